This is an optimization exercise on Yosys and OpenROAD, whose aim is a short achievable clock period and few clock cycles, not a production implementation. The RTL was checked by simulation tests, not by an equivalence proof against the original design. Order is by start time. A run may have started before the one above it ended, and the first run may already hold edits. Not every run is shown, and edits may drop behaviour that the tests do not exercise. Power is estimated from default activity; no workload was simulated.

==> design/flow/design.v <==
module ALU (
    input   logic   [ 3:0]  alu_ctrl,
    input   logic   [31:0]  src1,
    input   logic   [31:0]  src2,
    output  logic   [31:0]  out
);
    always_comb begin
        case(alu_ctrl)
            4'b0000: out = src1 + src2;
            4'b0001: out = src1 - src2;
            4'b0010: out = src1 & src2;
            4'b0011: out = src1 | src2;
            4'b0100: out = ~ (src1 | src2);
            4'b0101: out = src1 ^ src2;        
            4'b0110: out = src2 << src1;
            4'b0111: out = $signed(src2) >>> src1;
            4'b1000: out = src2 >> src1;
            4'b1001: out = {31'b0, $signed(src1) < $signed(src2)};
            4'b1010: out = {31'b0, src1 < src2};
            4'b1011: out = {src2[15:0], 16'b0};
            4'b1110: out = src1;
            4'b1111: out = src2;
            default: out = 32'b0;
        endcase
    end
endmodule
module SignExtend (
    input   logic   [15:0] in,
    output  logic   [31:0] out
);
    assign out = {{16{in[15]}}, in};
endmodule
/*verilator lint_off WIDTHTRUNC*/
module RegFile(
    input   logic   rst,
    input   logic   clk,
    input   logic   [4:0]read_addr_1,
    input   logic   [4:0]read_addr_2,
    input   logic   [4:0]write_addr,
    input   logic   [31:0]write_data,
    input   logic   write_enabled,
    output  logic   [31:0]data_1,
    output  logic   [31:0]data_2,
    output  logic   magic
);
    assign magic = (regs[2] == 32'h12345);
    logic [31:0] regs[31:0];
    integer i;
    always_ff @(posedge clk) begin
        if (rst) begin
            for (i = 0; i <= 31; i = i + 1) begin
                if (i == 32'd29) begin
                    regs[i] <= 32'h8000;
                end else if (i == 32'd31) begin
                    regs[i] <= 32'h1000 + 32'h8080;
                end else begin
                    regs[i] <= 32'b0;
                end
            end
        end
    end
    always_ff @(posedge clk) begin
        if (write_enabled && write_addr == read_addr_1) begin
            data_1 <= write_data;
        end else begin
            data_1 <= regs[read_addr_1];
        end
        if (write_enabled && write_addr == read_addr_2) begin
            data_2 <= write_data;
        end else begin
            data_2 <= regs[read_addr_2];
        end
    end
    always_ff @(posedge clk) begin
        if (write_enabled) begin
            regs[write_addr] <= write_data;
        end
    end
endmodule
/*verilator lint_off UNUSEDSIGNAL*/
module Hazard(
    input   logic   rst,
    input   logic   clk,
    input   logic   reg_write_e,
    input   logic   reg_write_m,
    input   logic   reg_write_w,
    input   logic   [4:0] rs_d,
    input   logic   [4:0] rt_d,
    input   logic   [4:0] write_reg_e,
    input   logic   [4:0] write_reg_m,
    input   logic   [4:0] write_reg_w,
    input   logic   [31:0] alu_out_e,
    input   logic   [31:0] alu_out_m,
    input   logic   [31:0] result_w,
    output  logic   forward_src_a_enabled,
    output  logic   [31:0] forward_src_a,
    output  logic   forward_src_b_enabled,
    output  logic   [31:0] forward_src_b
);
    always_comb begin
        if (reg_write_e && write_reg_e == rs_d) begin
            forward_src_a_enabled = 1'b1;
            forward_src_a = alu_out_e;
        end else if (reg_write_m && write_reg_m == rs_d) begin
            forward_src_a_enabled = 1'b1;
            forward_src_a = alu_out_m;
        end else if (reg_write_w && write_reg_w == rs_d) begin
            forward_src_a_enabled = 1'b1;
            forward_src_a = result_w;
        end else begin
            forward_src_a_enabled = 1'b0;
            forward_src_a = 32'b0;
        end
        if (reg_write_e && write_reg_e == rt_d) begin
            forward_src_b_enabled = 1'b1;
            forward_src_b = alu_out_e;
        end else if (reg_write_m && write_reg_m == rt_d) begin
            forward_src_b_enabled = 1'b1;
            forward_src_b = alu_out_m;
        end else if (reg_write_w && write_reg_w == rt_d) begin
            forward_src_b_enabled = 1'b1;
            forward_src_b = result_w;
        end else begin
            forward_src_b_enabled = 1'b0;
            forward_src_b = 32'b0;
        end
    end
endmodule
/*verilator lint_off UNUSEDSIGNAL*/
module InstMemory(
    input   logic   clk,
    input   logic   rst,
    input   logic   stall,
    input   logic   [31:0] addr,
    input   logic   [31:0] mem_rdata,
    output  logic   [31:0] r_data,
    output  logic   [1:0] r_data_status
);
    parameter latency_cycles = 1;
    logic [7:0] cycle_counter;
    always_ff @(posedge clk) begin
        if (rst || stall) begin
            r_data_status <= 2'b0;
            cycle_counter <= 8'b0;
            r_data <= 32'b0;
        end else begin
            if (r_data_status == 2'b0) begin
                r_data_status <= 2'b1;
                cycle_counter <= 8'b0;
                r_data <= 32'b0;
            end else if (r_data_status == 2'b1) begin
                if (cycle_counter == latency_cycles) begin
                    r_data <= mem_rdata;
                    r_data_status <= 2'b10;
                    cycle_counter <= 8'b0;
                end else begin
                    cycle_counter <= cycle_counter + 1;
                end
            end else begin
                r_data_status <= 2'b0;
                cycle_counter <= 8'b0;
                r_data <= 32'b0;
            end
        end
    end
endmodule
/*verilator lint_off UNUSEDSIGNAL*/
module DataMemory(
    input   logic   reset,
    input   logic   clk,
    input   logic   valid,
    input   logic   [31:0] addr,
    input   logic   write_enabled,
    input   logic   [31:0] w_data,
    input   logic   [31:0] mem_rdata,
    output  logic   mem_we,
    output  logic   [31:0] r_data,
    output  logic   [1:0] status
);
    parameter latency_cycles = 10;
    logic [7:0] cycle_counter;
    assign mem_we = ~reset && status == 2'b1 && cycle_counter == latency_cycles && write_enabled;
    always_ff @(posedge clk) begin
        if (reset) begin
            status <= 2'b0;
            cycle_counter <= 8'b0;
        end else begin
            if (status == 2'b0 && valid) begin
                status <= 2'b1;
                cycle_counter <= 8'b1;
            end else if (status == 2'b1) begin
                if (cycle_counter == latency_cycles) begin
                    if (!write_enabled) begin
                        r_data <= mem_rdata;
                    end
                    status <= 2'b10;
                    cycle_counter <= 8'b0;
                end else begin
                    cycle_counter <= cycle_counter + 1;
                end
            end else begin
                status <= 2'b0;
                cycle_counter <= 8'b0;
            end
        end
    end
endmodule
/*verilator lint_off UNUSEDSIGNAL*/
/*verilator lint_off UNDRIVEN*/
module Decode(
    input   logic   rst,
    input   logic   clk,
    input   logic   [31:0]inst,
    input   logic   [31:0]pc,
    input   logic   [4:0]write_reg,
    input   logic   [31:0]write_data,
    input   logic   write_enabled,
    input   logic   branch_continue,
    input   logic   dmem_continue,
    output  logic   branch_stall,
    output  logic   dmem_stall,
    output  logic   reg_write_d,
    output  logic   mem_to_reg_d,
    output  logic   mem_write_d,
    output  logic   branch_d,
    output  logic   [3:0]alu_control_d,
    output  logic   [1:0]alu_src_d,
    output  logic   reg_dst_d,
    output  logic   [31:0]rd1_d,
    output  logic   [31:0]rd2_d,
    output  logic   [4:0]rs_d,
    output  logic   [4:0]rt_d,
    output  logic   [4:0]rd_d,
    output  logic   [31:0]imm_d,
    output  logic   [4:0]shamt_d,
    output  logic   [31:0]pc_plus_4d,
    output  logic   [31:0]jump_addr_d,
    output  logic   [3:0]branch_type_d,
    output  logic   mem_access_d,
    output  logic   magic
);
    logic [5:0] op, funct;
    logic [4:0] rs, rt, rd;
    logic [15:0] imm;
    assign op = inst[31:26];
    assign funct = inst[5:0];
    assign rs = inst[25:21];
    assign rt = inst[20:16];
    assign rd = inst[15:11];
    always_ff @(posedge clk) begin
        shamt_d <= inst[10:6];
        rs_d <= inst[25:21];
        rt_d <= inst[20:16];
        rd_d <= inst[15:11];
        imm <= inst[15:0];
        pc_plus_4d <= pc + 4;
        jump_addr_d <= {pc[31:28], inst[25:0], 2'b0};
        if (branch_stall && branch_continue) begin
            branch_stall <= 1'b0;
        end else if (op == 6'b000100 || op == 6'b000101 || op == 6'b000001 || op == 6'b000010 || op == 6'b000011 || (op == 6'b000000 && funct == 6'b001000)) begin
            if (op == 6'b000010) begin
                branch_type_d <= 4'b0001;
            end else if (op == 6'b000011) begin
                branch_type_d <= 4'b0010;
            end else if (op == 6'b000000 && funct == 6'b001000) begin
                branch_type_d <= 4'b0011;
            end else if (op == 6'b000100) begin
                branch_type_d <= 4'b0100;
            end else if (op == 6'b000101) begin
                branch_type_d <= 4'b0101;
            end else if (op == 6'b000001 && inst[20:16] == 5'b1) begin
                branch_type_d <= 4'b0110;
            end else if (op == 6'b000001 && inst[20:16] != 5'b1) begin
                branch_type_d <= 4'b0111;
            end
            branch_stall <= 1'b1;
        end else begin
            branch_type_d <= 4'b0000;
        end
        if (dmem_stall && dmem_continue) begin
            dmem_stall <= 1'b0;
        end else if (op == 6'b101011  || op == 6'b100011) begin
            dmem_stall <= 1'b1;
        end
        if (rst) begin
            reg_write_d <= 1'b0;
            mem_to_reg_d <= 1'b0;
            mem_write_d <= 1'b0;
            branch_d <= 1'b0;
            alu_control_d <= 4'b0000;
            alu_src_d <= 2'b00;
            reg_dst_d <= 1'b1;
            mem_access_d <= 1'b0;
            branch_stall <= 1'b0;
            dmem_stall <= 1'b0;
        end 
        else if (op == 6'b000000) begin
            case(funct)
                6'b100000: begin
                    reg_write_d <= 1'b1;
                    mem_to_reg_d <= 1'b0;
                    mem_write_d <= 1'b0;
                    branch_d <= 1'b0;
                    alu_control_d <= 4'b0000;
                    alu_src_d <= 2'b00;
                    reg_dst_d <= 1'b1;
                    mem_access_d <= 1'b0;
                end
                6'b100001: begin
                    reg_write_d <= 1'b1;
                    mem_to_reg_d <= 1'b0;
                    mem_write_d <= 1'b0;
                    branch_d <= 1'b0;
                    alu_control_d <= 4'b0000;
                    alu_src_d <= 2'b00;
                    reg_dst_d <= 1'b1;
                    mem_access_d <= 1'b0;
                end
                6'b100011: begin
                    reg_write_d <= 1'b1;
                    mem_to_reg_d <= 1'b0;
                    mem_write_d <= 1'b0;
                    branch_d <= 1'b0;
                    alu_control_d <= 4'b0001;
                    alu_src_d <= 2'b00;
                    reg_dst_d <= 1'b1;
                    mem_access_d <= 1'b0;
                end
                6'b100100: begin
                    reg_write_d <= 1'b1;
                    mem_to_reg_d <= 1'b0;
                    mem_write_d <= 1'b0;
                    branch_d <= 1'b0;
                    alu_control_d <= 4'b0010;
                    alu_src_d <= 2'b00;
                    reg_dst_d <= 1'b1;
                    mem_access_d <= 1'b0;
                end
                6'b100101: begin
                    reg_write_d <= 1'b1;
                    mem_to_reg_d <= 1'b0;
                    mem_write_d <= 1'b0;
                    branch_d <= 1'b0;
                    alu_control_d <= 4'b0011;
                    alu_src_d <= 2'b00;
                    reg_dst_d <= 1'b1;
                    mem_access_d <= 1'b0;
                end
                6'b100111: begin
                    reg_write_d <= 1'b1;
                    mem_to_reg_d <= 1'b0;
                    mem_write_d <= 1'b0;
                    branch_d <= 1'b0;
                    alu_control_d <= 4'b0100;
                    alu_src_d <= 2'b00;
                    reg_dst_d <= 1'b1;
                    mem_access_d <= 1'b0;
                end
                6'b100110: begin
                    reg_write_d <= 1'b1;
                    mem_to_reg_d <= 1'b0;
                    mem_write_d <= 1'b0;
                    branch_d <= 1'b0;
                    alu_control_d <= 4'b0101;
                    alu_src_d <= 2'b00;
                    reg_dst_d <= 1'b1;
                    mem_access_d <= 1'b0;
                end     
                6'b000000: begin
                    if (inst[15:11] == 5'b0) begin
                        reg_write_d <= 1'b0;
                        mem_to_reg_d <= 1'b0;
                        mem_write_d <= 1'b0;
                        branch_d <= 1'b0;
                        alu_control_d <= 4'b0000;
                        alu_src_d <= 2'b00;
                        reg_dst_d <= 1'b0;
                        mem_access_d <= 1'b0;
                    end else begin
                        reg_write_d <= 1'b1;
                        mem_to_reg_d <= 1'b0;
                        mem_write_d <= 1'b0;
                        branch_d <= 1'b0;
                        alu_control_d <= 4'b0110;
                        alu_src_d <= 2'b01;
                        reg_dst_d <= 1'b1;
                        mem_access_d <= 1'b0;
                    end
                end
                6'b000011: begin
                    reg_write_d <= 1'b1;
                    mem_to_reg_d <= 1'b0;
                    mem_write_d <= 1'b0;
                    branch_d <= 1'b0;
                    alu_control_d <= 4'b0111;
                    alu_src_d <= 2'b01;
                    reg_dst_d <= 1'b1;
                    mem_access_d <= 1'b0;
                end
                6'b000010: begin
                    reg_write_d <= 1'b1;
                    mem_to_reg_d <= 1'b0;
                    mem_write_d <= 1'b0;
                    branch_d <= 1'b0;
                    alu_control_d <= 4'b1000;
                    alu_src_d <= 2'b01;
                    reg_dst_d <= 1'b1;
                    mem_access_d <= 1'b0;
                end
                6'b101010: begin
                    reg_write_d <= 1'b1;
                    mem_to_reg_d <= 1'b0;
                    mem_write_d <= 1'b0;
                    branch_d <= 1'b0;
                    alu_control_d <= 4'b1001;
                    alu_src_d <= 2'b00;
                    reg_dst_d <= 1'b1;
                    mem_access_d <= 1'b0;
                end
                6'b101011: begin
                    reg_write_d <= 1'b1;
                    mem_to_reg_d <= 1'b0;
                    mem_write_d <= 1'b0;
                    branch_d <= 1'b0;
                    alu_control_d <= 4'b1010;
                    alu_src_d <= 2'b00;
                    reg_dst_d <= 1'b1;
                    mem_access_d <= 1'b0;
                end
                6'b001000: begin
                    reg_write_d <= 1'b0;
                    mem_to_reg_d <= 1'b0;
                    mem_write_d <= 1'b0;
                    branch_d <= 1'b1;
                    alu_control_d <= 4'b1110;
                    alu_src_d <= 2'b00;
                    reg_dst_d <= 1'b1;
                    mem_access_d <= 1'b0;
                end
                default: begin
                end
            endcase
        end else begin
            case(op)
                6'b001001: begin
                    reg_write_d <= 1'b1;
                    mem_to_reg_d <= 1'b0;
                    mem_write_d <= 1'b0;
                    branch_d <= 1'b0;
                    alu_control_d <= 4'b0000;
                    alu_src_d <= 2'b10;
                    reg_dst_d <= 1'b0;
                    mem_access_d <= 1'b0;
                end
                6'b001100: begin
                    reg_write_d <= 1'b1;
                    mem_to_reg_d <= 1'b0;
                    mem_write_d <= 1'b0;
                    branch_d <= 1'b0;
                    alu_control_d <= 4'b0010;
                    alu_src_d <= 2'b10;
                    reg_dst_d <= 1'b0;
                    mem_access_d <= 1'b0;
                end
                6'b001101: begin
                    reg_write_d <= 1'b1;
                    mem_to_reg_d <= 1'b0;
                    mem_write_d <= 1'b0;
                    branch_d <= 1'b0;
                    alu_control_d <= 4'b0011;
                    alu_src_d <= 2'b10;
                    reg_dst_d <= 1'b0;
                    mem_access_d <= 1'b0;
                end
                6'b001110: begin
                    reg_write_d <= 1'b1;
                    mem_to_reg_d <= 1'b0;
                    mem_write_d <= 1'b0;
                    branch_d <= 1'b0;
                    alu_control_d <= 4'b0101;
                    alu_src_d <= 2'b10;
                    reg_dst_d <= 1'b0;
                    mem_access_d <= 1'b0;
                end
                6'b001010: begin
                    reg_write_d <= 1'b1;
                    mem_to_reg_d <= 1'b0;
                    mem_write_d <= 1'b0;
                    branch_d <= 1'b0;
                    alu_control_d <= 4'b1001;
                    alu_src_d <= 2'b10;
                    reg_dst_d <= 1'b0;
                    mem_access_d <= 1'b0;
                end
                6'b001011: begin
                    reg_write_d <= 1'b1;
                    mem_to_reg_d <= 1'b0;
                    mem_write_d <= 1'b0;
                    branch_d <= 1'b0;
                    alu_control_d <= 4'b1010;
                    alu_src_d <= 2'b10;
                    reg_dst_d <= 1'b0;
                    mem_access_d <= 1'b0;
                end
                6'b001111: begin
                    reg_write_d <= 1'b1;
                    mem_to_reg_d <= 1'b0;
                    mem_write_d <= 1'b0;
                    branch_d <= 1'b0;
                    alu_control_d <= 4'b1011;
                    alu_src_d <= 2'b10;
                    reg_dst_d <= 1'b0;
                    mem_access_d <= 1'b0;
                end
                6'b000100: begin
                    reg_write_d <= 1'b0;
                    mem_to_reg_d <= 1'b0;
                    mem_write_d <= 1'b0;
                    branch_d <= 1'b1;
                    alu_control_d <= 4'b0001;
                    alu_src_d <= 2'b00;
                    reg_dst_d <= 1'b0;
                    mem_access_d <= 1'b0;
                end
                6'b000101: begin
                    reg_write_d <= 1'b0;
                    mem_to_reg_d <= 1'b0;
                    mem_write_d <= 1'b0;
                    branch_d <= 1'b1;
                    alu_control_d <= 4'b0001;
                    alu_src_d <= 2'b00;
                    reg_dst_d <= 1'b0;
                    mem_access_d <= 1'b0;
                end
                6'b000001: begin
                    reg_write_d <= 1'b0;
                    mem_to_reg_d <= 1'b0;
                    mem_write_d <= 1'b0;
                    branch_d <= 1'b1;
                    alu_control_d <= 4'b1110;
                    alu_src_d <= 2'b00;
                    reg_dst_d <= 1'b0;
                    mem_access_d <= 1'b0;
                end
                6'b101011: begin
                    reg_write_d <= 1'b0;
                    mem_to_reg_d <= 1'b0;
                    mem_write_d <= 1'b1;
                    branch_d <= 1'b0;
                    alu_control_d <= 4'b0000;
                    alu_src_d <= 2'b10;
                    reg_dst_d <= 1'b0;
                    mem_access_d <= 1'b1;
                end
                6'b100011: begin
                    reg_write_d <= 1'b1;
                    mem_to_reg_d <= 1'b1;
                    mem_write_d <= 1'b0;
                    branch_d <= 1'b0;
                    alu_control_d <= 4'b0000;
                    alu_src_d <= 2'b10;
                    reg_dst_d <= 1'b0;
                    mem_access_d <= 1'b1;
                end
                6'b000010: begin
                    reg_write_d <= 1'b0;
                    mem_to_reg_d <= 1'b0;
                    mem_write_d <= 1'b0;
                    branch_d <= 1'b1;
                    alu_control_d <= 4'b0000;
                    alu_src_d <= 2'b00;
                    reg_dst_d <= 1'b0;
                    mem_access_d <= 1'b0;
                end
                default: begin
                    $display("[PC: %0x] instruction %0x not implemented. ", pc, inst);
                end
            endcase
        end
    end
    RegFile reg_file(
        .rst(rst),
        .clk(clk),
        .read_addr_1(rs),
        .read_addr_2(rt),
        .write_addr(write_reg),
        .write_data(write_data),
        .write_enabled(write_enabled),
        .data_1(rd1_d),
        .data_2(rd2_d),
        .magic(magic)
    );
    SignExtend extend(
        .in(imm),
        .out(imm_d)
    );
endmodule
module Execute(
    input   logic   clk,
    input   logic   rst,
    input   logic   [4:0] shamt_d,
    input   logic   [31:0] rd1_d,
    input   logic   [31:0] rd2_d,
    input   logic   [4:0] rt_d,
    input   logic   [4:0] rd_d,
    input   logic   [31:0] imm_d,
    input   logic   reg_write_d,
    input   logic   mem_to_reg_d,
    input   logic   mem_write_d,
    input   logic   branch_d,
    input   logic   [3:0] alu_control_d,
    input   logic   [1:0] alu_src_d,
    input   logic   reg_dst_d,
    input   logic   [31:0] pc_plus_4d,
    input   logic   mem_access_d,
    input   logic   forward_src_a_enabled,
    input   logic   [31:0] forward_src_a,
    input   logic   forward_src_b_enabled,
    input   logic   [31:0] forward_src_b,
    input   logic   [31:0] jump_addr_d,
    input   logic   [3:0] branch_type_d,
    output  logic   [31:0] alu_out_e,
    output  logic   [31:0] write_data_e,
    output  logic   [4:0] write_reg_e,
    output  logic   reg_write_e,
    output  logic   mem_to_reg_e,
    output  logic   mem_write_e,
    output  logic   branch_e,
    output  logic   zero_e,
    output  logic   [31:0] pc_branch_e,
    output  logic   [31:0] jump_addr_e,
    output  logic   [3:0] branch_type_e,
    output  logic   mem_access_e
);
    logic [3:0]alu_control_e;
    logic [1:0]alu_src_e;
    logic reg_dst_e;
    logic [31:0]rd1_e;
    logic [31:0]rd2_e;
    logic [4:0]rt_e;
    logic [4:0]rd_e;
    logic [31:0]imm_e;
    logic [31:0]src1_e;
    logic [31:0]src2_e;
    logic [4:0]shamt_e;
    assign src1_e = alu_src_e[0] ? {27'b0, shamt_e} : rd1_e;
    assign src2_e = alu_src_e[1] ? imm_e : rd2_e;
    assign write_data_e = rd2_e;
    assign write_reg_e = reg_dst_e ? rd_e : rt_e;
    always_ff @(posedge clk) begin
        if (rst) begin
            reg_write_e <= 1'b0;
            mem_to_reg_e <= 1'b0;
            mem_write_e <= 1'b0;
            branch_e <= 1'b0;
            alu_control_e <= 4'b0;
            alu_src_e <= 2'b0;
            reg_dst_e <= 1'b0;
            rd1_e <= 32'b0;
            rd2_e <= 32'b0;
            rt_e <= 5'b0;
            rd_e <= 5'b0;
            imm_e <= 32'b0;
            shamt_e <= 5'b0;
            pc_branch_e <= 32'b0;
            jump_addr_e <= 32'b0;
            branch_type_e <= 4'b0;
            mem_access_e <= 1'b0;
        end else begin
            reg_write_e <= reg_write_d;
            mem_to_reg_e <= mem_to_reg_d;
            mem_write_e <= mem_write_d;
            branch_e <= branch_d;
            alu_control_e <= alu_control_d;
            alu_src_e <= alu_src_d;
            reg_dst_e <= reg_dst_d;
            pc_branch_e <= pc_plus_4d + (imm_d << 2);
            jump_addr_e <= jump_addr_d;
            branch_type_e <= branch_type_d;
            mem_access_e <= mem_access_d;
            if (forward_src_a_enabled) begin
                rd1_e <= forward_src_a;
            end else begin
                rd1_e <= rd1_d;
            end
            if (forward_src_b_enabled) begin
                rd2_e <= forward_src_b;
            end else begin
                rd2_e <= rd2_d;
            end
            rt_e <= rt_d;
            rd_e <= rd_d;
            imm_e <= imm_d;
            shamt_e <= shamt_d;
        end
    end
    ALU alu(
        .alu_ctrl(alu_control_e),
        .src1(src1_e),
        .src2(src2_e),
        .out(alu_out_e)
    );
    assign zero_e = (alu_out_e == 32'b0) ? 1 : 0;
endmodule
/*verilator lint_off UNUSEDSIGNAL*/
/*verilator lint_off UNDRIVEN*/
module Memory(
    input   logic   clk,
    input   logic   rst,
    input   logic   mem_access_e,
    input   logic   reg_write_e,
    input   logic   mem_to_reg_e,
    input   logic   mem_write_e,
    input   logic   branch_e,
    input   logic   [31:0] alu_out_e,
    input   logic   [31:0] write_data_e,
    input   logic   [4:0] write_reg_e,
    input   logic   zero_e,
    input   logic   [31:0] pc_branch_e,
    input   logic   [31:0] jump_addr_e,
    input   logic   [3:0] branch_type_e,
    output  logic   [31:0] read_data_m,
    output  logic   [31:0] alu_out_m,
    output  logic   [4:0] write_reg_m,
    output  logic   reg_write_m,
    output  logic   mem_to_reg_m,
    output  logic   [1:0] if_pc_src,
    output  logic   [31:0] if_pc_branch_in,
    output  logic   [1:0] dmem_status,
    input   logic   [31:0] dmem_rdata,
    output  logic   dmem_we,
    output  logic   [31:0] dmem_wdata
);
    logic zero_m;
    logic [31:0] write_data_m;
    logic mem_write_m;
    logic branch_m;
    logic is_jump;
    logic branch_take;
    logic mem_access_m;
    always_comb begin
        is_jump = (branch_type_e == 4'b0001) || (branch_type_e == 4'b0010) || (branch_type_e == 4'b0011);
        branch_take = (branch_e) && ((zero_e && branch_type_e == 4'b0100) ||(!zero_e && branch_type_e == 4'b0101) || (($signed(alu_out_e) >= 0) && branch_type_e == 4'b0110) || (($signed(alu_out_e) < 0) && branch_type_e == 4'b0111));
        if_pc_src = (is_jump || branch_take) ? 2'b1 : 2'b0;
        if (branch_e) begin
            if (branch_take) begin
                if_pc_branch_in = pc_branch_e;
            end else if (branch_type_e == 4'b0011) begin
                if_pc_branch_in = alu_out_e;
            end else if (branch_type_e == 4'b0010 || branch_type_e == 4'b0001) begin
                if_pc_branch_in = jump_addr_e;
            end else begin
                if_pc_branch_in = 32'b0;
            end
        end else begin
            if_pc_branch_in = 32'b0;
        end
    end
    always_ff @(posedge clk) begin
        if (rst) begin
            reg_write_m <= 1'b0;
            mem_to_reg_m <= 1'b0;
            mem_write_m <= 1'b0;
            branch_m <= 1'b0;
            alu_out_m <= 32'b0;
            write_data_m <= 32'b0;
            write_reg_m <= 5'b0;
            zero_m <= 1'b0;
            mem_access_m <= 1'b0;
        end else if ((~mem_access_m) || (mem_access_m && dmem_status == 2'b10)) begin
            reg_write_m <= reg_write_e;
            mem_to_reg_m <= mem_to_reg_e;
            mem_write_m <= mem_write_e;
            branch_m <= branch_e;
            alu_out_m <= alu_out_e;
            write_data_m <= write_data_e;
            write_reg_m <= write_reg_e;
            zero_m <= zero_e;
            mem_access_m <= mem_access_e;
        end
    end
    DataMemory data_memory(
        .reset(rst),
        .clk(clk),
        .write_enabled(mem_write_m),
        .valid(mem_access_m),
        .addr(alu_out_m),
        .w_data(write_data_m),
        .mem_rdata(dmem_rdata),
        .mem_we(dmem_we),
        .r_data(read_data_m),
        .status(dmem_status)
    );
    assign dmem_wdata = write_data_m;
endmodule
/*verilator lint_off UNUSEDSIGNAL*/
module WriteBack(
    input   logic   rst,
    input   logic   clk,
    input   logic   reg_write_m,
    input   logic   mem_to_reg_m,
    input   logic   [31:0] alu_out_m,
    input   logic   [31:0] read_data_m,
    input   logic   [4:0] write_reg_m,
    output  logic   [31:0] result_w,
    output  logic   [4:0] write_reg_w,
    output  logic   reg_write_w
);
    logic   mem_to_reg_w;
    logic   [31:0] read_data_w;
    always_ff @(posedge clk) begin
        if (rst) begin
            reg_write_w <= 1'b0;
            mem_to_reg_w <= 1'b0;
            read_data_w <= 32'b0;
            write_reg_w <= 5'b0;
            result_w <= 32'b0;
        end else begin
            reg_write_w <= reg_write_m;
            mem_to_reg_w <= mem_to_reg_m;
            read_data_w <= read_data_m;
            write_reg_w <= write_reg_m;
            result_w <= mem_to_reg_m ? read_data_m : alu_out_m;
        end
    end
endmodule
module Top (
    input	logic	rst,
    input	logic	clk,
    output	logic	halt,
    output	logic	err,
    output	logic	[31:0] imem_addr,
    input	logic	[31:0] imem_rdata,
    output	logic	[31:0] dmem_addr,
    output	logic	[31:0] dmem_wdata,
    output	logic	dmem_we,
    input	logic	[31:0] dmem_rdata
);
    logic [31:0] pc;
    logic magic;
    always_comb begin
        if (pc == 32'h1000 + 32'h8080) begin
            halt = 1'b1;
            err = ~magic;
        end else begin
            halt = 1'b0;
            err = 1'b0;
        end
    end
    logic branch_stall;
    logic imem_stall;
    logic dmem_stall;
    logic branch_continue;
    logic dmem_continue;
    logic stall;
    assign imem_stall = ~(imem_status == 2'b10);
    assign branch_continue = branch_e;
    assign dmem_continue = dmem_status == 2'b10;
    assign stall = branch_stall || imem_stall || dmem_stall;
    logic forward_src_a_enabled;
    logic [31:0] forward_src_a;
    logic forward_src_b_enabled;
    logic [31:0] forward_src_b;
    Hazard hazard(
        .clk(clk),
        .rst(rst),
        .reg_write_e(reg_write_e),
        .reg_write_m(reg_write_m),
        .reg_write_w(reg_write_w),
        .rs_d(rs_d),
        .rt_d(rt_d),
        .write_reg_e(write_reg_e),
        .write_reg_m(write_reg_m),
        .write_reg_w(write_reg_w),
        .alu_out_e(alu_out_e),
        .alu_out_m(alu_out_m),
        .result_w(result_w),
        .forward_src_a_enabled(forward_src_a_enabled),
        .forward_src_a(forward_src_a),
        .forward_src_b_enabled(forward_src_b_enabled),
        .forward_src_b(forward_src_b)
    );
    logic [31:0] inst;
    logic [1:0] if_pc_src;
    logic [31:0] if_pc_branch_in;
    logic [1:0] imem_status;
    always_ff @(posedge clk) begin
        if (rst) begin
            pc <= 32'h1000;
        end else begin
            case (if_pc_src)
                2'h0: begin
                    pc <= stall ? pc : pc + 32'd4;
                end
                2'h1: begin
                    pc <= if_pc_branch_in;
                end
                default: begin
                    pc <= 32'h1000;
                end
            endcase  
        end
    end
    InstMemory inst_mem (
        .rst(rst),
        .clk(clk),
        .stall(dmem_stall || branch_stall),
        .addr(pc),
        .mem_rdata(imem_rdata),
        .r_data(inst),
        .r_data_status(imem_status)
    );
    logic reg_write_d;
    logic mem_to_reg_d;
    logic mem_write_d;
    logic branch_d;
    logic [3:0]alu_control_d;
    logic [1:0]alu_src_d;
    logic reg_dst_d;
    logic [31:0]rd1_d;
    logic [31:0]rd2_d;
    logic [4:0]rs_d;
    logic [4:0]rt_d;
    logic [4:0]rd_d;
    logic [31:0]imm_d;
    logic [4:0]shamt_d;
    logic [31:0]pc_plus_4d;
    logic [31:0]jump_addr_d;
    logic [3:0] branch_type_d;
    logic mem_access_d;
    Decode decode(
        .inst(inst),
        .rst(rst),
        .clk(clk),
        .pc(pc),
        .reg_write_d(reg_write_d),
        .mem_to_reg_d(mem_to_reg_d),
        .mem_write_d(mem_write_d),
        .branch_d(branch_d),
        .alu_control_d(alu_control_d),
        .alu_src_d(alu_src_d),
        .reg_dst_d(reg_dst_d),
        .rd1_d(rd1_d),
        .rd2_d(rd2_d),
        .rs_d(rs_d),
        .rt_d(rt_d),
        .rd_d(rd_d),
        .imm_d(imm_d),
        .shamt_d(shamt_d),
        .write_reg(write_reg_w),
        .write_data(result_w),
        .write_enabled(reg_write_w),
        .branch_stall(branch_stall),
        .dmem_stall(dmem_stall),
        .pc_plus_4d(pc_plus_4d),
        .branch_continue(branch_continue),
        .dmem_continue(dmem_continue),
        .jump_addr_d(jump_addr_d),
        .branch_type_d(branch_type_d),
        .magic(magic),
        .mem_access_d(mem_access_d)
    );
    logic [31:0] alu_out_e;
    logic [31:0] write_data_e;
    logic [4:0] write_reg_e;
    logic reg_write_e;
    logic mem_to_reg_e;
    logic mem_write_e;
    logic branch_e;
    logic zero_e;
    logic [31:0] pc_branch_e;
    logic [31:0]jump_addr_e;
    logic [3:0] branch_type_e;
    logic mem_access_e;
    Execute execute (
        .clk(clk),
        .rst(rst),
        .shamt_d(shamt_d),
        .rd1_d(rd1_d),
        .rd2_d(rd2_d),
        .rt_d(rt_d),
        .rd_d(rd_d),
        .imm_d(imm_d),
        .reg_write_d(reg_write_d),
        .mem_to_reg_d(mem_to_reg_d),
        .mem_write_d(mem_write_d),
        .branch_d(branch_d),
        .alu_control_d(alu_control_d),
        .alu_src_d(alu_src_d),
        .reg_dst_d(reg_dst_d),
        .jump_addr_d(jump_addr_d),
        .branch_type_d(branch_type_d),
        .mem_access_d(mem_access_d),
        .forward_src_a_enabled(forward_src_a_enabled),
        .forward_src_a(forward_src_a),
        .forward_src_b_enabled(forward_src_b_enabled),
        .forward_src_b(forward_src_b),
        .alu_out_e(alu_out_e),
        .write_data_e(write_data_e),
        .write_reg_e(write_reg_e),
        .reg_write_e(reg_write_e),
        .mem_to_reg_e(mem_to_reg_e),
        .mem_write_e(mem_write_e),
        .branch_e(branch_e),
        .zero_e(zero_e),
        .pc_plus_4d(pc_plus_4d),
        .pc_branch_e(pc_branch_e),
        .jump_addr_e(jump_addr_e),
        .branch_type_e(branch_type_e),
        .mem_access_e(mem_access_e)
    );
    logic [31:0] read_data_m;
    logic [31:0] alu_out_m;
    logic reg_write_m;
    logic mem_to_reg_m;
    logic [4:0] write_reg_m;
    logic [1:0] dmem_status;
    Memory memory(
        .clk(clk),
        .rst(rst),
        .mem_access_e(mem_access_e),
        .reg_write_e(reg_write_e),
        .mem_to_reg_e(mem_to_reg_e),
        .mem_write_e(mem_write_e),
        .branch_e(branch_e),
        .alu_out_e(alu_out_e),
        .write_data_e(write_data_e),
        .write_reg_e(write_reg_e),
        .zero_e(zero_e),
        .read_data_m(read_data_m),
        .alu_out_m(alu_out_m),
        .reg_write_m(reg_write_m),
        .mem_to_reg_m(mem_to_reg_m),
        .write_reg_m(write_reg_m),
        .if_pc_branch_in(if_pc_branch_in),
        .if_pc_src(if_pc_src),
        .pc_branch_e(pc_branch_e),
        .jump_addr_e(jump_addr_e),
        .branch_type_e(branch_type_e),
        .dmem_status(dmem_status),
        .dmem_rdata(dmem_rdata),
        .dmem_we(dmem_we),
        .dmem_wdata(dmem_wdata)
    );
    assign imem_addr = pc;
    assign dmem_addr = alu_out_m;
    logic [31:0] result_w;
    logic [4:0] write_reg_w;
    logic reg_write_w;
    WriteBack write_back(
        .rst(rst),
        .clk(clk),
        .reg_write_m(reg_write_m),
        .mem_to_reg_m(mem_to_reg_m),
        .alu_out_m(alu_out_m),
        .read_data_m(read_data_m),
        .write_reg_m(write_reg_m),
        .write_reg_w(write_reg_w),
        .result_w(result_w),
        .reg_write_w(reg_write_w)
    );
endmodule
==> design/flow/run.sh <==
#!/bin/bash
# synth_recipe.tcl (not shown) runs the flow's synth.tcl, then flattens the netlist and writes it again
# the make line also repeats each setting of config.mk as NAME=value (left out here)
make -C /OpenROAD-flow-scripts/flow DESIGN_CONFIG=/design/flow/config.mk WORK_HOME=/design/flow/orfs CLKGATE_MAP_FILE= SYNTH_SCRIPT=/design/flow/synth_recipe.tcl finish
==> design/flow/config.mk <==
export PLATFORM = sky130hd
export DESIGN_NAME = Top
export DESIGN_NICKNAME = Top
export VERILOG_FILES = /design/flow/design.v
export SDC_FILE = /design/flow/constraint.sdc
export NUM_CORES = 4
export LEC_CHECK = 0
export CAP_MARGIN = 20
export CORE_MARGIN = 2
export CORE_UTILIZATION = 40
export SLEW_MARGIN = 20
==> design/flow/constraint.sdc <==
create_clock -name core_clock -period 8.5 [get_ports {clk}]
set_input_delay 1.7000 -clock core_clock [delete_from_list [all_inputs] [get_ports {clk}]]
set_output_delay 1.7000 -clock core_clock [all_outputs]
set_load 0.01 [all_outputs]
==> results.txt, run 1 <==
* Final nets at 9,573
* Finish-stage setup viols at 0
* Register area share after synthesis at 0.371
* Vias in the first global route at 74,004
* CP arrival at 8350 ps
* Reg2Reg Setup Slack at 880 ps
* Post-DRT Antenna Nets at 0
* Worst hold margin at 358 ps
* Hold WC Path Type: reg -> reg
* Initial antenna violation count at 17
* Simple-gate area share of the yosys netlist at 0.182
* CTS Buf Count at 172
* Routability cong. at 1.09
* XOR/XNOR share of the synthesized area at 0.0135
* Ys async rst share at 0
* Gr ovfl total at 0
* First-pass GRT wire length at 568 mm
* Sw power at 4.72 mW
* Final hold violations at 0
* Setup Buffers After CTS at 0
* Area delta synth->final at 12.8%
* Pint at 12.5 mW
* Max cap viols at 0
* Clk buf depth at 3
* Die W at 462 µm
* Synth Warn # at 10
* Hold_sp: inst_mem.r_data[9]
* Gate power share at 0.103
* Req. time, crit path at 9230 ps
* Hold Crit Endpoint: decode.shamt_d[3]
* Synth cell types at 98
* Largest net degree at the start of global routing at 225
* PortBufs at 164
* Total Routing Usage GR at 0.373
* Starting Density at 0.403
* Crit Path Max Fanout at 21
* Critical path class: reg -> reg
* Top Ports at 165
* Commonest cells post-synth: 2,535 x nand2_1, 1,500 x dfxtp_1, 1,338 x a21oi_1, 746 x clkbuf_1, 644 x mux4_2
* Insertion delay to the later sink of the worst-skew pair at 870 ps
* Root Driver: clkbuf_16
* Mapped Cells at 9,631
* Sw Share at 0.275
* First drt pass iteration count at 6
* Period utilization at 0.896
* Routed vias/inst at 6.35
* Top cells by area, synth: dfxtp_1 36%, mux4_2 17%, nand2_1 11%
* Slew Limit Headroom at 0.104
* Post-synthesis compound-gate area fraction at 0.152
* Status: timing/DRC/antenna clean
* Final min period at 7620 ps
* Clock power frac at 0.464
* Cell area power density at 182 nW/µm²
* Die area at 213,000 µm²
* Max VDD drop at 0.000234 V
* Sequential share of power at 0.432
* Final wirelength at 408 mm
* Syn_area_per_cell at 8.70 µm²
* Post-synth top flop: dfxtp_1
* R2R depth at 22
* Maximum clock frequency at 131 MHz
* Residual DRC count at 0
* Synth top area share at 0.359
* CTS clk-pin slew, worst paths at 60 ps
* Mean routed wirelength per cell at 33.1 µm
* Layout cell share with drive strength beyond 1 at 0.152
* RSZ-0062 raised after global routing: false
* Main combinational cell family by area after synthesis: multiplexers
* Worst Tran Pin Value at 1330 ps
* Post-synth top area cell: dfxtp_1
* Most numerous cell in the Yosys netlist: nand2_1
* CTS tree: done
* Mux contribution to synthesized area at 0.215
* Netlist Area Pre-Place at 83,800 µm²
* CP Capture Type: register
* Setup TNS at 0 ps
* H-tree levels at 4
* Sink Count at 1,535
* Post-Synth Adder-Cell Area at 0.0203
* CP startpoint kind: register
* Critical R2R Launch: execute.alu_src_e[1]
* Cell Rows at 167
* Hold depth at 0
* Leakage at 31.2 nW
* Terminus of the critical flop-to-flop path: pc[0]
* Die H at 462 µm
* Skew final at 58.1 ps
* Vias at 78,166
* Post-CTS resize count at 0
* Yosys reg bits at 1,535
* Post-DP HPWL at 272 mm
* Core area at 208,000 µm²
* Number of DRC violations after detailed-routing iteration 0 at 10,657
* Post-CTS Hold Buffers at 0
* Fin. max-slew vios at 0
* Post-synth EDFFs at 35
-- per-stage QoR --
stage	setup slack (ps)	util	cell area [µm²]	std cells	total power, mW
floorplan	2510	-	83800	9631	8.51
global placement	944	0.426	88400	11987	9.32
detailed placement	1080	0.426	88400	11987	9.30
CTS	1070	0.455	94500	12310	17.2
global route	686	0.455	94500	12311	17.6
finish	881	0.455	94500	12317	17.2
-- worst max path at each step --
stage,to,slack (ps),cells past startpoint,startpoint
4_1_cts,pc[0],1070,21,execute.alu_src_e[1]
5_1_grt,pc[3],690,20,execute.alu_src_e[1]
3_3_place_gp,pc[0],940,21,execute.alu_src_e[1]
3_5_place_dp,pc[0],1080,21,execute.alu_src_e[1]
6_report,pc[0],880,22,execute.alu_src_e[1]
2_1_floorplan,pc[11],2510,25,execute.alu_src_e[0]
-- cell usage in the layout (no fill, tap or decap), types with 40 or more instances in the layout --
cell type / Yosys / layout
o211ai_1: 49 / 49
dfxtp_1: 1500 / 1484
inv_1: 98 / 97
clkbuf_16: 0 / 174
ha_1: 131 / 131
and3_1: 58 / 52
buf_4: 3 / 286
xor2_1: 64 / 64
nand2_1: 2535 / 2504
o21ai_0: 200 / 200
mux2i_1: 293 / 288
mux4_2: 644 / 644
xnor2_1: 65 / 65
clkdlybuf4s50_1: 0 / 163
nand3_1: 78 / 75
a22oi_1: 64 / 64
a21oi_1: 1338 / 1336
a211oi_1: 126 / 126
nor3_1: 110 / 107
o22ai_1: 53 / 53
nor2_1: 540 / 507
nor2b_1: 104 / 102
nor4_1: 41 / 40
-- power groups by stage --
stage               Combinational [mW]  Clock (mW)  Sequential (mW)
finish                            1.78        7.97             7.43
global route                      1.84        8.32             7.43
CTS                               1.72        8.03             7.43
detailed placement                1.72           0             7.58
global placement                  1.73           0             7.58
floorplan                         1.02           0             7.49
-- routing by layer --
metal  vias up  global-route usage  share of wire
met3      1202              0.0842           0.10
met4        12               0.270          0.085
met1     38559               0.471           0.38
li1      33668                   -              -
met2      4725               0.563           0.44
met5         -                   0        0.00021
-- area by class of cell --
cell class,count,area [µm²]
Antenna cell,7,17.5
Clock buffer,246,5000
Clock inverter,77,1050
Fill cell,19943,113000
Inverter,113,427
Multi-Input combinational cell,7085,49300
Sequential cell,1535,31100
Tap cell,2788,3490
Timing Repair Buffer,466,4110
-- sequential cells by signal, summed over array words and instances, names as in the netlist, 7 cells and up --
name	flops
memory.data_memory.cycle_counter	8
pc	32
memory.write_data_m	32
write_back.result_w	32
decode.reg_file.regs	1024
decode.jump_addr_d	7
decode.reg_file.data_1	32
decode.imm	7
memory.data_memory.r_data	32
execute.pc_branch_e	32
inst_mem.r_data	32
inst_mem.cycle_counter	8
execute.rd1_e	32
decode.reg_file.data_2	32
memory.alu_out_m	32
execute.rd2_e	32
decode.pc_plus_4d	32
execute.jump_addr_e	22
-- critical path: stages (launching register included) --
cell and delay (ps):
dfxtp_2 840, buf_4 450, mux2i_1 640, ha_1 450
nand2b_1 110, o211ai_1 170, a31oi_1 370, nor4b_1 700
o22ai_1 220, and2_1 210, o22ai_1 490, o2111a_1 400
nand4_1 230, nor4_2 540, buf_4 200, nand4_1 140
nor3_1 280, buf_4 160, o21a_1 120, nand3_1 70
buf_4 190, a221o_1 350, nor2b_1 120
-- kinds of logic after synthesis --
family / after synthesis
flip-flops: 1535
adder cells (fa/ha/maj): 134
buffers and inverters: 1011
AO/OA/AOI/OAI: 2172
AND/OR/NAND/NOR: 3670
multiplexers: 980
XOR/XNOR: 129
Testbench counts, summed over its fixed seeds: cycles 178,236.
==> run 2, diff against run 1 <==
==> design/flow/design.v (replaced) <==
module Top (
    input	logic	rst,
    input	logic	clk,
    output	logic	halt,
    output	logic	err,
    output	logic	[31:0] imem_addr,
    input	logic	[31:0] imem_rdata,
    output	logic	[31:0] dmem_addr,
    output	logic	[31:0] dmem_wdata,
    output	logic	dmem_we,
    input	logic	[31:0] dmem_rdata
);
    localparam logic [31:0] EXIT = 32'h1000 + 32'h8080;
    logic [31:0] pc_f;
    logic        valid_e;
    logic [31:0] a_e, b_e, sd_e;
    logic        fwd_a_e, fwd_b_e, fwd_sd_e;
    logic [4:0]  sh_e;
    logic        s_add_e, s_sub_e, s_and_e, s_or_e, s_xor_e, s_nor_e;
    logic        s_slt_e, s_sltu_e, s_sll_e, s_srl_e, s_sra_e, s_lui_e;
    logic        wr_e, ld_e, st_e;
    logic [4:0]  wreg_e;
    logic        beq_e, bne_e, bgez_e, bltz_e, br_e, j_e, jr_e, pred_e;
    logic [31:0] tgt_e, pc4_e;
    logic        wr_m, ld_m, st_m;
    logic [4:0]  wreg_m;
    logic [31:0] alu_m, sd_m;
    logic        halt_r, err_r, magic_r;
    logic [31:0] rf [1:31];
    logic [31:0] res_m;
    assign res_m = ld_m ? dmem_rdata : alu_m;
    genvar gi;
    generate
        for (gi = 1; gi < 32; gi = gi + 1) begin : g_rf
            always_ff @(posedge clk) begin
                if (rst) begin
                    if (gi == 29)      rf[gi] <= 32'h8000;
                    else if (gi == 31) rf[gi] <= EXIT;
                    else               rf[gi] <= 32'h0;
                end else if (wr_m && wreg_m == gi) begin
                    rf[gi] <= res_m;
                end
            end
        end
    endgenerate
    logic [31:0] ins;
    logic [5:0]  op, fn;
    logic [4:0]  rs, rt, rd;
    logic [15:0] imm;
    logic [31:0] se;
    assign ins = imem_rdata;
    assign op  = ins[31:26];
    assign fn  = ins[5:0];
    assign rs  = ins[25:21];
    assign rt  = ins[20:16];
    assign rd  = ins[15:11];
    assign imm = ins[15:0];
    assign se  = {{16{imm[15]}}, imm};
    logic is_r, is_jr, is_addiu, is_andi, is_ori, is_xori, is_slti, is_sltiu, is_lui;
    logic is_lw, is_sw, is_beq, is_bne, is_regimm, is_j, is_br, is_ialu;
    logic is_shift;
    assign is_r      = op == 6'b000000;
    assign is_jr     = is_r && fn == 6'b001000;
    assign is_addiu  = op == 6'b001001;
    assign is_andi   = op == 6'b001100;
    assign is_ori    = op == 6'b001101;
    assign is_xori   = op == 6'b001110;
    assign is_slti   = op == 6'b001010;
    assign is_sltiu  = op == 6'b001011;
    assign is_lui    = op == 6'b001111;
    assign is_lw     = op == 6'b100011;
    assign is_sw     = op == 6'b101011;
    assign is_beq    = op == 6'b000100;
    assign is_bne    = op == 6'b000101;
    assign is_regimm = op == 6'b000001;
    assign is_j      = op == 6'b000010;
    assign is_br     = is_beq || is_bne || is_regimm;
    assign is_ialu   = is_addiu || is_andi || is_ori || is_xori || is_slti || is_sltiu || is_lui;
    assign is_shift  = is_r && (fn == 6'b000000 || fn == 6'b000010 || fn == 6'b000011);
    logic       wr_d, use_rs, use_rt, b_imm;
    logic [4:0] wreg_d;
    assign wreg_d = is_r ? rd : rt;
    assign wr_d   = ((is_r && !is_jr) || is_ialu || is_lw) && wreg_d != 5'd0;
    assign use_rs = !is_j && !is_shift && !is_lui;
    assign use_rt = is_r || is_beq || is_bne || is_sw;
    assign b_imm  = is_ialu || is_lw || is_sw;
    logic [31:0] ra, rb;
    logic        byp_a, byp_b;
    assign byp_a = wr_m && wreg_m == rs;
    assign byp_b = wr_m && wreg_m == rt;
    assign ra = byp_a ? res_m : (rs == 5'd0 ? 32'h0 : rf[rs]);
    assign rb = byp_b ? res_m : (rt == 5'd0 ? 32'h0 : rf[rt]);
    logic m_rs_e, m_rt_e, stall;
    assign m_rs_e = valid_e && wr_e && wreg_e == rs;
    assign m_rt_e = valid_e && wr_e && wreg_e == rt;
    assign stall  = ld_e && ((use_rs && m_rs_e) || (use_rt && m_rt_e));
    logic [31:0] pc4_f, btgt_f, jtgt_f, ptgt_f;
    logic        pred_f;
    logic [16:0] lo_sum;
    logic [13:0] hi_inc, hi_dec, hi_sel;
    assign pc4_f  = pc_f + 32'd4;
    assign lo_sum = {1'b0, pc4_f[17:2]} + {1'b0, imm};
    assign hi_inc = pc4_f[31:18] + 14'd1;
    assign hi_dec = pc4_f[31:18] - 14'd1;
    always_comb begin
        case ({lo_sum[16], imm[15]})
            2'b10:   hi_sel = hi_inc;
            2'b01:   hi_sel = hi_dec;
            default: hi_sel = pc4_f[31:18];
        endcase
    end
    assign btgt_f = {hi_sel, lo_sum[15:0], 2'b00};
    assign jtgt_f = {pc_f[31:28], ins[25:0], 2'b00};
    assign pred_f = is_j || (is_br && imm[15]);
    assign ptgt_f = is_j ? jtgt_f : btgt_f;
    logic [31:0] a, b, sdv, alu_e;
    assign a   = fwd_a_e ? alu_m : a_e;
    assign b   = fwd_b_e ? alu_m : b_e;
    assign sdv = fwd_sd_e ? alu_m : sd_e;
    logic [31:0] sum, dif, sra_v;
    assign sra_v = $signed(b) >>> sh_e;
    logic        lt_s, lt_u;
    assign sum  = a + b;
    assign dif  = a - b;
    assign lt_u = a < b;
    assign lt_s = $signed(a) < $signed(b);
    always_comb begin
        alu_e = ({32{s_add_e}}  & sum)
              | ({32{s_sub_e}}  & dif)
              | ({32{s_and_e}}  & (a & b))
              | ({32{s_or_e}}   & (a | b))
              | ({32{s_xor_e}}  & (a ^ b))
              | ({32{s_nor_e}}  & ~(a | b))
              | ({32{s_slt_e}}  & {31'b0, lt_s})
              | ({32{s_sltu_e}} & {31'b0, lt_u})
              | ({32{s_sll_e}}  & (b << sh_e))
              | ({32{s_srl_e}}  & (b >> sh_e))
              | ({32{s_sra_e}}  & sra_v)
              | ({32{s_lui_e}}  & b);
    end
    logic eq, taken, mispred, redirect;
    logic [31:0] rtgt;
    assign eq       = a == b;
    assign taken    = (beq_e && eq) || (bne_e && !eq) || (bgez_e && !a[31]) || (bltz_e && a[31]);
    assign mispred  = valid_e && br_e && (taken != pred_e);
    assign redirect = mispred || (valid_e && jr_e);
    assign rtgt     = jr_e ? a : (pred_e ? pc4_e : tgt_e);
    logic halt_c;
    always_comb begin
        if (jr_e)
            halt_c = a == EXIT;
        else if (j_e || (br_e && taken))
            halt_c = tgt_e == EXIT;
        else
            halt_c = pc4_e == EXIT;
        halt_c = halt_c && valid_e;
    end
    always_ff @(posedge clk) begin
        if (rst)           pc_f <= 32'h1000;
        else if (redirect) pc_f <= rtgt;
        else if (stall)    pc_f <= pc_f;
        else if (pred_f)   pc_f <= ptgt_f;
        else               pc_f <= pc4_f;
    end
    always_ff @(posedge clk) begin
        valid_e <= !(rst || redirect || stall);
        a_e     <= ra;
        b_e     <= b_imm ? (is_lui ? {imm, 16'h0} : se) : rb;
        sd_e    <= rb;
        fwd_a_e <= m_rs_e;
        fwd_b_e <= m_rt_e && !b_imm;
        fwd_sd_e <= m_rt_e;
        sh_e    <= ins[10:6];
        s_add_e  <= (is_r && (fn == 6'b100000 || fn == 6'b100001)) || is_addiu || is_lw || is_sw;
        s_sub_e  <= is_r && fn == 6'b100011;
        s_and_e  <= (is_r && fn == 6'b100100) || is_andi;
        s_or_e   <= (is_r && fn == 6'b100101) || is_ori;
        s_xor_e  <= (is_r && fn == 6'b100110) || is_xori;
        s_nor_e  <= is_r && fn == 6'b100111;
        s_slt_e  <= (is_r && fn == 6'b101010) || is_slti;
        s_sltu_e <= (is_r && fn == 6'b101011) || is_sltiu;
        s_sll_e  <= is_r && fn == 6'b000000;
        s_srl_e  <= is_r && fn == 6'b000010;
        s_sra_e  <= is_r && fn == 6'b000011;
        s_lui_e  <= is_lui;
        wr_e    <= wr_d;
        ld_e    <= is_lw && !(rst || redirect || stall);
        st_e    <= is_sw;
        wreg_e  <= wreg_d;
        beq_e   <= is_beq;
        bne_e   <= is_bne;
        bgez_e  <= is_regimm && rt == 5'd1;
        bltz_e  <= is_regimm && rt != 5'd1;
        br_e    <= is_br;
        j_e     <= is_j;
        jr_e    <= is_jr;
        pred_e  <= pred_f;
        tgt_e   <= ptgt_f;
        pc4_e   <= pc4_f;
    end
    always_ff @(posedge clk) begin
        wr_m   <= !rst && valid_e && wr_e;
        ld_m   <= ld_e;
        st_m   <= !rst && valid_e && st_e;
        wreg_m <= wreg_e;
        alu_m  <= alu_e;
        sd_m   <= sdv;
    end
    logic magic_n;
    assign magic_n = (wr_m && wreg_m == 5'd2) ? (res_m == 32'h12345) : magic_r;
    always_ff @(posedge clk) begin
        if (rst) begin
            halt_r  <= 1'b0;
            err_r   <= 1'b0;
            magic_r <= 1'b0;
        end else begin
            magic_r <= magic_n;
            if (!halt_r) begin
                halt_r <= halt_c;
                err_r  <= halt_c && !magic_n;
            end
        end
    end
    assign halt       = halt_r;
    assign err        = err_r;
    assign imem_addr  = pc_f;
    assign dmem_addr  = alu_m;
    assign dmem_wdata = sd_m;
    assign dmem_we    = st_m;
endmodule
==> results.txt, run 2 <==
* Pint at 10.6 mW (-15%)
* Slew Limit Headroom at 0.0975 (-0.00683)
* Yosys reg bits at 1,294 (-16%)
* Area delta synth->final at 14.6%
* Crit Path Max Fanout at 7 (-67%)
* Commonest cells post-synth: 1,337 x nor2_1, 1,294 x dfxtp_1, 1,038 x a211oi_1, 740 x clkbuf_1, 681 x a22oi_1
* Post-DP HPWL at 230 mm (-15%)
* Final wirelength at 370 mm (-9.4%)
* Sink Count at 1,294 (-16%)
* Skew final at 52.5 ps (-5.61 ps)
* H-tree levels at 4 (unchanged)
* First-pass GRT wire length at 511 mm (-10%)
* CTS clk-pin slew, worst paths at 60 ps (about the same)
* Routed vias/inst at 7.16 (+13%)
* Status: timing/DRC/antenna clean
* Setup TNS at 0 ps (unchanged)
* Critical R2R Launch: pc_f[2]
* Die area at 171,000 µm² (-20%)
* Mean routed wirelength per cell at 36.5 µm (+10%)
* Most common cell after layout, fill and taps aside: dfxtp_1
* Post-CTS Hold Buffers at 0 (unchanged)
* Final std cells w/o fill at 10,117 (-18%)
* CP startpoint kind: input port
* Synth top area share at 0.386 (+0.0279)
* Core area at 167,000 µm² (-20%)
* CP arrival at 7980 ps (-370 ps)
* Initial antenna violation count at 20 (+3)
* Worst Tran Pin Value at 1350 ps (+24.3 ps)
* Max VDD drop at 0.000190 V (-19%)
* Vias at 72,471 (-7.3%)
* Top cells by area, synth: dfxtp_1 39%, a211oi_1 12%, a22oi_1 7.6%
* Synth Warn # at 34 (+24)
* Top Ports at 165 (unchanged)
* Hold WC Path Type: reg -> reg
* Clock power frac at 0.464 (about the same)
* Cell Rows at 150 (-10%)
* Area of the multi-input gates at 38,600 µm² (-22%)
* Residual DRC count at 0 (unchanged)
* Gate power share at 0.112 (+0.009)
* Syn_area_per_cell at 8.33 µm² (-4.2%)
* Register area share after synthesis at 0.386 (+0.0153)
* Most frequent cells in the layout: 1,283 x dfxtp_1, 1,245 x nor2_1, 1,038 x a211oi_1
* CTS tree: done
* Total Routing Usage GR at 0.415 (+0.0415)
* Cell area power density at 192 nW/µm² (+5.6%)
* Placed Instances at 9,829 (-18%)
* Synth cell types at 100 (+2.0%)
* Mapped Cells at 8,043 (-16%)
* Period utilization at 0.856 (-0.0399)
* Post-CTS resize count at 0 (unchanged)
* Hold_sp: wreg_e[1]
* Final nets at 7,976 (-17%)
* Post-synth top flop: dfxtp_1
* Final hold violations at 0 (unchanged)
* Routability cong. at 1.03 (-4.8%)
* CTS Buf Count at 147 (-15%)
* Biggest register: rf
* Sw power at 4.11 mW (-13%)
* RSZ-0062 raised after global routing: false
* Setup Buffers After CTS at 0 (unchanged)
* Netlist Area Pre-Place at 67,000 µm² (-20%)
* Gr ovfl total at 0 (unchanged)
* Fill count at 16,101 (-19%)
* Number of DRC violations after detailed-routing iteration 0 at 14,553 (+37%)
* Post-DRT Antenna Nets at 0 (unchanged)
* Starting Density at 0.402 (-0.00146)
* Largest net degree at the start of global routing at 238 (+5.8%)
* Root Driver: clkbuf_16
* Die W at 413 µm (-10%)
* Register area at 25,900 µm² (-17%)
* Most numerous cell in the Yosys netlist: nor2_1
* Req. time, crit path at 9210 ps (-20 ps)
* Largest register FFs at 992 (-3.1%)
* Final min period at 7280 ps (-339 ps)
* Layout cell share with drive strength beyond 1 at 0.104 (-0.0483)
* Clk buf depth at 3 (unchanged)
* Sw Share at 0.279 (+0.00373)
* PortBufs at 164 (unchanged)
* Fin. max-slew vios at 0 (unchanged)
* Post-synth EDFFs at 0 (-100%)
* Finish-stage setup viols at 0 (unchanged)
* Insertion delay to the later sink of the worst-skew pair at 820 ps (-50 ps)
* Die H at 413 µm (-10%)
* Critical Path Source: imem_rdata[0]
* Ys async rst share at 0 (unchanged)
* Sequential share of power at 0.424 (-0.008)
* Max cap viols at 0 (unchanged)
* Critical path class: in -> reg
* First drt pass iteration count at 12 (+6)
* Vias in the first global route at 66,436 (-10%)
* CP Capture Type: register
* Maximum clock frequency at 137 MHz (+4.7%)
* Post-synth top area cell: dfxtp_1
* Leakage at 25.4 nW (-18%)
==> run 2: changes by cell type in the layout (fill, tap and decap cells not counted), moves of 58 or more <==
cell,change
mux4_2,-609
a21oi_1,-1020
nand4_1,+159
a221oi_1,+92
a211oi_1,+912
nor2_4,+58
a22oi_1,+617
nand2_1,-2142
mux2i_1,-124
nor2b_1,-72
a22o_1,+77
dfxtp_1,-201
nor2_1,+738
==> run 2: per-stage QoR <==
stage | setup WS (ps) | hold WS [ps] | power (mW) | util | instance area (µm²)
after floorplan | 1770 | 346 | 7.23 | - | 67000
after global placement | 564 | 387 | 7.92 | 0.428 | 71300
after detailed placement | 569 | 381 | 7.93 | 0.428 | 71400
after CTS | 1360 | 389 | 14.6 | 0.459 | 76500
after global routing | 744 | 399 | 15.0 | 0.460 | 76800
final | 1220 | 399 | 14.8 | 0.461 | 76800
==> run 2: layout make-up <==
cell class	count	share of cell area
clock buffer	197	0.0544
clock inverter	71	0.0129
sequential	1294	0.337
antenna	8	0.000261
tap	2204	0.0359
multi-input combinational	5785	0.502
timing repair buffer	416	0.0501
inverter	142	0.00694
==> run 2: logic make-up after synthesis <==
family          after synthesis  synth area share
flops                      1294             0.386
compound gates             2871             0.312
fa+ha+maj                   124            0.0236
xor+xnor                     70           0.00915
mux                         311            0.0548
buf+inv                     964            0.0547
simple gates               2409             0.160
==> run 2: worst max-delay path, cell delays in order <==
cell and delay, ps:
clkdlybuf4s50_1 530, ha_1 260, inv_1 80, fa_1 210, nor2b_1 50, o21ai_0 220, a21oi_1 130, o21ai_0 350
a211oi_1 200, o21ai_0 420, a21oi_1 190, a21o_1 220, a21o_1 170, a21oi_1 280, ha_1 400, ha_1 340
and3_1 190, o41ai_1 60, o211ai_1 260, o221ai_1 320, a221oi_1 190, a221oi_2 480, o21ai_2 120, a211oi_2 260
xnor2_1 100, o32ai_1 240
==> run 2: final timing paths <==
path	to	slack (ps)	cells after the start
hold / removal	wreg_m[1]	400	0
hold reg to reg	wreg_m[1]	400	0
setup / recovery	pc_f[29]	1220	26
setup reg to reg	pc_f[29]	1630	25
==> run 2: power groups by stage <==
stage | Clock (mW) | Combinational, mW | Sequential (mW)
2_1_floorplan | 0 | 0.892 | 6.34
3_3_place_gp | 0 | 1.53 | 6.39
3_5_place_dp | 0 | 1.54 | 6.39
4_1_cts | 6.84 | 1.54 | 6.26
5_1_grt | 7.09 | 1.68 | 6.26
6_report | 6.85 | 1.65 | 6.26
==> run 2: metal layers <==
| metal | GRT usage | part of all wire |
|---|---|---|
| met3 | 0.160 | 0.15 |
| met4 | 0.280 | 0.086 |
| met2 | 0.589 | 0.40 |
| met5 | 0.0107 | 0.0010 |
| met1 | 0.515 | 0.36 |
Testbench counts for the RTL of run 2, summed over its fixed seeds: cycles 24,664.
==> run 3, diff against run 2 <==
==> design/flow/design.v (replaced) <==
module bit_and #(parameter int W = 32) (
    input  logic [W-1:0] a,
    input  logic [W-1:0] b,
    output logic [W-1:0] y
);
    assign y = a & b;
endmodule
module bit_xor #(parameter int W = 32) (
    input  logic [W-1:0] a,
    input  logic [W-1:0] b,
    output logic [W-1:0] y
);
    assign y = a ^ b;
endmodule
module ks_tree #(parameter int W = 32) (
    input  logic [W-1:0] g_in,
    input  logic [W-1:0] p_in,
    input  logic         cin,
    output logic [W-1:0] s,
    output logic         cout
);
    localparam int L = (W >= 32) ? 6 : (W >= 16) ? 5 : (W >= 8) ? 4 : 3;   
    logic [W:0] g [0:L];
    logic [W:0] p [0:L];
    assign g[0] = {g_in, cin};
    assign p[0] = {p_in, 1'b0};
    genvar lv, i;
    generate
        for (lv = 0; lv < L; lv = lv + 1) begin : g_lv
            for (i = 0; i <= W; i = i + 1) begin : g_bit
                if (i >= (1 << lv)) begin : g_op
                    assign g[lv+1][i] = g[lv][i] | (p[lv][i] & g[lv][i - (1 << lv)]);
                    assign p[lv+1][i] = p[lv][i] & p[lv][i - (1 << lv)];
                end else begin : g_pass
                    assign g[lv+1][i] = g[lv][i];
                    assign p[lv+1][i] = p[lv][i];
                end
            end
        end
    endgenerate
    assign s    = p_in ^ g[L][W-1:0];
    assign cout = g[L][W];
endmodule
module ks_add #(parameter int W = 32) (
    input  logic [W-1:0] a,
    input  logic [W-1:0] b,
    input  logic         cin,
    output logic [W-1:0] s,
    output logic         cout
);
    logic [W-1:0] g, p;
    bit_and #(.W(W)) u_g (.a(a), .b(b), .y(g));
    bit_xor #(.W(W)) u_p (.a(a), .b(b), .y(p));
    ks_tree #(.W(W)) u_t (.g_in(g), .p_in(p), .cin(cin), .s(s), .cout(cout));
endmodule
module ks_inc #(parameter int W = 14) (
    input  logic [W-1:0] x,
    output logic [W-1:0] inc,
    output logic [W-1:0] dec
);
    genvar i;
    generate
        for (i = 0; i < W; i = i + 1) begin : g_bit
            if (i == 0) begin : g_lsb
                assign inc[i] = ~x[i];
                assign dec[i] = ~x[i];
            end else begin : g_up
                assign inc[i] = x[i] ^ (&x[i-1:0]);
                assign dec[i] = x[i] ^ ~(|x[i-1:0]);
            end
        end
    endgenerate
endmodule
module eq32 (
    input  logic [31:0] a,
    input  logic [31:0] b,
    output logic        eq
);
    assign eq = a == b;
endmodule
module rf_read (
    input  logic [1023:0] regs,
    input  logic [4:0]    idx,
    output logic [31:0]   q
);
    assign q = regs[idx*32 +: 32];
endmodule
module br_target (
    input  logic [15:0] lo,        
    input  logic [13:0] hi,        
    input  logic [13:0] hi_inc,
    input  logic [13:0] hi_dec,
    input  logic [15:0] imm,
    input  logic        cin,       
    output logic [31:0] tgt
);
    logic [15:0] s;
    logic        c;
    logic [13:0] h;
    ks_add #(.W(16)) u_lo (.a(lo), .b(imm), .cin(cin), .s(s), .cout(c));
    always_comb begin
        case ({c, imm[15]})
            2'b10:   h = hi_inc;
            2'b01:   h = hi_dec;
            default: h = hi;
        endcase
    end
    assign tgt = {h, s, 2'b00};
endmodule
module pc_parts (
    input  logic [29:0] w,
    output logic [13:0] hi_inc,
    output logic [13:0] hi_dec
);
    ks_inc #(.W(14)) u_hi (.x(w[29:16]), .inc(hi_inc), .dec(hi_dec));
endmodule
module idec (
    input  logic [31:0] ins,
    output logic        wr,           
    output logic [4:0]  wreg,
    output logic        use_rs,
    output logic        use_rt,
    output logic        b_imm,        
    output logic [31:0] bimm,
    output logic        is_lw,
    output logic        is_sw,
    output logic        is_mem,
    output logic        is_ctl,       
    output logic        is_j,
    output logic        is_jr,
    output logic        is_br,
    output logic        pred,         
    output logic        rd_eq,        
    output logic        rd_ne,        
    output logic        rd_neg,       
    output logic        rd_pos,       
    output logic        s_add, s_sub, s_log, s_sll, s_srl, s_sra, s_lui, s_slt, s_sltu,
    output logic [1:0]  lop
);
    logic [5:0]  op, fn;
    logic [4:0]  rs, rt, rd;
    logic [15:0] imm;
    logic is_r, is_addiu, is_andi, is_ori, is_xori, is_slti, is_sltiu, is_lui;
    logic is_beq, is_bne, is_regimm, is_ialu, is_shift;
    assign op  = ins[31:26];
    assign fn  = ins[5:0];
    assign rs  = ins[25:21];
    assign rt  = ins[20:16];
    assign rd  = ins[15:11];
    assign imm = ins[15:0];
    assign is_r      = op == 6'b000000;
    assign is_jr     = is_r && fn == 6'b001000;
    assign is_addiu  = op == 6'b001001;
    assign is_andi   = op == 6'b001100;
    assign is_ori    = op == 6'b001101;
    assign is_xori   = op == 6'b001110;
    assign is_slti   = op == 6'b001010;
    assign is_sltiu  = op == 6'b001011;
    assign is_lui    = op == 6'b001111;
    assign is_lw     = op == 6'b100011;
    assign is_sw     = op == 6'b101011;
    assign is_beq    = op == 6'b000100;
    assign is_bne    = op == 6'b000101;
    assign is_regimm = op == 6'b000001;
    assign is_j      = op == 6'b000010;
    assign is_br     = is_beq || is_bne || is_regimm;
    assign is_ialu   = is_addiu || is_andi || is_ori || is_xori || is_slti || is_sltiu || is_lui;
    assign is_shift  = is_r && (fn == 6'b000000 || fn == 6'b000010 || fn == 6'b000011);
    assign is_mem    = is_lw || is_sw;
    assign is_ctl    = is_j || is_jr || is_br;
    assign wreg   = is_r ? rd : rt;
    assign wr     = ((is_r && !is_jr) || is_ialu || is_lw) && wreg != 5'd0;
    assign use_rs = !is_j && !is_shift && !is_lui;
    assign use_rt = is_r || is_beq || is_bne || is_sw;
    assign b_imm  = is_ialu || is_lw || is_sw;
    assign bimm   = is_lui ? {imm, 16'h0} : {{16{imm[15]}}, imm};
    logic pbr;
    assign pbr  = imm[15] || (is_beq && rs == rt) || (is_bne && rs != rt)
               || (is_regimm && rt == 5'd1 && rs == 5'd0);
    assign pred = is_j || (is_br && pbr);
    assign rd_eq  = (is_beq && !pbr) || (is_bne && pbr);
    assign rd_ne  = (is_beq && pbr) || (is_bne && !pbr);
    assign rd_neg = is_regimm && (rt == 5'd1 ? pbr : !pbr);
    assign rd_pos = is_regimm && (rt == 5'd1 ? !pbr : pbr);
    assign s_add  = (is_r && (fn == 6'b100000 || fn == 6'b100001)) || is_addiu || is_lw || is_sw;
    assign s_sub  = is_r && fn == 6'b100011;
    assign s_log  = (is_r && (fn == 6'b100100 || fn == 6'b100101 || fn == 6'b100110 || fn == 6'b100111))
                 || is_andi || is_ori || is_xori;
    assign lop    = is_r ? fn[1:0] : op[1:0];
    assign s_slt  = (is_r && fn == 6'b101010) || is_slti;
    assign s_sltu = (is_r && fn == 6'b101011) || is_sltiu;
    assign s_sll  = is_r && fn == 6'b000000;
    assign s_srl  = is_r && fn == 6'b000010;
    assign s_sra  = is_r && fn == 6'b000011;
    assign s_lui  = is_lui;
endmodule
module fwd_sel (
    input  logic [4:0] r,
    input  logic       use_r,
    input  logic       we0, we1,      
    input  logic [4:0] de0, de1,
    input  logic       le0, le1,      
    input  logic       wm0, wm1,      
    input  logic [4:0] dm0, dm1,
    output logic [6:0] sel
);
    logic e0, e1, m0, m1;
    assign e1 = we1 && de1 == r;
    assign e0 = we0 && de0 == r;
    assign m1 = wm1 && dm1 == r;
    assign m0 = wm0 && dm0 == r;
    always_comb begin
        sel = 7'b0;
        if (e1)      sel = le1 ? (use_r ? 7'b1000000 : 7'b0000001) : 7'b0000100;
        else if (e0) sel = le0 ? (use_r ? 7'b0100000 : 7'b0000001) : 7'b0000010;
        else if (m1) sel = 7'b0010000;
        else if (m0) sel = 7'b0001000;
        else         sel = 7'b0000001;
    end
endmodule
module alu (
    input  logic [31:0] a,
    input  logic [31:0] b,
    input  logic [4:0]  sh,
    input  logic        s_add, s_sub,
    input  logic        s_log,           
    input  logic [1:0]  lop,
    input  logic        s_sll, s_srl, s_sra, s_lui,
    input  logic        s_slt, s_sltu,
    output logic [31:0] y,
    output logic [31:0] sum
);
    logic [31:0] dif, sra_v, logv, other;
    logic        c_add, c_sub, lt_s, lt_u;
    ks_add #(.W(32)) u_add (.a(a), .b(b),  .cin(1'b0), .s(sum), .cout(c_add));
    ks_add #(.W(32)) u_sub (.a(a), .b(~b), .cin(1'b1), .s(dif), .cout(c_sub));
    assign lt_u  = !c_sub;
    assign lt_s  = (a[31] != b[31]) ? a[31] : lt_u;
    assign sra_v = $signed(b) >>> sh;
    always_comb begin
        case (lop)
            2'd0:    logv = a & b;
            2'd1:    logv = a | b;
            2'd2:    logv = a ^ b;
            default: logv = ~(a | b);
        endcase
    end
    assign other = ({32{s_log}} & logv)
                 | ({32{s_sll}} & (b << sh))
                 | ({32{s_srl}} & (b >> sh))
                 | ({32{s_sra}} & sra_v)
                 | ({32{s_lui}} & b);
    alu_out u_out (.sum(sum), .dif(dif),
                   .other({other[31:1], other[0] | (s_slt & lt_s) | (s_sltu & lt_u)}),
                   .s_add(s_add), .s_sub(s_sub), .y(y));
endmodule
module alu_out (
    input  logic [31:0] sum,
    input  logic [31:0] dif,
    input  logic [31:0] other,
    input  logic        s_add,
    input  logic        s_sub,
    output logic [31:0] y
);
    assign y = ({32{s_add}} & sum) | ({32{s_sub}} & dif) | other;
endmodule
module pc_sel (
    input  logic        rst,
    input  logic        redirect,
    input  logic [31:0] rtgt,
    input  logic [31:0] fd_next,
    output logic [31:0] pc_next
);
    assign pc_next = rst ? 32'h1000 : redirect ? rtgt : fd_next;
endmodule
module pc_sel4 (
    input  logic        rst,
    input  logic        redirect,
    input  logic [31:0] rtgt,
    input  logic [31:0] fd_next,
    output logic [31:0] pc_next
);
    assign pc_next = rst ? 32'h1000 + 32'd4 : redirect ? rtgt : fd_next;
endmodule
module Top (
    input	logic	rst,
    input	logic	clk,
    output	logic	halt,
    output	logic	err,
    output	logic	[31:0] imem_addr,
    input	logic	[31:0] imem_rdata,
    output	logic	[31:0] dmem_addr,
    output	logic	[31:0] dmem_wdata,
    output	logic	dmem_we,
    input	logic	[31:0] dmem_rdata
);
    localparam logic [31:0] EXIT = 32'h1000 + 32'h8080;
    logic [31:0] pc_f;           
    logic [31:0] pc4_r;          
    logic [31:0] da_r;           
    logic        f1_r;           
    logic [1:0]        v_e;
    logic [1:0][31:0]  a_e, b_e;
    logic [1:0][6:0]   as_e, bs_e;        
    logic [1:0][4:0]   sh_e;
    logic [1:0]        s_add_e, s_sub_e, s_log_e, s_sll_e, s_srl_e, s_sra_e, s_lui_e;
    logic [1:0]        s_slt_e, s_sltu_e;
    logic [1:0][1:0]   lop_e;
    logic [1:0]        wr_e, ld_e;
    logic [1:0][4:0]   wreg_e;
    logic [1:0]        rd_eq_e, rd_ne_e, rd_neg_e, rd_pos_e;
    logic              memop_e, mslot_e, st_e;
    logic [31:0]       sd_e;
    logic [6:0]        ss_e;
    logic              jr_e, jrs_e, j_e, cb_e, cbs_e, pred_e;
    logic [31:0]       tgt_e, tgt4_e, pcn_e, pcn4_e;
    logic              tx_e, px_e;   
    assign tx_e = tgt_e == EXIT;
    assign px_e = pcn_e == EXIT;
    logic [1:0]        wr_m, ld_m;
    logic [1:0][4:0]   wreg_m;
    logic [1:0][31:0]  alu_m;
    logic              st_m;
    logic [31:0]       sd_m;
    logic [1:0][31:0]  w_val;
    logic        halt_r, halt_p, err_r, magic_r;
    logic [31:0] rf [1:31];
    logic [1:0][31:0] res_m;
    assign res_m[0] = ld_m[0] ? dmem_rdata : alu_m[0];
    assign res_m[1] = ld_m[1] ? dmem_rdata : alu_m[1];
    genvar gi;
    generate
        for (gi = 1; gi < 32; gi = gi + 1) begin : g_rf
            always_ff @(posedge clk) begin
                if (rst) begin
                    if (gi == 29)      rf[gi] <= 32'h8000;
                    else if (gi == 31) rf[gi] <= EXIT;
                    else               rf[gi] <= 32'h0;
                end else if (wr_m[1] && wreg_m[1] == gi) begin
                    rf[gi] <= res_m[1];
                end else if (wr_m[0] && wreg_m[0] == gi) begin
                    rf[gi] <= res_m[0];
                end
            end
        end
    endgenerate
    logic [1023:0] rf_flat;
    always_comb begin
        rf_flat[31:0] = 32'h0;
        for (int k = 1; k < 32; k++) rf_flat[k*32 +: 32] = rf[k];
    end
    logic [1:0][31:0] ins;
    assign ins[0] = imem_rdata;
    assign ins[1] = dmem_rdata;
    logic [1:0]       d_wr, d_use_rs, d_use_rt, d_b_imm, d_lw, d_sw, d_mem, d_ctl;
    logic [1:0]       d_j, d_jr, d_br, d_pred, d_rd_eq, d_rd_ne, d_rd_neg, d_rd_pos;
    logic [1:0]       d_add, d_sub, d_log, d_sll, d_srl, d_sra, d_lui, d_slt, d_sltu;
    logic [1:0][1:0]  d_lop;
    logic [1:0][4:0]  d_wreg;
    logic [1:0][31:0] d_bimm, ra, rb;
    logic [1:0][6:0]  asel, bsel;
    genvar gs;
    generate
        for (gs = 0; gs < 2; gs = gs + 1) begin : g_dec
            idec u_dec (
                .ins(ins[gs]), .wr(d_wr[gs]), .wreg(d_wreg[gs]),
                .use_rs(d_use_rs[gs]), .use_rt(d_use_rt[gs]),
                .b_imm(d_b_imm[gs]), .bimm(d_bimm[gs]),
                .is_lw(d_lw[gs]), .is_sw(d_sw[gs]), .is_mem(d_mem[gs]), .is_ctl(d_ctl[gs]),
                .is_j(d_j[gs]), .is_jr(d_jr[gs]), .is_br(d_br[gs]), .pred(d_pred[gs]),
                .rd_eq(d_rd_eq[gs]), .rd_ne(d_rd_ne[gs]), .rd_neg(d_rd_neg[gs]), .rd_pos(d_rd_pos[gs]),
                .s_add(d_add[gs]), .s_sub(d_sub[gs]), .s_log(d_log[gs]), .s_sll(d_sll[gs]),
                .s_srl(d_srl[gs]), .s_sra(d_sra[gs]), .s_lui(d_lui[gs]), .s_slt(d_slt[gs]),
                .s_sltu(d_sltu[gs]), .lop(d_lop[gs]));
            rf_read u_ra (.regs(rf_flat), .idx(ins[gs][25:21]), .q(ra[gs]));
            rf_read u_rb (.regs(rf_flat), .idx(ins[gs][20:16]), .q(rb[gs]));
            fwd_sel u_fa (.r(ins[gs][25:21]), .use_r(d_use_rs[gs]),
                          .we0(v_e[0] && wr_e[0]), .we1(v_e[1] && wr_e[1]),
                          .de0(wreg_e[0]), .de1(wreg_e[1]), .le0(ld_e[0]), .le1(ld_e[1]),
                          .wm0(wr_m[0]), .wm1(wr_m[1]), .dm0(wreg_m[0]), .dm1(wreg_m[1]),
                          .sel(asel[gs]));
            fwd_sel u_fb (.r(ins[gs][20:16]), .use_r(d_use_rt[gs]),
                          .we0(v_e[0] && wr_e[0]), .we1(v_e[1] && wr_e[1]),
                          .de0(wreg_e[0]), .de1(wreg_e[1]), .le0(ld_e[0]), .le1(ld_e[1]),
                          .wm0(wr_m[0]), .wm1(wr_m[1]), .dm0(wreg_m[0]), .dm1(wreg_m[1]),
                          .sel(bsel[gs]));
        end
    endgenerate
    logic [29:0] pc4w, pc8w, pc12w, unused_w0, unused_w1;
    assign pc4w = pc4_r[31:2];
    ks_inc #(.W(30)) u_i8  (.x(pc4w), .inc(pc8w),  .dec(unused_w0));
    ks_inc #(.W(30)) u_i12 (.x(pc8w), .inc(pc12w), .dec(unused_w1));
    logic [31:0] pc4_f, pc8_f, pc12_f;
    assign pc4_f  = pc4_r;
    assign pc8_f  = {pc8w, 2'b00};
    assign pc12_f = {pc12w, 2'b00};
    logic [13:0] h4i, h4d, h8i, h8d;
    pc_parts u_p4  (.w(pc4w),  .hi_inc(h4i),  .hi_dec(h4d));
    pc_parts u_p8  (.w(pc8w),  .hi_inc(h8i),  .hi_dec(h8d));
    logic [31:0] bt0, bt0p4, bt1, bt1p4, jt0, jt0p4, jt1, jt1p4;
    logic [31:0] t0, t0p4, t1, t1p4;
    br_target u_bt0   (.lo(pc4w[15:0]), .hi(pc4w[29:16]), .hi_inc(h4i), .hi_dec(h4d),
                       .imm(ins[0][15:0]), .cin(1'b0), .tgt(bt0));
    br_target u_bt0p4 (.lo(pc4w[15:0]), .hi(pc4w[29:16]), .hi_inc(h4i), .hi_dec(h4d),
                       .imm(ins[0][15:0]), .cin(1'b1), .tgt(bt0p4));
    br_target u_bt1   (.lo(pc4w[15:0]), .hi(pc4w[29:16]), .hi_inc(h4i), .hi_dec(h4d),
                       .imm(ins[1][15:0]), .cin(1'b1), .tgt(bt1));
    br_target u_bt1p4 (.lo(pc8w[15:0]), .hi(pc8w[29:16]), .hi_inc(h8i), .hi_dec(h8d),
                       .imm(ins[1][15:0]), .cin(1'b1), .tgt(bt1p4));
    logic [29:0] jw0p4, jw1p4;
    logic [29:0] unused_w5, unused_w6;
    assign jt0 = {pc_f[31:28], ins[0][25:0], 2'b00};
    assign jt1 = {pc4_f[31:28], ins[1][25:0], 2'b00};
    ks_inc #(.W(30)) u_j0 (.x(jt0[31:2]), .inc(jw0p4), .dec(unused_w5));
    ks_inc #(.W(30)) u_j1 (.x(jt1[31:2]), .inc(jw1p4), .dec(unused_w6));
    assign jt0p4 = {jw0p4, 2'b00};
    assign jt1p4 = {jw1p4, 2'b00};
    assign t0    = d_j[0] ? jt0 : bt0;
    assign t0p4  = d_j[0] ? jt0p4 : bt0p4;
    assign t1    = d_j[1] ? jt1 : bt1;
    assign t1p4  = d_j[1] ? jt1p4 : bt1p4;
    logic dual, dep;
    assign dep  = d_wr[0] && ((d_use_rs[1] && d_wreg[0] == ins[1][25:21])
                           || (d_use_rt[1] && d_wreg[0] == ins[1][20:16])
                           || (d_wr[1] && d_wreg[0] == d_wreg[1]));
    assign dual = f1_r && !d_ctl[0] && !dep && !(d_mem[0] && d_mem[1]) && pc4_f != EXIT;
    logic take0, take1;
    assign take0 = d_ctl[0] && d_pred[0];
    assign take1 = dual && d_ctl[1] && d_pred[1];
    logic [1:0][31:0] a, b, alu_e, sum_e;
    logic [1:0]       eq;
    logic [31:0]      sdv;
    generate
        for (gs = 0; gs < 2; gs = gs + 1) begin : g_ex
            assign a[gs] = ({32{as_e[gs][0]}} & a_e[gs])
                         | ({32{as_e[gs][1]}} & alu_m[0]) | ({32{as_e[gs][2]}} & alu_m[1])
                         | ({32{as_e[gs][3]}} & w_val[0]) | ({32{as_e[gs][4]}} & w_val[1]);
            assign b[gs] = ({32{bs_e[gs][0]}} & b_e[gs])
                         | ({32{bs_e[gs][1]}} & alu_m[0]) | ({32{bs_e[gs][2]}} & alu_m[1])
                         | ({32{bs_e[gs][3]}} & w_val[0]) | ({32{bs_e[gs][4]}} & w_val[1]);
            alu u_alu (.a(a[gs]), .b(b[gs]), .sh(sh_e[gs]),
                       .s_add(s_add_e[gs]), .s_sub(s_sub_e[gs]), .s_log(s_log_e[gs]),
                       .lop(lop_e[gs]), .s_sll(s_sll_e[gs]), .s_srl(s_srl_e[gs]),
                       .s_sra(s_sra_e[gs]), .s_lui(s_lui_e[gs]),
                       .s_slt(s_slt_e[gs]), .s_sltu(s_sltu_e[gs]),
                       .y(alu_e[gs]), .sum(sum_e[gs]));
            eq32 u_eq (.a(a[gs]), .b(b[gs]), .eq(eq[gs]));
        end
    endgenerate
    assign sdv = ({32{ss_e[0]}} & sd_e)
               | ({32{ss_e[1]}} & alu_m[0]) | ({32{ss_e[2]}} & alu_m[1])
               | ({32{ss_e[3]}} & w_val[0]) | ({32{ss_e[4]}} & w_val[1])
               | ({32{ss_e[5] || ss_e[6]}} & dmem_rdata);
    logic stall_e, go_e;
    assign stall_e = (v_e[0] && (as_e[0][5] || as_e[0][6] || bs_e[0][5] || bs_e[0][6]))
                  || (v_e[1] && (as_e[1][5] || as_e[1][6] || bs_e[1][5] || bs_e[1][6]));
    assign go_e    = v_e[0] && !stall_e;
    logic redirect, taken;
    logic [31:0] a_j, rtgt, rtgt4, a_j4;
    logic [29:0] a_j4w, unused_w7;
    assign redirect = go_e && (jr_e
        || (eq[0] && rd_eq_e[0]) || (!eq[0] && rd_ne_e[0])
        || (a[0][31] && rd_neg_e[0]) || (!a[0][31] && rd_pos_e[0])
        || (eq[1] && rd_eq_e[1]) || (!eq[1] && rd_ne_e[1])
        || (a[1][31] && rd_neg_e[1]) || (!a[1][31] && rd_pos_e[1]));
    assign taken = j_e || (cb_e && (pred_e != (cbs_e
        ? ((eq[1] && rd_eq_e[1]) || (!eq[1] && rd_ne_e[1]) || (a[1][31] && rd_neg_e[1]) || (!a[1][31] && rd_pos_e[1]))
        : ((eq[0] && rd_eq_e[0]) || (!eq[0] && rd_ne_e[0]) || (a[0][31] && rd_neg_e[0]) || (!a[0][31] && rd_pos_e[0])))));
    assign a_j = jrs_e ? a[1] : a[0];
    ks_inc #(.W(30)) u_aj4 (.x(a_j[31:2]), .inc(a_j4w), .dec(unused_w7));
    assign a_j4  = {a_j4w, a_j[1:0]};
    assign rtgt  = jr_e ? a_j  : (pred_e ? pcn_e  : tgt_e);
    assign rtgt4 = jr_e ? a_j4 : (pred_e ? pcn4_e : tgt4_e);
    logic halt_c, nx_exit;
    always_comb begin
        if (jr_e)       nx_exit = a_j == EXIT;
        else if (taken) nx_exit = tx_e;
        else            nx_exit = px_e;
    end
    assign halt_c = go_e && nx_exit;
    logic [31:0] fd_next, fd_next4, pc_next, dnext;
    always_comb begin
        if (stall_e)    begin fd_next = pc_f;  fd_next4 = pc4_f;  end
        else if (take0) begin fd_next = t0;    fd_next4 = t0p4;   end
        else if (take1) begin fd_next = t1;    fd_next4 = t1p4;   end
        else if (dual)  begin fd_next = pc8_f; fd_next4 = pc12_f; end
        else            begin fd_next = pc4_f; fd_next4 = pc8_f;  end
    end
    pc_sel u_pcsel (.rst(rst), .redirect(redirect), .rtgt(rtgt), .fd_next(fd_next),
                    .pc_next(pc_next));
    pc_sel4 u_dsel (.rst(rst), .redirect(redirect), .rtgt(rtgt4), .fd_next(fd_next4),
                    .pc_next(dnext));
    logic mem_go;
    assign mem_go = go_e && memop_e;
    always_ff @(posedge clk) begin
        pc_f <= pc_next;
        pc4_r <= dnext;
        da_r <= mem_go ? (mslot_e ? sum_e[1] : sum_e[0]) : dnext;
        f1_r <= !mem_go;
    end
    logic [1:0] v_in;
    assign v_in[0] = 1'b1;
    assign v_in[1] = dual;
    always_ff @(posedge clk) begin
        if (rst || redirect)
            v_e <= 2'b00;
        else if (!stall_e)
            v_e <= v_in;
    end
    generate
        for (gs = 0; gs < 2; gs = gs + 1) begin : g_fde
            always_ff @(posedge clk) begin
                if (stall_e) begin
                    a_e[gs]  <= a[gs];
                    as_e[gs] <= {2'b00, as_e[gs][6], as_e[gs][5], 2'b00, !(as_e[gs][5] || as_e[gs][6])};
                    b_e[gs]  <= b[gs];
                    bs_e[gs] <= {2'b00, bs_e[gs][6], bs_e[gs][5], 2'b00, !(bs_e[gs][5] || bs_e[gs][6])};
                end else begin
                    a_e[gs]  <= ra[gs];
                    as_e[gs] <= asel[gs];
                    b_e[gs]  <= d_b_imm[gs] ? d_bimm[gs] : rb[gs];
                    bs_e[gs] <= d_b_imm[gs] ? 7'b0000001 : bsel[gs];
                    sh_e[gs]     <= ins[gs][10:6];
                    s_add_e[gs]  <= d_add[gs];
                    s_sub_e[gs]  <= d_sub[gs];
                    s_log_e[gs]  <= d_log[gs];
                    lop_e[gs]    <= d_lop[gs];
                    s_sll_e[gs]  <= d_sll[gs];
                    s_srl_e[gs]  <= d_srl[gs];
                    s_sra_e[gs]  <= d_sra[gs];
                    s_lui_e[gs]  <= d_lui[gs];
                    s_slt_e[gs]  <= d_slt[gs];
                    s_sltu_e[gs] <= d_sltu[gs];
                    wr_e[gs]     <= d_wr[gs];
                    ld_e[gs]     <= d_lw[gs];
                    wreg_e[gs]   <= d_wreg[gs];
                    rd_eq_e[gs]  <= v_in[gs] && d_rd_eq[gs];
                    rd_ne_e[gs]  <= v_in[gs] && d_rd_ne[gs];
                    rd_neg_e[gs] <= v_in[gs] && d_rd_neg[gs];
                    rd_pos_e[gs] <= v_in[gs] && d_rd_pos[gs];
                end
            end
        end
    endgenerate
    logic [31:0] g_pcn, g_pcn4, g_tgt, g_tgt4;
    logic        g_c1;
    assign g_c1   = !d_ctl[0];                  
    assign g_pcn  = d_ctl[0] ? pc4_f : dual ? pc8_f : pc4_f;
    assign g_pcn4 = d_ctl[0] ? pc8_f : dual ? pc12_f : pc8_f;
    assign g_tgt  = g_c1 ? t1 : t0;
    assign g_tgt4 = g_c1 ? t1p4 : t0p4;
    always_ff @(posedge clk) begin
        if (stall_e) begin
            sd_e <= sdv;
            ss_e <= 7'b0000001;
        end else begin
            memop_e <= d_mem[0] || (dual && d_mem[1]);
            mslot_e <= !d_mem[0];
            st_e    <= d_sw[0] || (dual && d_sw[1]);
            sd_e    <= d_sw[0] ? rb[0] : rb[1];
            ss_e    <= d_sw[0] ? bsel[0] : bsel[1];
            jr_e    <= d_jr[0] || (dual && d_jr[1]);
            jrs_e   <= !d_jr[0];
            j_e     <= d_j[0] || (dual && d_j[1]);
            cb_e    <= d_br[0] || (dual && d_br[1]);
            cbs_e   <= !d_br[0];
            pred_e  <= d_ctl[0] ? d_pred[0] : d_pred[1];
            tgt_e   <= g_tgt;
            tgt4_e  <= g_tgt4;
            pcn_e   <= g_pcn;
            pcn4_e  <= g_pcn4;
        end
    end
    always_ff @(posedge clk) begin
        wr_m[0] <= !rst && go_e && wr_e[0];
        wr_m[1] <= !rst && go_e && v_e[1] && wr_e[1];
        ld_m[0] <= go_e && ld_e[0];
        ld_m[1] <= go_e && v_e[1] && ld_e[1];
        st_m    <= !rst && go_e && st_e;
        wreg_m  <= wreg_e;
        alu_m   <= alu_e;
        sd_m    <= sdv;
        w_val   <= res_m;
    end
    logic magic_n, halt_n;
    always_comb begin
        if (wr_m[1] && wreg_m[1] == 5'd2)      magic_n = res_m[1] == 32'h12345;
        else if (wr_m[0] && wreg_m[0] == 5'd2) magic_n = res_m[0] == 32'h12345;
        else                                   magic_n = magic_r;
    end
    assign halt_n = (halt_c && !v_e[1]) || halt_p;
    always_ff @(posedge clk) begin
        if (rst) begin
            halt_r  <= 1'b0;
            halt_p  <= 1'b0;
            err_r   <= 1'b0;
            magic_r <= 1'b0;
        end else begin
            magic_r <= magic_n;
            if (!halt_r) begin
                halt_p <= halt_c && v_e[1];
                halt_r <= halt_n;
                err_r  <= halt_n && !magic_n;
            end
        end
    end
    assign halt       = halt_r;
    assign err        = err_r;
    assign imem_addr  = pc_f;
    assign dmem_addr  = da_r;
    assign dmem_wdata = sd_m;
    assign dmem_we    = st_m;
endmodule
--- a/design/flow/config.mk
+++ b/design/flow/config.mk
@@ -9,3 +9,7 @@
 export CORE_MARGIN = 2
-export CORE_UTILIZATION = 40
+export CORE_UTILIZATION = 65
+export SETUP_SLACK_MARGIN = 5
 export SLEW_MARGIN = 20
+export SYNTH_HIERARCHICAL = 1
+export SYNTH_MINIMUM_KEEP_SIZE = 0
+export TNS_END_PERCENT = 100
==> results.txt, run 3 <==
* Status: did not finish
* Last stage: 5_1_grt
* First error: [ERROR GRT-0232] Routing congestion too high. Check the congestion heatmap in the GUI.
* Worst setup endpoint GRT: halt_p$_SDFFE_PP0N_/D
* Routability cong. at 1.14 (+10%)
* CTS Buf Count at 189 (+29%)
* Clk buf depth at 3 (unchanged)
* Synth Warn # at 17 (-50%)
* Post-CTS Hold Buffers at 0 (unchanged)
* H-tree levels at 4 (unchanged)
* Netlist Area Pre-Place at 146,000 µm² (+120%)
* PortBufs at 164 (unchanged)
* Cell Rows at 174 (+16%)
* Worst endpoint type: sequential cell input
* Root Driver: clkbuf_16
* Mapped Cells at 18,617 (+130%)
* Largest net degree at the start of global routing at 179
* Total Routing Usage GR at 0.813
* Syn_area_per_cell at 7.85 µm² (-5.9%)
* Die H at 478 µm (+16%)
* Post-DP HPWL at 498 mm (+120%)
* Top Ports at 165 (unchanged)
* Die W at 478 µm (+16%)
* Gr ovfl total at 526
* Starting Density at 0.652 (+0.250)
* Placed Instance Area at 149,000 µm² (+110%)
## run 3: per-layer routing
metal / GRT overflow / global-route usage
met2: 206 / 0.925
met5: 10 / 0.466
met4: 203 / 0.761
met1: 51 / 0.843
met3: 56 / 0.697
## run 3: worst max-delay path by stage
stage / start / end / slack (ps) / cells after the start
after floorplan: imem_rdata[29] / da_r[12] / 3200 / 18
after global placement: dmem_rdata[30] / pc_f[31] / 1540 / 16
after detailed placement: dmem_rdata[30] / pc_f[30] / 1480 / 16
after CTS: as_e[3] / halt_p / 3840 / 15
## run 3: stage by stage
stage               cells  utilization  hold WS (ps)  worst slack [ps]
floorplan           18763            -           434              3200
global placement    20642        0.666           463              1540
detailed placement  20643        0.666           472              1480
CTS                 21639        0.758           459              3840
## run 3: timing repair
action	CTS
gates cloned	73
setup buffers	577
gates resized for setup	1895
setup endpoints to repair	617
pin swaps	437
## run 3: power groups by stage
stage | Combinational, mW | Sequential [mW] | Clock [mW]
global placement | 7.78 | 8.62 | 0
CTS | 9.12 | 8.45 | 8.79
detailed placement | 7.81 | 8.62 | 0
floorplan | 4.83 | 8.52 | 0
Testbench counts for the RTL of run 3, summed over its fixed seeds: cycles 18,472.
==> run 4, diff against run 3 <==
--- a/design/flow/design.v
+++ b/design/flow/design.v
@@ -223,2 +223,4 @@
     input  logic [31:0] b,
+    input  logic [31:0] aa,              
+    input  logic [31:0] ba,
     input  logic [4:0]  sh,
@@ -233,7 +235,6 @@
     logic [31:0] dif, sra_v, logv, other;
-    logic        c_add, c_sub, lt_s, lt_u;
-    ks_add #(.W(32)) u_add (.a(a), .b(b),  .cin(1'b0), .s(sum), .cout(c_add));
-    ks_add #(.W(32)) u_sub (.a(a), .b(~b), .cin(1'b1), .s(dif), .cout(c_sub));
+    logic        c_add, c_sub, lt_u;
+    ks_add #(.W(32)) u_add (.a(aa), .b(ba),  .cin(1'b0), .s(sum), .cout(c_add));
+    ks_add #(.W(32)) u_sub (.a(aa), .b(~ba), .cin(1'b1), .s(dif), .cout(c_sub));
     assign lt_u  = !c_sub;
-    assign lt_s  = (a[31] != b[31]) ? a[31] : lt_u;
     assign sra_v = $signed(b) >>> sh;
@@ -252,5 +253,8 @@
                  | ({32{s_lui}} & b);
-    alu_out u_out (.sum(sum), .dif(dif),
-                   .other({other[31:1], other[0] | (s_slt & lt_s) | (s_sltu & lt_u)}),
-                   .s_add(s_add), .s_sub(s_sub), .y(y));
+    logic sdiff, lt_sel, neg_sel;
+    assign sdiff   = aa[31] != ba[31];
+    assign lt_sel  = (s_slt && !sdiff) || s_sltu;
+    assign neg_sel = s_slt && sdiff && aa[31];
+    alu_out u_out (.sum(sum), .dif(dif), .other({other[31:1], other[0] || neg_sel}),
+                   .s_add(s_add), .s_sub(s_sub), .lt_sel(lt_sel), .lt_u(lt_u), .y(y));
 endmodule
@@ -262,23 +266,37 @@
     input  logic        s_sub,
+    input  logic        lt_sel,
+    input  logic        lt_u,
     output logic [31:0] y
 );
-    assign y = ({32{s_add}} & sum) | ({32{s_sub}} & dif) | other;
+    assign y = ({32{s_add}} & sum) | ({32{s_sub}} & dif) | other | {31'b0, lt_sel && lt_u};
 endmodule
-module pc_sel (
-    input  logic        rst,
-    input  logic        redirect,
-    input  logic [31:0] rtgt,
-    input  logic [31:0] fd_next,
-    output logic [31:0] pc_next
+module opnd_nx (
+    input  logic        stall,
+    input  logic [6:0]  sel,
+    input  logic [1:0]  lq,
+    input  logic [31:0] rv,
+    input  logic [31:0] cur,
+    input  logic [31:0] m0,
+    input  logic [31:0] m1,
+    input  logic [31:0] x0,
+    input  logic [31:0] x1,
+    output logic [31:0] y
 );
-    assign pc_next = rst ? 32'h1000 : redirect ? rtgt : fd_next;
+    logic s_r, s_m0, s_m1, s_cur, s_x0, s_x1;
+    assign s_r   = !stall && !(sel[1] || sel[2] || sel[3] || sel[4]);
+    assign s_m0  = stall ? lq[0] : sel[3];
+    assign s_m1  = stall ? lq[1] : sel[4];
+    assign s_cur = stall && lq == 2'b00;
+    assign s_x0  = !stall && sel[1];
+    assign s_x1  = !stall && sel[2];
+    assign y = ({32{s_r}} & rv) | ({32{s_m0}} & m0) | ({32{s_m1}} & m1) | ({32{s_cur}} & cur)
+             | ({32{s_x0}} & x0) | ({32{s_x1}} & x1);
 endmodule
-module pc_sel4 (
-    input  logic        rst,
-    input  logic        redirect,
-    input  logic [31:0] rtgt,
-    input  logic [31:0] fd_next,
-    output logic [31:0] pc_next
+module nxt_sel (
+    input  logic [7:0]  s,
+    input  logic [31:0] v0, v1, v2, v3, v4, v5, v6, v7,
+    output logic [31:0] y
 );
-    assign pc_next = rst ? 32'h1000 + 32'd4 : redirect ? rtgt : fd_next;
+    assign y = ({32{s[0]}} & v0) | ({32{s[1]}} & v1) | ({32{s[2]}} & v2) | ({32{s[3]}} & v3)
+             | ({32{s[4]}} & v4) | ({32{s[5]}} & v5) | ({32{s[6]}} & v6) | ({32{s[7]}} & v7);
 endmodule
@@ -303,3 +321,3 @@
     logic [1:0][31:0]  a_e, b_e;
-    logic [1:0][6:0]   as_e, bs_e;        
+    logic [1:0][1:0]   al_e, bl_e;        
     logic [1:0][4:0]   sh_e;
@@ -313,5 +331,9 @@
     logic [31:0]       sd_e;
-    logic [6:0]        ss_e;
+    logic              sl_e;              
     logic              jr_e, jrs_e, j_e, cb_e, cbs_e, pred_e;
-    logic [31:0]       tgt_e, tgt4_e, pcn_e, pcn4_e;
+    logic [31:0]       tgt_e, pcn_e, pcn4_e;
+    logic [31:0]       p4_e, p8_e, p12_e;     
+    logic              two_e;                 
+    assign pcn_e  = two_e ? p8_e : p4_e;
+    assign pcn4_e = two_e ? p12_e : p8_e;
     logic              tx_e, px_e;   
@@ -324,3 +346,2 @@
     logic [31:0]       sd_m;
-    logic [1:0][31:0]  w_val;
     logic        halt_r, halt_p, err_r, magic_r;
@@ -388,6 +409,8 @@
     endgenerate
-    logic [29:0] pc4w, pc8w, pc12w, unused_w0, unused_w1;
+    logic [29:0] pc4w, pc8w, pc12w, unused_w0;
+    logic [28:0] unused_w1;
     assign pc4w = pc4_r[31:2];
     ks_inc #(.W(30)) u_i8  (.x(pc4w), .inc(pc8w),  .dec(unused_w0));
-    ks_inc #(.W(30)) u_i12 (.x(pc8w), .inc(pc12w), .dec(unused_w1));
+    ks_inc #(.W(29)) u_i12 (.x(pc4w[29:1]), .inc(pc12w[29:1]), .dec(unused_w1));
+    assign pc12w[0] = pc4w[0];
     logic [31:0] pc4_f, pc8_f, pc12_f;
@@ -396,6 +419,5 @@
     assign pc12_f = {pc12w, 2'b00};
-    logic [13:0] h4i, h4d, h8i, h8d;
+    logic [13:0] h4i, h4d;
     pc_parts u_p4  (.w(pc4w),  .hi_inc(h4i),  .hi_dec(h4d));
-    pc_parts u_p8  (.w(pc8w),  .hi_inc(h8i),  .hi_dec(h8d));
-    logic [31:0] bt0, bt0p4, bt1, bt1p4, jt0, jt0p4, jt1, jt1p4;
+    logic [31:0] bt0, bt0p4, bt1, jt0, jt0p4, jt1, jt1p4;
     logic [31:0] t0, t0p4, t1, t1p4;
@@ -407,4 +429,2 @@
                        .imm(ins[1][15:0]), .cin(1'b1), .tgt(bt1));
-    br_target u_bt1p4 (.lo(pc8w[15:0]), .hi(pc8w[29:16]), .hi_inc(h8i), .hi_dec(h8d),
-                       .imm(ins[1][15:0]), .cin(1'b1), .tgt(bt1p4));
     logic [29:0] jw0p4, jw1p4;
@@ -420,12 +440,17 @@
     assign t1    = d_j[1] ? jt1 : bt1;
-    assign t1p4  = d_j[1] ? jt1p4 : bt1p4;
+    assign t1p4  = jt1p4;         
     logic dual, dep;
-    assign dep  = d_wr[0] && ((d_use_rs[1] && d_wreg[0] == ins[1][25:21])
-                           || (d_use_rt[1] && d_wreg[0] == ins[1][20:16])
-                           || (d_wr[1] && d_wreg[0] == d_wreg[1]));
-    assign dual = f1_r && !d_ctl[0] && !dep && !(d_mem[0] && d_mem[1]) && pc4_f != EXIT;
-    logic take0, take1;
+    logic rd_rs, rd_rt, rt_rs, rt_rt, is_r0;
+    assign rd_rs = ins[0][15:11] == ins[1][25:21];
+    assign rd_rt = ins[0][15:11] == ins[1][20:16];
+    assign rt_rs = ins[0][20:16] == ins[1][25:21];
+    assign rt_rt = ins[0][20:16] == ins[1][20:16];
+    assign is_r0 = ins[0][31:26] == 6'b000000;
+    assign dep  = d_wr[0] && (is_r0 ? ((d_use_rs[1] && rd_rs) || (d_use_rt[1] && rd_rt))
+                                    : ((d_use_rs[1] && rt_rs) || (d_use_rt[1] && rt_rt)));
+    assign dual = f1_r && !d_ctl[0] && !dep && !(d_mem[0] && d_mem[1])
+               && !(d_br[1] && d_pred[1]) && pc4_f != EXIT;
+    logic take0;
     assign take0 = d_ctl[0] && d_pred[0];
-    assign take1 = dual && d_ctl[1] && d_pred[1];
-    logic [1:0][31:0] a, b, alu_e, sum_e;
+    logic [1:0][31:0] a, b, aa, ba, alu_e, sum_e;
     logic [1:0]       eq;
@@ -434,9 +459,7 @@
         for (gs = 0; gs < 2; gs = gs + 1) begin : g_ex
-            assign a[gs] = ({32{as_e[gs][0]}} & a_e[gs])
-                         | ({32{as_e[gs][1]}} & alu_m[0]) | ({32{as_e[gs][2]}} & alu_m[1])
-                         | ({32{as_e[gs][3]}} & w_val[0]) | ({32{as_e[gs][4]}} & w_val[1]);
-            assign b[gs] = ({32{bs_e[gs][0]}} & b_e[gs])
-                         | ({32{bs_e[gs][1]}} & alu_m[0]) | ({32{bs_e[gs][2]}} & alu_m[1])
-                         | ({32{bs_e[gs][3]}} & w_val[0]) | ({32{bs_e[gs][4]}} & w_val[1]);
-            alu u_alu (.a(a[gs]), .b(b[gs]), .sh(sh_e[gs]),
+            assign a[gs]  = a_e[gs];
+            assign b[gs]  = b_e[gs];
+            assign aa[gs] = a_e[gs];
+            assign ba[gs] = b_e[gs];
+            alu u_alu (.a(a[gs]), .b(b[gs]), .aa(aa[gs]), .ba(ba[gs]), .sh(sh_e[gs]),
                        .s_add(s_add_e[gs]), .s_sub(s_sub_e[gs]), .s_log(s_log_e[gs]),
@@ -449,9 +472,6 @@
     endgenerate
-    assign sdv = ({32{ss_e[0]}} & sd_e)
-               | ({32{ss_e[1]}} & alu_m[0]) | ({32{ss_e[2]}} & alu_m[1])
-               | ({32{ss_e[3]}} & w_val[0]) | ({32{ss_e[4]}} & w_val[1])
-               | ({32{ss_e[5] || ss_e[6]}} & dmem_rdata);
+    assign sdv = sl_e ? dmem_rdata : sd_e;
     logic stall_e, go_e;
-    assign stall_e = (v_e[0] && (as_e[0][5] || as_e[0][6] || bs_e[0][5] || bs_e[0][6]))
-                  || (v_e[1] && (as_e[1][5] || as_e[1][6] || bs_e[1][5] || bs_e[1][6]));
+    assign stall_e = (v_e[0] && (al_e[0] != 2'b00 || bl_e[0] != 2'b00))
+                  || (v_e[1] && (al_e[1] != 2'b00 || bl_e[1] != 2'b00));
     assign go_e    = v_e[0] && !stall_e;
@@ -472,3 +492,5 @@
     assign rtgt  = jr_e ? a_j  : (pred_e ? pcn_e  : tgt_e);
-    assign rtgt4 = jr_e ? a_j4 : (pred_e ? pcn4_e : tgt4_e);
+    logic [29:0] tgt4w, unused_w8;
+    ks_inc #(.W(30)) u_t4 (.x(tgt_e[31:2]), .inc(tgt4w), .dec(unused_w8));
+    assign rtgt4 = jr_e ? a_j4 : (pred_e ? pcn4_e : {tgt4w, 2'b00});
     logic halt_c, nx_exit;
@@ -480,14 +502,18 @@
     assign halt_c = go_e && nx_exit;
-    logic [31:0] fd_next, fd_next4, pc_next, dnext;
-    always_comb begin
-        if (stall_e)    begin fd_next = pc_f;  fd_next4 = pc4_f;  end
-        else if (take0) begin fd_next = t0;    fd_next4 = t0p4;   end
-        else if (take1) begin fd_next = t1;    fd_next4 = t1p4;   end
-        else if (dual)  begin fd_next = pc8_f; fd_next4 = pc12_f; end
-        else            begin fd_next = pc4_f; fd_next4 = pc8_f;  end
-    end
-    pc_sel u_pcsel (.rst(rst), .redirect(redirect), .rtgt(rtgt), .fd_next(fd_next),
-                    .pc_next(pc_next));
-    pc_sel4 u_dsel (.rst(rst), .redirect(redirect), .rtgt(rtgt4), .fd_next(fd_next4),
-                    .pc_next(dnext));
+    logic [31:0] pc_next, pc4_next, dnext;
+    logic [7:0] nsel;
+    assign nsel[0] = !rst && redirect;                                    
+    assign nsel[1] = !rst && !redirect && !stall_e && take0 && d_br[0];    
+    assign nsel[2] = !rst && !redirect && !stall_e && take0 && d_j[0];     
+    assign nsel[3] = !rst && !redirect && stall_e;                         
+    assign nsel[4] = !rst && !redirect && !stall_e && dual && d_j[1];      
+    assign nsel[5] = !rst && !redirect && !stall_e && dual && !d_j[1];     
+    assign nsel[6] = !rst && !redirect && !stall_e && !take0 && !dual;     
+    assign nsel[7] = rst;
+    nxt_sel u_npc  (.s(nsel), .v0(rtgt), .v1(bt0), .v2(jt0), .v3(pc_f), .v4(jt1),
+                    .v5(pc8_f), .v6(pc4_f), .v7(32'h1000), .y(pc_next));
+    nxt_sel u_npc4 (.s(nsel), .v0(rtgt4), .v1(bt0p4), .v2(jt0p4), .v3(pc4_f), .v4(jt1p4),
+                    .v5(pc12_f), .v6(pc8_f), .v7(32'h1000 + 32'd4), .y(pc4_next));
+    nxt_sel u_nda  (.s(nsel), .v0(rtgt4), .v1(bt0p4), .v2(jt0p4), .v3(pc4_f), .v4(jt1p4),
+                    .v5(pc12_f), .v6(pc8_f), .v7(32'h1000 + 32'd4), .y(dnext));
     logic mem_go;
@@ -496,3 +522,3 @@
         pc_f <= pc_next;
-        pc4_r <= dnext;
+        pc4_r <= pc4_next;
         da_r <= mem_go ? (mslot_e ? sum_e[1] : sum_e[0]) : dnext;
@@ -500,2 +526,26 @@
     end
+    logic [1:0][31:0] a_nx, b_nx;
+    logic [31:0]      sd_nx;
+    logic [31:0]      sd_rb;
+    logic [6:0]       sd_sel;
+    assign sd_rb  = d_sw[0] ? rb[0] : rb[1];
+    assign sd_sel = d_sw[0] ? bsel[0] : bsel[1];
+    generate
+        for (gs = 0; gs < 2; gs = gs + 1) begin : g_opnx
+            logic [31:0] ra_v, rb_v;
+            logic [6:0]  bs_v;
+            assign ra_v = ra[gs];
+            assign rb_v = d_b_imm[gs] ? d_bimm[gs] : rb[gs];
+            assign bs_v = d_b_imm[gs] ? 7'b0000001 : bsel[gs];
+            opnd_nx u_an (.stall(stall_e), .sel(asel[gs]), .lq(al_e[gs]), .rv(ra_v),
+                          .cur(a_e[gs]), .m0(res_m[0]), .m1(res_m[1]),
+                          .x0(alu_e[0]), .x1(alu_e[1]), .y(a_nx[gs]));
+            opnd_nx u_bn (.stall(stall_e), .sel(bs_v), .lq(bl_e[gs]), .rv(rb_v),
+                          .cur(b_e[gs]), .m0(res_m[0]), .m1(res_m[1]),
+                          .x0(alu_e[0]), .x1(alu_e[1]), .y(b_nx[gs]));
+        end
+    endgenerate
+    opnd_nx u_sn (.stall(stall_e), .sel(sd_sel), .lq(2'b00), .rv(sd_rb),
+                  .cur(sdv), .m0(res_m[0]), .m1(res_m[1]),
+                  .x0(alu_e[0]), .x1(alu_e[1]), .y(sd_nx));
     logic [1:0] v_in;
@@ -512,12 +562,10 @@
             always_ff @(posedge clk) begin
+                a_e[gs] <= a_nx[gs];
+                b_e[gs] <= b_nx[gs];
                 if (stall_e) begin
-                    a_e[gs]  <= a[gs];
-                    as_e[gs] <= {2'b00, as_e[gs][6], as_e[gs][5], 2'b00, !(as_e[gs][5] || as_e[gs][6])};
-                    b_e[gs]  <= b[gs];
-                    bs_e[gs] <= {2'b00, bs_e[gs][6], bs_e[gs][5], 2'b00, !(bs_e[gs][5] || bs_e[gs][6])};
+                    al_e[gs] <= 2'b00;
+                    bl_e[gs] <= 2'b00;
                 end else begin
-                    a_e[gs]  <= ra[gs];
-                    as_e[gs] <= asel[gs];
-                    b_e[gs]  <= d_b_imm[gs] ? d_bimm[gs] : rb[gs];
-                    bs_e[gs] <= d_b_imm[gs] ? 7'b0000001 : bsel[gs];
+                    al_e[gs] <= asel[gs][6:5];
+                    bl_e[gs] <= d_b_imm[gs] ? 2'b00 : bsel[gs][6:5];
                     sh_e[gs]     <= ins[gs][10:6];
@@ -544,13 +592,10 @@
     endgenerate
-    logic [31:0] g_pcn, g_pcn4, g_tgt, g_tgt4;
+    logic [31:0] g_tgt;
     logic        g_c1;
     assign g_c1   = !d_ctl[0];                  
-    assign g_pcn  = d_ctl[0] ? pc4_f : dual ? pc8_f : pc4_f;
-    assign g_pcn4 = d_ctl[0] ? pc8_f : dual ? pc12_f : pc8_f;
     assign g_tgt  = g_c1 ? t1 : t0;
-    assign g_tgt4 = g_c1 ? t1p4 : t0p4;
     always_ff @(posedge clk) begin
+        sd_e <= sd_nx;
         if (stall_e) begin
-            sd_e <= sdv;
-            ss_e <= 7'b0000001;
+            sl_e <= 1'b0;
         end else begin
@@ -559,4 +604,3 @@
             st_e    <= d_sw[0] || (dual && d_sw[1]);
-            sd_e    <= d_sw[0] ? rb[0] : rb[1];
-            ss_e    <= d_sw[0] ? bsel[0] : bsel[1];
+            sl_e    <= d_sw[0] ? (bsel[0][6:5] != 2'b00) : (bsel[1][6:5] != 2'b00);
             jr_e    <= d_jr[0] || (dual && d_jr[1]);
@@ -568,5 +612,6 @@
             tgt_e   <= g_tgt;
-            tgt4_e  <= g_tgt4;
-            pcn_e   <= g_pcn;
-            pcn4_e  <= g_pcn4;
+            p4_e    <= pc4_f;
+            p8_e    <= pc8_f;
+            p12_e   <= pc12_f;
+            two_e   <= dual;
         end
@@ -582,3 +627,2 @@
         sd_m    <= sdv;
-        w_val   <= res_m;
     end
--- a/design/flow/config.mk
+++ b/design/flow/config.mk
@@ -8,4 +8,6 @@
 export CAP_MARGIN = 20
+export CELL_PAD_IN_SITES_DETAIL_PLACEMENT = 1
+export CELL_PAD_IN_SITES_GLOBAL_PLACEMENT = 2
 export CORE_MARGIN = 2
-export CORE_UTILIZATION = 65
+export CORE_UTILIZATION = 50
 export SETUP_SLACK_MARGIN = 5
==> results.txt, run 4 <==
* Die W at 544 µm (+14%)
* Root Driver: clkbuf_16
* H-tree levels at 4 (unchanged)
* PortBufs at 164 (unchanged)
* Largest net degree at the start of global routing at 191
* Syn_area_per_cell at 7.89 µm² (+0.50%)
* Gr ovfl total at 142
* Post-DP HPWL at 564 mm (+13%)
* Die H at 544 µm (+14%)
* Cell Rows at 198 (+14%)
* Last stage: 5_1_grt
* Clk buf depth at 4 (+1)
* Top Ports at 165 (unchanged)
* CTS Buf Count at 198 (+4.8%)
* Status: did not finish
* Netlist Area Pre-Place at 146,000 µm² (about the same)
* First error: [ERROR GRT-0232] Routing congestion too high. Check the congestion heatmap in the GUI.
* Synth Warn # at 17 (unchanged)
* Mapped Cells at 18,518 (-0.53%)
* Starting Density at 0.502 (-0.150)
* Total Routing Usage GR at 0.740
* Post-CTS Hold Buffers at 0 (unchanged)
* Routability cong. at 1.07 (-6.1%)
run 4: power by group through the flow:
stage,combinational [mW],clock (mW),sequential [mW]
floorplan,5.03,0,8.40
global placement,8.61,0,8.41
detailed placement,8.71,0,8.42
CTS,10.4,8.98,8.29
run 4: worst min path at each step:
stage	startpoint	to	slack [ps]	cells past startpoint
4_1_cts	halt_p	halt_p	460	2
3_5_place_dp	halt_p	halt_p	460	2
3_3_place_gp	halt_p	halt_p	440	2
2_1_floorplan	st_e	st_m	420	1
run 4: metrics by stage:
stage | setup WS (ps) | hold slack [ps] | total power [mW] | cell area (µm²) | instances
detailed placement | 1860 | 457 | 17.1 | 151000 | 21566
CTS | 4520 | 464 | 27.6 | 175000 | 22678
global placement | 1980 | 443 | 17.0 | 151000 | 21563
floorplan | 4010 | 420 | 13.4 | 148000 | 18788
run 4: repair_timing:
item	4_1_cts
pin swaps	359
resized for setup	2026
gates cloned	131
buffers inserted	617
setup endpoints to repair	813
run 4: routing by layer:
metal	GRT overflow	global-route usage
met2	76	0.890
met1	2	0.767
met4	61	0.683
met3	3	0.587
met5	0	0.347
Testbench counts for the RTL of run 4, summed over its fixed seeds: cycles 18,452.
==> run 5, diff against run 4 <==
--- a/design/flow/design.v
+++ b/design/flow/design.v
@@ -232,2 +232,4 @@
     output logic [31:0] y,
+    output logic [31:0] yf0,             
+    output logic [31:0] yf1,
     output logic [31:0] sum
@@ -257,4 +259,8 @@
     assign neg_sel = s_slt && sdiff && aa[31];
-    alu_out u_out (.sum(sum), .dif(dif), .other({other[31:1], other[0] || neg_sel}),
-                   .s_add(s_add), .s_sub(s_sub), .lt_sel(lt_sel), .lt_u(lt_u), .y(y));
+    alu_out u_out  (.sum(sum), .dif(dif), .other({other[31:1], other[0] || neg_sel}),
+                    .s_add(s_add), .s_sub(s_sub), .lt_sel(lt_sel), .lt_u(lt_u), .y(y));
+    alu_out u_outf0 (.sum(sum), .dif(dif), .other({other[31:1], other[0] || neg_sel}),
+                    .s_add(s_add), .s_sub(s_sub), .lt_sel(lt_sel), .lt_u(lt_u), .y(yf0));
+    alu_out u_outf1 (.sum(sum), .dif(dif), .other({other[31:1], other[0] || neg_sel}),
+                    .s_add(s_add), .s_sub(s_sub), .lt_sel(lt_sel), .lt_u(lt_u), .y(yf1));
 endmodule
@@ -302,2 +308,24 @@
 endmodule
+module nsel_gen (
+    input  logic       rst,
+    input  logic       redirect,
+    input  logic       stall,
+    input  logic       take0,       
+    input  logic       br0,
+    input  logic       j0,
+    input  logic       dual,
+    input  logic       j1,
+    output logic [7:0] s
+);
+    logic go;
+    assign go   = !rst && !redirect && !stall;
+    assign s[0] = !rst && redirect;               
+    assign s[1] = go && take0 && br0;             
+    assign s[2] = go && take0 && j0;              
+    assign s[3] = !rst && !redirect && stall;     
+    assign s[4] = go && dual && j1;               
+    assign s[5] = go && dual && !j1;              
+    assign s[6] = go && !take0 && !dual;          
+    assign s[7] = rst;
+endmodule
 module Top (
@@ -454,3 +482,3 @@
     assign take0 = d_ctl[0] && d_pred[0];
-    logic [1:0][31:0] a, b, aa, ba, alu_e, sum_e;
+    logic [1:0][31:0] a, b, aa, ba, alu_e, sum_e, xf0, xf1;    
     logic [1:0]       eq;
@@ -468,3 +496,3 @@
                        .s_slt(s_slt_e[gs]), .s_sltu(s_sltu_e[gs]),
-                       .y(alu_e[gs]), .sum(sum_e[gs]));
+                       .y(alu_e[gs]), .yf0(xf0[gs]), .yf1(xf1[gs]), .sum(sum_e[gs]));
             eq32 u_eq (.a(a[gs]), .b(b[gs]), .eq(eq[gs]));
@@ -503,16 +531,14 @@
     logic [31:0] pc_next, pc4_next, dnext;
-    logic [7:0] nsel;
-    assign nsel[0] = !rst && redirect;                                    
-    assign nsel[1] = !rst && !redirect && !stall_e && take0 && d_br[0];    
-    assign nsel[2] = !rst && !redirect && !stall_e && take0 && d_j[0];     
-    assign nsel[3] = !rst && !redirect && stall_e;                         
-    assign nsel[4] = !rst && !redirect && !stall_e && dual && d_j[1];      
-    assign nsel[5] = !rst && !redirect && !stall_e && dual && !d_j[1];     
-    assign nsel[6] = !rst && !redirect && !stall_e && !take0 && !dual;     
-    assign nsel[7] = rst;
-    nxt_sel u_npc  (.s(nsel), .v0(rtgt), .v1(bt0), .v2(jt0), .v3(pc_f), .v4(jt1),
+    logic [2:0][7:0] nsel;
+    generate
+        for (gs = 0; gs < 3; gs = gs + 1) begin : g_nsel
+            nsel_gen u_ns (.rst(rst), .redirect(redirect), .stall(stall_e), .take0(take0),
+                           .br0(d_br[0]), .j0(d_j[0]), .dual(dual), .j1(d_j[1]), .s(nsel[gs]));
+        end
+    endgenerate
+    nxt_sel u_npc  (.s(nsel[0]), .v0(rtgt), .v1(bt0), .v2(jt0), .v3(pc_f), .v4(jt1),
                     .v5(pc8_f), .v6(pc4_f), .v7(32'h1000), .y(pc_next));
-    nxt_sel u_npc4 (.s(nsel), .v0(rtgt4), .v1(bt0p4), .v2(jt0p4), .v3(pc4_f), .v4(jt1p4),
+    nxt_sel u_npc4 (.s(nsel[1]), .v0(rtgt4), .v1(bt0p4), .v2(jt0p4), .v3(pc4_f), .v4(jt1p4),
                     .v5(pc12_f), .v6(pc8_f), .v7(32'h1000 + 32'd4), .y(pc4_next));
-    nxt_sel u_nda  (.s(nsel), .v0(rtgt4), .v1(bt0p4), .v2(jt0p4), .v3(pc4_f), .v4(jt1p4),
+    nxt_sel u_nda  (.s(nsel[2]), .v0(rtgt4), .v1(bt0p4), .v2(jt0p4), .v3(pc4_f), .v4(jt1p4),
                     .v5(pc12_f), .v6(pc8_f), .v7(32'h1000 + 32'd4), .y(dnext));
@@ -541,6 +567,6 @@
                           .cur(a_e[gs]), .m0(res_m[0]), .m1(res_m[1]),
-                          .x0(alu_e[0]), .x1(alu_e[1]), .y(a_nx[gs]));
+                          .x0(gs == 0 ? xf0[0] : xf1[0]), .x1(gs == 0 ? xf0[1] : xf1[1]), .y(a_nx[gs]));
             opnd_nx u_bn (.stall(stall_e), .sel(bs_v), .lq(bl_e[gs]), .rv(rb_v),
                           .cur(b_e[gs]), .m0(res_m[0]), .m1(res_m[1]),
-                          .x0(alu_e[0]), .x1(alu_e[1]), .y(b_nx[gs]));
+                          .x0(gs == 0 ? xf0[0] : xf1[0]), .x1(gs == 0 ? xf0[1] : xf1[1]), .y(b_nx[gs]));
         end
@@ -549,3 +575,3 @@
                   .cur(sdv), .m0(res_m[0]), .m1(res_m[1]),
-                  .x0(alu_e[0]), .x1(alu_e[1]), .y(sd_nx));
+                  .x0(xf0[0]), .x1(xf0[1]), .y(sd_nx));
     logic [1:0] v_in;
--- a/design/flow/config.mk
+++ b/design/flow/config.mk
@@ -11,3 +11,3 @@
 export CORE_MARGIN = 2
-export CORE_UTILIZATION = 50
+export CORE_UTILIZATION = 38
 export SETUP_SLACK_MARGIN = 5
==> results.txt, run 5 <==
* Status: complete, but fails checks
* Layout check failures: capacitance limit
* Residual DRC count at 0
* Cell Rows at 229 (+16%)
* Skew final at 71.0 ps
* CTS Buf Count at 214 (+8.1%)
* Mean routed wirelength per cell at 42.9 µm
* Gate power share at 0.419
* Most common cell after layout, fill and taps aside: mux2i_1
* Final nets at 19,388
* Mapped Cells at 18,680 (+0.87%)
* Netlist Area Pre-Place at 148,000 µm² (+1.3%)
* Die H at 628 µm (+15%)
* CTS tree: done
* Worst Tran Pin Value at 1460 ps
* Total Routing Usage GR at 0.506
* Crit Path Max Fanout at 8
* Setup TNS at 0 ps
* Req. time, crit path at 9410 ps
* Critical path class: reg -> reg
* Top cell family by delay on the critical path: simple AND/OR/NAND/NOR gates
* CP max stage delay at 520 ps
* CTS clk-pin slew, worst paths at 60 ps
* Die area at 394,000 µm²
* Slew Limit Headroom at 0.00893
* Insertion delay to the later sink of the worst-skew pair at 1020 ps
* Post-layout util at 0.478
* Pint at 17.7 mW
* First-pass GRT wire length at 1400 mm
* Hold WC Path Type: reg -> reg
* Number of DRC violations after detailed-routing iteration 0 at 24,892
* Max VDD drop at 0.000186 V
* Most frequent cells in the layout: 2,278 x mux2i_1, 2,070 x nand2_1, 1,594 x a21oi_1
* Final wirelength at 1050 mm
* Sink Count at 1,562
* Core area at 388,000 µm²
* RSZ-0062 raised after global routing: true
* Leakage at 71.5 nW
* Cells along the critical path: buf_12, buf_8, xor2_2, nor4_2, nand4_1, nor2_4, mux2i_2, nand2_1, nor2_1, a31oi_1, buf_4, nor3_4, nor3b_4, buf_6, buf_12, a22oi_1, nand4_1, nand2_1, o21ai_2
* Area delta synth->final at 25.6%
* Gr ovfl total at 0
* Syn_area_per_cell at 7.92 µm² (+0.40%)
* H-tree levels at 4 (unchanged)
* Worst path slowest cell: nor2_4
* Initial antenna violation count at 129
* Period utilization at 0.502
* Maximum clock frequency at 235 MHz
* Buf/Inv on CP at 5
* Top Ports at 165 (unchanged)
* Max cap viols at 1
* Finish-stage setup viols at 0
* Vias at 174,787
* CP arrival at 5170 ps
* Die W at 628 µm (+15%)
* PortBufs at 164 (unchanged)
* Vias in the first global route at 162,841
* First drt pass iteration count at 10
* Largest register FFs at 992
* Post-DRT Antenna Nets at 0
* Layout cell share with drive strength beyond 1 at 0.217
* Synth Warn # at 17 (unchanged)
* Clk buf depth at 4 (unchanged)
* CP Capture Type: register
* Biggest register: rf
* Root Driver: clkbuf_16
* Starting Density at 0.381 (-0.121)
* Final hold violations at 0
* Clock power frac at 0.313
* Sw power at 13.6 mW
* CP startpoint kind: register
* Post-CTS Hold Buffers at 0 (unchanged)
* Largest net degree at the start of global routing at 182
* Fin. max-slew vios at 0
* Routability cong. at 1.04 (-3.0%)
* Sw Share at 0.434
* Final min period at 4260 ps
* Cell area power density at 169 nW/µm²
* Sequential share of power at 0.268
* Routed vias/inst at 7.11
* Post-DP HPWL at 659 mm (+17%)
-- run 5: what timing repair did --
action                                  4_1_cts  5_1_grt
gates resized for setup                    2326      541
endpoints found under the setup margin      704      481
pin swaps                                   457      361
cloned                                      108       21
hold endpoints to repair                      0        0
setup buffers                               642      228
-- run 5: cell type report --
cell class                      instances  area [µm²]
Sequential cell                      1562       33400
Clock buffer                          296        6150
Inverter                              385        1500
Timing Repair Buffer                 1856       21800
Multi-Input combinational cell      15118      115000
Antenna cell                           70         175
Clock inverter                         96        1020
Fill cell                           44794      203000
Tap cell                             5197        6500
-- run 5: path summary, 6_finish.rpt --
kind | start | end | slack, ps | depth (start not counted)
worst max-delay path | b_e[42] | da_r[31] | 4240 | 19
worst min-delay path | pc_f[27] | pc_f[27] | 490 | 2
worst max register to register | b_e[42] | da_r[31] | 4240 | 19
worst min register to register | pc_f[27] | pc_f[27] | 490 | 2
-- run 5: power by group through the flow --
stage	combinational, mW	clock (mW)	sequential, mW
2_1_floorplan	5.21	0	8.41
3_3_place_gp	9.77	0	8.47
3_5_place_dp	9.81	0	8.47
4_1_cts	11.7	9.81	8.33
5_1_grt	13.1	10.1	8.39
6_report	13.1	9.82	8.40
-- run 5: layer usage --
| layer | vias up | global-route usage | part of all wire |
|---|---|---|---|
| li1 | 70520 | - | - |
| met2 | 12090 | 0.720 | 0.40 |
| met4 | 80 | 0.417 | 0.10 |
| met1 | 88162 | 0.613 | 0.37 |
| met5 | - | 0.000988 | 0.00076 |
| met3 | 3935 | 0.170 | 0.12 |
-- run 5: worst reg2reg max path: stages (launching register included) --
cell and delay [ps]:
dfxtp_4 430, buf_12 180, buf_8 130, xor2_2 170
nor4_2 290, nand4_1 200, nor2_4 520, mux2i_2 320
nand2_1 100, nor2_1 140, a31oi_1 100, buf_4 180
nor3_4 210, nor3b_4 330, buf_6 180, buf_12 170
a22oi_1 140, nand4_1 160, nand2_1 120, o21ai_2 140
-- run 5: stage by stage --
step	setup slack [ps]	hold slack [ps]	area (µm²)	instances	power [mW]
2_1_floorplan	4060	451	149000	18950	13.6
3_3_place_gp	1560	474	155000	23112	18.2
3_5_place_dp	1640	484	155000	23117	18.3
4_1_cts	4500	493	181000	24259	29.9
5_1_grt	4280	507	186000	24521	31.6
6_report	4240	490	186000	24580	31.3
Testbench counts for the RTL of run 5, summed over its fixed seeds: cycles 18,452.
==> run 6, diff against run 5 <==
==> design/flow/design.v (replaced) <==
module bit_and #(parameter int W = 32) (
    input  logic [W-1:0] a,
    input  logic [W-1:0] b,
    output logic [W-1:0] y
);
    assign y = a & b;
endmodule
module bit_xor #(parameter int W = 32) (
    input  logic [W-1:0] a,
    input  logic [W-1:0] b,
    output logic [W-1:0] y
);
    assign y = a ^ b;
endmodule
module ks_tree #(parameter int W = 32) (
    input  logic [W-1:0] g_in,
    input  logic [W-1:0] p_in,
    input  logic         cin,
    output logic [W-1:0] s,
    output logic         cout
);
    localparam int L = (W >= 32) ? 6 : (W >= 16) ? 5 : (W >= 8) ? 4 : 3;   
    logic [W:0] g [0:L];
    logic [W:0] p [0:L];
    assign g[0] = {g_in, cin};
    assign p[0] = {p_in, 1'b0};
    genvar lv, i;
    generate
        for (lv = 0; lv < L; lv = lv + 1) begin : g_lv
            for (i = 0; i <= W; i = i + 1) begin : g_bit
                if (i >= (1 << lv)) begin : g_op
                    assign g[lv+1][i] = g[lv][i] | (p[lv][i] & g[lv][i - (1 << lv)]);
                    assign p[lv+1][i] = p[lv][i] & p[lv][i - (1 << lv)];
                end else begin : g_pass
                    assign g[lv+1][i] = g[lv][i];
                    assign p[lv+1][i] = p[lv][i];
                end
            end
        end
    endgenerate
    assign s    = p_in ^ g[L][W-1:0];
    assign cout = g[L][W];
endmodule
module ks_add #(parameter int W = 32) (
    input  logic [W-1:0] a,
    input  logic [W-1:0] b,
    input  logic         cin,
    output logic [W-1:0] s,
    output logic         cout
);
    logic [W-1:0] g, p;
    bit_and #(.W(W)) u_g (.a(a), .b(b), .y(g));
    bit_xor #(.W(W)) u_p (.a(a), .b(b), .y(p));
    ks_tree #(.W(W)) u_t (.g_in(g), .p_in(p), .cin(cin), .s(s), .cout(cout));
endmodule
module ks_inc #(parameter int W = 14) (
    input  logic [W-1:0] x,
    output logic [W-1:0] inc,
    output logic [W-1:0] dec
);
    genvar i;
    generate
        for (i = 0; i < W; i = i + 1) begin : g_bit
            if (i == 0) begin : g_lsb
                assign inc[i] = ~x[i];
                assign dec[i] = ~x[i];
            end else begin : g_up
                assign inc[i] = x[i] ^ (&x[i-1:0]);
                assign dec[i] = x[i] ^ ~(|x[i-1:0]);
            end
        end
    endgenerate
endmodule
module eq32 (
    input  logic [31:0] a,
    input  logic [31:0] b,
    output logic        eq
);
    assign eq = a == b;
endmodule
module rf_read (
    input  logic [1023:0] regs,
    input  logic [4:0]    idx,
    output logic [31:0]   q
);
    assign q = regs[idx*32 +: 32];
endmodule
module br_target (
    input  logic [15:0] lo,        
    input  logic [13:0] hi,        
    input  logic [13:0] hi_inc,
    input  logic [13:0] hi_dec,
    input  logic [15:0] imm,
    output logic [31:0] tgt
);
    logic [15:0] s;
    logic        c;
    logic [13:0] h;
    ks_add #(.W(16)) u_lo (.a(lo), .b(imm), .cin(1'b0), .s(s), .cout(c));
    always_comb begin
        case ({c, imm[15]})
            2'b10:   h = hi_inc;
            2'b01:   h = hi_dec;
            default: h = hi;
        endcase
    end
    assign tgt = {h, s, 2'b00};
endmodule
module alu (
    input  logic [31:0] a,
    input  logic [31:0] b,
    input  logic [4:0]  sh,
    input  logic        s_add, s_sub,
    input  logic        s_log,           
    input  logic [1:0]  lop,
    input  logic        s_sll, s_srl, s_sra, s_lui,
    input  logic        s_slt, s_sltu,
    output logic [31:0] y,
    output logic [31:0] sum
);
    logic [31:0] dif, sra_v, logv, other;
    logic        c_add, c_sub, lt_s, lt_u;
    ks_add #(.W(32)) u_add (.a(a), .b(b),  .cin(1'b0), .s(sum), .cout(c_add));
    ks_add #(.W(32)) u_sub (.a(a), .b(~b), .cin(1'b1), .s(dif), .cout(c_sub));
    assign lt_u  = !c_sub;
    assign lt_s  = (a[31] != b[31]) ? a[31] : lt_u;
    assign sra_v = $signed(b) >>> sh;
    always_comb begin
        case (lop)
            2'd0:    logv = a & b;
            2'd1:    logv = a | b;
            2'd2:    logv = a ^ b;
            default: logv = ~(a | b);
        endcase
    end
    assign other = ({32{s_log}} & logv)
                 | ({32{s_sll}} & (b << sh))
                 | ({32{s_srl}} & (b >> sh))
                 | ({32{s_sra}} & sra_v)
                 | ({32{s_lui}} & b);
    alu_out u_out (.sum(sum), .dif(dif),
                   .other({other[31:1], other[0] | (s_slt & lt_s) | (s_sltu & lt_u)}),
                   .s_add(s_add), .s_sub(s_sub), .y(y));
endmodule
module alu_out (
    input  logic [31:0] sum,
    input  logic [31:0] dif,
    input  logic [31:0] other,
    input  logic        s_add,
    input  logic        s_sub,
    output logic [31:0] y
);
    assign y = ({32{s_add}} & sum) | ({32{s_sub}} & dif) | other;
endmodule
module pc_sel (
    input  logic        rst,
    input  logic        redirect,
    input  logic [31:0] rtgt,
    input  logic [31:0] fd_next,
    output logic [31:0] pc_next
);
    assign pc_next = rst ? 32'h1000 : redirect ? rtgt : fd_next;
endmodule
module Top (
    input	logic	rst,
    input	logic	clk,
    output	logic	halt,
    output	logic	err,
    output	logic	[31:0] imem_addr,
    input	logic	[31:0] imem_rdata,
    output	logic	[31:0] dmem_addr,
    output	logic	[31:0] dmem_wdata,
    output	logic	dmem_we,
    input	logic	[31:0] dmem_rdata
);
    localparam logic [31:0] EXIT = 32'h1000 + 32'h8080;
    logic [31:0] pc_f;
    logic        valid_e;
    logic [31:0] a_e, b_e, sd_e;
    logic        ar_e, am_e, aw_e, al_e;
    logic        br_e, bm_e, bw_e, bl_e;
    logic        sr_e, sm_e, sw_e, sl_e;
    logic [4:0]  sh_e;
    logic        s_add_e, s_sub_e, s_log_e, s_sll_e, s_srl_e, s_sra_e, s_lui_e;
    logic        s_slt_e, s_sltu_e;
    logic [1:0]  lop_e;
    logic        wr_e, ld_e, st_e;
    logic [4:0]  wreg_e;
    logic        beq_e, bne_e, bgez_e, bltz_e, cb_e, j_e, jr_e, pred_e;
    logic        rd_eq_e, rd_ne_e, rd_neg_e, rd_pos_e;
    logic [31:0] tgt_e, pc4_e;
    logic        tx_e, px_e;         
    logic        wr_m, ld_m, st_m;
    logic [4:0]  wreg_m;
    logic [31:0] alu_m, addr_m, sd_m;
    logic [31:0] w_val;
    logic        halt_r, err_r, magic_r;
    logic [31:0] rf [1:31];
    logic [31:0] res_m;
    assign res_m = ld_m ? dmem_rdata : alu_m;
    genvar gi;
    generate
        for (gi = 1; gi < 32; gi = gi + 1) begin : g_rf
            always_ff @(posedge clk) begin
                if (rst) begin
                    if (gi == 29)      rf[gi] <= 32'h8000;
                    else if (gi == 31) rf[gi] <= EXIT;
                    else               rf[gi] <= 32'h0;
                end else if (wr_m && wreg_m == gi) begin
                    rf[gi] <= res_m;
                end
            end
        end
    endgenerate
    logic [31:0] ins;
    logic [5:0]  op, fn;
    logic [4:0]  rs, rt, rd;
    logic [15:0] imm;
    logic [31:0] se;
    assign ins = imem_rdata;
    assign op  = ins[31:26];
    assign fn  = ins[5:0];
    assign rs  = ins[25:21];
    assign rt  = ins[20:16];
    assign rd  = ins[15:11];
    assign imm = ins[15:0];
    assign se  = {{16{imm[15]}}, imm};
    logic is_r, is_jr, is_addiu, is_andi, is_ori, is_xori, is_slti, is_sltiu, is_lui;
    logic is_lw, is_sw, is_beq, is_bne, is_regimm, is_j, is_br, is_ialu;
    assign is_r      = op == 6'b000000;
    assign is_jr     = is_r && fn == 6'b001000;
    assign is_addiu  = op == 6'b001001;
    assign is_andi   = op == 6'b001100;
    assign is_ori    = op == 6'b001101;
    assign is_xori   = op == 6'b001110;
    assign is_slti   = op == 6'b001010;
    assign is_sltiu  = op == 6'b001011;
    assign is_lui    = op == 6'b001111;
    assign is_lw     = op == 6'b100011;
    assign is_sw     = op == 6'b101011;
    assign is_beq    = op == 6'b000100;
    assign is_bne    = op == 6'b000101;
    assign is_regimm = op == 6'b000001;
    assign is_j      = op == 6'b000010;
    assign is_br     = is_beq || is_bne || is_regimm;
    assign is_ialu   = is_addiu || is_andi || is_ori || is_xori || is_slti || is_sltiu || is_lui;
    logic       wr_d, b_imm;
    logic [4:0] wreg_d;
    assign wreg_d = is_r ? rd : rt;
    assign wr_d   = ((is_r && !is_jr) || is_ialu || is_lw) && wreg_d != 5'd0;
    assign b_imm  = is_ialu || is_lw || is_sw;
    logic [31:0]   ra, rb;
    logic [1023:0] rf_flat;
    always_comb begin
        rf_flat[31:0] = 32'h0;
        for (int k = 1; k < 32; k++) rf_flat[k*32 +: 32] = rf[k];
    end
    rf_read u_ra (.regs(rf_flat), .idx(rs), .q(ra));
    rf_read u_rb (.regs(rf_flat), .idx(rt), .q(rb));
    logic he_a, he_b, hm_a, hm_b;
    assign he_a = valid_e && wr_e && wreg_e == rs;
    assign he_b = valid_e && wr_e && wreg_e == rt;
    assign hm_a = wr_m && wreg_m == rs;
    assign hm_b = wr_m && wreg_m == rt;
    logic [31:0] pc4_f, btgt_f, jtgt_f, ptgt_f;
    logic        pred_f;
    logic [13:0] hi_inc, hi_dec;
    logic [29:0] pcw_inc, pcw_dec;
    ks_inc #(.W(30)) u_pcinc (.x(pc_f[31:2]), .inc(pcw_inc), .dec(pcw_dec));
    assign pc4_f = {pcw_inc, 2'b00};
    ks_inc #(.W(14)) u_hi (.x(pc4_f[31:18]), .inc(hi_inc), .dec(hi_dec));
    br_target u_bt (.lo(pc4_f[17:2]), .hi(pc4_f[31:18]), .hi_inc(hi_inc), .hi_dec(hi_dec),
                    .imm(imm), .tgt(btgt_f));
    assign jtgt_f = {pc_f[31:28], ins[25:0], 2'b00};
    assign pred_f = is_j || (is_br && imm[15])
                 || (is_beq && rs == rt) || (is_bne && rs != rt)
                 || (is_regimm && rt == 5'd1 && rs == 5'd0);
    assign ptgt_f = is_j ? jtgt_f : btgt_f;
    logic [31:0] a, b, sdv, alu_e, sum_e;
    assign a   = ({32{ar_e}} & a_e) | ({32{am_e}} & alu_m) | ({32{aw_e}} & w_val);
    assign b   = ({32{br_e}} & b_e) | ({32{bm_e}} & alu_m) | ({32{bw_e}} & w_val);
    assign sdv = ({32{sr_e}} & sd_e) | ({32{sm_e}} & alu_m) | ({32{sw_e}} & w_val)
               | ({32{sl_e}} & dmem_rdata);
    logic stall_e;
    assign stall_e = valid_e && (al_e || bl_e);
    alu u_alu (.a(a), .b(b), .sh(sh_e),
               .s_add(s_add_e), .s_sub(s_sub_e), .s_log(s_log_e), .lop(lop_e),
               .s_sll(s_sll_e), .s_srl(s_srl_e), .s_sra(s_sra_e), .s_lui(s_lui_e),
               .s_slt(s_slt_e), .s_sltu(s_sltu_e),
               .y(alu_e), .sum(sum_e));
    logic eq, taken, go_e, redirect;
    logic [31:0] rtgt;
    eq32 u_eq (.a(a), .b(b), .eq(eq));
    assign taken    = (beq_e && eq) || (bne_e && !eq) || (bgez_e && !a[31]) || (bltz_e && a[31]);
    assign go_e     = valid_e && !stall_e;
    assign redirect = go_e && (jr_e || (eq && rd_eq_e) || (!eq && rd_ne_e)
                                    || (a[31] && rd_neg_e) || (!a[31] && rd_pos_e));
    assign rtgt     = jr_e ? a : (pred_e ? pc4_e : tgt_e);
    logic halt_c, nx_exit;
    always_comb begin
        if (jr_e)
            nx_exit = a == EXIT;
        else if (j_e || (cb_e && taken))
            nx_exit = tx_e;
        else
            nx_exit = px_e;
    end
    assign halt_c = go_e && nx_exit;
    logic [31:0] fd_next, pc_next;
    assign fd_next = stall_e ? pc_f : pred_f ? ptgt_f : pc4_f;
    pc_sel u_pcsel (.rst(rst), .redirect(redirect), .rtgt(rtgt), .fd_next(fd_next),
                    .pc_next(pc_next));
    always_ff @(posedge clk) pc_f <= pc_next;
    always_ff @(posedge clk) begin
        if (rst || redirect)
            valid_e <= 1'b0;
        else if (!stall_e)
            valid_e <= 1'b1;
        if (stall_e) begin
            a_e  <= a;
            ar_e <= !al_e; am_e <= 1'b0; aw_e <= al_e; al_e <= 1'b0;
            b_e  <= b;
            br_e <= !bl_e; bm_e <= 1'b0; bw_e <= bl_e; bl_e <= 1'b0;
            sd_e <= sdv;
            sr_e <= 1'b1;  sm_e <= 1'b0; sw_e <= 1'b0; sl_e <= 1'b0;
        end else begin
            a_e  <= ra;
            ar_e <= !he_a && !hm_a;
            am_e <= he_a && !ld_e;
            al_e <= he_a && ld_e;
            aw_e <= !he_a && hm_a;
            b_e  <= b_imm ? (is_lui ? {imm, 16'h0} : se) : rb;
            br_e <= b_imm || (!he_b && !hm_b);
            bm_e <= !b_imm && he_b && !ld_e;
            bl_e <= !b_imm && he_b && ld_e;
            bw_e <= !b_imm && !he_b && hm_b;
            sd_e <= rb;
            sr_e <= !he_b && !hm_b;
            sm_e <= he_b && !ld_e;
            sl_e <= he_b && ld_e;
            sw_e <= !he_b && hm_b;
            sh_e     <= ins[10:6];
            s_add_e  <= (is_r && (fn == 6'b100000 || fn == 6'b100001)) || is_addiu || is_lw || is_sw;
            s_sub_e  <= is_r && fn == 6'b100011;
            s_log_e  <= (is_r && (fn == 6'b100100 || fn == 6'b100101 || fn == 6'b100110 || fn == 6'b100111))
                     || is_andi || is_ori || is_xori;
            lop_e    <= is_r ? fn[1:0] : op[1:0];
            s_slt_e  <= (is_r && fn == 6'b101010) || is_slti;
            s_sltu_e <= (is_r && fn == 6'b101011) || is_sltiu;
            s_sll_e  <= is_r && fn == 6'b000000;
            s_srl_e  <= is_r && fn == 6'b000010;
            s_sra_e  <= is_r && fn == 6'b000011;
            s_lui_e  <= is_lui;
            wr_e    <= wr_d;
            ld_e    <= is_lw;
            st_e    <= is_sw;
            wreg_e  <= wreg_d;
            beq_e   <= is_beq;
            bne_e   <= is_bne;
            bgez_e  <= is_regimm && rt == 5'd1;
            bltz_e  <= is_regimm && rt != 5'd1;
            cb_e    <= is_br;
            j_e     <= is_j;
            jr_e    <= is_jr;
            pred_e  <= pred_f;
            rd_eq_e  <= (is_beq && !pred_f) || (is_bne && pred_f);
            rd_ne_e  <= (is_beq && pred_f) || (is_bne && !pred_f);
            rd_neg_e <= is_regimm && (rt == 5'd1 ? pred_f : !pred_f);
            rd_pos_e <= is_regimm && (rt == 5'd1 ? !pred_f : pred_f);
            tx_e     <= ptgt_f == EXIT;
            px_e     <= pc4_f == EXIT;
            tgt_e   <= ptgt_f;
            pc4_e   <= pc4_f;
        end
    end
    always_ff @(posedge clk) begin
        wr_m   <= !rst && go_e && wr_e;
        ld_m   <= go_e && ld_e;
        st_m   <= !rst && go_e && st_e;
        wreg_m <= wreg_e;
        alu_m  <= alu_e;
        addr_m <= sum_e;
        sd_m   <= sdv;
        w_val  <= res_m;
    end
    logic magic_n;
    assign magic_n = (wr_m && wreg_m == 5'd2) ? (res_m == 32'h12345) : magic_r;
    always_ff @(posedge clk) begin
        if (rst) begin
            halt_r  <= 1'b0;
            err_r   <= 1'b0;
            magic_r <= 1'b0;
        end else begin
            magic_r <= magic_n;
            if (!halt_r) begin
                halt_r <= halt_c;
                err_r  <= halt_c && !magic_n;
            end
        end
    end
    assign halt       = halt_r;
    assign err        = err_r;
    assign imem_addr  = pc_f;
    assign dmem_addr  = addr_m;
    assign dmem_wdata = sd_m;
    assign dmem_we    = st_m;
endmodule
--- a/design/flow/config.mk
+++ b/design/flow/config.mk
@@ -8,6 +8,4 @@
 export CAP_MARGIN = 20
-export CELL_PAD_IN_SITES_DETAIL_PLACEMENT = 1
-export CELL_PAD_IN_SITES_GLOBAL_PLACEMENT = 2
 export CORE_MARGIN = 2
-export CORE_UTILIZATION = 38
+export CORE_UTILIZATION = 40
 export SETUP_SLACK_MARGIN = 5
==> results.txt, run 6 <==
* Status: timing/DRC/antenna clean
* Post-CTS Hold Buffers at 0 (unchanged)
* Cells along the critical path: clkdlybuf4s15_2, xor2_4, a21o_1, a211oi_4, nand2b_4, o31ai_4, o21ai_4, inv_2, ha_4, buf_4, nand2_1, o21ai_2, nor4b_2, and4_1, nand4_1, a221oi_2, and4b_1
* Post-DRT Antenna Nets at 0 (unchanged)
* Most common cell after layout, fill and taps aside: nor2_1
* CP max stage delay at 330 ps (-190 ps)
* Biggest register: rf
* Post-layout util at 0.484 (+0.00614)
* Area of the multi-input gates at 50,800 µm² (-56%)
* Layout cell share with drive strength beyond 1 at 0.161 (-0.0553)
* Leakage at 37.0 nW (-48%)
* Final min period at 4430 ps (+165 ps)
* CP Capture Type: register
* Insertion delay to the later sink of the worst-skew pair at 840 ps (-180 ps)
* Routability cong. at 0.994 (-4.0%)
* Final hold violations at 0 (unchanged)
* Worst Tran Pin Value at 1210 ps (-251 ps)
* Die area at 204,000 µm² (-48%)
* Gr ovfl total at 0 (unchanged)
* CTS Buf Count at 159 (-26%)
* Cell Rows at 164 (-28%)
* First-pass GRT wire length at 503 mm (-64%)
* Req. time, crit path at 9200 ps (-210 ps)
* Sequential share of power at 0.370 (+0.102)
* Max VDD drop at 0.000220 V (+18%)
* Largest register FFs at 992 (unchanged)
* Routed vias/inst at 6.34 (-11%)
* Hold WC Path Type: reg -> reg
* Residual DRC count at 0 (unchanged)
* Number of DRC violations after detailed-routing iteration 0 at 9,491 (-62%)
* CTS tree: done
* Final wirelength at 357 mm (-66%)
* Largest net degree at the start of global routing at 233 (+28%)
* Synth Warn # at 16 (-1)
* Initial antenna violation count at 26 (-80%)
* Post-route cell area at 96,700 µm² (-48%)
* Worst hold margin at 457 ps (-33.4 ps)
* Placed Instance Area at 83,900 µm² (-46%)
* Post-DP HPWL at 212 mm (-68%)
* Maximum clock frequency at 226 MHz (-3.7%)
* Max cap viols at 0 (-1)
* Finish-stage setup viols at 0 (unchanged)
* PnR worst setup slack at 4070 ps (-165 ps)
* H-tree levels at 4 (unchanged)
* Slew Limit Headroom at 0.195 (+0.186)
* Period utilization at 0.521 (+0.0194)
* Top cell family by delay on the critical path: compound AO/OA/AOI/OAI gates
* Sw power at 6.08 mW (-55%)
* Fill count at 18,727 (-58%)
* Sw Share at 0.327 (-0.106)
* Mean routed wirelength per cell at 29.6 µm (-31%)
* Die H at 452 µm (-28%)
* Area delta synth->final at 20.4%
* Mapped Cells at 9,198 (-51%)
* Pre-CTS setup slack at 1910 ps (+261 ps)
* Top Ports at 165 (unchanged)
* Final nets at 9,401 (-52%)
* Die W at 452 µm (-28%)
* Root Driver: clkbuf_16
* CP arrival at 5130 ps (-40 ps)
* Starting Density at 0.402 (+0.0213)
* CP startpoint kind: input port
* Crit Path Max Fanout at 6 (-2)
* Sink Count at 1,372 (-12%)
* Critical path class: in -> reg
* First drt pass iteration count at 13 (+3)
* Vias at 76,544 (-56%)
* Clk buf depth at 3 (-1)
* Setup TNS at 0 ps (unchanged)
* Fin. max-slew vios at 0 (unchanged)
* Gate power share at 0.251 (-0.168)
* Total Routing Usage GR at 0.330 (-0.176)
* Clock power frac at 0.379 (+0.066)
* Register area at 28,600 µm² (-14%)
* Vias in the first global route at 71,379 (-56%)
* Syn_area_per_cell at 8.73 µm² (+10%)
* Pint at 12.5 mW (-30%)
* Worst path slowest cell: clkdlybuf4s15_2
* CTS clk-pin slew, worst paths at 60 ps (about the same)
* PortBufs at 164 (unchanged)
* Most frequent cells in the layout: 1,240 x nor2_1, 1,228 x dfxtp_1, 1,174 x mux2i_1
* Skew final at 35.1 ps (-35.9 ps)
* Buf/Inv on CP at 3 (-2)
* Netlist Area Pre-Place at 80,300 µm² (-46%)
* RSZ-0062 raised after global routing: true
* Core area at 200,000 µm² (-49%)
* Cell area power density at 192 nW/µm² (+14%)
-- run 6: path summary, 6_finish.rpt --
check	start	end	slack (ps)	cells after the start
setup / recovery	imem_rdata[9]	tx_e	4070	17
hold / removal	sd_e[20]	sd_m[20]	460	2
setup reg to reg	pc_f[3]	tx_e	4100	22
hold reg to reg	sd_e[20]	sd_m[20]	460	2
-- run 6: power groups by stage --
stage	sequential (mW)	clock (mW)	combinational, mW
detailed placement	7.01	0	3.72
CTS	6.87	7.09	4.26
floorplan	7.00	0	2.25
global route	6.89	7.36	4.82
finish	6.87	7.04	4.67
global placement	7.00	0	3.70
-- run 6: metal layers --
metal  GRT usage  wire length, µm  vias to the layer above
met4       0.220            26200                        8
met1       0.421           140000                    37332
met2       0.499           154000                     4350
met5           0               57                        -
met3      0.0727            36500                     1032
li1            -                -                    33822
-- run 6: layout make-up --
cell class / instances / area share
multi-input cells: 6808 / 0.525
clock buffers: 244 / 0.0496
well taps: 2656 / 0.0344
diodes: 27 / 0.000698
repair buffers: 716 / 0.0811
inverters: 195 / 0.00811
clock inverters: 48 / 0.00609
flip-flops and latches: 1372 / 0.295
-- run 6: repair_timing --
item	CTS	global route
pin swaps	155	111
setup endpoints to repair	269	190
cloned	29	12
resized for setup	635	217
buffers inserted	202	96
-- run 6: worst register-to-register path: stages, from the launching register on --
cell and delay [ps]:
dfxtp_2 360, ha_4 140, and3_4 290, nand2_4 80, inv_2 60, ha_4 140, xor2_4 240, xor2_4 100
a21o_1 230, a211oi_4 290, nand2b_4 80, o31ai_4 270, o21ai_4 130, inv_2 90, ha_4 240, buf_4 150
nand2_1 70, o21ai_2 70, nor4b_2 290, and4_1 240, nand4_1 170, a221oi_2 310, and4b_1 230
-- run 6: per-stage QoR --
| stage | cells | power (mW) |
|---|---|---|
| final | 12066 | 18.6 |
| after global routing | 12057 | 19.1 |
| after CTS | 11916 | 18.2 |
| after detailed placement | 11393 | 10.7 |
| after global placement | 11389 | 10.7 |
| after floorplan | 9268 | 9.25 |
Testbench counts for the RTL of run 6, summed over its fixed seeds: cycles 24,469.
==> run 7, diff against run 6 <==
==> design/flow/design.v: back to that of run 5 <==
--- a/design/flow/config.mk
+++ b/design/flow/config.mk
@@ -7,7 +7,9 @@
 export LEC_CHECK = 0
-export CAP_MARGIN = 20
+export CAP_MARGIN = 50
+export CELL_PAD_IN_SITES_DETAIL_PLACEMENT = 1
+export CELL_PAD_IN_SITES_GLOBAL_PLACEMENT = 2
 export CORE_MARGIN = 2
-export CORE_UTILIZATION = 40
+export CORE_UTILIZATION = 36
 export SETUP_SLACK_MARGIN = 5
-export SLEW_MARGIN = 20
+export SLEW_MARGIN = 40
 export SYNTH_HIERARCHICAL = 1
==> results.txt, run 7 <==
* Status: timing/DRC/antenna clean
* Finish-stage setup viols at 0 (unchanged)
* Slew Limit Headroom at 0.354 (+0.159)
* Placed Instance Area at 159,000 µm² (+89%)
* Cell area power density at 168 nW/µm² (-12%)
* Synth Warn # at 17 (+1)
* Max VDD drop at 0.000185 V (-16%)
* Post-DRT Antenna Nets at 0 (unchanged)
* Area delta synth->final at 28.2%
* Most common cell after layout, fill and taps aside: mux2i_1
* Max cap viols at 0 (unchanged)
* CTS clk-pin slew, worst paths at 60 ps (about the same)
* Leakage at 73.1 nW (+98%)
* Vias in the first global route at 164,951 (+130%)
* Mapped Cells at 18,680 (+100%)
* Syn_area_per_cell at 7.92 µm² (-9.3%)
* CTS Buf Count at 213 (+34%)
* Final wirelength at 1060 mm (+200%)
* Req. time, crit path at 9320 ps (+120 ps)
* Largest net degree at the start of global routing at 132 (-43%)
* Die H at 645 µm (+43%)
* Fin. max-slew vios at 0 (unchanged)
* Sw power at 13.6 mW (+120%)
* Clock power frac at 0.325 (-0.054)
* Final hold violations at 0 (unchanged)
* Insertion delay to the later sink of the worst-skew pair at 1060 ps (+220 ps)
* Root Driver: clkbuf_16
* PortBufs at 164 (unchanged)
* Largest register FFs at 992 (unchanged)
* Number of DRC violations after detailed-routing iteration 0 at 22,909 (+140%)
* First-pass GRT wire length at 1430 mm (+180%)
* Routed vias/inst at 6.96 (+9.7%)
* Post-route cell area at 190,000 µm² (+96%)
* Final nets at 19,563 (+110%)
* Post-DP HPWL at 689 mm (+230%)
* Sequential share of power at 0.262 (-0.108)
* Setup TNS at 0 ps (unchanged)
* Hold WC Path Type: reg -> reg
* CP Capture Type: register
* Gate power share at 0.413 (+0.162)
* Most frequent cells in the layout: 2,266 x mux2i_1, 2,072 x nand2_1, 1,584 x a21oi_1
* Worst Tran Pin Value at 969 ps (-238 ps)
* Crit Path Max Fanout at 10 (+4)
* Core area at 409,000 µm² (+100%)
* First drt pass iteration count at 13 (unchanged)
* Routability cong. at 1.02 (+2.7%)
* CP arrival at 4890 ps (-240 ps)
* Pre-CTS setup slack at 2060 ps (+156 ps)
* Period utilization at 0.479 (-0.0416)
* Top Ports at 165 (unchanged)
* Initial antenna violation count at 88 (+240%)
* Total Routing Usage GR at 0.486 (+0.156)
* Vias at 173,867 (+130%)
* Residual DRC count at 0 (unchanged)
* PnR worst setup slack at 4420 ps (+354 ps)
* CP startpoint kind: register
* Gr ovfl total at 0 (unchanged)
* Biggest register: rf
* Starting Density at 0.361 (-0.0409)
* Die W at 645 µm (+43%)
* Sw Share at 0.425 (+0.0975)
* Worst hold margin at 499 ps (+41.9 ps)
* Maximum clock frequency at 245 MHz (+8.7%)
* Netlist Area Pre-Place at 148,000 µm² (+84%)
* Cell Rows at 235 (+43%)
* Clk buf depth at 4 (+1)
* Post-CTS Hold Buffers at 0 (unchanged)
* H-tree levels at 4 (unchanged)
* Pint at 18.4 mW (+47%)
* Skew final at 136 ps (+101 ps)
* Mean routed wirelength per cell at 42.6 µm (+44%)
* Critical path class: reg -> reg
* Die area at 416,000 µm² (+100%)
* Post-layout util at 0.463 (-0.0212)
* CTS tree: done
* RSZ-0062 raised after global routing: true
* Final min period at 4080 ps (-354 ps)
* Sink Count at 1,562 (+14%)
* Layout cell share with drive strength beyond 1 at 0.222 (+0.0607)
[run 7: timing repair]
item	in CTS	in global routing
resized for setup	2359	451
pin swaps	579	334
cloned	125	12
setup buffers	645	147
setup endpoints to repair	555	354
[run 7: power by group through the flow]
stage	Combinational (mW)	Clock [mW]	Sequential [mW]
after floorplan	5.21	0	8.41
after global placement	9.84	0	8.45
after detailed placement	10.1	0	8.44
after CTS	12.0	10.4	8.32
after global routing	13.2	10.6	8.36
final	13.2	10.4	8.37
[run 7: critical path: stages, from the launching register on]
cell and delay, ps:
dfxtp_1 360, buf_8 250, xor2_4 220, buf_4 170
o21ai_1 50, o21ai_0 280, o2111a_2 310, a2111oi_4 60
buf_4 170, o211ai_4 260, a41oi_4 190, xnor2_4 260
a221o_2 510, a222oi_1 320, nand2_1 100, a221o_1 370
[run 7: area by class of cell]
cell class | count | area (µm²)
repair buffers | 2040 | 25300
clock buffers | 300 | 6220
fillers | 47112 | 220000
diodes | 51 | 128
well taps | 5451 | 6820
multi-input cells | 15110 | 115000
clock inverters | 87 | 1340
inverters | 385 | 1490
flip-flops and latches | 1562 | 33300
[run 7: stage by stage]
stage               power (mW)  std cells
global placement          18.3      23348
finish                    31.9      24986
floorplan                 13.6      18950
CTS                       30.7      24740
global route              32.2      24942
detailed placement        18.6      23583
[run 7: worst paths after layout]
path / startpoint / cells after the start / slack (ps) / end
worst max-delay path: a_e[40] / 15 / 4420 / a_e[30]
worst min-delay path: halt_p / 2 / 500 / halt_p
worst max register to register: a_e[40] / 15 / 4420 / a_e[30]
worst min register to register: halt_p / 2 / 500 / halt_p
[run 7: routing by layer]
layer	vias to the layer above	global-route usage	wire length [µm]
met3	3668	0.131	112000
met4	52	0.398	108000
met1	88037	0.593	404000
met2	11215	0.716	438000
li1	70895	-	-
met5	-	0	402
Testbench counts for the RTL of run 7, summed over its fixed seeds: cycles 18,452.

[port drivers added, routing unchanged]
The flow's constraints put no driver on any port. The routed layouts listed below were extracted and timed again, unchanged, in two steps. Step 1 assumes that a clkbuf_16 drives the clock port and a buf_2 every other input. Step 2 times the ports against the registers' clock, not the clock port: input delays grow and output delays shrink by t, the midpoint of the rising clock arrivals with the driver on. Three values: ideal ports, drivers, drivers and shift; two values: the first two.
| run | shift t [ns] | setup slack, ns | worst setup path at the end |
|---|---|---|---|
| run 1 | 0.938 | 0.881 / 0.882 / 0.882 | register to register |
| run 2 | 0.879 | 1.221 / 1.279 / 0.400 | input to register |
| run 5 | 1.120 | 4.236 / 4.236 / 3.195 | input to register |
| run 6 | 0.917 | 4.071 / 4.103 / 3.198 | input to register |
| run 7 | 1.129 | 4.425 / 4.421 / 3.292 | input to register |
For run 7, which loses most, drivers alone change the setup slack by -0.004 ns; drivers and shift together by -1.133 ns.
